Source: an optimization exercise on an open RTL-to-GDS flow (aim: small area). Production flows keep margins and buffers that such runs may drop.
RTL that was checked went through simulation tests only; none was proved equivalent to the original.
Runs are listed by start time; runs that overlapped did not see each other's results, and the first one shown may already differ from the original design.
Not every run is shown, and edits may drop behaviour that the tests do not exercise.
The RTL of run 1 was laid out without a check of its function.
Power and IR drop assume default switching activity.

`design/flow/constraint.sdc`:
```
create_clock -name core_clock -period 5.0 [get_ports {clk}]
set_input_delay 1.0000 -clock core_clock [delete_from_list [all_inputs] [get_ports {clk}]]
set_output_delay 1.0000 -clock core_clock [all_outputs]
set_load 0.01 [all_outputs]
```
`design/flow/run.sh`:
```
#!/bin/bash
# synth_recipe.tcl (not shown) runs the flow's synth.tcl, then flattens the netlist and writes it again
# the make line also repeats each setting of config.mk as NAME=value (left out here)
make -C /OpenROAD-flow-scripts/flow DESIGN_CONFIG=/design/flow/config.mk WORK_HOME=/design/flow/orfs CLKGATE_MAP_FILE= SYNTH_SCRIPT=/design/flow/synth_recipe.tcl finish
```
`design/flow/design.v`:
```
`timescale 1ns / 1ps
module utile_To_Pulse(
	input		clk,
	input		signal_in,
	output	reg	pulse_out
    );
    reg		temp_state;
    always	@(posedge clk)	begin
    	pulse_out	<=	1'b0;
    	if(temp_state == 0)	begin
    		if(signal_in == 1)	begin
    			pulse_out	<=	1'b1;
    			temp_state	<=	1'b1;
    		end
    	end
    	else begin
    		if(signal_in == 0)	begin
    			pulse_out	<=	1'b0;
    			temp_state	<=	1'b0;
    		end
    	end
    end
endmodule
`timescale 1ns / 1ps
module Grar_Box_6b_2_12b(
	input				clk,
	input				rst, 
	input				ce,    
	output				rise,  
	input		[5:0]	data_in,
	input				order,
	output	reg [11:0]	data_out,
	output	reg			ready
    );
    reg		[11:0]	temp_data;
    reg				state;
    assign rise = ce & state & ~rst;
    always	@(posedge clk)	begin
		if (rst == 1'b1)begin
			temp_data <= 12'b0;
			data_out <= 12'b0;
			ready	<= 1'b0;
			state <= 1'b0;
		end
		else if (ce) begin
			if (state == 1'b0)begin
				data_out[11:0] <= temp_data[11:0];
				if (order) begin
					temp_data[5:0] <= data_in[5:0];
				end
				else begin
					temp_data[11:6] <= data_in[5:0];
				end
				ready <= 1'b0;
				state <= 1'b1;
			end
			else begin
				if (order) begin
					temp_data[11:6] <= data_in[5:0];
				end
				else begin
					temp_data[5:0] <= data_in[5:0];
				end
				ready <= 1'b1;
				state <= 1'b0;
			end
		end
    end
endmodule
`timescale 1ns / 1ps
module add_operation
(
	input				rst,
	input 				clk,
	input				ce,    
	input 		[10:0]	add_times,
	input				en,
	input		[11:0]	data_in,
	output	reg	[27:0]	data_out
	);
	reg		[12:0]	cnt_add;
	reg		[27:0]	temp_sum;
	reg		[10:0]	add_times_copy;
	reg				flag_add_times_changed;
	always	@(posedge clk)	begin
		if (rst == 1'b1) begin
			flag_add_times_changed <= 0;
			add_times_copy <= add_times;
		end
		else if (ce == 1'b0) begin
		end
		else if (en == 1'b0) begin
			flag_add_times_changed <= 0;
			add_times_copy <= add_times;
		end
		else begin
			if(add_times != add_times_copy) begin
				flag_add_times_changed <= 1'b1;
			end
			else begin
				flag_add_times_changed <= 1'b0;
			end
			add_times_copy <= add_times;
		end
	end
	always	@(posedge clk)	begin
		if (rst == 1'b1) begin
			cnt_add <= 0;
			temp_sum <= 0;
			data_out <= 0;
		end
		else if (ce == 1'b0) begin
		end
		else if ((en == 1'b0) || (flag_add_times_changed == 1'b1))begin
			cnt_add <= 0;
			temp_sum <= 0;
			data_out <= 0;
		end
		else begin
			if (cnt_add < add_times)begin
				temp_sum <= temp_sum + data_in;
				cnt_add <= cnt_add + 1'b1;
			end
			else begin
				cnt_add <= 0;
				temp_sum <= data_in;
				data_out 	<= temp_sum;
			end
		end
	end
endmodule
`timescale 1ns / 1ps
module Data_processing 
	(
	input 		wire			clk,
	input		wire			rst,
	input		wire	[95:0]	data_in_adc0,
	input		wire	[95:0]	data_in_adc1,
	input		wire	[7:0]	ce_adc0,    
	input		wire	[7:0]	ce_adc1,
	input 		wire	[15:0]	en_channel,
	input		wire			en_trans,
	input		wire	[10:0]	add_times, 
	input		wire			S_AXIS_tready,
	output		wire	[3:0]	S_AXIS_tkeep,
	output		reg				S_AXIS_tlast,
	output		reg				S_AXIS_tvalid,
	output		reg		[31:0]	S_AXIS_tdata
	);
	wire	en_pulse;
	wire	[223:0]		result_add_adc0;
	wire	[223:0]		result_add_adc1;
	reg		[27:0]		test_reg;
	wire	[27:0]		test_wire;
	reg	[1:0]	state;
	reg [3:0]	cnt_ch;
	assign S_AXIS_tkeep = 4'b1111;
	assign	test_wire = test_reg;
	utile_To_Pulse u_to_pulse_en(
		.clk			(clk), 
		.signal_in		(en_trans),
		.pulse_out		(en_pulse)
	);
	genvar adc0_add_opt_var;
	generate	
		for(adc0_add_opt_var = 0; adc0_add_opt_var < 8; adc0_add_opt_var = adc0_add_opt_var + 1) begin:	gen_add_option_adc0
			add_operation u_add_opt_adc0(
				.rst(rst),
				.clk(clk),
				.ce(ce_adc0[adc0_add_opt_var]),
				.add_times(add_times),
				.en(en_channel[adc0_add_opt_var]),
				.data_in(data_in_adc0[(adc0_add_opt_var*12+11) : (adc0_add_opt_var*12)]),
				.data_out(result_add_adc0[(adc0_add_opt_var*28+27) : (adc0_add_opt_var*28)])
			);
		end
	endgenerate
	genvar adc1_add_opt_var;
	generate	
		for(adc1_add_opt_var = 0; adc1_add_opt_var < 8; adc1_add_opt_var = adc1_add_opt_var + 1) begin:	gen_add_option_adc1
			add_operation u_add_opt_adc1(
				.rst(rst),
				.clk(clk),
				.ce(ce_adc1[adc1_add_opt_var]),
				.add_times(add_times),
				.en(en_channel[adc1_add_opt_var + 8]),
				.data_in(data_in_adc1[(adc1_add_opt_var*12+11) : (adc1_add_opt_var*12)]),
				.data_out(result_add_adc1[(adc1_add_opt_var*28+27) : (adc1_add_opt_var*28)])
			);
		end
	endgenerate
always@(posedge clk)
begin
	if(rst) begin
		S_AXIS_tvalid <= 1'b0;
		S_AXIS_tdata <= 32'd0;
		S_AXIS_tlast <= 1'b0;
		state 		<=0;
		cnt_ch 		<= 4'd0;
	end
	else begin
		case(state)
			0: 	begin
				if(en_pulse && S_AXIS_tready) begin
					S_AXIS_tvalid <= 1'b0; 
					S_AXIS_tdata <= 32'd0;
					S_AXIS_tlast <= 1'b0;
					cnt_ch <= 4'd0;
					state <= 1;
				end
				else begin
					S_AXIS_tvalid <= 1'b0;
					S_AXIS_tlast <= 1'b0;
					S_AXIS_tdata <= 32'd0;
					cnt_ch <= 4'd0;
					state <= 0;
				end
			end
			1:	begin
				if(S_AXIS_tready) begin
					case(cnt_ch)
						4'd0:begin
								S_AXIS_tdata <= {cnt_ch[3:0], result_add_adc0[27:0]};
							end
						4'd1:begin
								S_AXIS_tdata <= {cnt_ch[3:0], result_add_adc0[55:28]};
							end
						4'd2:begin
								S_AXIS_tdata <= {cnt_ch[3:0], result_add_adc0[83:56]};
							end
						4'd3:begin
								S_AXIS_tdata <= {cnt_ch[3:0], result_add_adc0[111:84]};
							end
						4'd4:begin
								S_AXIS_tdata <= {cnt_ch[3:0], result_add_adc0[139:112]};
							end
						4'd5:begin
								S_AXIS_tdata <= {cnt_ch[3:0], result_add_adc0[167:140]};
							end
						4'd6:begin
								S_AXIS_tdata <= {cnt_ch[3:0], result_add_adc0[195:168]};
							end
						4'd7:begin
								S_AXIS_tdata <= {cnt_ch[3:0], result_add_adc0[223:196]};
							end
						4'd8:begin
								S_AXIS_tdata <= {cnt_ch[3:0], result_add_adc1[27:0]};
							end
						4'd9:begin
								S_AXIS_tdata <= {cnt_ch[3:0], result_add_adc1[55:28]};
							end
						4'd10:begin
								S_AXIS_tdata <= {cnt_ch[3:0], result_add_adc1[83:56]};
							end
						4'd11:begin
								S_AXIS_tdata <= {cnt_ch[3:0], result_add_adc1[111:84]};
							end
						4'd12:begin
								S_AXIS_tdata <= {cnt_ch[3:0], result_add_adc1[139:112]};
							end
						4'd13:begin
								S_AXIS_tdata <= {cnt_ch[3:0], result_add_adc1[167:140]};
							end
						4'd14:begin
								S_AXIS_tdata <= {cnt_ch[3:0], result_add_adc1[195:168]};
							end
						4'd15:begin
								S_AXIS_tdata <= {cnt_ch[3:0], result_add_adc1[223:196]};
							end
						default:S_AXIS_tdata <= 0;
					endcase
					S_AXIS_tlast <= 1'b1;
					S_AXIS_tvalid <= 1'b1;
					if(cnt_ch == 4'b1111)begin
						state <= 0;
						cnt_ch <= 4'd0;
					end
					else begin
						state <= 2;
					end
				end
				else begin
					S_AXIS_tdata <= S_AXIS_tdata;
					S_AXIS_tvalid <= S_AXIS_tvalid;
					S_AXIS_tlast <= S_AXIS_tlast;
					state <= 1;
				end
			end       
			2:	begin
				if(S_AXIS_tready) begin
					cnt_ch <= cnt_ch + 1'b1;
					S_AXIS_tvalid <= 1'b0;
					S_AXIS_tlast <= 1'b0;
					S_AXIS_tdata <= 32'd0;
					state <= 1;
				end
				else begin
					S_AXIS_tdata <= S_AXIS_tdata;
					S_AXIS_tvalid <= S_AXIS_tvalid;
					S_AXIS_tlast <= S_AXIS_tlast;
					state <= 2;
				end
			end
			default: state <=0;
		endcase
	end              
end	
endmodule
`timescale 1ns / 1ps
module ad9637_datapath (
	input	wire			clk,
	input	wire			rst,			 
	input	wire			adc0_word_valid,	 
	input	wire	[47:0]	adc0_word,			 
	input	wire			adc1_word_valid,
	input	wire	[47:0]	adc1_word,
	input	wire	[15:0]	bit_order,
	input	wire	[15:0]	en_data_process,
	input	wire			en_trans,
	input	wire	[10:0]	add_times_cfg,
	input	wire			debug_choise,
	output	wire	[5:0]	led_data_show,
	input	wire			M_AXIS_tready,
	output	wire	[3:0]	M_AXIS_tkeep,
	output	wire			M_AXIS_tlast,
	output	wire			M_AXIS_tvalid,
	output	wire	[31:0]	M_AXIS_tdata,
	output	wire			M_AXIS_aresetn
);
	wire	[95:0]	data_paral_adc0;
	wire	[95:0]	data_paral_adc1;
	wire	[7:0]	adc0_data_ready;
	wire	[7:0]	adc1_data_ready;
	wire	[7:0]	adc0_sample;
	wire	[7:0]	adc1_sample;
	assign	led_data_show[5:0] = (debug_choise == 1'b1) ? adc1_word[5:0] : adc0_word[5:0];
	assign	M_AXIS_aresetn = ~rst;
	genvar	g;
	generate
		for (g = 0; g < 8; g = g + 1) begin: gen_adc0_gear_box
			Grar_Box_6b_2_12b GB_adc0(
				.rst		(rst),
				.clk		(clk),
				.ce			(adc0_word_valid),
				.rise		(adc0_sample[g]),
				.data_in	(adc0_word[(g*6+5) : (g*6)]),
				.order		(bit_order[g]),
				.data_out	(data_paral_adc0[(g*12+11) : (g*12)]),
				.ready		(adc0_data_ready[g])
			);
		end
		for (g = 0; g < 8; g = g + 1) begin: gen_adc1_gear_box
			Grar_Box_6b_2_12b GB_adc1(
				.rst		(rst),
				.clk		(clk),
				.ce			(adc1_word_valid),
				.rise		(adc1_sample[g]),
				.data_in	(adc1_word[(g*6+5) : (g*6)]),
				.order		(bit_order[g+8]),
				.data_out	(data_paral_adc1[(g*12+11) : (g*12)]),
				.ready		(adc1_data_ready[g])
			);
		end
	endgenerate
	Data_processing	u_data_processing_ch0(
		.rst				(rst),
		.clk				(clk),
		.ce_adc0			(adc0_sample),
		.ce_adc1			(adc1_sample),
		.data_in_adc0		(data_paral_adc0),
		.data_in_adc1		(data_paral_adc1),
		.en_channel			(en_data_process),
		.en_trans			(en_trans),
		.add_times			(add_times_cfg),
		.S_AXIS_tready		(M_AXIS_tready),
		.S_AXIS_tkeep		(M_AXIS_tkeep),
		.S_AXIS_tlast		(M_AXIS_tlast),
		.S_AXIS_tvalid		(M_AXIS_tvalid),
		.S_AXIS_tdata		(M_AXIS_tdata)
	);
endmodule
```
`design/flow/config.mk`:
```
export PLATFORM = sky130hd
export DESIGN_NAME = ad9637_datapath
export DESIGN_NICKNAME = ad9637_datapath
export VERILOG_FILES = /design/flow/design.v
export SDC_FILE = /design/flow/constraint.sdc
export NUM_CORES = 4
export LEC_CHECK = 0
export CAP_MARGIN = 20
export CORE_MARGIN = 2
export CORE_UTILIZATION = 40
export SLEW_MARGIN = 20
```
==> results.yml, run 1 <==
outcome:
  status: "finished clean"
global_routing:
  grt_pass1_vias: 62630
  grt_usage: 0.2617
  grt_overflow: 0
  antenna_found_initial: 17
  grt_max_degree: 131
  grt_pass1_wl_mm: 408.0
hold_path:
  holdPathEnd: "u_data_processing_ch0.u_to_pulse_en.pulse_out"
  hold_depth: 1
  min_path_type: "flip-flop to flip-flop"
  worstHoldStart: "u_data_processing_ch0.u_to_pulse_en.temp_state"
place:
  place_ws_ns: 0.8813
  dp_cells: 11330
  gp_congestion: 1.085
  dpl-instance-area_mm2: 0.08534
  port_buffers: 186
  dp_hpwl_mm: 205.0
drt:
  initialDrtViolationCount: 6283
  vias_per_cell: 5.803
  drt-wirelength-per-cell_um: 23.65
  final_antenna_net_count: 0
  vias: 67760
  dr.pass1.iters: 6
  drt-total-wl_mm: 276.1
  drc: 0
worst_setup_path:
  cp-end-kind: "flip-flop"
  rr_endpoint: "u_data_processing_ch0.S_AXIS_tdata[12]"
  worstReg2RegStart: "u_data_processing_ch0.cnt_ch[0]"
  crit_path_start_kind: "flip-flop"
  setup.worst_path.start: "u_data_processing_ch0.cnt_ch[0]"
  cp.arrival_ns: 4.97
  critPathRequiredTime_ns: 5.69
  worst-r2r-setup-slack_ns: 0.72
  critical_path_class: "flip-flop to flip-flop"
  worst-path-max-fanout: 11
  reg2regPathDepth: 8
power:
  p_clk_frac: 0.470
  comb_power_share: 0.056
  p_sw_mw: 7.250
  power_mw: 30.65
  p_per_area_mw_per_mm2: 333.9
  leakage_nw: 36.79
  peakVddDrop_v: 0.0003573
  seqPwrFrac: 0.474
  swShare: 0.2365
  power.internal_mw: 23.40
clock_tree:
  postCtsHoldBufs: 0
  cts_sinks: 1737
  cts_buffers: 184
  htree_levels: 4
  cts_tree: "yes"
  cts.clk_slew.worst_paths_ns: 0.06
  cts_buffer_depth: 3
  postCtsSetupRepairBufs: 0
  ctsResizeCount: 0
  cts_root_buffer: "clkbuf_16"
  clock_latency_ns: 0.85
logic_synthesis:
  ys_warn_count: 4
  synth_cell_type_count: 91
  seq_area_frac_synth: 0.4547
  synth_edf_count: 176
  ys_top_cells_by_area: "dfxtp_1 (39%), edfxtp_1 (6.6%), ha_1 (5.8%), a22o_1 (5.4%), nand2_1 (5.1%)"
  yosysTopAreaCellShare: 0.3889
  ys_seq_elements: 1737
  netlist_instances: 8765
  async_flop_share: 0
  synth.avg_cell_area_um2: 9.167
  yosysTopAreaCell: "dfxtp_1"
  syn_area_mm2: 0.08035
  dominantRegCellSynth: "dfxtp_1"
floorplanning:
  core_mm2: 0.1997
  dieArea_mm2: 0.2045
  dieHeight_um: 452.2
  start_util: 0.4025
  fp.dieW_um: 452.2
  rows: 164
  pin_count: 191
timing:
  finalSetupViolCount: 0
  rsz0062_at_grt: "no"
  min_period_ns: 4.276
  whs_ns: 0.3943
  slew_headroom: 0.1914
  timing.fmax_mhz: 233.8
  finalWorstSetupSlack_ns: 0.7236
  finalMaxSlewViolations: 0
  tightest_slew_ns: 1.213
  finalCritPeriodShare: 0.8553
  clock_skew_ns: 0.03307
  hold_viol_final: 0
  finalSetupTns_ns: 0
finish:
  syn_to_final_growth_pct: 14.24
  final_util: 0.4597
  drive_above_1_share: 0.06999
  post-route-cell-area_mm2: 0.09179
  final_net_count: 9397
  fin_cells: 11680
  layout_commonest_cell: "dfxtp_1"
  layout_common_cells: "dfxtp_1 (1559), nand2_1 (1098), o21ai_0 (743)"
job:
  cap_violations: 0
-- power by group through the flow --
stage	clock, mW	combinational (mW)	sequential, mW
floorplan	0	1.10	14.8
global placement	0	1.67	14.8
detailed placement	0	1.71	14.8
CTS	14.6	1.72	14.5
global route	15.2	1.88	14.6
finish	14.4	1.72	14.5
-- worst max-delay path by stage --
stage,end,depth (start not counted),slack [ns]
after CTS,u_data_processing_ch0.S_AXIS_tdata[1],10,1.13
after detailed placement,flip-flop,13,0.88
final,u_data_processing_ch0.S_AXIS_tdata[12],8,0.72
after global routing,u_data_processing_ch0.S_AXIS_tdata[12],8,0.85
after floorplan,flip-flop,15,0.55
after global placement,flip-flop,13,0.96
-- metal layers --
metal  vias to the layer above  part of all wire  global-route usage
met5                         -           0.00022                   0
met2                      2204              0.43              0.3954
met3                       477             0.064             0.03839
met1                     32950              0.45              0.3647
li1                      32120                 -                   -
met4                        10             0.053              0.1268
-- cell families after synthesis --
family / Yosys count / share of synthesized area
compound gates: 2568 / 0.2114
xor+xnor: 441 / 0.04807
fa+ha+maj: 389 / 0.06204
buf+inv: 638 / 0.03110
flops: 1737 / 0.4547
mux: 298 / 0.03742
other cells: 1 / 0.00004667
simple gates: 2693 / 0.1553
-- cells in the mapped netlist (all sizes together) (16+ instances only) --
library cell and n:
dfxtp 1561, nand2 1098, o21ai 755, nor2 538, a21oi 528, a22o 499, clkbuf 387, ha 372
mux2i 279, nand3 271, xor2 269, edfxtp 176, xnor2 172, and3 158, inv 158, a21o 141
a22oi 123, nand4 121, nor3 97, buf 88, a31oi 83, and2 73, nor2b 66, nand2b 57
o211ai 47, nor4 41, nor3b 37, or2 37, a211oi 34, o21a 34, or3 32, o31ai 31
a32oi 26, a211o 22, a222oi 22, a221oi 21, o21bai 21, o22ai 21, mux2 19, and4 18
o221ai 18, fa 16
-- critical path, cell delays in order (launching register included) --
cell      delay, ns
dfxtp_1        0.47
ha_1           0.54
buf_4          0.31
and2_0         0.43
a22o_1         0.36
a221oi_1       0.94
nand4_1        0.24
o221ai_1       0.70
a21oi_1        0.14
-- area by class of cell --
class,count,area (um2)
Sequential cell,1737,36540
Tap cell,2656,3323
Timing Repair Buffer,384,3416
Antenna cell,6,15.01
Inverter,163,611.8
Clock inverter,89,1135
Fill cell,18870,107900
Clock buffer,249,5265
Multi-Input combinational cell,6393,41490
==> run 2: changes to the inputs <==
==> design/flow/design.v (replaced) <==
module utile_To_Pulse(
	input		clk,
	input		signal_in,
	output	reg	pulse_out
	);
	reg		temp_state;
	always	@(posedge clk)	begin
		temp_state	<= signal_in;
		pulse_out	<= signal_in & ~temp_state;
	end
endmodule
module Grar_Box_6b_2_12b(
	input				clk,
	input				rst,
	input				ce,			 
	input				rise,		 
	input		[5:0]	data_in,
	input				order,
	output	reg [11:0]	data_out
	);
	reg		[5:0]	w;
	reg				o1;
	always	@(posedge clk)	begin
		if (ce) begin
			w	<= data_in;
			o1	<= order;
		end
	end
	wire	[5:0]	hi = order ? data_in : (o1 ? data_out[11:6] : w);
	wire	[5:0]	lo = order ? (o1 ? w : data_out[5:0]) : data_in;
	always	@(posedge clk)	begin
		if (rst)
			data_out <= 12'd0;
		else if (rise)
			data_out <= {hi, lo};
	end
endmodule
module add_operation
(
	input				rst,
	input 				clk,
	input				ce,			 
	input				chg,		 
	input 		[10:0]	add_times,
	input				en,
	input		[11:0]	data_in,
	output	reg	[22:0]	res,
	output	reg			res_ok
	);
	reg		[10:0]	cnt_add;
	reg		[22:0]	temp_sum;
	reg				flag_add_times_changed;
	wire	clr  = ~en | flag_add_times_changed;
	wire	lt   = cnt_add < add_times;
	wire	keep = ~ce | (~clr & lt);
	wire	add  = ce & ~clr;
	wire	ld   = ce & ~clr & ~lt;
	always	@(posedge clk)	begin
		if (rst) begin
			cnt_add		<= 11'd0;
			temp_sum	<= 23'd0;
			flag_add_times_changed <= 1'b0;
			res_ok		<= 1'b0;
		end
		else begin
			temp_sum	<= (keep ? temp_sum : 23'd0) + (add ? {11'd0, data_in} : 23'd0);
			cnt_add		<= keep ? cnt_add + {10'd0, add} : 11'd0;
			if (ce)
				flag_add_times_changed <= en & chg;
			if (ce & clr)
				res_ok	<= 1'b0;
			else if (ld)
				res_ok	<= 1'b1;
		end
	end
	always	@(posedge clk)	begin
		if (ld)
			res <= temp_sum;
	end
endmodule
module Data_processing
	(
	input		wire			clk,
	input		wire			rst,
	input		wire	[367:0]	res_all,	 
	input		wire	[15:0]	res_ok,
	input		wire			en_trans,
	input		wire			S_AXIS_tready,
	output		wire	[3:0]	S_AXIS_tkeep,
	output		wire			S_AXIS_tlast,
	output		wire			S_AXIS_tvalid,
	output		wire	[31:0]	S_AXIS_tdata
	);
	localparam	IDLE = 2'b00, LAST = 2'b01, WAIT = 2'b10, BEAT = 2'b11;
	wire			en_pulse;
	reg		[1:0]	state;
	reg		[3:0]	cnt_ch;
	reg		[22:0]	beat_data;
	assign S_AXIS_tkeep  = 4'b1111;
	assign S_AXIS_tvalid = state[0];
	assign S_AXIS_tlast  = state[0];
	assign S_AXIS_tdata  = {cnt_ch & {4{state[0]}}, 5'd0, beat_data & {23{state[0]}}};
	utile_To_Pulse u_to_pulse_en(
		.clk		(clk),
		.signal_in	(en_trans),
		.pulse_out	(en_pulse)
	);
	wire	[22:0]	sel_res = res_all[cnt_ch*23 +: 23] & {23{res_ok[cnt_ch]}};
	always @(posedge clk) begin
		if (rst) begin
			state	<= IDLE;
			cnt_ch	<= 4'd0;
		end
		else if (!state[1]) begin
			cnt_ch	<= 4'd0;
			state	<= (en_pulse && S_AXIS_tready) ? WAIT : IDLE;
		end
		else if (S_AXIS_tready) begin
			if (state == WAIT)
				state	<= (cnt_ch == 4'd15) ? LAST : BEAT;
			else begin
				state	<= WAIT;
				cnt_ch	<= cnt_ch + 4'd1;
			end
		end
	end
	always @(posedge clk) begin
		if (state == WAIT && S_AXIS_tready)
			beat_data	<= sel_res;
	end
endmodule
module ad9637_datapath (
	input	wire			clk,
	input	wire			rst,			 
	input	wire			adc0_word_valid,	 
	input	wire	[47:0]	adc0_word,			 
	input	wire			adc1_word_valid,
	input	wire	[47:0]	adc1_word,
	input	wire	[15:0]	bit_order,
	input	wire	[15:0]	en_data_process,
	input	wire			en_trans,
	input	wire	[10:0]	add_times_cfg,
	input	wire			debug_choise,
	output	wire	[5:0]	led_data_show,
	input	wire			M_AXIS_tready,
	output	wire	[3:0]	M_AXIS_tkeep,
	output	wire			M_AXIS_tlast,
	output	wire			M_AXIS_tvalid,
	output	wire	[31:0]	M_AXIS_tdata,
	output	wire			M_AXIS_aresetn
);
	assign	led_data_show[5:0] = (debug_choise == 1'b1) ? adc1_word[5:0] : adc0_word[5:0];
	assign	M_AXIS_aresetn = ~rst;
	reg		[1:0]	phase;
	reg		[10:0]	add_times_copy0, add_times_copy1;
	wire	[1:0]	valid = {adc1_word_valid, adc0_word_valid};
	wire	[1:0]	first = valid & ~phase;
	wire	[1:0]	rise  = valid & phase & {2{~rst}};
	wire	[1:0]	chg;
	assign	chg[0] = add_times_cfg != add_times_copy0;
	assign	chg[1] = add_times_cfg != add_times_copy1;
	always @(posedge clk) begin
		if (rst)
			phase <= 2'b00;
		else
			phase <= phase ^ valid;
		if (rst | rise[0])
			add_times_copy0 <= add_times_cfg;
		if (rst | rise[1])
			add_times_copy1 <= add_times_cfg;
	end
	wire	[95:0]	word = {adc1_word, adc0_word};
	wire	[191:0]	sample;
	wire	[367:0]	res_all;
	wire	[15:0]	res_ok;
	genvar	g;
	generate
		for (g = 0; g < 16; g = g + 1) begin: gen_ch
			Grar_Box_6b_2_12b GB(
				.clk		(clk),
				.rst		(rst),
				.ce			(first[g/8]),
				.rise		(rise[g/8]),
				.data_in	(word[g*6 +: 6]),
				.order		(bit_order[g]),
				.data_out	(sample[g*12 +: 12])
			);
			add_operation ACC(
				.rst		(rst),
				.clk		(clk),
				.ce			(rise[g/8]),
				.chg		(chg[g/8]),
				.add_times	(add_times_cfg),
				.en			(en_data_process[g]),
				.data_in	(sample[g*12 +: 12]),
				.res		(res_all[g*23 +: 23]),
				.res_ok		(res_ok[g])
			);
		end
	endgenerate
	Data_processing	u_data_processing(
		.clk			(clk),
		.rst			(rst),
		.res_all		(res_all),
		.res_ok			(res_ok),
		.en_trans		(en_trans),
		.S_AXIS_tready	(M_AXIS_tready),
		.S_AXIS_tkeep	(M_AXIS_tkeep),
		.S_AXIS_tlast	(M_AXIS_tlast),
		.S_AXIS_tvalid	(M_AXIS_tvalid),
		.S_AXIS_tdata	(M_AXIS_tdata)
	);
endmodule
==> run 2 against run 1 <==
Effect of this change: still clean on timing, DRC and antenna; via count down 33%; clock power down 24%; combinational power down 37%; hold slack worse by 0.0037 ns; sequential share of layout area up 1.5 points; core utilization up 2.8 points; final cell count down 26%; synthesized cell count down 34%; sequential power down 23%; clock skew down 0.0014 ns; first-iteration DRC count down 45%; largest power group unchanged; critical path type is now input port to flip-flop.
==> results.yml, run 2 <==
drt:
  drt-total-wl_mm: 170.8
  initialDrtViolationCount: 3461
  drc: 0
  drt-wirelength-per-cell_um: 19.73
  vias: 45280
  dr.pass1.iters: 5
  final_antenna_net_count: 0
  vias_per_cell: 5.229
clock_tree:
  cts.clk_slew.worst_paths_ns: 0.06
  cts_buffers: 146
  htree_levels: 4
  cts_root_buffer: "clkbuf_16"
  cts_buffer_depth: 3
  cts_sinks: 1303
  clock_latency_ns: 0.78
  cts_tree: "yes"
  postCtsHoldBufs: 0
power:
  leakage_nw: 29.87
  p_sw_mw: 5.210
  comb_power_share: 0.047
  p_clk_frac: 0.470
  peakVddDrop_v: 0.0003308
  power.internal_mw: 18.05
  swShare: 0.2240
  seqPwrFrac: 0.483
  p_per_area_mw_per_mm2: 306.3
floorplanning:
  start_util: 0.4017
  fp.dieW_um: 399.4
  pin_count: 191
  dieHeight_um: 399.4
  core_mm2: 0.1557
  dieArea_mm2: 0.1595
  rows: 145
logic_synthesis:
  synth_edf_count: 525
  netlist_instances: 5778
  syn_area_mm2: 0.06253
  dominantRegCellSynth: "dfxtp_1"
  async_flop_share: 0
  yosysTopAreaCell: "edfxtp_1"
  ys_warn_count: 5
  post-synth-top-count-cell: "nor2_1"
  synth.avg_cell_area_um2: 10.82
  yosysTopAreaCellShare: 0.2521
  ys_seq_elements: 1303
  ys_top_cells_by_count: "nor2_1 (822), dfxtp_1 (778), edfxtp_1 (525)"
  synth_cell_type_count: 86
  seq_area_frac_synth: 0.5012
  ys_top_cells_by_area: "edfxtp_1 (25%), dfxtp_1 (25%), ha_1 (7.8%), nor2_1 (4.9%), mux4_2 (4.3%)"
hold_path:
  holdPathEnd: "u_data_processing.u_to_pulse_en.pulse_out"
  hold_depth: 1
  min_path_type: "flip-flop to flip-flop"
  worstHoldStart: "u_data_processing.u_to_pulse_en.temp_state"
finish:
  drive_above_1_share: 0.1588
  syn_to_final_growth_pct: 21.46
  layout_commonest_cell: "nor2_1"
  layout_common_cells: "nor2_1 (816), dfxtp_1 (774), buf_4 (562)"
  final_net_count: 7018
worst_setup_path:
  slowest_delay_ns: 0.55
  worst-r2r-setup-slack_ns: 0.68
  crit_path_start_kind: "input port"
  reg2regPathDepth: 21
  worst-path-max-fanout: 7
  crit_chain: "clkdlybuf4s50_1 > inv_2 > buf_4 > ha_1 > a2111oi_2 > o21ai_1 > a2111oi_4 > a311oi_2 > buf_12 > nor2b_1 > ha_1 > inv_1 > fa_1 > nor2b_2 > o31a_1 > o21ba_2 > o31ai_2 > nor2_1 > buf_4 > nand4_1 > xor2_1 > nor3_1"
  critPathRequiredTime_ns: 5.69
  critical_path_class: "input port to flip-flop"
  cp.arrival_ns: 5.51
  cp-end-kind: "flip-flop"
  slowest_stage: "clkdlybuf4s50_1"
  rr_endpoint: "gen_ch[7].ACC.temp_sum[14]"
  worstReg2RegStart: "gen_ch[7].ACC.cnt_add[4]"
place:
  port_buffers: 181
  place_ws_ns: -0.8229
  dp_hpwl_mm: 129.6
  gp_congestion: 0.9008
job:
  cap_violations: 0
global_routing:
  grt_overflow: 0
  grt_pass1_wl_mm: 259.2
  antenna_found_initial: 13
  grt_pass1_vias: 43540
  grt_max_degree: 161
  grt_usage: 0.2117
timing:
  whs_ns: 0.3906
  finalCritPeriodShare: 0.9640
  finalWorstSetupSlack_ns: 0.1800
  slew_headroom: 0.2989
  finalMaxSlewViolations: 0
  finalSetupViolCount: 0
  clock_skew_ns: 0.03165
  hold_viol_final: 0
  min_period_ns: 4.820
  tightest_slew_ns: 1.052
  finalSetupTns_ns: 0
  timing.fmax_mhz: 207.5
outcome:
  status: "finished clean"
==> run 2: power groups by stage <==
stage	Sequential [mW]	Combinational (mW)	Clock, mW
after global routing	11.3	1.18	11.6
final	11.2	1.08	10.9
after CTS	11.2	1.08	11.2
after global placement	11.5	1.06	0
after detailed placement	11.5	1.07	0
after floorplan	11.4	0.570	0
==> run 2: worst max path at each step <==
stage,end,from,cells past startpoint,slack [ns]
final,gen_ch[6].ACC.temp_sum[22],add_times_cfg[3],22,0.18
after global routing,gen_ch[6].ACC.temp_sum[11],add_times_cfg[3],21,-0.06
after CTS,gen_ch[10].ACC.temp_sum[22],add_times_cfg[8],23,0.01
after detailed placement,gen_ch[8].ACC.temp_sum[22],add_times_cfg[8],22,-0.82
after global placement,gen_ch[7].ACC.temp_sum[22],add_times_cfg[4],24,-0.81
after floorplan,gen_ch[0].ACC.temp_sum[22],add_times_cfg[6],20,0.15
==> run 2: critical path: cells and delay by family <==
kind | cells | cell delay, ns
AOI/OAI and AO/OA | 7 | 1.71
adders and majority gates | 3 | 0.76
and+or+nand+nor | 5 | 0.61
buffers and inverters | 6 | 1.22
xor gates and xnor gates | 1 | 0.16
==> run 2: cells by family (layout without fill, tap and decap cells) <==
logic type,Yosys count,after routing,share of synthesized area
XOR/XNOR,406,406,0.05687
buffers and inverters,354,1162,0.02265
multiplexers,319,319,0.07502
flip-flops,1303,1303,0.5012
other,2,16,0.0001201
AO/OA/AOI/OAI,865,865,0.09293
adder cells (fa/ha/maj),405,405,0.08296
AND/OR/NAND/NOR,2124,2124,0.1682
==> run 2: cell type report <==
type | count | area [um2]
antenna | 7 | 17.52
inverter | 122 | 465.4
sequential | 1303 | 31350
tap | 2058 | 2575
fill | 14130 | 79710
clock inverter | 68 | 739.5
clock buffer | 206 | 4155
timing repair buffer | 766 | 6507
multi-input combinational | 4128 | 30140
==> run 2: per-stage QoR <==
step	area, um2	power (mW)	util	instances
floorplan	62560	12.02	-	5785
global placement	70730	12.53	0.4544	8373
detailed placement	70730	12.55	0.4544	8373
CTS	75630	23.48	0.4858	8647
global route	75940	24.02	0.4878	8653
finish	75950	23.26	0.4879	8658
==> run 2: routing by layer <==
layer  GRT usage  vias to the layer above  wire, um
met5           0                        -        15
li1            -                    22130         -
met4     0.05505                        2      3730
met3     0.02969                      217      9523
met2      0.3254                     1093     75030
met1      0.3117                    21830     82510
==> run 2: what timing repair did <==
item / in CTS / in global routing
setup buffers: 0 / 4
setup endpoints to repair: 1 / 153
resized for setup: 1 / 72
pin swaps: 0 / 14
==> run 3: changes to the inputs <==
--- a/design/flow/design.v
+++ b/design/flow/design.v
@@ -41,29 +41,38 @@
 	input 				clk,
 	input				ce,			 
+	input				pc,			 
 	input				chg,		 
 	input 		[10:0]	add_times,
+	input				at_nz,		 
 	input				en,
 	input		[11:0]	data_in,
-	output	reg	[22:0]	res,
+	output	wire [22:0]	res,
 	output	reg			res_ok
 	);
 	reg		[10:0]	cnt_add;
-	reg		[22:0]	temp_sum;
+	reg		[11:0]	sum_lo;
+	reg		[10:0]	sum_hi;
+	reg				carry;
+	reg		[22:0]	res_q;
 	reg				flag_add_times_changed;
+	assign	res = res_q;
 	wire	clr  = ~en | flag_add_times_changed;
 	wire	lt   = cnt_add < add_times;
-	wire	keep = ~ce | (~clr & lt);
-	wire	add  = ce & ~clr;
-	wire	ld   = ce & ~clr & ~lt;
+	wire	run  = ~clr & ~pc;
+	wire	keep = ~ce | (run & lt);
+	wire	add  = ce & run;
+	wire	ld   = ce & run & ~lt;
+	wire	inc  = ce & ~clr & (pc ? at_nz : lt);
+	always	@(posedge clk)	begin
+		{carry, sum_lo}	<= {1'b0, keep ? sum_lo : 12'd0} + {1'b0, add ? data_in : 12'd0};
+		sum_hi		<= keep ? sum_hi + {10'd0, carry} : 11'd0;
+		cnt_add		<= (keep ? cnt_add : 11'd0) + {10'd0, inc};
+	end
 	always	@(posedge clk)	begin
 		if (rst) begin
-			cnt_add		<= 11'd0;
-			temp_sum	<= 23'd0;
 			flag_add_times_changed <= 1'b0;
 			res_ok		<= 1'b0;
 		end
 		else begin
-			temp_sum	<= (keep ? temp_sum : 23'd0) + (add ? {11'd0, data_in} : 23'd0);
-			cnt_add		<= keep ? cnt_add + {10'd0, add} : 11'd0;
 			if (ce)
 				flag_add_times_changed <= en & chg;
@@ -76,5 +85,5 @@
 	always	@(posedge clk)	begin
 		if (ld)
-			res <= temp_sum;
+			res_q <= {sum_hi, sum_lo};
 	end
 endmodule
@@ -153,4 +162,5 @@
 	assign	M_AXIS_aresetn = ~rst;
 	reg		[1:0]	phase;
+	reg		[1:0]	pc;
 	reg		[10:0]	add_times_copy0, add_times_copy1;
 	wire	[1:0]	valid = {adc1_word_valid, adc0_word_valid};
@@ -161,8 +171,12 @@
 	assign	chg[1] = add_times_cfg != add_times_copy1;
 	always @(posedge clk) begin
-		if (rst)
+		if (rst) begin
 			phase <= 2'b00;
-		else
+			pc <= 2'b11;
+		end
+		else begin
 			phase <= phase ^ valid;
+			pc <= pc & ~rise;
+		end
 		if (rst | rise[0])
 			add_times_copy0 <= add_times_cfg;
@@ -190,5 +204,7 @@
 				.clk		(clk),
 				.ce			(rise[g/8]),
+				.pc			(pc[g/8]),
 				.chg		(chg[g/8]),
+				.at_nz		(|add_times_cfg),
 				.add_times	(add_times_cfg),
 				.en			(en_data_process[g]),
==> design/flow/flow/run.sh (new file) <==
#!/bin/bash
# Standard ORFS layout (standard.sh, standard synthesis unchanged) with the
# port buffers made from buf_2 instead of the default buffer cell.
set -euo pipefail
bash standard.sh "BUFFER_PORTS_ARGS=-buffer_cell sky130_fd_sc_hd__buf_2" finish > make_finish.log 2>&1
==> design/flow/standard.sh (new file) <==
#!/bin/bash
# synth_recipe.tcl (not shown) runs the flow's synth.tcl, then flattens the netlist and writes it again
# the make line also repeats each setting of config.mk as NAME=value (left out here)
make -C /OpenROAD-flow-scripts/flow DESIGN_CONFIG=/design/flow/config.mk WORK_HOME=/design/flow/orfs CLKGATE_MAP_FILE= SYNTH_SCRIPT=/design/flow/synth_recipe.tcl "${@:-finish}"
--- a/design/flow/config.mk
+++ b/design/flow/config.mk
@@ -9,3 +9,7 @@
 export CORE_MARGIN = 2
 export CORE_UTILIZATION = 40
+export CTS_CLUSTER_DIAMETER = 60
+export CTS_CLUSTER_SIZE = 30
+export GPL_TIMING_DRIVEN = 0
+export SETUP_SLACK_MARGIN = 0.2
 export SLEW_MARGIN = 20
removed: design/flow/run.sh
==> run 3 against run 2 <==
Effect of this change: register-to-register slack worse by 0.17 ns; core utilization shrank 2.8 points; area after synthesis decreased by 0.80%; via count shrank 6.5%; clock power down 11%; critical path depth down 3; sequential cell count rose by 18; maximum frequency up 3.2%; hold slack worse by 0.027 ns; non-clock buffer count decreased by 299; die area decreased by 0.79%.
==> results.yml, run 3 <==
worst_setup_path:
  critical_path_class: "input port to flip-flop"
  critPathRequiredTime_ns: 5.68
  worst-path-max-fanout: 10
  worst-r2r-setup-slack_ns: 0.51
  rr_endpoint: "gen_ch[13].ACC.carry"
  cp.arrival_ns: 5.35
  worstReg2RegStart: "phase[1]"
  crit_path_start_kind: "input port"
  cp-end-kind: "flip-flop"
  reg2regPathDepth: 17
global_routing:
  grt_max_degree: 52
  grt_pass1_wl_mm: 248.8
  grt_pass1_vias: 40670
  antenna_found_initial: 17
  grt_overflow: 0
  grt_usage: 0.2068
finish:
  final_util: 0.4602
  largest_register: "gen_ch.ACC.res_q"
  layout_common_cells: "dfxtp_1 (796), nor2_1 (647), edfxtp_1 (525)"
  largest_reg_flops: 368
  layout_commonest_cell: "dfxtp_1"
  seqCellArea_mm2: 0.03170
  fillers: 14210
  drive_above_1_share: 0.1277
  syn_to_final_growth_pct: 14.29
  multiInputGateArea_mm2: 0.02933
  final_net_count: 6481
logic_synthesis:
  synth_cell_type_count: 57
  post-synth-top-count-cell: "dfxtp_1"
  netlist_instances: 5518
  yosysTopAreaCellShare: 0.2569
  ys_warn_count: 5
  syn_area_mm2: 0.06203
  synth_edf_count: 525
  async_flop_share: 0
  seq_area_frac_synth: 0.5110
  synth.avg_cell_area_um2: 11.24
  ys_top_cells_by_count: "dfxtp_1 (796), nor2_1 (654), edfxtp_1 (525)"
  dominantRegCellSynth: "dfxtp_1"
  ys_seq_elements: 1321
  yosysTopAreaCell: "dfxtp_1"
  ys_top_cells_by_area: "dfxtp_1 (26%), edfxtp_1 (25%), ha_1 (8.5%), mux4_2 (4.3%), nor2_1 (4.0%)"
timing:
  finalMaxSlewViolations: 0
  clock_skew_ns: 0.03251
  tightest_slew_ns: 1.203
  finalSetupViolCount: 0
  timing.fmax_mhz: 214.1
  finalCritPeriodShare: 0.9341
  min_period_ns: 4.671
  rsz0062_at_grt: "yes"
  hold_viol_final: 0
  whs_ns: 0.3639
  slew_headroom: 0.1983
  finalWorstSetupSlack_ns: 0.3295
floorplanning:
  rows: 144
  pin_count: 191
  core_mm2: 0.1540
  start_util: 0.4027
  dieHeight_um: 397.8
  fp.dieW_um: 397.8
  dieArea_mm2: 0.1582
clock_tree:
  htree_levels: 3
  cts.clk_slew.worst_paths_ns: 0.09
  clock_latency_ns: 0.75
  cts_tree: "yes"
  cts_sinks: 1321
  cts_buffers: 114
  cts_buffer_depth: 3
  postCtsHoldBufs: 0
  cts_root_buffer: "clkbuf_16"
hold_path:
  holdPathEnd: "u_data_processing.u_to_pulse_en.temp_state"
  hold_depth: 1
  min_path_type: "input port to flip-flop"
  worstHoldStart: "en_trans"
drt:
  wl_met1_mm: 79.07
  drt-wirelength-per-cell_um: 20.44
  route.met2.wl_mm: 69.61
  initialDrtViolationCount: 3313
  final_antenna_net_count: 0
  vias_per_cell: 5.259
  wl_met3_mm: 10.73
  drt-total-wl_mm: 164.5
  drc: 0
  dr.pass1.iters: 5
  vias: 42340
  highest_layer: "met5"
power:
  leakage_nw: 28.64
  power_mw: 22.89
  p_per_area_mw_per_mm2: 322.9
  peakVddDrop_v: 0.0003323
outcome:
  status: "finished clean"
job:
  cap_violations: 0
place:
  place_ws_ns: -1.658
  dp_hpwl_mm: 126.3
  gp_congestion: 0.8813
  port_buffers: 179
run 3: cell types whose count changed after synthesis, sizes merged, moves of 54 or more:
cell / delta
and2: -89
nand2: -66
nor2: -167
nor2b: +118
or3: -54
xnor2: +87
run 3: how the worst max path moves through the flow:
| stage | from | cells past startpoint | end | slack, ns |
|---|---|---|---|---|
| 5_1_grt | add_times_cfg[4] | 19 | gen_ch[7].ACC.sum_lo[11] | 0.11 |
| 2_1_floorplan | add_times_cfg[4] | 16 | gen_ch[7].ACC.sum_lo[11] | 0.35 |
| 4_1_cts | add_times_cfg[4] | 19 | gen_ch[7].ACC.sum_lo[11] | 0.11 |
| 3_3_place_gp | rst | 14 | gen_ch[7].ACC.sum_lo[11] | -2.00 |
| 3_5_place_dp | add_times_cfg[2] | 17 | gen_ch[7].ACC.sum_lo[11] | -1.66 |
| 6_report | add_times_cfg[4] | 19 | gen_ch[7].ACC.sum_lo[11] | 0.33 |
run 3: critical path, cell delays in order:
cell        delay [ns]
buf_2             0.19
clkinvlp_4        0.15
buf_12            0.16
ha_1              0.31
a21o_1            0.21
a221oi_2          0.30
o21ai_2           0.14
a2111oi_4         0.38
buf_4             0.21
nor2_1            0.12
buf_2             0.29
nor2b_1           0.18
ha_1              0.29
and3_1            0.23
a2111oi_4         0.46
o21ai_1           0.18
a21o_1            0.21
a21oi_1           0.18
xnor2_1           0.13
run 3: timing repair:
action                                  in CTS  in global routing
hold endpoints to repair                     0                  0
setup buffers                               36                  6
endpoints found under the setup margin     102                 58
pin swaps                                    6                  7
resized for setup                           38                 80
run 3: cells by family (layout without fill, tap and decap cells):
family                     count (synthesis)  after routing  share of synthesized area
AOI/OAI and AO/OA                        846            846                    0.09184
xor gates and xnor gates                 449            449                    0.06340
adders and majority gates                437            437                    0.09008
buffers and inverters                    347            822                    0.02332
DFF                                     1321           1321                     0.5110
muxes                                    319            319                    0.07562
other                                      2             16                  0.0001211
and+or+nand+nor                         1797           1797                     0.1446
run 3: cell type report:
type	count	area share
inverters	137	0.007713
clock buffers	124	0.04121
multi-input cells	3857	0.4137
repair buffers	257	0.02310
well taps	2044	0.03607
clock inverters	94	0.01687
flip-flops and latches	1321	0.4472
plain buffers	210	0.01394
diodes	7	0.0002471
run 3: where the power goes:
group | internal [mW] | switching (mW) | total (mW)
sequential | 11.6 | 0.296 | 11.9
clock | 4.81 | 4.85 | 9.65
combinational | 0.563 | 0.796 | 1.36
run 3: routing by layer:
metal  GRT usage  vias to the layer above
li1            -                    20600
met1      0.3033                    20560
met2      0.3052                      967
met3     0.03813                      203
met4     0.06879                        8
met5           0                        -
run 3: per-stage QoR:
step	TNS, ns	cells	instance area, um2
after floorplan	0	5525	62060
after global placement	-546.28	7748	65510
after detailed placement	-147.47	7784	65980
after CTS	0	8038	70640
after global routing	0	8047	70880
final	0	8051	70890
==> run 4: changes to the inputs <==
--- a/design/flow/config.mk
+++ b/design/flow/config.mk
@@ -9,6 +9,6 @@
 export CORE_MARGIN = 2
 export CORE_UTILIZATION = 40
-export CTS_CLUSTER_DIAMETER = 60
-export CTS_CLUSTER_SIZE = 30
+export CTS_CLUSTER_DIAMETER = 80
+export CTS_CLUSTER_SIZE = 20
 export GPL_TIMING_DRIVEN = 0
 export SETUP_SLACK_MARGIN = 0.2
==> run 4 against run 3 <==
Effect of this change: wire length fell by 0.33%; hold slack gained 0.027 ns; highest routed layer unchanged; still clean; final cell count fell by 0.65%.
==> results.yml, run 4 <==
worst_setup_path:
  worst-path-max-fanout: 10
  cp-end-kind: "flip-flop"
  critical_path_class: "input port to flip-flop"
  crit_path_start_kind: "input port"
  cp.arrival_ns: 5.34
  critPathRequiredTime_ns: 5.67
  worst-r2r-setup-slack_ns: 0.56
finish:
  largest_register: "gen_ch.ACC.res_q"
  seqCellArea_mm2: 0.03170
  multiInputGateArea_mm2: 0.02937
  largest_reg_flops: 368
  layout_commonest_cell: "dfxtp_1"
  layout_common_cells: "dfxtp_1 (796), nor2_1 (646), edfxtp_1 (525)"
  drive_above_1_share: 0.1168
  syn_to_final_growth_pct: 12.44
  fillers: 14310
  final_net_count: 6456
place:
  place_ws_ns: -1.658
  port_buffers: 179
  dp_hpwl_mm: 126.3
  gp_congestion: 0.8813
drt:
  dr.pass1.iters: 5
  drc: 0
  drt-total-wl_mm: 164.0
  drt-wirelength-per-cell_um: 20.50
  vias_per_cell: 5.271
  vias: 42160
  final_antenna_net_count: 0
  initialDrtViolationCount: 3196
global_routing:
  antenna_found_initial: 19
  grt_pass1_vias: 40250
  grt_pass1_wl_mm: 247.5
  grt_max_degree: 52
  grt_usage: 0.2060
  grt_overflow: 0
timing:
  min_period_ns: 4.662
  finalCritPeriodShare: 0.9323
  finalSetupTns_ns: 0
  rsz0062_at_grt: "yes"
  finalMaxSlewViolations: 0
  whs_ns: 0.3904
  tightest_slew_ns: 1.169
  finalSetupViolCount: 0
  timing.fmax_mhz: 214.5
  finalWorstSetupSlack_ns: 0.3383
  hold_viol_final: 0
  slew_headroom: 0.2206
  clock_skew_ns: 0.04559
clock_tree:
  clock_latency_ns: 0.74
  cts_buffer_depth: 3
  cts_buffers: 88
  postCtsHoldBufs: 0
  cts_root_buffer: "clkbuf_16"
  cts.clk_slew.worst_paths_ns: 0.08
  cts_sinks: 1321
  htree_levels: 3
  cts_tree: "yes"
power:
  p_per_area_mw_per_mm2: 301.3
  leakage_nw: 28.09
  peakVddDrop_v: 0.0003081
hold_path:
  min_path_type: "input port to flip-flop"
floorplanning:
  core_mm2: 0.1540
  pin_count: 191
  fp.dieW_um: 397.8
  dieArea_mm2: 0.1582
  dieHeight_um: 397.8
  start_util: 0.4027
  rows: 144
logic_synthesis:
  post-synth-top-count-cell: "dfxtp_1"
  netlist_instances: 5518
  yosysTopAreaCell: "dfxtp_1"
  synth.avg_cell_area_um2: 11.24
  ys_top_cells_by_area: "dfxtp_1 (26%), edfxtp_1 (25%), ha_1 (8.5%), mux4_2 (4.3%), nor2_1 (4.0%)"
  dominantRegCellSynth: "dfxtp_1"
  synth_cell_type_count: 57
  seq_area_frac_synth: 0.5110
  syn_area_mm2: 0.06203
  ys_warn_count: 5
  ys_seq_elements: 1321
  yosysTopAreaCellShare: 0.2569
  async_flop_share: 0
  synth_edf_count: 525
  ys_top_cells_by_count: "dfxtp_1 (796), nor2_1 (654), edfxtp_1 (525)"
job:
  cap_violations: 0
outcome:
  status: "finished clean"
-- run 4: cell counts after synthesis --
Identical to the previous run, type by type.
-- run 4: stage by stage --
stage | cells | util | cell area, um2 | power, mW
floorplan | 5525 | - | 62060 | 12.90
global placement | 7748 | 0.4253 | 65510 | 13.37
detailed placement | 7784 | 0.4283 | 65980 | 13.44
CTS | 7986 | 0.4508 | 69450 | 21.21
global route | 7996 | 0.4527 | 69740 | 21.83
finish | 7999 | 0.4528 | 69750 | 21.01
-- run 4: final timing paths --
| path | start | to | cells after the start |
|---|---|---|---|
| min reg2reg | u_data_processing.u_to_pulse_en.temp_state | u_data_processing.u_to_pulse_en.pulse_out | 1 |
| max reg2reg | phase[0] | gen_ch[4].ACC.carry | 16 |
| max | rst | gen_ch[7].ACC.sum_lo[11] | 13 |
| min | en_trans | u_data_processing.u_to_pulse_en.temp_state | 1 |
-- run 4: final cells by class --
| cell class | count | share of cell area |
|---|---|---|
| sequential | 1321 | 0.4545 |
| multi-input combinational | 3857 | 0.4211 |
| tap | 2044 | 0.03667 |
| clock buffer | 132 | 0.03600 |
| timing repair buffer | 258 | 0.02341 |
| buffer | 210 | 0.01433 |
| inverter | 137 | 0.007804 |
| clock inverter | 34 | 0.005956 |
| antenna | 6 | 0.0002153 |
-- run 4: logic make-up (layout without fill, tap and decap cells) --
family	after synthesis	in the layout	share of synthesized area
compound gates	846	846	0.09184
xor+xnor	449	449	0.06340
fa+ha+maj	437	437	0.09008
buf+inv	347	771	0.02332
flops	1321	1321	0.5110
mux	319	319	0.07562
other cells	2	15	0.0001211
simple gates	1797	1797	0.1446
-- run 4: critical path: stages --
cell and delay [ns]:
buf_2 0.38, clkinv_1 0.50, nand2_2 0.47, clkdlybuf4s15_1 0.77
o21ai_0 0.48, inv_1 0.14, ha_1 0.23, a21o_1 0.21
a2111oi_4 0.39, o21ai_1 0.17, a21o_1 0.21, a21oi_1 0.19
xnor2_1 0.13
-- run 4: report_power, final --
group	internal, mW	switching, mW	total (mW)
sequential	11.6	0.295	11.9
clock	3.77	4.00	7.78
combinational	0.563	0.798	1.36
total	15.9	5.10	21.0
-- run 4: timing repair --
item	4_1_cts	5_1_grt
setup endpoints to repair	109	58
pin swaps	6	8
gates resized for setup	40	95
buffers inserted	36	7
-- run 4: layer usage --
layer / vias up / global-route usage / share of wire / wire length (um)
met5: - / 0 / 0.00034 / 55
met4: 8 / 0.06453 / 0.030 / 4899
met3: 200 / 0.03338 / 0.067 / 10920
met2: 1018 / 0.3062 / 0.43 / 69750
met1: 20430 / 0.3048 / 0.48 / 78370
li1: 20510 / - / - / -
==> run 5: changes to the inputs <==
--- a/design/flow/design.v
+++ b/design/flow/design.v
@@ -165,5 +165,5 @@
 	reg		[10:0]	add_times_copy0, add_times_copy1;
 	wire	[1:0]	valid = {adc1_word_valid, adc0_word_valid};
-	wire	[1:0]	first = valid & ~phase;
+	wire	[1:0]	first = ~phase;
 	wire	[1:0]	rise  = valid & phase & {2{~rst}};
 	wire	[1:0]	chg;
==> design/flow/flow/run.sh (replaced) <==
#!/bin/bash
# Standard ORFS layout (standard.sh, standard synthesis unchanged) with the
# port buffers made from buf_2 instead of the default buffer cell, and power
# recovery (downsizing of gates off the critical paths) after global routing.
set -euo pipefail
bash standard.sh "BUFFER_PORTS_ARGS=-buffer_cell sky130_fd_sc_hd__buf_2" RECOVER_POWER=100 finish > make_finish.log 2>&1
==> run 5 against run 4 <==
Effect of this change: the layout now fails its checks (capacitance limit, slew limit); final area decreased by 1.2%; via count is essentially flat; hold slack lost 0.0032 ns; highest routed layer unchanged.
==> results.yml, run 5 <==
drt:
  wl_met1_mm: 78.02
  drt-total-wl_mm: 165.6
  route.met2.wl_mm: 71.90
  wl_met3_mm: 11.45
  highest_layer: "met5"
  final_antenna_net_count: 0
  dr.pass1.iters: 5
  initialDrtViolationCount: 3279
  vias: 42130
  drt-wirelength-per-cell_um: 20.72
  drc: 0
  vias_per_cell: 5.270
logic_synthesis:
  synth_cell_type_count: 57
  dominantRegCellSynth: "dfxtp_1"
  netlist_instances: 5518
  async_flop_share: 0
  post-synth-top-count-cell: "dfxtp_1"
  ys_top_cells_by_count: "dfxtp_1 (796), nor2_1 (653), edfxtp_1 (525)"
  ys_top_cells_by_area: "dfxtp_1 (26%), edfxtp_1 (25%), ha_1 (8.5%), mux4_2 (4.3%), nor2_1 (4.0%)"
  yosysTopAreaCell: "dfxtp_1"
  ys_warn_count: 5
  ys_seq_elements: 1321
  yosysTopAreaCellShare: 0.2571
  synth.avg_cell_area_um2: 11.23
  synth_edf_count: 525
  seq_area_frac_synth: 0.5114
  syn_area_mm2: 0.06199
worst_setup_path:
  slowest_delay_ns: 0.88
  cp.arrival_ns: 3.84
  critPathRequiredTime_ns: 4.00
  worst-path-max-fanout: 10
  crit_path_start_kind: "flip-flop"
  critical_path_class: "flip-flop to output port"
  crit_chain: "clkbuf_1 > clkbuf_1 > clkbuf_1 > and2_0 > buf_2"
  cp-end-kind: "output port"
  slowest_stage: "clkbuf_1"
  crit_top_cell: "clkbuf_1"
finish:
  largest_register: "gen_ch.ACC.res_q"
  syn_to_final_growth_pct: 11.12
  final_net_count: 6444
  layout_commonest_cell: "dfxtp_1"
  fillers: 14410
  final_util: 0.4471
  largest_reg_flops: 368
  layout_common_cells: "dfxtp_1 (796), nor2_1 (642), edfxtp_1 (525)"
  drive_above_1_share: 0.07931
timing:
  finalWorstSetupSlack_ns: 0.1615
  clock_skew_ns: 0.04128
  finalSetupTns_ns: 0
  tightest_slew_ns: 3.075
  rsz0062_at_grt: "yes"
  finalSetupViolCount: 0
  finalCritPeriodShare: 0.9677
  hold_viol_final: 0
  timing.fmax_mhz: 206.7
  finalMaxSlewViolations: 114
  slew_headroom: -1.050
  min_period_ns: 4.839
outcome:
  so_faults: "capacitance limit, slew limit"
  status: "failed layout checks"
floorplanning:
  fp.dieW_um: 397.7
  core_mm2: 0.1540
  start_util: 0.4024
  rows: 144
  dieHeight_um: 397.7
  dieArea_mm2: 0.1581
  pin_count: 191
global_routing:
  grt_pass1_wl_mm: 248.6
  grt_max_degree: 50
  grt_pass1_vias: 40560
  antenna_found_initial: 25
  grt_usage: 0.2075
  grt_overflow: 0
power:
  p_per_area_mw_per_mm2: 303.4
  leakage_nw: 27.38
  peakVddDrop_v: 0.0002723
hold_path:
  min_path_type: "input port to flip-flop"
clock_tree:
  cts.clk_slew.worst_paths_ns: 0.08
  cts_buffers: 88
  cts_tree: "yes"
  clock_latency_ns: 0.74
  cts_sinks: 1321
  cts_buffer_depth: 3
  htree_levels: 3
  cts_root_buffer: "clkbuf_16"
job:
  cap_violations: 4
place:
  place_ws_ns: -2.100
  port_buffers: 179
  gp_congestion: 0.8863
  dp_hpwl_mm: 126.8
[run 5: changes by cell type after synthesis, moves of 14 or more]
| cell | previous run | this run |
|---|---|---|
| and2_1 | 221 | 238 |
| buf_2 | 34 | 52 |
| clkbuf_1 | 149 | 128 |
| nand3_1 | 205 | 184 |
| nor2b_1 | 300 | 286 |
[run 5: cell families after synthesis]
kind of cell / Yosys count / synth area share
and+or+nand+nor: 1793 / 0.1442
DFF: 1321 / 0.5114
AOI/OAI and AO/OA: 857 / 0.09279
xor gates and xnor gates: 441 / 0.06231
adders and majority gates: 435 / 0.08974
buffers and inverters: 350 / 0.02376
muxes: 319 / 0.07567
other: 2 / 0.0001212
[run 5: final timing paths]
path | start | end | slack [ns] | depth (start not counted)
worst min-delay path | en_trans | u_data_processing.u_to_pulse_en.temp_state | 0.39 | 1
worst min register to register | u_data_processing.u_to_pulse_en.temp_state | u_data_processing.u_to_pulse_en.pulse_out | 0.40 | 1
worst max-delay path | u_data_processing.cnt_ch[1] | M_AXIS_tdata[29] | 0.16 | 5
worst max register to register | u_data_processing.cnt_ch[1] | u_data_processing.beat_data[4] | 0.54 | 6
[run 5: per-stage QoR]
stage	hold WS (ns)	std cells	cell area, um2	power, mW
2_1_floorplan	0.3674	5525	62010	12.95
3_3_place_gp	0.3884	7748	65470	13.42
3_5_place_dp	0.3924	7780	65840	13.50
4_1_cts	0.3128	7976	69180	21.15
5_1_grt	0.3792	7987	68860	21.72
6_report	0.3872	7994	68880	20.90
[run 5: metal layers]
metal,vias to the layer above,global-route usage
met5,-,0
met4,8,0.06446
met3,163,0.03265
met2,1057,0.3133
met1,20400,0.3041
li1,20500,-
[run 5: power by group]
part / internal [mW] / switching [mW]
Combinational: 0.531 / 0.799
Sequential: 11.6 / 0.312
Clock: 3.59 / 4.05
Total: 15.7 / 5.16
[run 5: cell type report]
cell class | count | area, um2 | share of cell area
Sequential cell | 1321 | 31700 | 0.4602
Multi-Input combinational cell | 3854 | 29130 | 0.4229
Tap cell | 2044 | 2557 | 0.03713
Clock buffer | 126 | 2401 | 0.03486
Timing Repair Buffer | 248 | 1109 | 0.01609
Buffer | 208 | 939.7 | 0.01364
Inverter | 142 | 565.5 | 0.008210
Clock inverter | 40 | 450.4 | 0.006539
Antenna cell | 11 | 27.53 | 0.0003996
[run 5: worst max-delay path: cells and delay by family (launching register included)]
kind,cells,cell delay [ns]
DFF,1,0.36
and+or+nand+nor,1,0.30
buffers and inverters,4,2.44
[run 5: timing repair]
item,in CTS,in global routing
hold buffers,0,0
cloned,0,0
setup endpoints to repair,152,53
gates resized for setup,46,79
setup buffers,30,7
pin swaps,7,8
==> run 6: changes to the inputs <==
==> design/flow/flow/run.sh (replaced) <==
#!/bin/bash
# Layout flow: the standard synthesis, then the combinational logic re-mapped
# for area by Yosys/ABC (flip-flops untouched), then the standard ORFS layout
# with the port buffers made from buf_2. Each tool's output goes to a log here.
set -euo pipefail
W=$PWD
R=$W/orfs/results/sky130hd/ad9637_datapath/base
BP="BUFFER_PORTS_ARGS=-buffer_cell sky130_fd_sc_hd__buf_2"
LIB=$FLOW_HOME/platforms/sky130hd/lib/sky130_fd_sc_hd__tt_025C_1v80.lib
bash standard.sh "$BP" synth > make_synth.log 2>&1
cp "$R/1_2_yosys.v" "$W/std_1_2_yosys.v"
sed -e "s#@LIB@#$LIB#g" -e "s#@IN@#$W/std_1_2_yosys.v#" -e "s#@OUT@#$W/remap_1_2_yosys.v#" \
    -e "s#@ABC@#$W/flow/area.abc#" flow/remap.ys > remap_run.ys
yosys -s remap_run.ys > yosys_remap.log 2>&1
cp "$W/remap_1_2_yosys.v" "$R/1_2_yosys.v"
rm -f "$R/1_synth.odb" "$R/1_synth.sdc"
bash standard.sh "$BP" finish > make_finish.log 2>&1
==> design/flow/flow/area.abc (new file) <==
strash
&get -n
&fraig -x
&put
dch -f
map -a
strash
dch -f
map -a
topo
==> design/flow/flow/remap.ys (new file) <==
# Re-map the combinational logic of the standard synthesis for area. The
# flip-flops (and tie cells) stay as the standard synthesis made them, with
# the same instance names and cell types.
read_liberty -ignore_miss_func @LIB@
read_verilog @IN@
hierarchy -top ad9637_datapath
setattr -mod -set keep_hierarchy 1 sky130_fd_sc_hd__df* sky130_fd_sc_hd__edf* sky130_fd_sc_hd__conb_1
flatten
blackbox sky130_fd_sc_hd__*
opt_clean -purge
abc -liberty @LIB@ -script @ABC@ -dont_use *lpflow* -dont_use *probe*
opt_clean -purge
read_liberty -lib -ignore_redef @LIB@
hilomap -singleton -hicell sky130_fd_sc_hd__conb_1 HI -locell sky130_fd_sc_hd__conb_1 LO
splitnets
opt_clean -purge
check -assert
stat -liberty @LIB@
write_verilog -noattr -nohex -nodec @OUT@
==> run 6 against run 5 <==
Effect of this change: wire length decreased by 0.96%; power fell by 4.1%; the run now finishes clean; sequential cell count is the same; clock skew decreased by 0.0054 ns; non-clock buffer count is 175 lower; clock power fell by 8.9%; via count rose by 8.8%; register-to-register slack worse by 0.20 ns; critical path depth increased by 6; count of clock-buffer cells in the layout rose by 4.
==> results.yml, run 6 <==
outcome:
  status: "finished clean"
floorplanning:
  dieHeight_um: 377.9
  fp.dieW_um: 377.9
  rows: 137
  core_mm2: 0.1392
  pin_count: 191
  dieArea_mm2: 0.1428
  start_util: 0.4018
worst_setup_path:
  worstReg2RegStart: "u_data_processing.cnt_ch[0]"
  worst-r2r-setup-slack_ns: 0.34
  rr_endpoint: "u_data_processing.beat_data[18]"
  crit_path_start_kind: "flip-flop"
  worst-path-max-fanout: 25
  critPathCapture: "u_data_processing.beat_data[18]"
  critPathRequiredTime_ns: 5.40
  cp.arrival_ns: 5.06
  setup.worst_path.start: "u_data_processing.cnt_ch[0]"
  cp-end-kind: "flip-flop"
  reg2regPathDepth: 11
  critical_path_class: "flip-flop to flip-flop"
power:
  peakVddDrop_v: 0.0002509
  p_per_area_mw_per_mm2: 311.2
  leakage_nw: 22.37
logic_synthesis:
  synth.avg_cell_area_um2: 8.813
  ys_warn_count: 5
  syn_area_mm2: 0.05593
  netlist_instances: 6346
global_routing:
  antenna_found_initial: 7
  grt_pass1_wl_mm: 242.4
  grt_max_degree: 46
  grt_pass1_vias: 41690
  grt_usage: 0.2209
  grt_overflow: 0
clock_tree:
  clock_latency_ns: 0.72
  cts_root_buffer: "clkbuf_16"
  cts_sinks: 1321
  cts_buffer_depth: 3
  cts.clk_slew.worst_paths_ns: 0.08
  cts_buffers: 80
  cts_tree: "yes"
  htree_levels: 3
finish:
  final_net_count: 6883
  syn_to_final_growth_pct: 15.17
  multiInputGateArea_mm2: 0.02127
  drive_above_1_share: 0.09191
  largest_reg_flops: 368
  layout_common_cells: "clkinv_1 (979), nor2_1 (854), nand2_1 (824)"
  largest_register: "gen_ch.ACC.res_q"
  seqCellArea_mm2: 0.03171
  layout_commonest_cell: "clkinv_1"
  fillers: 13440
drt:
  final_antenna_net_count: 0
  drc: 0
  initialDrtViolationCount: 4171
  vias_per_cell: 5.279
  drt-total-wl_mm: 164.1
  dr.pass1.iters: 5
  drt-wirelength-per-cell_um: 18.90
  vias: 45830
timing:
  slew_headroom: 0.3230
  rsz0062_at_grt: "yes"
  finalCritPeriodShare: 0.9314
  finalSetupViolCount: 0
  finalWorstSetupSlack_ns: 0.3432
  whs_ns: 0.3891
  timing.fmax_mhz: 214.7
  min_period_ns: 4.657
  hold_viol_final: 0
  clock_skew_ns: 0.03587
  finalSetupTns_ns: 0
  finalMaxSlewViolations: 0
  tightest_slew_ns: 1.013
place:
  place_ws_ns: -2.668
  gp_congestion: 0.8485
  dp_hpwl_mm: 111.6
  port_buffers: 181
hold_path:
  min_path_type: "flip-flop to flip-flop"
job:
  cap_violations: 0
==> run 6: cell types whose count changed in the layout (fill, tap and decap cells not counted), sizes merged, moves of 193 or more <==
cell    change
clkbuf    -328
nor2      +236
a21oi     +203
ha        -419
clkinv   +1001
and2      -228
mux2i     -193
o21ai     +425
nand2     +698
a211oi    -215
nor2b     -286
==> run 6: metal layers <==
layer	up-vias	wire length, um	track usage
li1	22640	-	-
met1	21560	74690	0.3143
met2	1394	71640	0.3421
met3	231	11780	0.03007
met4	2	5923	0.08156
met5	-	13	0
==> run 6: where the power goes <==
group          internal, mW  switching [mW]
registers              11.5           0.231
clock network          3.19            3.77
logic                 0.434           0.893
total                  15.1            4.90
==> run 6: area by class of cell <==
cell class | count | share of cell area
clock inverter | 15 | 0.002253
timing repair buffer | 281 | 0.03685
tap | 1876 | 0.03644
timing repair inverter | 11 | 0.001573
multi-input combinational | 4015 | 0.3302
clock buffer | 130 | 0.03530
sequential | 1321 | 0.4924
antenna | 5 | 0.0001943
inverter | 1027 | 0.06488
==> run 6: worst max-delay path: stages (launching register included) <==
cell and delay [ns]:
dfxtp_1 0.57, clkinv_1 0.46, nor2_4 0.55, buf_12 0.27, buf_16 0.18, buf_16 0.18
a22oi_1 0.09, a21oi_1 0.20, nor3_1 0.08, nor2_1 0.11, clkinv_1 0.67, a21oi_1 0.96
==> run 6: worst min-delay path by stage <==
stage,depth (start not counted),endpoint,slack [ns],startpoint
6_report,1,u_data_processing.u_to_pulse_en.pulse_out,0.39,u_data_processing.u_to_pulse_en.temp_state
2_1_floorplan,1,u_data_processing.u_to_pulse_en.pulse_out,0.37,u_data_processing.u_to_pulse_en.temp_state
4_1_cts,1,u_data_processing.u_to_pulse_en.temp_state,0.36,en_trans
3_5_place_dp,1,u_data_processing.u_to_pulse_en.pulse_out,0.37,u_data_processing.u_to_pulse_en.temp_state
3_3_place_gp,1,u_data_processing.u_to_pulse_en.pulse_out,0.37,u_data_processing.u_to_pulse_en.temp_state
5_1_grt,1,u_data_processing.u_to_pulse_en.temp_state,0.39,en_trans
==> run 6: what timing repair did <==
item / CTS / global route
setup endpoints to repair: 584 / 80
gates cloned: 10 / 11
hold buffers: 0 / 0
resized for setup: 112 / 100
pin swaps: 12 / 31
setup buffers: 18 / 44
==> run 6: per-stage QoR <==
stage	util	std cells	instance area, um2	total power [mW]
after detailed placement	0.4343	8447	60440	13.18
after global placement	0.4269	8410	59420	13.13
after floorplan	-	6353	56160	12.69
after global routing	0.4627	8676	64400	20.76
final	0.4628	8681	64410	20.04
after CTS	0.4564	8620	63520	20.15
==> run 7: changes to the inputs <==
==> design/flow/flow/area.abc (replaced) <==
strash
dch -f
amap
topo
--- a/design/flow/config.mk
+++ b/design/flow/config.mk
@@ -12,4 +12,4 @@
 export CTS_CLUSTER_SIZE = 20
 export GPL_TIMING_DRIVEN = 0
-export SETUP_SLACK_MARGIN = 0.2
+export SETUP_SLACK_MARGIN = 0.0
 export SLEW_MARGIN = 20
==> run 7 against run 6 <==
Effect of this change: core utilization barely moved; critical endpoint is now gen_ch[5].ACC.carry; global-route usage fell by 0.27 points; combinational power barely moved; sequential power barely moved; via count fell by 1.2%; largest cell class unchanged; wire length fell by 3.2%; still clean; worst setup slack got worse by 0.18 ns; power rose by 0.77%; count of clock-buffer cells in the layout rose by 2; sequential cell count did not move; critical path depth rose by 8.
==> results.yml, run 7 <==
floorplanning:
  pin_count: 191
  core_mm2: 0.1372
  dieArea_mm2: 0.1407
  rows: 136
  fp.dieW_um: 375.1
  start_util: 0.4017
  dieHeight_um: 375.1
drt:
  drt-wirelength-per-cell_um: 19.61
  vias_per_cell: 5.587
  drc: 0
  dr.pass1.iters: 7
  initialDrtViolationCount: 3801
  vias: 45260
  final_antenna_net_count: 0
  drt-total-wl_mm: 158.9
clock_tree:
  clock_latency_ns: 0.71
  cts.clk_slew.worst_paths_ns: 0.09
  cts_tree: "yes"
  cts_sinks: 1321
  cts_buffer_depth: 3
  htree_levels: 3
  cts_buffers: 81
  cts_root_buffer: "clkbuf_16"
worst_setup_path:
  crit_path_start_kind: "flip-flop"
  crit_chain: "clkinv_2 > buf_12 > a31oi_4 > buf_6 > nor2b_1 > a31oi_2 > o21a_1 > a21oi_1 > a21oi_1 > nor2_2 > o32ai_2 > nor2_1 > a31o_1 > a21oi_1 > nor3_2 > nor2_1 > a21oi_2 > and2_0 > a221o_1"
  setup.worst_path.start: "pc[0]"
  critical_path_class: "flip-flop to flip-flop"
  slowest_delay_ns: 0.76
  crit_top_cell: "a21oi_1"
  path_delay_family: "compound AO/OA/AOI/OAI gates"
  critPathRequiredTime_ns: 5.61
  cp_num_buf_inv: 3
  cp-end-kind: "flip-flop"
  slowest_stage: "dfxtp_1"
  worst-path-max-fanout: 19
  cp.arrival_ns: 5.44
  worstReg2RegStart: "pc[0]"
hold_path:
  min_path_type: "flip-flop to flip-flop"
  worstHoldStart: "gen_ch[14].ACC.sum_lo[8]"
finish:
  syn_to_final_growth_pct: 15.16
  largest_register: "gen_ch.ACC.res_q"
  layout_common_cells: "nor2_1 (1021), dfxtp_1 (791), edfxtp_1 (525)"
  fillers: 12940
  largest_reg_flops: 368
  fin_cells: 8100
  layout_commonest_cell: "nor2_1"
  drive_above_1_share: 0.08772
  final_net_count: 6383
place:
  port_buffers: 181
  gp_congestion: 0.8627
  dp_cells: 7880
  place_ws_ns: -2.540
  dp_hpwl_mm: 108.9
global_routing:
  grt_pass1_vias: 40910
  grt_pass1_wl_mm: 239.9
  antenna_found_initial: 9
  grt_overflow: 0
  grt_usage: 0.2181
  grt_max_degree: 120
timing:
  timing.fmax_mhz: 206.9
  finalSetupTns_ns: 0
  finalCritPeriodShare: 0.9665
  finalWorstSetupSlack_ns: 0.1677
  slew_headroom: 0.1446
  hold_viol_final: 0
  whs_ns: 0.4160
  min_period_ns: 4.832
  tightest_slew_ns: 1.270
  finalMaxSlewViolations: 0
  clock_skew_ns: 0.03021
  finalSetupViolCount: 0
logic_synthesis:
  ys_warn_count: 5
  netlist_instances: 5856
  synth.avg_cell_area_um2: 9.409
  syn_area_mm2: 0.05510
outcome:
  status: "finished clean"
power:
  p_per_area_mw_per_mm2: 318.3
  leakage_nw: 21.70
  peakVddDrop_v: 0.0003272
job:
  cap_violations: 0
[run 7: final timing paths]
kind / to / slack (ns) / depth (start not counted)
worst min register to register: gen_ch[14].ACC.res_q[8] / 0.42 / 0
worst max-delay path: gen_ch[5].ACC.carry / 0.17 / 19
worst min-delay path: gen_ch[14].ACC.res_q[8] / 0.42 / 0
worst max register to register: gen_ch[5].ACC.carry / 0.17 / 19
[run 7: cell type report]
class | instances | area, um2 | share of cell area
antenna | 2 | 5.005 | 0.00007888
clock buffer | 132 | 2302 | 0.03629
clock inverter | 18 | 205.2 | 0.003234
inverter | 537 | 2320 | 0.03656
multi-input combinational | 4011 | 22300 | 0.3515
sequential | 1321 | 31710 | 0.4998
tap | 1794 | 2245 | 0.03538
timing repair buffer | 280 | 2321 | 0.03658
timing repair inverter | 5 | 37.54 | 0.0005916
[run 7: what timing repair did]
item | CTS | global route
pin swaps | 20 | 23
setup buffers | 39 | 18
hold buffers | 0 | 0
endpoints found under the setup margin | 247 | 76
cloned | 7 | 4
gates resized for setup | 57 | 105
[run 7: power by group]
group | internal [mW] | total [mW] | leakage, nW | switching (mW)
logic | 0.472 | 1.33 | 8.72 | 0.861
clock network | 3.25 | 7.08 | 1.20 | 3.83
registers | 11.6 | 11.8 | 11.8 | 0.233
[run 7: per-stage QoR]
stage	instance area (um2)	total power [mW]	util
after global placement	58680	13.22	0.4278
after floorplan	55530	12.75	-
final	63450	20.20	0.4626
after detailed placement	59770	13.29	0.4358
after global routing	63440	20.94	0.4626
after CTS	62910	20.30	0.4587
[run 7: worst register-to-register path: stages (launching register included)]
cell	delay (ns)
dfxtp_1	0.76
clkinv_2	0.62
buf_12	0.37
a31oi_4	0.33
buf_6	0.26
nor2b_1	0.12
a31oi_2	0.22
o21a_1	0.15
a21oi_1	0.06
a21oi_1	0.23
nor2_2	0.09
o32ai_2	0.24
nor2_1	0.10
a31o_1	0.21
a21oi_1	0.18
nor3_2	0.07
nor2_1	0.13
a21oi_2	0.07
and2_0	0.19
a221o_1	0.34
[run 7: metal layers]
metal  share of wire  vias up  track usage
li1                -    22450            -
met1            0.47    21380       0.3168
met2            0.43     1200       0.3326
met3           0.064      223      0.03517
met4           0.031       10      0.06683
met5         0.00043        -            0
==> run 8: changes to the inputs <==
--- a/design/flow/design.v
+++ b/design/flow/design.v
@@ -104,6 +104,11 @@
 	wire			en_pulse;
 	reg		[1:0]	state;
-	reg		[3:0]	cnt_ch;
+	reg		[15:0]	sel;
 	reg		[22:0]	beat_data;
+	wire	[3:0]	cnt_ch;
+	assign	cnt_ch[0] = sel[1] | sel[3] | sel[5] | sel[7] | sel[9] | sel[11] | sel[13] | sel[15];
+	assign	cnt_ch[1] = sel[2] | sel[3] | sel[6] | sel[7] | sel[10] | sel[11] | sel[14] | sel[15];
+	assign	cnt_ch[2] = |sel[7:4] | (|sel[15:12]);
+	assign	cnt_ch[3] = |sel[15:8];
 	assign S_AXIS_tkeep  = 4'b1111;
 	assign S_AXIS_tvalid = state[0];
@@ -115,20 +120,26 @@
 		.pulse_out	(en_pulse)
 	);
-	wire	[22:0]	sel_res = res_all[cnt_ch*23 +: 23] & {23{res_ok[cnt_ch]}};
+	reg		[22:0]	sel_res;
+	integer	i;
+	always @(*) begin
+		sel_res = 23'd0;
+		for (i = 0; i < 16; i = i + 1)
+			sel_res = sel_res | (res_all[i*23 +: 23] & {23{sel[i] & res_ok[i]}});
+	end
 	always @(posedge clk) begin
 		if (rst) begin
 			state	<= IDLE;
-			cnt_ch	<= 4'd0;
+			sel		<= 16'd1;
 		end
 		else if (!state[1]) begin
-			cnt_ch	<= 4'd0;
+			sel		<= 16'd1;
 			state	<= (en_pulse && S_AXIS_tready) ? WAIT : IDLE;
 		end
 		else if (S_AXIS_tready) begin
 			if (state == WAIT)
-				state	<= (cnt_ch == 4'd15) ? LAST : BEAT;
+				state	<= sel[15] ? LAST : BEAT;
 			else begin
 				state	<= WAIT;
-				cnt_ch	<= cnt_ch + 4'd1;
+				sel		<= {sel[14:0], sel[15]};
 			end
 		end
==> design/flow/flow/area.abc (replaced) <==
strash
dch -f
amap
strash
dch -f
amap
strash
dch -f
amap
strash
dch -f
amap
strash
dch -f
amap
strash
dch -f
amap
strash
dch -f
amap
strash
dch -f
amap
strash
dch -f
amap
strash
dch -f
amap
strash
dch -f
amap
strash
dch -f
amap
strash
dch -f
amap
strash
dch -f
amap
strash
dch -f
amap
strash
dch -f
amap
topo
--- a/design/flow/config.mk
+++ b/design/flow/config.mk
@@ -12,4 +12,4 @@
 export CTS_CLUSTER_SIZE = 20
 export GPL_TIMING_DRIVEN = 0
-export SETUP_SLACK_MARGIN = 0.0
+export SETUP_SLACK_MARGIN = 0.1
 export SLEW_MARGIN = 20
==> run 8 against run 7 <==
Effect of this change: global-route usage up 2.9 points; count of clock-buffer cells in the layout unchanged; synthesized cell count is 7.9% lower; power rose by 1.3%; area after synthesis shrank 4.1%; wire length rose by 11%; final cell count is 4.8% lower; worst setup slack gained 0.060 ns; first-iteration DRC count grew 13%; combinational power increased by 13%.
==> results.yml, run 8 <==
floorplanning:
  dieArea_mm2: 0.1350
  start_util: 0.4025
  rows: 133
  fp.dieW_um: 367.5
  pin_count: 191
  core_mm2: 0.1313
  dieHeight_um: 367.5
logic_synthesis:
  netlist_instances: 5395
  synth.avg_cell_area_um2: 9.795
  ys_warn_count: 5
  syn_area_mm2: 0.05285
finish:
  largest_register: "gen_ch.ACC.res_q"
  final_net_count: 6037
  syn_to_final_growth_pct: 19.24
  layout_commonest_cell: "dfxtp_1"
  layout_common_cells: "dfxtp_1 (805), nor2_1 (794), edfxtp_1 (525)"
  final_util: 0.4799
  largest_reg_flops: 368
  drive_above_1_share: 0.1429
hold_path:
  worstHoldStart: "u_data_processing.u_to_pulse_en.temp_state"
  min_path_type: "flip-flop to flip-flop"
timing:
  hold_viol_final: 0
  rsz0062_at_grt: "yes"
  timing.fmax_mhz: 209.5
  finalMaxSlewViolations: 0
  slew_headroom: 0.1595
  finalSetupViolCount: 0
  finalWorstSetupSlack_ns: 0.2276
  finalCritPeriodShare: 0.9545
  tightest_slew_ns: 1.257
  min_period_ns: 4.772
  clock_skew_ns: 0.03620
  finalSetupTns_ns: 0
drt:
  dr.pass1.iters: 9
  drt-total-wl_mm: 175.8
  drt-wirelength-per-cell_um: 22.79
  vias_per_cell: 5.645
  drc: 0
  initialDrtViolationCount: 4301
  final_antenna_net_count: 0
  vias: 43540
clock_tree:
  cts_buffers: 80
  cts_tree: "yes"
  cts_sinks: 1333
  cts_buffer_depth: 3
  htree_levels: 3
  clock_latency_ns: 0.70
  postCtsHoldBufs: 0
  cts_root_buffer: "clkbuf_16"
  cts.clk_slew.worst_paths_ns: 0.09
outcome:
  status: "finished clean"
place:
  port_buffers: 181
  place_ws_ns: -2.665
  dp_hpwl_mm: 121.5
  gp_congestion: 0.9118
worst_setup_path:
  setup.worst_path.start: "add_times_cfg[1]"
  slowest_stage: "o32ai_2"
  critPathRequiredTime_ns: 5.58
  cp.arrival_ns: 5.35
  rr_endpoint: "gen_ch[6].ACC.sum_lo[11]"
  worst-r2r-setup-slack_ns: 0.38
  worst-path-max-fanout: 8
  slowest_delay_ns: 0.27
  critical_path_class: "input port to flip-flop"
  critPathCapture: "gen_ch[14].ACC.sum_lo[11]"
  crit_top_cell: "nand2_2"
  reg2regPathDepth: 33
  crit_path_start_kind: "input port"
  cp-end-kind: "flip-flop"
  worstReg2RegStart: "gen_ch[6].ACC.cnt_add[1]"
global_routing:
  grt_usage: 0.2474
  grt_pass1_wl_mm: 249.0
  antenna_found_initial: 6
  grt_pass1_vias: 38530
  grt_max_degree: 57
  grt_overflow: 0
job:
  cap_violations: 0
power:
  p_per_area_mw_per_mm2: 324.8
  peakVddDrop_v: 0.0002711
  leakage_nw: 22.36
  power_mw: 20.47
-- run 8: power breakdown --
group          internal (mW)  switching [mW]
logic                  0.560           0.941
registers               11.7           0.249
clock network           3.24            3.81
-- run 8: routing by layer --
metal,wire [um],track usage,vias up
met5,34,0,-
met4,9235,0.1189,6
met3,14340,0.03378,347
met2,77520,0.3857,1607
met1,74650,0.3390,20720
li1,-,-,20860
-- run 8: critical path: cells and delay by family --
kind / cells / cell delay [ns]
AO/OA/AOI/OAI: 21 / 2.68
AND/OR/NAND/NOR: 13 / 1.06
buffers and inverters: 4 / 0.59
-- run 8: final cells by class --
class,count,area [um2]
Sequential cell,1333,31940
Multi-Input combinational cell,3659,21150
Clock buffer,132,2312
Clock inverter,15,160.2
Timing Repair Buffer,394,3422
Fill cell,12100,68280
Inverter,420,1780
Antenna cell,2,5.005
Timing Repair inverter,3,41.29
Tap cell,1755,2196
-- run 8: worst min path at each step --
| stage | to | depth (start not counted) |
|---|---|---|
| 2_1_floorplan | u_data_processing.u_to_pulse_en.pulse_out | 1 |
| 3_3_place_gp | u_data_processing.u_to_pulse_en.pulse_out | 1 |
| 3_5_place_dp | u_data_processing.u_to_pulse_en.pulse_out | 1 |
| 6_report | u_data_processing.u_to_pulse_en.pulse_out | 1 |
| 4_1_cts | u_data_processing.u_to_pulse_en.temp_state | 1 |
| 5_1_grt | u_data_processing.u_to_pulse_en.temp_state | 1 |
-- run 8: metrics by stage --
stage | hold WS, ns | area [um2] | instances
floorplan | 0.3674 | 53370 | 5402
finish | 0.3919 | 63020 | 7713
global placement | 0.3722 | 56470 | 7338
CTS | 0.3875 | 61160 | 7607
global route | 0.4053 | 63010 | 7711
detailed placement | 0.3886 | 57590 | 7388
-- run 8: repair_timing --
action | in CTS | in global routing
cloned | 14 | 6
endpoints found under the setup margin | 250 | 89
pin swaps | 35 | 125
buffers inserted | 58 | 95
gates resized for setup | 100 | 283
==> run 9: changes to the inputs <==
==> design/flow/flow/area.abc (replaced) <==
strash
dch -f
amap
strash
dch -f
amap
strash
dch -f
amap
strash
dch -f
amap
strash
dch -f
amap
strash
dch -f
amap
strash
dch -f
amap
strash
dch -f
amap
strash
dch -f
map -D 3000
topo
==> run 9 against run 8 <==
Effect of this change: still clean; via count increased by 3.5%; final area about the same; clock power increased by 4.8%; critical path depth decreased by 10; power increased by 1.0%; non-clock buffer count decreased by 116; clock skew decreased by 0.0010 ns; die area increased by 3.8%; largest cell class unchanged; highest routed layer unchanged.
==> results.yml, run 9 <==
clock_tree:
  cts_sinks: 1333
  clock_latency_ns: 0.72
  cts_root_buffer: "clkbuf_16"
  postCtsHoldBufs: 0
  htree_levels: 3
  cts_tree: "yes"
  cts_buffer_depth: 3
  cts.clk_slew.worst_paths_ns: 0.09
  cts_buffers: 83
drt:
  final_antenna_net_count: 0
  drt-wirelength-per-cell_um: 21.58
  dr.pass1.iters: 6
  drc: 0
  vias: 45050
  drt-total-wl_mm: 178.4
  initialDrtViolationCount: 4893
  vias_per_cell: 5.447
timing:
  clock_skew_ns: 0.03520
  tightest_slew_ns: 1.162
  slew_headroom: 0.2202
  finalCritPeriodShare: 0.9545
  rsz0062_at_grt: "yes"
  hold_viol_final: 0
  finalSetupViolCount: 0
  timing.fmax_mhz: 209.5
  min_period_ns: 4.772
  finalMaxSlewViolations: 0
place:
  dp_hpwl_mm: 123.5
  port_buffers: 181
  gp_congestion: 0.9073
  dpl-instance-area_mm2: 0.05886
logic_synthesis:
  netlist_instances: 6026
  synth.avg_cell_area_um2: 9.107
  ys_warn_count: 5
  syn_area_mm2: 0.05488
global_routing:
  grt_pass1_vias: 40490
  grt_usage: 0.2434
  antenna_found_initial: 14
  grt_overflow: 0
  grt_pass1_wl_mm: 255.2
  grt_max_degree: 41
power:
  p_sw_mw: 5.122
  p_clk_frac: 0.358
  comb_power_share: 0.066
  p_per_area_mw_per_mm2: 327.8
  power.internal_mw: 15.55
  seqPwrFrac: 0.576
  leakage_nw: 21.94
  peakVddDrop_v: 0.0002757
  swShare: 0.2477
finish:
  layout_common_cells: "clkinv_1 (900), nand2_1 (815), dfxtp_1 (806)"
  final_net_count: 6562
  largest_reg_flops: 368
  seqCellArea_mm2: 0.03195
  drive_above_1_share: 0.09437
  layout_commonest_cell: "clkinv_1"
  post-route-cell-area_mm2: 0.06306
  fillers: 12880
  multiInputGateArea_mm2: 0.02037
  syn_to_final_growth_pct: 14.92
  final_util: 0.4644
  largest_register: "gen_ch.ACC.res_q"
floorplanning:
  start_util: 0.4041
  core_mm2: 0.1358
  rows: 135
  pin_count: 191
  dieHeight_um: 374.4
  fp.dieW_um: 374.4
  dieArea_mm2: 0.1402
worst_setup_path:
  critical_path_class: "input port to flip-flop"
  critPathRequiredTime_ns: 5.56
  crit_path_start_kind: "input port"
  worst-path-max-fanout: 26
  cp.arrival_ns: 5.34
  cp-end-kind: "flip-flop"
hold_path:
  min_path_type: "input port to flip-flop"
job:
  cap_violations: 0
outcome:
  status: "finished clean"
==> run 9: final timing paths <==
path                                   from                                    endpoint  slack (ns)  cells past startpoint
setup / recovery           add_times_cfg[5]                         gen_ch[2].ACC.carry        0.23                     28
hold / removal                     en_trans  u_data_processing.u_to_pulse_en.temp_state        0.40                      1
setup reg to reg  u_data_processing.sel[10]              u_data_processing.beat_data[1]        0.27                      6
hold reg to reg     gen_ch[2].ACC.sum_lo[5]                      gen_ch[2].ACC.res_q[5]        0.44                      0
==> run 9: worst max-delay path, cell delays in order <==
cell and delay [ns]:
buf_4 0.33, inv_8 0.15, nand2_1 0.08, o21ai_0 0.07, o22ai_1 0.14, a21oi_1 0.08
o22ai_1 0.12, o21ai_0 0.12, o221ai_1 0.13, o21ai_4 0.17, o21ai_4 0.21, buf_12 0.17
buf_16 0.18, nand3_1 0.13, clkinv_1 0.08, a21boi_0 0.12, nand2_1 0.11, a31oi_1 0.12
o21bai_1 0.29, nand3_1 0.11, nand2_1 0.10, clkinv_1 0.07, nand2_1 0.05, nand2_1 0.10
o21ai_2 0.19, and2_2 0.18, nor2_1 0.10, o41ai_4 0.54
==> run 9: final cells by class <==
cell class                      instances  share of cell area
Tap cell                             1781             0.03534
Sequential cell                      1333              0.5066
Timing Repair inverter                  9            0.001250
Clock buffer                          133             0.03807
Clock inverter                         21            0.003849
Multi-Input combinational cell       3773              0.3230
Inverter                              938             0.06037
Antenna cell                            4           0.0001587
Timing Repair Buffer                  278             0.03133
==> run 9: metal layers <==
metal | vias to the layer above | part of all wire | wire, um | GRT usage
li1 | 21660 | - | - | -
met1 | 21400 | 0.42 | 74880 | 0.3293
met2 | 1713 | 0.45 | 79640 | 0.3890
met3 | 274 | 0.095 | 16900 | 0.04468
met4 | 8 | 0.039 | 6976 | 0.08818
met5 | - | 0.00031 | 55 | 0
==> run 9: stage by stage <==
step                setup TNS, ns  hold slack (ns)  worst slack [ns]  total power, mW  std cells
floorplan                       0           0.3656            0.1036            12.88       6033
global placement         -1406.25           0.4155            -4.803            13.34       7995
detailed placement        -750.47           0.4190            -3.103            13.39       8020
CTS                             0           0.3519           0.09054            20.70       8215
global route                    0           0.3861           0.06745            21.32       8267
finish                          0           0.3969            0.2277            20.68       8270
==> run 9: power groups by stage <==
stage,logic (mW),registers (mW),clock network [mW]
after detailed placement,1.24,12.2,0
after floorplan,0.801,12.1,0
after global routing,1.51,12.0,7.84
after global placement,1.19,12.1,0
final,1.37,11.9,7.39
after CTS,1.31,11.9,7.48
==> run 9: what timing repair did <==
action / CTS / global route
pin swaps: 14 / 19
setup buffers: 31 / 41
gates resized for setup: 107 / 76
endpoints found under the setup margin: 648 / 63
cloned: 10 / 10
==> run 10: changes to the inputs <==
--- a/design/flow/design.v
+++ b/design/flow/design.v
@@ -63,9 +63,13 @@
 	wire	add  = ce & run;
 	wire	ld   = ce & run & ~lt;
-	wire	inc  = ce & ~clr & (pc ? at_nz : lt);
-	always	@(posedge clk)	begin
-		{carry, sum_lo}	<= {1'b0, keep ? sum_lo : 12'd0} + {1'b0, add ? data_in : 12'd0};
+	wire	[12:0]	sum_plus = {1'b0, sum_lo} + {1'b0, data_in};
+	wire	[10:0]	cnt_inc = cnt_add + 11'd1;
+	always	@(posedge clk)	begin
+		sum_lo	<= (sum_lo & {12{~ce}}) | (sum_plus[11:0] & {12{ce & run & lt}})
+				 | (data_in & {12{ce & run & ~lt}});
+		carry	<= ce & run & lt & sum_plus[12];
 		sum_hi		<= keep ? sum_hi + {10'd0, carry} : 11'd0;
-		cnt_add		<= (keep ? cnt_add : 11'd0) + {10'd0, inc};
+		cnt_add		<= (cnt_add & {11{~ce}}) | (cnt_inc & {11{ce & run & lt}})
+					 | {10'd0, ce & ~clr & pc & at_nz};
 	end
 	always	@(posedge clk)	begin
--- a/design/flow/flow/area.abc
+++ b/design/flow/flow/area.abc
@@ -25,4 +25,25 @@
 strash
 dch -f
-map -D 3000
+amap
+strash
+dch -f
+amap
+strash
+dch -f
+amap
+strash
+dch -f
+amap
+strash
+dch -f
+amap
+strash
+dch -f
+amap
+strash
+dch -f
+amap
+strash
+dch -f
+amap
 topo
==> run 10 against run 9 <==
Effect of this change: power up 1.9%; final cell count down 7.8%; worst setup slack better by 0.090 ns; core utilization down 0.78 points; largest power group unchanged; largest cell class unchanged; maximum frequency up 1.9%; sequential cell count unchanged.
==> results.yml, run 10 <==
hold_path:
  min_path_type: "flip-flop to flip-flop"
floorplanning:
  core_mm2: 0.1333
  rows: 134
  fp.dieW_um: 370.4
  pin_count: 191
  dieArea_mm2: 0.1372
  dieHeight_um: 370.4
  start_util: 0.4030
worst_setup_path:
  cp.arrival_ns: 5.26
  slowest_delay_ns: 0.59
  crit_chain: "buf_2 > inv_4 > buf_16 > o22ai_1 > a31oi_1 > a21oi_1 > o21ai_0 > o221ai_1 > o221ai_1 > o221ai_1 > o221ai_1 > o221ai_1 > o221ai_1 > o21ai_0 > nand2_1 > o21ai_1 > nand2_1 > clkinvlp_4 > nor2_4 > buf_16 > a211oi_1"
  worst-path-max-fanout: 19
  slowest_stage: "o21ai_1"
  cp-end-kind: "flip-flop"
  critPathRequiredTime_ns: 5.58
  critical_path_class: "input port to flip-flop"
  crit_top_cell: "o221ai_1"
  crit_path_start_kind: "input port"
  path_delay_family: "compound AO/OA/AOI/OAI gates"
  cp_num_buf_inv: 5
outcome:
  status: "finished clean"
clock_tree:
  cts_tree: "yes"
  htree_levels: 3
  cts_buffer_depth: 3
  cts_sinks: 1333
  postCtsHoldBufs: 0
  cts_buffers: 81
  cts_root_buffer: "clkbuf_16"
  cts.clk_slew.worst_paths_ns: 0.08
  clock_latency_ns: 0.69
global_routing:
  grt_overflow: 0
  grt_pass1_wl_mm: 253.3
  grt_max_degree: 69
  antenna_found_initial: 15
  grt_pass1_vias: 40150
  grt_usage: 0.2439
drt:
  final_antenna_net_count: 0
  initialDrtViolationCount: 4601
  drt-wirelength-per-cell_um: 22.44
  vias: 44260
  drt-total-wl_mm: 171.0
  drc: 0
  dr.pass1.iters: 6
  vias_per_cell: 5.807
finish:
  largest_reg_flops: 368
  drive_above_1_share: 0.07415
  final_net_count: 5934
  layout_commonest_cell: "dfxtp_1"
  layout_common_cells: "dfxtp_1 (808), nor2_1 (676), clkinv_1 (566)"
  fillers: 12560
  final_util: 0.4566
  largest_register: "gen_ch.ACC.res_q"
  fin_cells: 7622
  syn_to_final_growth_pct: 13.30
timing:
  timing.fmax_mhz: 213.6
  tightest_slew_ns: 1.147
  rsz0062_at_grt: "yes"
  clock_skew_ns: 0.04032
  finalCritPeriodShare: 0.9365
  finalMaxSlewViolations: 0
  slew_headroom: 0.2309
  finalSetupViolCount: 0
  finalSetupTns_ns: 0
  min_period_ns: 4.682
  hold_viol_final: 0
place:
  gp_congestion: 0.8858
  dp_cells: 7461
  dp_hpwl_mm: 124.2
  port_buffers: 181
logic_synthesis:
  synth.avg_cell_area_um2: 9.839
  netlist_instances: 5459
  ys_warn_count: 5
  syn_area_mm2: 0.05371
job:
  cap_violations: 0
power:
  p_per_area_mw_per_mm2: 346.3
  peakVddDrop_v: 0.0002552
  leakage_nw: 20.60
run 10: layout make-up:
class                           count  area [um2]  share of cell area
Clock buffer                      133        2370             0.03894
Timing Repair Buffer              239        1883             0.03094
Clock inverter                     15       157.7            0.002591
Sequential cell                  1333       31940              0.5249
Antenna cell                        1       2.502          0.00004112
Tap cell                         1768        2212             0.03635
Multi-Input combinational cell   3534       19950              0.3278
Inverter                          599        2340             0.03845
run 10: path summary, 6_finish.rpt:
kind / start / endpoint / slack, ns / cells after the start
worst max-delay path: add_times_cfg[1] / gen_ch[2].ACC.sum_lo[5] / 0.32 / 21
worst min-delay path: u_data_processing.u_to_pulse_en.temp_state / u_data_processing.u_to_pulse_en.pulse_out / 0.39 / 1
worst max register to register: phase[1] / gen_ch[9].ACC.cnt_add[10] / 0.78 / 15
worst min register to register: u_data_processing.u_to_pulse_en.temp_state / u_data_processing.u_to_pulse_en.pulse_out / 0.39 / 1
run 10: stage by stage:
stage | total power, mW | cell area, um2 | setup WS [ns] | hold slack [ns]
floorplan | 13.46 | 53840 | 0.1211 | 0.3674
global placement | 14.00 | 56950 | -3.884 | 0.3784
detailed placement | 14.09 | 58020 | -2.062 | 0.3819
CTS | 21.16 | 60640 | 0.1372 | 0.3904
global route | 21.86 | 60850 | 0.09377 | 0.4136
finish | 21.07 | 60850 | 0.3177 | 0.3940
run 10: report_power, final:
group / internal (mW) / total [mW] / switching [mW] / leakage (nW)
combinational: 0.614 / 1.65 / 1.04 / 7.76
clock: 3.36 / 7.20 / 3.84 / 1.22
sequential: 11.8 / 12.2 / 0.405 / 11.6
run 10: what timing repair did:
item                       in CTS  in global routing
gates resized for setup        27                 28
setup endpoints to repair     435                241
buffers inserted                2                  8
pin swaps                       1                  2
run 10: per-layer routing:
| metal | vias to the layer above | wire, um | share of wire | track usage |
|---|---|---|---|---|
| li1 | 21350 | - | - | - |
| met1 | 21150 | 75460 | 0.44 | 0.3369 |
| met2 | 1481 | 77030 | 0.45 | 0.3865 |
| met3 | 273 | 11670 | 0.068 | 0.03548 |
| met4 | 2 | 6852 | 0.040 | 0.09350 |
| met5 | - | 13 | 0.000076 | 0 |
==> run 11: changes to the inputs <==
--- a/design/flow/design.v
+++ b/design/flow/design.v
@@ -64,5 +64,5 @@
 	wire	ld   = ce & run & ~lt;
 	wire	[12:0]	sum_plus = {1'b0, sum_lo} + {1'b0, data_in};
-	wire	[10:0]	cnt_inc = cnt_add + 11'd1;
+	wire	inc  = ce & ~clr & (pc ? at_nz : lt);
 	always	@(posedge clk)	begin
 		sum_lo	<= (sum_lo & {12{~ce}}) | (sum_plus[11:0] & {12{ce & run & lt}})
@@ -70,6 +70,5 @@
 		carry	<= ce & run & lt & sum_plus[12];
 		sum_hi		<= keep ? sum_hi + {10'd0, carry} : 11'd0;
-		cnt_add		<= (cnt_add & {11{~ce}}) | (cnt_inc & {11{ce & run & lt}})
-					 | {10'd0, ce & ~clr & pc & at_nz};
+		cnt_add		<= (keep ? cnt_add : 11'd0) + {10'd0, inc};
 	end
 	always	@(posedge clk)	begin
==> run 11 against run 10 <==
Effect of this change: critical endpoint is now gen_ch[8].ACC.cnt_add[10]; critical path type unchanged; register-to-register slack lost 0.44 ns; die area fell by 0.26%; still clean on timing, DRC and antenna; power fell by 0.83%; count of clock-buffer cells in the layout fell by 7; sequential share of layout area fell by 0.36 points.
==> results.yml, run 11 <==
global_routing:
  grt_max_degree: 61
  grt_pass1_wl_mm: 256.5
  grt_pass1_vias: 40540
  grt_overflow: 0
  antenna_found_initial: 13
  grt_usage: 0.2483
finish:
  largest_reg_flops: 368
  seqCellArea_mm2: 0.03194
  multiInputGateArea_mm2: 0.02010
  syn_to_final_growth_pct: 14.39
  drive_above_1_share: 0.08504
  largest_register: "gen_ch.ACC.res_q"
  fillers: 12510
  layout_commonest_cell: "dfxtp_1"
  layout_common_cells: "dfxtp_1 (808), nor2_1 (665), o22ai_1 (553)"
  final_net_count: 5938
drt:
  drt-wirelength-per-cell_um: 23.07
  dr.pass1.iters: 7
  vias_per_cell: 5.894
  vias: 44990
  final_antenna_net_count: 0
  drc: 0
  initialDrtViolationCount: 4795
  drt-total-wl_mm: 176.1
power:
  p_per_area_mw_per_mm2: 341.0
  power.internal_mw: 15.68
  p_sw_mw: 5.215
  seqPwrFrac: 0.578
  leakage_nw: 21.07
  peakVddDrop_v: 0.0002294
  power_mw: 20.90
  swShare: 0.2496
  p_clk_frac: 0.345
  comb_power_share: 0.077
logic_synthesis:
  netlist_instances: 5430
  ys_warn_count: 5
  synth.avg_cell_area_um2: 9.866
  syn_area_mm2: 0.05357
timing:
  timing.fmax_mhz: 211.6
  finalMaxSlewViolations: 0
  finalWorstSetupSlack_ns: 0.2735
  finalSetupViolCount: 0
  finalSetupTns_ns: 0
  tightest_slew_ns: 1.284
  hold_viol_final: 0
  slew_headroom: 0.1438
  min_period_ns: 4.726
  finalCritPeriodShare: 0.9453
  clock_skew_ns: 0.03323
  rsz0062_at_grt: "yes"
clock_tree:
  cts.clk_slew.worst_paths_ns: 0.08
  cts_buffers: 81
  cts_buffer_depth: 3
  postCtsHoldBufs: 0
  cts_sinks: 1333
  clock_latency_ns: 0.71
  htree_levels: 3
  cts_root_buffer: "clkbuf_16"
  cts_tree: "yes"
place:
  port_buffers: 181
  dp_hpwl_mm: 126.3
  place_ws_ns: -2.386
  gp_congestion: 0.8898
worst_setup_path:
  worstReg2RegStart: "phase[1]"
  crit_path_start_kind: "input port"
  reg2regPathDepth: 16
  worst-path-max-fanout: 62
  cp-end-kind: "flip-flop"
  critPathRequiredTime_ns: 5.57
  critical_path_class: "input port to flip-flop"
  cp.arrival_ns: 5.30
  worst-r2r-setup-slack_ns: 0.34
  setup.worst_path.start: "rst"
floorplanning:
  start_util: 0.4024
  core_mm2: 0.1331
  pin_count: 191
  rows: 134
  dieHeight_um: 370.0
  fp.dieW_um: 370.0
  dieArea_mm2: 0.1369
hold_path:
  hold_depth: 1
  min_path_type: "flip-flop to flip-flop"
  worstHoldStart: "u_data_processing.u_to_pulse_en.temp_state"
outcome:
  status: "finished clean"
job:
  cap_violations: 0
run 11: cell types whose count changed in the layout (fill, tap and decap cells not counted), sizes merged, moves of 15 or more:
cell    change
a211oi     -57
a21oi      -53
a221oi     -15
and2       +16
buf        +24
nand3      +32
o21a       -33
o221ai     +41
o22ai      +34
run 11: metrics by stage:
| stage | instances | cell area [um2] | hold WS [ns] | util |
|---|---|---|---|---|
| after floorplan | 5437 | 53740 | 0.3674 | - |
| after global placement | 7386 | 56860 | 0.3774 | 0.4271 |
| after detailed placement | 7441 | 57860 | 0.3834 | 0.4347 |
| after CTS | 7606 | 60810 | 0.3948 | 0.4568 |
| after global routing | 7626 | 61260 | 0.4155 | 0.4602 |
| final | 7634 | 61280 | 0.3899 | 0.4603 |
run 11: final timing paths:
path                                          endpoint
min          u_data_processing.u_to_pulse_en.pulse_out
max reg2reg                  gen_ch[8].ACC.cnt_add[10]
max                          gen_ch[8].ACC.cnt_add[10]
min reg2reg  u_data_processing.u_to_pulse_en.pulse_out
run 11: cell type report:
class,count,area share
Inverter,584,0.03863
Clock buffer,126,0.03741
Timing Repair inverter,3,0.0003063
Tap cell,1768,0.03610
Sequential cell,1333,0.5212
Multi-Input combinational cell,3524,0.3280
Antenna cell,10,0.0004084
Clock inverter,21,0.004063
Timing Repair Buffer,265,0.03383
run 11: power by group through the flow:
stage / Clock, mW / Combinational, mW / Sequential, mW
2_1_floorplan: 0 / 1.01 / 12.2
3_3_place_gp: 0 / 1.44 / 12.3
3_5_place_dp: 0 / 1.51 / 12.3
4_1_cts: 7.29 / 1.57 / 12.1
5_1_grt: 7.68 / 1.78 / 12.1
6_report: 7.20 / 1.61 / 12.1
run 11: repair_timing:
item,CTS,global route
endpoints found under the setup margin,326,71
hold endpoints to repair,0,0
resized for setup,59,69
buffers inserted,17,9
pin swaps,6,10
gates cloned,1,6
run 11: worst max-delay path: stages:
cell      delay, ns
buf_2          0.39
nor2_4         0.74
buf_16         0.25
buf_12         0.20
clkinv_4       0.52
a31oi_4        0.72
nor2_1         0.11
nand2_1        0.13
nor2_1         0.09
and3_1         0.21
and3_1         0.22
and3_1         0.22
nand2_1        0.10
nor2_1         0.05
nor2_1         0.09
nor2_1         0.05
run 11: metal layers:
metal  vias to the layer above  wire, um  global-route usage
met4                         8      7572             0.09967
met2                      1719     79000              0.3906
met3                       313     14240             0.03732
li1                      21330         -                   -
met1                     21620     75250              0.3432
met5                         -        55                   0
==> run 12: changes to the inputs <==
--- a/design/flow/design.v
+++ b/design/flow/design.v
@@ -64,5 +64,5 @@
 	wire	ld   = ce & run & ~lt;
 	wire	[12:0]	sum_plus = {1'b0, sum_lo} + {1'b0, data_in};
-	wire	inc  = ce & ~clr & (pc ? at_nz : lt);
+	wire	[10:0]	cnt_inc = cnt_add + 11'd1;
 	always	@(posedge clk)	begin
 		sum_lo	<= (sum_lo & {12{~ce}}) | (sum_plus[11:0] & {12{ce & run & lt}})
@@ -70,5 +70,6 @@
 		carry	<= ce & run & lt & sum_plus[12];
 		sum_hi		<= keep ? sum_hi + {10'd0, carry} : 11'd0;
-		cnt_add		<= (keep ? cnt_add : 11'd0) + {10'd0, inc};
+		cnt_add		<= (cnt_add & {11{~ce}}) | (cnt_inc & {11{ce & run & lt}})
+					 | {10'd0, ce & ~clr & pc & at_nz};
 	end
 	always	@(posedge clk)	begin
--- a/design/flow/config.mk
+++ b/design/flow/config.mk
@@ -9,6 +9,7 @@
 export CORE_MARGIN = 2
 export CORE_UTILIZATION = 40
-export CTS_CLUSTER_DIAMETER = 80
-export CTS_CLUSTER_SIZE = 20
+export CTS_BUF_LIST = sky130_fd_sc_hd__clkbuf_8
+export CTS_CLUSTER_DIAMETER = 50
+export CTS_CLUSTER_SIZE = 14
 export GPL_TIMING_DRIVEN = 0
 export SETUP_SLACK_MARGIN = 0.1
==> run 12 against run 11 <==
Effect of this change: still clean on timing, DRC and antenna; worst setup slack better by 0.032 ns; critical path depth is 5 higher; die area is 0.26% higher; count of clock-buffer cells in the layout grew 29; sequential power about the same; wire length fell by 2.2%; via count down 0.70%; non-clock buffer count decreased by 30; first-iteration DRC count is 6.1% lower; sequential cell count unchanged; area after synthesis rose by 0.27%; largest cell class unchanged; highest routed layer unchanged.
==> results.yml, run 12 <==
place:
  dpl-instance-area_mm2: 0.05802
  dp_cells: 7461
  place_ws_ns: -2.062
  dp_hpwl_mm: 124.2
  gp_congestion: 0.8858
  port_buffers: 181
global_routing:
  grt_overflow: 0
  grt_max_degree: 69
  antenna_found_initial: 15
  grt_pass1_vias: 40600
  grt_usage: 0.2469
  grt_pass1_wl_mm: 255.3
floorplanning:
  core_mm2: 0.1333
  dieHeight_um: 370.4
  pin_count: 191
  rows: 134
  start_util: 0.4030
  fp.dieW_um: 370.4
  dieArea_mm2: 0.1372
clock_tree:
  postCtsHoldBufs: 0
  cts_buffers: 144
  cts_tree: "yes"
  cts.clk_slew.worst_paths_ns: 0.09
  cts_root_buffer: "clkbuf_8"
  htree_levels: 4
  clock_latency_ns: 0.93
  cts_buffer_depth: 3
  cts_sinks: 1333
hold_path:
  min_path_type: "input port to flip-flop"
  holdPathEnd: "u_data_processing.u_to_pulse_en.temp_state"
  worstHoldStart: "en_trans"
  hold_depth: 1
drt:
  drt-wirelength-per-cell_um: 22.24
  final_antenna_net_count: 0
  dr.pass1.iters: 6
  vias: 44680
  drc: 0
  vias_per_cell: 5.770
  drt-total-wl_mm: 172.2
  initialDrtViolationCount: 4502
logic_synthesis:
  syn_area_mm2: 0.05371
  ys_warn_count: 5
  netlist_instances: 5459
  synth.avg_cell_area_um2: 9.839
worst_setup_path:
  critPathRequiredTime_ns: 5.84
  crit_path_start_kind: "input port"
  rr_endpoint: "gen_ch[10].ACC.cnt_add[5]"
  setup.worst_path.start: "add_times_cfg[2]"
  worst-r2r-setup-slack_ns: 0.68
  crit_chain: "buf_2 > clkinv_2 > a221oi_1 > o32ai_1 > o21a_1 > a221oi_1 > nor2_1 > a221oi_1 > a21oi_1 > o21a_1 > a21oi_1 > o21a_1 > a21oi_1 > o21a_1 > a21oi_1 > nand2_1 > nor2_2 > nand2_2 > clkinv_1 > o211ai_1 > o221ai_1"
  critical_path_class: "input port to flip-flop"
  worstReg2RegStart: "gen_ch[10].ACC.cnt_add[1]"
  cp-end-kind: "flip-flop"
  worst-path-max-fanout: 13
  slowest_stage: "nor2_2"
  cp.arrival_ns: 5.53
  reg2regPathDepth: 15
  slowest_delay_ns: 0.44
timing:
  timing.fmax_mhz: 213.0
  hold_viol_final: 0
  finalCritPeriodShare: 0.9390
  rsz0062_at_grt: "yes"
  clock_skew_ns: 0.05407
  finalMaxSlewViolations: 0
  min_period_ns: 4.695
  tightest_slew_ns: 1.145
  finalWorstSetupSlack_ns: 0.3051
  finalSetupViolCount: 0
  slew_headroom: 0.2322
power:
  seqPwrFrac: 0.557
  p_sw_mw: 5.819
  leakage_nw: 21.04
  swShare: 0.2651
  p_clk_frac: 0.368
  p_per_area_mw_per_mm2: 357.2
  power.internal_mw: 16.14
  peakVddDrop_v: 0.0002855
  comb_power_share: 0.075
finish:
  post-route-cell-area_mm2: 0.06147
  largest_register: "gen_ch.ACC.res_q"
  seqCellArea_mm2: 0.03194
  drive_above_1_share: 0.09348
  final_util: 0.4611
  layout_common_cells: "dfxtp_1 (808), nor2_1 (676), clkinv_1 (573)"
  largest_reg_flops: 368
  final_net_count: 5994
  layout_commonest_cell: "dfxtp_1"
  syn_to_final_growth_pct: 14.43
  multiInputGateArea_mm2: 0.01992
  fillers: 12620
  fin_cells: 7743
outcome:
  status: "finished clean"
job:
  cap_violations: 0
==> run 12: power by group through the flow <==
stage	clock [mW]	combinational [mW]	sequential [mW]
2_1_floorplan	0	1.12	12.3
3_3_place_gp	0	1.55	12.4
3_5_place_dp	0	1.63	12.5
4_1_cts	8.19	1.64	12.2
5_1_grt	8.62	1.86	12.3
6_report	8.08	1.65	12.2
==> run 12: what timing repair did <==
item | in CTS | in global routing
buffers inserted | 0 | 6
setup endpoints to repair | 249 | 158
pin swaps | 0 | 2
gates resized for setup | 17 | 26
gates cloned | 0 | 1
==> run 12: metal layers <==
metal / wire length (um) / track usage
met5: 24 / 0
met2: 78150 / 0.3885
met1: 75600 / 0.3388
met4: 6591 / 0.1007
met3: 11850 / 0.03922
==> run 12: per-stage QoR <==
step	power (mW)	setup TNS, ns	hold slack, ns
final	21.96	0	0.1897
after global routing	22.78	0	0.1582
after CTS	22.04	0	0.1159
after detailed placement	14.09	-530.63	0.3819
after global placement	14.00	-2080.77	0.3784
after floorplan	13.46	0	0.3674
==> run 12: worst max-delay path, delay by kind of cell <==
kind	cells	cell delay [ns]
AOI/OAI and AO/OA	14	2.37
and+or+nand+nor	4	0.95
buffers and inverters	3	1.16
==> run 12: worst max-delay path by stage <==
stage | endpoint | slack, ns | cells after the start
6_report | gen_ch[3].ACC.sum_lo[3] | 0.31 | 21
3_3_place_gp | gen_ch[15].ACC.carry | -3.88 | 6
5_1_grt | gen_ch[11].ACC.sum_lo[6] | 0.009 | 22
2_1_floorplan | gen_ch[9].ACC.sum_lo[3] | 0.12 | 18
3_5_place_dp | gen_ch[15].ACC.carry | -2.06 | 19
4_1_cts | gen_ch[0].ACC.sum_lo[10] | 0.08 | 23
==> run 12: final cells by class <==
class / count / share of cell area
diodes: 6 / 0.0002443
repair inverters: 1 / 0.0001221
repair buffers: 235 / 0.03007
clock inverters: 112 / 0.01722
well taps: 1768 / 0.03599
clock buffers: 155 / 0.03471
multi-input cells: 3534 / 0.3241
inverters: 599 / 0.03790
flip-flops and latches: 1333 / 0.5197
==> run 13: changes to the inputs <==
--- a/design/flow/config.mk
+++ b/design/flow/config.mk
@@ -9,8 +9,7 @@
 export CORE_MARGIN = 2
 export CORE_UTILIZATION = 40
-export CTS_BUF_LIST = sky130_fd_sc_hd__clkbuf_8
-export CTS_CLUSTER_DIAMETER = 50
-export CTS_CLUSTER_SIZE = 14
+export CTS_CLUSTER_DIAMETER = 80
+export CTS_CLUSTER_SIZE = 20
 export GPL_TIMING_DRIVEN = 0
-export SETUP_SLACK_MARGIN = 0.1
+export SETUP_SLACK_MARGIN = 0.03
 export SLEW_MARGIN = 20
==> run 13 against run 12 <==
Effect of this change: still clean; power down 4.3%; first-iteration DRC count rose by 0.58%; register-to-register slack gained 0.11 ns; worst setup slack got worse by 0.035 ns; critical path type unchanged; critical endpoint is now gen_ch[2].ACC.sum_lo[4]; highest routed layer unchanged.
==> results.yml, run 13 <==
floorplanning:
  start_util: 0.4030
  rows: 134
  dieArea_mm2: 0.1372
  fp.dieW_um: 370.4
  pin_count: 191
  core_mm2: 0.1333
  dieHeight_um: 370.4
power:
  leakage_nw: 20.57
  p_per_area_mw_per_mm2: 345.4
  peakVddDrop_v: 0.0002849
logic_synthesis:
  netlist_instances: 5459
  synth.avg_cell_area_um2: 9.839
  ys_warn_count: 5
  syn_area_mm2: 0.05371
finish:
  drive_above_1_share: 0.07164
  largest_register: "gen_ch.ACC.res_q"
  syn_to_final_growth_pct: 13.25
  layout_commonest_cell: "dfxtp_1"
  final_util: 0.4564
  layout_common_cells: "dfxtp_1 (808), nor2_1 (676), clkinv_1 (573)"
  fin_cells: 7621
  largest_reg_flops: 368
  final_net_count: 5930
worst_setup_path:
  crit_chain: "buf_2 > inv_4 > o22ai_1 > a31oi_1 > a21oi_1 > o21ai_0 > o221ai_1 > o221ai_1 > o221ai_1 > o221ai_1 > o221ai_1 > o221ai_1 > o21ai_0 > nand2_1 > o21ai_1 > nand2_1 > clkinv_1 > nor2_4 > buf_16 > a211oi_1"
  slowest_stage: "clkinv_1"
  crit_path_start_kind: "input port"
  cp-end-kind: "flip-flop"
  slowest_delay_ns: 0.67
  cp.arrival_ns: 5.26
  cp_num_buf_inv: 4
  path_delay_family: "compound AO/OA/AOI/OAI gates"
  worst-path-max-fanout: 18
  critPathRequiredTime_ns: 5.53
  critical_path_class: "input port to flip-flop"
  crit_top_cell: "o221ai_1"
drt:
  drt-wirelength-per-cell_um: 22.50
  final_antenna_net_count: 0
  initialDrtViolationCount: 4528
  dr.pass1.iters: 9
  drt-total-wl_mm: 171.4
  drc: 0
  vias: 44530
  vias_per_cell: 5.844
timing:
  hold_viol_final: 0
  clock_skew_ns: 0.03362
  tightest_slew_ns: 1.131
  finalWorstSetupSlack_ns: 0.2702
  finalSetupViolCount: 0
  finalMaxSlewViolations: 0
  finalCritPeriodShare: 0.9460
  rsz0062_at_grt: "no"
  timing.fmax_mhz: 211.4
  min_period_ns: 4.730
  finalSetupTns_ns: 0
  slew_headroom: 0.2412
global_routing:
  grt_usage: 0.2430
  grt_max_degree: 69
  grt_util_met1: 0.3325
  grtUsageMet3: 0.03567
  grt_use_met2: 0.3868
  grt-busiest-layer: "met2"
  grt_pass1_wl_mm: 252.6
  grt_overflow: 0
  antenna_found_initial: 11
  grt_pass1_vias: 40450
clock_tree:
  htree_levels: 3
  postCtsHoldBufs: 0
  cts.clk_slew.worst_paths_ns: 0.08
  clock_latency_ns: 0.71
  cts_tree: "yes"
  cts_buffers: 81
  cts_sinks: 1333
  cts_root_buffer: "clkbuf_16"
  cts_buffer_depth: 3
place:
  dp_cells: 7463
  gp_congestion: 0.8728
  port_buffers: 181
  place_ws_ns: -2.070
  dp_hpwl_mm: 125.3
hold_path:
  min_path_type: "flip-flop to flip-flop"
outcome:
  status: "finished clean"
job:
  cap_violations: 0
run 13: path summary, 6_finish.rpt:
path                                                            startpoint                                   endpoint  slack [ns]  cells after the start
worst max register to register                    gen_ch[2].ACC.cnt_add[2]                    gen_ch[2].ACC.sum_lo[4]        0.79                     18
worst max-delay path                                      add_times_cfg[2]                    gen_ch[2].ACC.sum_lo[4]        0.27                     20
worst min register to register  u_data_processing.u_to_pulse_en.temp_state  u_data_processing.u_to_pulse_en.pulse_out        0.39                      1
worst min-delay path            u_data_processing.u_to_pulse_en.temp_state  u_data_processing.u_to_pulse_en.pulse_out        0.39                      1
run 13: metal layers:
layer	routed length, um	share of wire
met2	77340	0.45
met5	30	0.00017
met4	7290	0.043
met1	74880	0.44
met3	11900	0.069
run 13: where the power goes:
part           switching (mW)  internal (mW)  leakage, nW
Clock                    3.88           3.25         1.19
Combinational            1.04          0.616         7.76
Sequential              0.409           11.8         11.6
run 13: layout make-up:
cell class | count | area (um2)
Timing Repair Buffer | 235 | 1919
Fill cell | 12530 | 72460
Clock inverter | 21 | 234.0
Tap cell | 1768 | 2212
Sequential cell | 1333 | 31940
Clock buffer | 127 | 2262
Inverter | 599 | 2332
Antenna cell | 4 | 10.01
Multi-Input combinational cell | 3534 | 19920
run 13: repair_timing:
action | in CTS | in global routing
resized for setup | 26 | 16
setup endpoints to repair | 386 | 148
buffers inserted | 0 | 4
pin swaps | 0 | 2
run 13: per-stage QoR:
step	power, mW	cell area (um2)	hold slack, ns
after floorplan	13.46	53830	0.3674
after global placement	14.00	56940	0.3760
after detailed placement	14.10	58100	0.3839
after CTS	21.08	60670	0.3923
after global routing	21.76	60830	0.4061
final	21.01	60830	0.3891
run 13: worst register-to-register path: cells and delay by family, from the launching register on:
family	cells	cell delay, ns
AND/OR/NAND/NOR	3	1.11
AO/OA/AOI/OAI	13	1.68
buffers and inverters	2	0.89
flip-flops	1	0.37
==> run 14: changes to the inputs <==
--- a/design/flow/config.mk
+++ b/design/flow/config.mk
@@ -10,5 +10,5 @@
 export CORE_UTILIZATION = 40
 export CTS_CLUSTER_DIAMETER = 80
-export CTS_CLUSTER_SIZE = 20
+export CTS_CLUSTER_SIZE = 25
 export GPL_TIMING_DRIVEN = 0
 export SETUP_SLACK_MARGIN = 0.03
==> run 14 against run 13 <==
Effect of this change: critical endpoint is now gen_ch[8].ACC.carry; non-clock buffer count is 1 lower; synthesized cell count is the same; count of clock-buffer cells in the layout fell by 28; critical path depth fell by 1; via count is 0.12% lower; hold slack better by 0.0013 ns; die area unchanged; still clean; wire length shrank 0.51%; final area decreased by 0.27%; critical path type unchanged; first-iteration DRC count increased by 3.2%; area after synthesis is the same; highest routed layer unchanged; combinational power about the same.
==> results.yml, run 14 <==
outcome:
  status: "finished clean"
floorplanning:
  dieArea_mm2: 0.1372
  fp.dieW_um: 370.4
  pin_count: 191
  dieHeight_um: 370.4
  start_util: 0.4030
  core_mm2: 0.1333
  rows: 134
global_routing:
  antenna_found_initial: 10
  grt_usage: 0.2427
  grt_pass1_vias: 40260
  grt_max_degree: 69
  grt_pass1_wl_mm: 251.8
  grt_overflow: 0
power:
  leakage_nw: 20.49
  p_per_area_mw_per_mm2: 342.2
  peakVddDrop_v: 0.0003150
  power_mw: 20.76
timing:
  finalSetupTns_ns: 0
  min_period_ns: 4.797
  clock_skew_ns: 0.03158
  finalMaxSlewViolations: 0
  hold_viol_final: 0
  finalCritPeriodShare: 0.9594
  tightest_slew_ns: 1.133
  slew_headroom: 0.2402
  timing.fmax_mhz: 208.5
  rsz0062_at_grt: "no"
  finalSetupViolCount: 0
clock_tree:
  cts_buffers: 72
  cts.clk_slew.worst_paths_ns: 0.10
  cts_root_buffer: "clkbuf_16"
  clock_latency_ns: 0.70
  cts_sinks: 1333
  cts_tree: "yes"
  cts_buffer_depth: 3
  htree_levels: 3
worst_setup_path:
  worst-r2r-setup-slack_ns: 0.81
  critPathRequiredTime_ns: 5.59
  cp-end-kind: "flip-flop"
  cp.arrival_ns: 5.39
  reg2regPathDepth: 18
  critical_path_class: "input port to flip-flop"
  rr_endpoint: "gen_ch[2].ACC.sum_lo[6]"
  worstReg2RegStart: "gen_ch[2].ACC.cnt_add[2]"
  crit_path_start_kind: "input port"
  worst-path-max-fanout: 18
drt:
  dr.pass1.iters: 7
  initialDrtViolationCount: 4674
  drt-total-wl_mm: 170.6
  drc: 0
  vias: 44480
  final_antenna_net_count: 0
  vias_per_cell: 5.850
  drt-wirelength-per-cell_um: 22.43
finish:
  syn_to_final_growth_pct: 12.95
  final_util: 0.4552
  largest_reg_flops: 368
  largest_register: "gen_ch.ACC.res_q"
  post-route-cell-area_mm2: 0.06067
  drive_above_1_share: 0.07151
  fillers: 12510
  final_net_count: 5920
  layout_commonest_cell: "dfxtp_1"
  layout_common_cells: "dfxtp_1 (808), nor2_1 (676), clkinv_1 (576)"
logic_synthesis:
  ys_warn_count: 5
  netlist_instances: 5459
  synth.avg_cell_area_um2: 9.839
  syn_area_mm2: 0.05371
place:
  gp_congestion: 0.8728
  dpl-instance-area_mm2: 0.05810
  port_buffers: 181
  dp_hpwl_mm: 125.3
hold_path:
  min_path_type: "flip-flop to flip-flop"
  holdPathEnd: "u_data_processing.u_to_pulse_en.pulse_out"
  hold_depth: 1
  worstHoldStart: "u_data_processing.u_to_pulse_en.temp_state"
job:
  cap_violations: 0
## run 14: what timing repair did
action,4_1_cts,5_1_grt
pin swaps,0,2
hold buffers,0,0
endpoints found under the setup margin,382,127
buffers inserted,0,3
gates resized for setup,25,16
## run 14: worst max-delay path by stage
stage / cells after the start / end / from / slack, ns
2_1_floorplan: 14 / gen_ch[6].ACC.sum_lo[10] / add_times_cfg[1] / 0.04
3_3_place_gp: 8 / gen_ch[13].ACC.sum_lo[11] / rst / -4.06
3_5_place_dp: 19 / gen_ch[15].ACC.carry / add_times_cfg[3] / -2.07
4_1_cts: 17 / gen_ch[12].ACC.carry / add_times_cfg[2] / 0.02
5_1_grt: 23 / gen_ch[0].ACC.cnt_add[0] / add_times_cfg[2] / 0.02
6_report: 19 / gen_ch[8].ACC.carry / add_times_cfg[2] / 0.20
## run 14: report_power, final
group	internal, mW	total [mW]	leakage [nW]	switching, mW
Sequential	11.8	12.2	11.6	0.408
Combinational	0.616	1.66	7.75	1.04
Clock	2.99	6.87	1.12	3.89
Total	15.4	20.8	20.5	5.34
## run 14: cell type report
| class | count | area [um2] | area share |
|---|---|---|---|
| diodes | 4 | 10.01 | 0.0001650 |
| clock buffers | 99 | 1987 | 0.03275 |
| clock inverters | 32 | 354.1 | 0.005836 |
| inverters | 599 | 2328 | 0.03838 |
| multi-input cells | 3534 | 19930 | 0.3284 |
| flip-flops and latches | 1333 | 31940 | 0.5265 |
| well taps | 1768 | 2212 | 0.03646 |
| repair buffers | 234 | 1912 | 0.03151 |
## run 14: per-layer routing
metal	vias up	track usage	wire length, um
met4	4	0.09686	7314
met5	-	0	30
li1	21320	-	-
met3	311	0.03709	11630
met1	21290	0.3333	74860
met2	1560	0.3840	76730
## run 14: stage by stage
| stage | std cells | setup slack, ns | hold slack, ns |
|---|---|---|---|
| 6_report | 7603 | 0.2031 | 0.3904 |
| 5_1_grt | 7602 | 0.01649 | 0.3844 |
| 4_1_cts | 7594 | 0.01711 | 0.3730 |
| 3_5_place_dp | 7463 | -2.070 | 0.3839 |
| 3_3_place_gp | 7415 | -4.062 | 0.3760 |
| 2_1_floorplan | 5466 | 0.04411 | 0.3674 |
## run 14: critical path, stage by stage
cell	delay (ns)
buf_2	0.41
inv_4	0.20
buf_16	0.21
a221oi_1	0.27
a21oi_1	0.08
o21ai_0	0.12
a222oi_1	0.10
o32ai_1	0.27
o21ai_0	0.13
o221a_1	0.15
a21oi_1	0.12
a21boi_0	0.20
nor2_1	0.07
o21a_1	0.10
a21oi_1	0.43
nand2_1	0.22
nor2_4	0.38
clkinv_1	0.43
a211oi_4	0.44
==> run 15: changes to the inputs <==
--- a/design/flow/flow/run.sh
+++ b/design/flow/flow/run.sh
@@ -6,5 +6,5 @@
 W=$PWD
 R=$W/orfs/results/sky130hd/ad9637_datapath/base
-BP="BUFFER_PORTS_ARGS=-buffer_cell sky130_fd_sc_hd__buf_2"
+BP="BUFFER_PORTS_ARGS=-buffer_cell sky130_fd_sc_hd__buf_1"
 LIB=$FLOW_HOME/platforms/sky130hd/lib/sky130_fd_sc_hd__tt_025C_1v80.lib
 bash standard.sh "$BP" synth > make_synth.log 2>&1
--- a/design/flow/config.mk
+++ b/design/flow/config.mk
@@ -10,5 +10,5 @@
 export CORE_UTILIZATION = 40
 export CTS_CLUSTER_DIAMETER = 80
-export CTS_CLUSTER_SIZE = 25
+export CTS_CLUSTER_SIZE = 20
 export GPL_TIMING_DRIVEN = 0
 export SETUP_SLACK_MARGIN = 0.03
==> run 15 against run 14 <==
Effect of this change: worst setup slack gained 0.047 ns; global-route usage is 0.070 points higher; power up 1.7%; maximum frequency is 1.0% higher; sequential cell count is the same; register-to-register slack better by 0.10 ns; final area about the same; critical endpoint is now gen_ch[0].ACC.sum_lo[10]; clock skew shrank 0.0050 ns; highest routed layer unchanged; hold slack worse by 0.00068 ns.
==> results.yml, run 15 <==
worst_setup_path:
  crit_path_start_kind: "input port"
  cp.arrival_ns: 5.36
  worst-path-max-fanout: 24
  critical_path_class: "input port to flip-flop"
  critPathRequiredTime_ns: 5.61
  cp-end-kind: "flip-flop"
power:
  p_clk_frac: 0.343
  peakVddDrop_v: 0.0002642
  swShare: 0.2515
  p_per_area_mw_per_mm2: 347.7
  leakage_nw: 20.13
  p_sw_mw: 5.308
  seqPwrFrac: 0.579
  power_mw: 21.11
  power.internal_mw: 15.80
  comb_power_share: 0.077
clock_tree:
  cts_buffer_depth: 3
  cts.clk_slew.worst_paths_ns: 0.08
  htree_levels: 3
  cts_root_buffer: "clkbuf_16"
  cts_sinks: 1333
  cts_buffers: 82
  clock_latency_ns: 0.70
  cts_tree: "yes"
place:
  place_ws_ns: -2.824
  port_buffers: 181
  gp_congestion: 0.8752
  dp_hpwl_mm: 124.9
logic_synthesis:
  ys_warn_count: 5
  syn_area_mm2: 0.05371
  netlist_instances: 5459
  synth.avg_cell_area_um2: 9.839
timing:
  rsz0062_at_grt: "yes"
  finalCritPeriodShare: 0.9499
  clock_skew_ns: 0.02660
  slew_headroom: 0.2227
  finalSetupViolCount: 0
  tightest_slew_ns: 1.159
  min_period_ns: 4.749
  finalMaxSlewViolations: 0
  finalSetupTns_ns: 0
  timing.fmax_mhz: 210.6
  finalWorstSetupSlack_ns: 0.2505
  hold_viol_final: 0
hold_path:
  min_path_type: "flip-flop to flip-flop"
drt:
  dr.pass1.iters: 7
  vias: 44390
  vias_per_cell: 5.817
  initialDrtViolationCount: 4435
  drt-wirelength-per-cell_um: 22.38
  drc: 0
  drt-total-wl_mm: 170.8
  final_antenna_net_count: 0
global_routing:
  grtUsageMet3: 0.03581
  grt-busiest-layer: "met2"
  antenna_found_initial: 13
  grt_pass1_wl_mm: 251.8
  grt_usage: 0.2434
  grt_util_met1: 0.3352
  grt_overflow: 0
  grt_max_degree: 69
  grt_use_met2: 0.3881
  grt_pass1_vias: 40250
finish:
  largest_reg_flops: 368
  final_net_count: 5937
  syn_to_final_growth_pct: 13.03
  drive_above_1_share: 0.04489
  layout_commonest_cell: "dfxtp_1"
  layout_common_cells: "dfxtp_1 (808), nor2_1 (677), clkinv_1 (567)"
  largest_register: "gen_ch.ACC.res_q"
floorplanning:
  start_util: 0.4030
  rows: 134
  core_mm2: 0.1333
  pin_count: 191
  dieArea_mm2: 0.1372
  dieHeight_um: 370.4
  fp.dieW_um: 370.4
outcome:
  status: "finished clean"
job:
  cap_violations: 0
## run 15: final timing paths
check	start	end	slack, ns	depth (start not counted)
worst min-delay path	u_data_processing.u_to_pulse_en.temp_state	u_data_processing.u_to_pulse_en.pulse_out	0.39	1
worst min register to register	u_data_processing.u_to_pulse_en.temp_state	u_data_processing.u_to_pulse_en.pulse_out	0.39	1
worst max register to register	gen_ch[12].GB.data_out[0]	gen_ch[12].ACC.carry	0.91	21
worst max-delay path	add_times_cfg[3]	gen_ch[0].ACC.sum_lo[10]	0.25	19
## run 15: layout make-up
type / instances / area (um2)
inverters: 599 / 2356
well taps: 1768 / 2212
fillers: 12570 / 72580
clock inverters: 17 / 158.9
diodes: 4 / 10.01
repair buffers: 241 / 1697
multi-input cells: 3534 / 19920
clock buffers: 135 / 2419
flip-flops and latches: 1333 / 31940
## run 15: power groups by stage
stage	clock network (mW)	registers, mW	logic [mW]
final	7.25	12.2	1.63
after global placement	0	12.4	1.53
after global routing	7.77	12.3	1.84
after detailed placement	0	12.5	1.61
after CTS	7.37	12.2	1.63
after floorplan	0	12.3	1.12
## run 15: timing repair
item / CTS / global route
pin swaps: 0 / 4
hold buffers: 0 / 0
setup buffers: 0 / 9
gates resized for setup: 40 / 18
endpoints found under the setup margin: 860 / 208
gates cloned: 0 / 0
## run 15: stage by stage
stage          hold WS [ns]  std cells    util  cell area [um2]
3_5_place_dp         0.3782       7465  0.4340            57850
3_3_place_gp         0.3767       7415  0.4255            56720
4_1_cts              0.3883       7617  0.4543            60560
5_1_grt              0.4101       7630  0.4555            60710
2_1_floorplan        0.3674       5466       -            53830
6_report             0.3897       7631  0.4555            60710
## run 15: worst max-delay path: stages
cell        delay (ns)
buf_2             0.46
clkinv_4          0.38
o221ai_1          0.28
o21ai_0           0.13
a222oi_1          0.28
nor2_1            0.09
a221oi_1          0.23
a21oi_1           0.07
o21a_1            0.13
a21oi_1           0.11
o21a_1            0.14
a21oi_1           0.05
o21a_1            0.15
a21oi_2           0.45
nor3b_1           0.38
nand2_1           0.35
clkinvlp_4        0.40
o211ai_1          0.14
o221ai_1          0.09
## run 15: layer usage
layer | vias up | part of all wire
met5 | - | 0.000076
met1 | 21220 | 0.44
met4 | 2 | 0.036
met2 | 1555 | 0.45
met3 | 262 | 0.072
li1 | 21360 | -
==> run 16: changes to the inputs <==
--- a/design/flow/config.mk
+++ b/design/flow/config.mk
@@ -10,5 +10,5 @@
 export CORE_UTILIZATION = 40
 export CTS_CLUSTER_DIAMETER = 80
-export CTS_CLUSTER_SIZE = 20
+export CTS_CLUSTER_SIZE = 25
 export GPL_TIMING_DRIVEN = 0
 export SETUP_SLACK_MARGIN = 0.03
==> run 16 against run 15 <==
Effect of this change: register-to-register slack lost 0.04 ns; via count shrank 0.35%; non-clock buffer count is the same; synthesized cell count is the same; maximum frequency shrank 0.36%; sequential power is essentially flat; critical endpoint is now gen_ch[15].ACC.carry; hold slack is essentially flat; die area is the same; highest routed layer unchanged; area after synthesis is the same; wire length shrank 0.11%; final cell count shrank 0.25%; power shrank 0.75%.
==> results.yml, run 16 <==
outcome:
  status: "finished clean"
finish:
  post-route-cell-area_mm2: 0.06063
  largest_register: "gen_ch.ACC.res_q"
  layout_commonest_cell: "dfxtp_1"
  drive_above_1_share: 0.04622
  largest_reg_flops: 368
  final_util: 0.4548
  layout_common_cells: "dfxtp_1 (808), nor2_1 (677), clkinv_1 (567)"
  fillers: 12570
  syn_to_final_growth_pct: 12.87
  multiInputGateArea_mm2: 0.01993
  seqCellArea_mm2: 0.03194
  fin_cells: 7612
  final_net_count: 5930
timing:
  slew_headroom: 0.2422
  tightest_slew_ns: 1.130
  finalCritPeriodShare: 0.9533
  min_period_ns: 4.766
  finalSetupTns_ns: 0
  rsz0062_at_grt: "yes"
  finalWorstSetupSlack_ns: 0.2336
  whs_ns: 0.3900
  timing.fmax_mhz: 209.8
  hold_viol_final: 0
  clock_skew_ns: 0.03829
  finalMaxSlewViolations: 0
  finalSetupViolCount: 0
clock_tree:
  cts_buffers: 75
  cts_tree: "yes"
  clock_latency_ns: 0.70
  postCtsHoldBufs: 0
  cts_buffer_depth: 3
  cts_root_buffer: "clkbuf_16"
  htree_levels: 3
  cts_sinks: 1333
  cts.clk_slew.worst_paths_ns: 0.10
worst_setup_path:
  cp-end-kind: "flip-flop"
  cp.arrival_ns: 5.35
  critPathRequiredTime_ns: 5.58
  critical_path_class: "input port to flip-flop"
  crit_path_start_kind: "input port"
  worst-path-max-fanout: 24
  worstReg2RegStart: "gen_ch[12].GB.data_out[0]"
  reg2regPathDepth: 21
  worst-r2r-setup-slack_ns: 0.87
  rr_endpoint: "gen_ch[12].ACC.carry"
  setup.worst_path.start: "add_times_cfg[3]"
place:
  port_buffers: 181
  dp_hpwl_mm: 124.9
  place_ws_ns: -2.824
  gp_congestion: 0.8752
  dpl-instance-area_mm2: 0.05785
  dp_cells: 7465
global_routing:
  grtUsageMet3: 0.03870
  grt_pass1_wl_mm: 251.2
  grt_pass1_vias: 40220
  grt_usage: 0.2427
  grt_util_met1: 0.3324
  antenna_found_initial: 16
  grt_max_degree: 69
  grt-busiest-layer: "met2"
  grt_use_met2: 0.3864
  grt_overflow: 0
floorplanning:
  pin_count: 191
  core_mm2: 0.1333
  dieArea_mm2: 0.1372
  fp.dieW_um: 370.4
  dieHeight_um: 370.4
  rows: 134
  start_util: 0.4030
logic_synthesis:
  netlist_instances: 5459
  ys_warn_count: 5
  syn_area_mm2: 0.05371
  synth.avg_cell_area_um2: 9.839
drt:
  drt-total-wl_mm: 170.6
  drt-wirelength-per-cell_um: 22.42
  final_antenna_net_count: 0
  vias: 44240
  drc: 0
  dr.pass1.iters: 8
  initialDrtViolationCount: 4603
  vias_per_cell: 5.812
power:
  leakage_nw: 20.10
  p_per_area_mw_per_mm2: 345.5
  peakVddDrop_v: 0.0002356
  power_mw: 20.95
hold_path:
  worstHoldStart: "u_data_processing.u_to_pulse_en.temp_state"
  holdPathEnd: "u_data_processing.u_to_pulse_en.pulse_out"
  hold_depth: 1
  min_path_type: "flip-flop to flip-flop"
job:
  cap_violations: 0
## run 16: area by class of cell
type | instances | area share
Timing Repair Buffer | 241 | 0.02799
Antenna cell | 2 | 0.00008255
Clock inverter | 36 | 0.007244
Clock buffer | 99 | 0.03383
Tap cell | 1768 | 0.03649
Inverter | 599 | 0.03886
Sequential cell | 1333 | 0.5269
Multi-Input combinational cell | 3534 | 0.3287
## run 16: what timing repair did
action / 4_1_cts / 5_1_grt
gates cloned: 0 / 0
gates resized for setup: 39 / 21
endpoints found under the setup margin: 866 / 237
pin swaps: 0 / 4
setup buffers: 0 / 9
## run 16: per-layer routing
metal | vias to the layer above | share of wire
met2 | 1523 | 0.45
met1 | 21140 | 0.44
met3 | 257 | 0.071
li1 | 21310 | -
met4 | 8 | 0.039
met5 | - | 0.00032
## run 16: worst max path at each step
stage | to | slack [ns] | cells past startpoint
floorplan | gen_ch[6].ACC.sum_lo[10] | 0.04 | 14
global placement | gen_ch[13].ACC.sum_lo[11] | -4.71 | 8
detailed placement | gen_ch[8].ACC.carry | -2.82 | 18
CTS | gen_ch[3].ACC.sum_lo[3] | 0.06 | 21
global route | gen_ch[11].ACC.carry | 0.02 | 19
finish | gen_ch[15].ACC.carry | 0.23 | 19
## run 16: power breakdown
group          internal (mW)  total, mW  switching [mW]
Clock                   3.09       7.09            4.00
Combinational          0.599       1.64            1.04
Sequential              11.8       12.2           0.407
## run 16: critical path, stage by stage
cell and delay (ns):
buf_2 0.46, clkinv_4 0.38, o221ai_1 0.30, o221ai_1 0.14
o21ai_0 0.12, o21a_1 0.14, a221oi_1 0.04, a221oi_1 0.23
nor2_1 0.09, o21a_1 0.11, a21oi_1 0.11, o21a_1 0.13
a21oi_1 0.04, o21a_1 0.13, a21oi_1 0.33, nand4_1 0.23
nor2_4 0.47, clkinv_2 0.40, a211oi_2 0.42
==> run 17: changes to the inputs <==
--- a/design/flow/config.mk
+++ b/design/flow/config.mk
@@ -8,8 +8,9 @@
 export CAP_MARGIN = 20
 export CORE_MARGIN = 2
-export CORE_UTILIZATION = 40
+export CORE_UTILIZATION = 60
 export CTS_CLUSTER_DIAMETER = 80
 export CTS_CLUSTER_SIZE = 25
 export GPL_TIMING_DRIVEN = 0
+export PLACE_DENSITY = 0.7
 export SETUP_SLACK_MARGIN = 0.03
 export SLEW_MARGIN = 20
==> run 17 against run 16 <==
Effect of this change: sequential share of layout area is 1.3 points higher; core utilization rose by 21 points; still clean; first-iteration DRC count up 15%; synthesized cell count stayed put; power is 5.7% lower.
==> results.yml, run 17 <==
worst_setup_path:
  critical_path_class: "input port to flip-flop"
  critPathRequiredTime_ns: 5.62
  reg2regPathDepth: 15
  cp-end-kind: "flip-flop"
  worst-r2r-setup-slack_ns: 0.91
  rr_endpoint: "gen_ch[10].ACC.sum_hi[5]"
  cp.arrival_ns: 5.36
  crit_path_start_kind: "input port"
  worst-path-max-fanout: 28
  worstReg2RegStart: "gen_ch[10].ACC.cnt_add[1]"
global_routing:
  grt_pass1_wl_mm: 234.2
  grt_max_degree: 69
  antenna_found_initial: 6
  grt_usage: 0.3376
  grt_overflow: 0
  grt_pass1_vias: 38940
clock_tree:
  cts_buffers: 61
  clock_latency_ns: 0.69
  cts_root_buffer: "clkbuf_16"
  htree_levels: 2
  cts_sinks: 1333
  cts_tree: "yes"
  cts.clk_slew.worst_paths_ns: 0.11
  cts_buffer_depth: 3
logic_synthesis:
  synth.avg_cell_area_um2: 9.839
  ys_warn_count: 5
  syn_area_mm2: 0.05371
  netlist_instances: 5459
power:
  peakVddDrop_v: 0.0003676
  p_per_area_mw_per_mm2: 333.8
  leakage_nw: 19.71
hold_path:
  holdPathEnd: "u_data_processing.u_to_pulse_en.pulse_out"
  min_path_type: "flip-flop to flip-flop"
  hold_depth: 1
  worstHoldStart: "u_data_processing.u_to_pulse_en.temp_state"
drt:
  initialDrtViolationCount: 5311
  drt-total-wl_mm: 159.4
  vias: 44360
  wl_met3_mm: 12.93
  final_antenna_net_count: 0
  vias_per_cell: 6.350
  highest_layer: "met5"
  drt-wirelength-per-cell_um: 22.83
  dr.pass1.iters: 6
  route.met2.wl_mm: 71.89
  drc: 0
  wl_met1_mm: 67.23
timing:
  finalCritPeriodShare: 0.9479
  finalMaxSlewViolations: 0
  finalWorstSetupSlack_ns: 0.2607
  timing.fmax_mhz: 211.0
  min_period_ns: 4.739
  tightest_slew_ns: 1.173
  slew_headroom: 0.2129
  hold_viol_final: 0
  whs_ns: 0.4034
  clock_skew_ns: 0.01648
  finalSetupViolCount: 0
  rsz0062_at_grt: "no"
floorplanning:
  dieArea_mm2: 0.09193
  start_util: 0.6068
  dieHeight_um: 303.2
  core_mm2: 0.08851
  pin_count: 191
  fp.dieW_um: 303.2
  rows: 109
outcome:
  status: "finished clean"
finish:
  layout_common_cells: "dfxtp_1 (808), nor2_1 (677), clkinv_1 (573)"
  layout_commonest_cell: "dfxtp_1"
  largest_register: "gen_ch.ACC.res_q"
  post-route-cell-area_mm2: 0.05917
  final_net_count: 5916
  fillers: 7110
  final_util: 0.6685
  syn_to_final_growth_pct: 10.17
  largest_reg_flops: 368
  drive_above_1_share: 0.03832
place:
  dpl-instance-area_mm2: 0.05704
  port_buffers: 181
  gp_congestion: 0.9074
  place_ws_ns: -2.852
  dp_hpwl_mm: 116.5
job:
  cap_violations: 0
## run 17: per-stage QoR
| stage | setup TNS (ns) | instances | total power, mW |
|---|---|---|---|
| 2_1_floorplan | 0 | 5466 | 13.46 |
| 3_3_place_gp | -2507.63 | 6812 | 13.94 |
| 3_5_place_dp | -1218.51 | 6860 | 14.04 |
| 4_1_cts | 0 | 6972 | 19.76 |
| 5_1_grt | 0 | 6985 | 20.44 |
| 6_report | 0 | 6985 | 19.75 |
## run 17: worst max-delay path, cell delays in order
cell,delay (ns)
clkdlybuf4s15_2,0.51
inv_8,0.18
o22ai_1,0.17
a31oi_1,0.07
o32ai_1,0.26
o21a_1,0.16
a21oi_1,0.04
o21ai_0,0.09
o221ai_1,0.13
o221ai_1,0.11
o21ai_0,0.12
o21a_1,0.13
a21oi_1,0.12
o21a_1,0.15
nor2_1,0.06
o21a_1,0.11
a21oi_2,0.32
clkinv_1,0.19
nor3_2,0.45
nand2_1,0.36
clkinv_1,0.36
o211ai_1,0.15
o221ai_1,0.09
## run 17: area by class of cell
class	instances	area [um2]	area share
Timing Repair inverter	1	7.507	0.0001269
Multi-Input combinational cell	3534	19930	0.3368
Antenna cell	1	2.502	0.00004229
Clock buffer	104	1760	0.02975
Tap cell	1165	1458	0.02463
Sequential cell	1333	31940	0.5398
Inverter	599	2347	0.03967
Clock inverter	8	73.82	0.001248
Timing Repair Buffer	240	1655	0.02797
## run 17: worst max-delay path by stage
stage	from	end	slack [ns]	cells past startpoint
after floorplan	add_times_cfg[1]	gen_ch[6].ACC.sum_lo[10]	0.04	14
after global placement	rst	gen_ch[13].ACC.sum_lo[11]	-4.38	8
after detailed placement	add_times_cfg[2]	gen_ch[11].ACC.carry	-2.85	19
after CTS	add_times_cfg[1]	gen_ch[15].ACC.carry	0.03	21
after global routing	add_times_cfg[3]	gen_ch[4].ACC.sum_lo[1]	0.05	19
final	add_times_cfg[1]	gen_ch[1].ACC.sum_lo[9]	0.26	23
## run 17: metal layers
metal	up-vias	global-route usage
met1	20960	0.4730
met5	-	0
li1	21280	-
met4	4	0.1407
met3	296	0.04191
met2	1825	0.5343
## run 17: timing repair
action | CTS | global route
gates cloned | 0 | 1
pin swaps | 0 | 2
resized for setup | 39 | 29
setup buffers | 0 | 10
setup endpoints to repair | 866 | 182
hold buffers | 0 | 0
endpoints found under the hold margin | 0 | 0
## run 17: report_power, final
group          switching [mW]  leakage (nW)  internal [mW]
Clock                    3.47         0.871           2.44
Combinational            1.03          7.22          0.595
Sequential              0.403          11.6           11.8
Total                    4.90          19.7           14.9
==> run 18: changes to the inputs <==
--- a/design/flow/config.mk
+++ b/design/flow/config.mk
@@ -8,9 +8,9 @@
 export CAP_MARGIN = 20
 export CORE_MARGIN = 2
-export CORE_UTILIZATION = 60
+export CORE_UTILIZATION = 70
 export CTS_CLUSTER_DIAMETER = 80
 export CTS_CLUSTER_SIZE = 25
 export GPL_TIMING_DRIVEN = 0
-export PLACE_DENSITY = 0.7
+export PLACE_DENSITY = 0.78
 export SETUP_SLACK_MARGIN = 0.03
 export SLEW_MARGIN = 20
==> run 18 against run 17 <==
Effect of this change: power is 0.31% lower; critical endpoint is now gen_ch[1].ACC.sum_lo[10]; clock power is 2% lower; count of clock-buffer cells in the layout up 4; die area is 14% lower; sequential power hardly changed; register-to-register slack got worse by 0.29 ns; via count grew 3.1%; critical path depth did not move; global-route usage up 5.8 points; synthesized cell count unchanged; maximum frequency fell by 0.75%.
==> results.yml, run 18 <==
worst_setup_path:
  worst-path-max-fanout: 27
  slowest_delay_ns: 0.44
  crit_top_cell: "o21a_1"
  cp-end-kind: "flip-flop"
  critPathRequiredTime_ns: 5.60
  critical_path_class: "input port to flip-flop"
  crit_path_start_kind: "input port"
  slowest_stage: "buf_2"
  cp.arrival_ns: 5.38
  crit_chain: "buf_2 > inv_8 > o22ai_1 > a31oi_1 > o32ai_1 > o21a_1 > a21oi_1 > o21ai_0 > o221ai_1 > o221ai_1 > o21ai_0 > o21a_1 > a21oi_1 > o21a_1 > nor2_1 > o21a_1 > a21oi_2 > clkinv_1 > nor3_4 > nand2_1 > clkinvlp_4 > o211ai_1 > o221ai_1"
job:
  cap_violations: 0
clock_tree:
  cts_sinks: 1333
  clock_latency_ns: 0.69
  postCtsHoldBufs: 0
  cts_buffers: 59
  cts_buffer_depth: 3
  cts_tree: "yes"
  htree_levels: 2
  cts_root_buffer: "clkbuf_16"
  cts.clk_slew.worst_paths_ns: 0.10
outcome:
  status: "finished clean"
timing:
  finalMaxSlewViolations: 0
  slew_headroom: 0.1909
  hold_viol_final: 0
  timing.fmax_mhz: 209.4
  min_period_ns: 4.775
  whs_ns: 0.3818
  finalSetupViolCount: 0
  rsz0062_at_grt: "no"
  clock_skew_ns: 0.02177
  finalCritPeriodShare: 0.9550
  finalSetupTns_ns: 0
  tightest_slew_ns: 1.206
drt:
  vias_per_cell: 6.685
  dr.pass1.iters: 9
  initialDrtViolationCount: 6035
  drc: 0
  drt-wirelength-per-cell_um: 23.21
  vias: 45720
  final_antenna_net_count: 0
  drt-total-wl_mm: 158.8
global_routing:
  grt_pass1_vias: 41190
  antenna_found_initial: 6
  grt_overflow: 0
  grt_usage: 0.3956
  grt_pass1_wl_mm: 237.4
  grt_max_degree: 84
hold_path:
  min_path_type: "flip-flop to flip-flop"
floorplanning:
  dieHeight_um: 281.0
  start_util: 0.7072
  fp.dieW_um: 281.0
  core_mm2: 0.07595
  dieArea_mm2: 0.07896
  rows: 101
  pin_count: 191
power:
  peakVddDrop_v: 0.0003614
  leakage_nw: 19.66
  power_mw: 19.69
  p_per_area_mw_per_mm2: 334.3
finish:
  largest_register: "gen_ch.ACC.res_q"
  drive_above_1_share: 0.03393
  layout_common_cells: "dfxtp_1 (808), nor2_1 (677), clkinv_1 (577)"
  largest_reg_flops: 368
  layout_commonest_cell: "dfxtp_1"
  final_util: 0.7756
  syn_to_final_growth_pct: 9.662
  final_net_count: 5903
  fillers: 5167
  fin_cells: 6840
logic_synthesis:
  netlist_instances: 5459
  ys_warn_count: 5
  syn_area_mm2: 0.05371
  synth.avg_cell_area_um2: 9.839
place:
  dp_cells: 6721
  dp_hpwl_mm: 115.0
  gp_congestion: 0.9513
  port_buffers: 181
[run 18: where the power goes]
group,switching [mW],internal [mW],total (mW)
registers,0.415,11.8,12.2
clock network,3.39,2.43,5.81
logic,1.05,0.599,1.64
[run 18: path summary, 6_finish.rpt]
| kind | slack (ns) | from | endpoint | cells after the start |
|---|---|---|---|---|
| worst min register to register | 0.38 | u_data_processing.u_to_pulse_en.temp_state | u_data_processing.u_to_pulse_en.pulse_out | 1 |
| worst min-delay path | 0.38 | u_data_processing.u_to_pulse_en.temp_state | u_data_processing.u_to_pulse_en.pulse_out | 1 |
| worst max-delay path | 0.23 | add_times_cfg[2] | gen_ch[1].ACC.sum_lo[10] | 23 |
| worst max register to register | 0.62 | gen_ch[10].ACC.cnt_add[1] | gen_ch[10].ACC.sum_hi[9] | 15 |
[run 18: layout make-up]
type                       instances  area [um2]  area share
antenna                            4       10.01   0.0001699
clock inverter                     2       33.78   0.0005735
sequential                      1333       31940      0.5423
multi-input combinational       3534       19910      0.3380
clock buffer                     108        1744     0.02961
timing repair buffer             230        1638     0.02781
inverter                         599        2337     0.03968
tap                             1030        1289     0.02188
[run 18: metal layers]
metal / track usage / wire length, um
met5: 0 / 32
met4: 0.2161 / 9960
met3: 0.07307 / 17550
met2: 0.6199 / 71480
met1: 0.5239 / 59760
[run 18: critical path: cells and delay by family]
family	cells	cell delay, ns
buf+inv	4	1.19
simple gates	3	0.71
compound gates	16	2.44
[run 18: through the flow]
stage               setup WS, ns  area [um2]
finish                    0.2251       58900
global route             0.04305       58900
CTS                      0.03007       58750
detailed placement        -2.645       56830
global placement          -4.157       55790
floorplan                0.04411       53830
[run 18: timing repair]
action	4_1_cts	5_1_grt
setup endpoints to repair	838	176
endpoints found under the hold margin	0	0
setup buffers	0	1
pin swaps	0	1
gates resized for setup	44	21
==> run 19: changes to the inputs <==
--- a/design/flow/flow/run.sh
+++ b/design/flow/flow/run.sh
@@ -2,5 +2,5 @@
 # Layout flow: the standard synthesis, then the combinational logic re-mapped
 # for area by Yosys/ABC (flip-flops untouched), then the standard ORFS layout
-# with the port buffers made from buf_2. Each tool's output goes to a log here.
+# with the port buffers made from buf_1. Each tool's output goes to a log here.
 set -euo pipefail
 W=$PWD
==> run 19 against run 18 <==
Effect of this change: still clean; final cell count did not move; highest routed layer unchanged; core utilization did not move; critical path type unchanged; worst setup slack did not move; global-route usage did not move.
==> results.yml, run 19 <==
global_routing:
  antenna_found_initial: 6
  grt_usage: 0.3956
  grt_overflow: 0
  grt_pass1_wl_mm: 237.4
  grt_pass1_vias: 41190
  grt_max_degree: 84
power:
  seqPwrFrac: 0.621
  power.internal_mw: 14.85
  leakage_nw: 19.66
  power_mw: 19.69
  p_per_area_mw_per_mm2: 334.3
  comb_power_share: 0.083
  p_clk_frac: 0.295
  swShare: 0.2461
  peakVddDrop_v: 0.0003614
  p_sw_mw: 4.845
drt:
  drc: 0
  initialDrtViolationCount: 6035
  drt-total-wl_mm: 158.8
  dr.pass1.iters: 9
  final_antenna_net_count: 0
  drt-wirelength-per-cell_um: 23.21
  vias: 45720
  vias_per_cell: 6.685
logic_synthesis:
  ys_warn_count: 5
  netlist_instances: 5459
  syn_area_mm2: 0.05371
  synth.avg_cell_area_um2: 9.839
finish:
  multiInputGateArea_mm2: 0.01991
  layout_commonest_cell: "dfxtp_1"
  syn_to_final_growth_pct: 9.662
  final_net_count: 5903
  seqCellArea_mm2: 0.03194
  largest_reg_flops: 368
  post-route-cell-area_mm2: 0.05890
  drive_above_1_share: 0.03393
  largest_register: "gen_ch.ACC.res_q"
  layout_common_cells: "dfxtp_1 (808), nor2_1 (677), clkinv_1 (577)"
  fillers: 5167
floorplanning:
  dieArea_mm2: 0.07896
  core_mm2: 0.07595
  rows: 101
  start_util: 0.7072
  dieHeight_um: 281.0
  pin_count: 191
  fp.dieW_um: 281.0
worst_setup_path:
  slowest_stage: "buf_2"
  worstReg2RegStart: "gen_ch[10].ACC.cnt_add[1]"
  reg2regPathDepth: 15
  cp_num_buf_inv: 4
  cp.arrival_ns: 5.38
  slowest_delay_ns: 0.44
  setup.worst_path.start: "add_times_cfg[2]"
  rr_endpoint: "gen_ch[10].ACC.sum_hi[9]"
  critPathRequiredTime_ns: 5.60
  worst-path-max-fanout: 27
  critical_path_class: "input port to flip-flop"
  crit_chain: "buf_2 > inv_8 > o22ai_1 > a31oi_1 > o32ai_1 > o21a_1 > a21oi_1 > o21ai_0 > o221ai_1 > o221ai_1 > o21ai_0 > o21a_1 > a21oi_1 > o21a_1 > nor2_1 > o21a_1 > a21oi_2 > clkinv_1 > nor3_4 > nand2_1 > clkinvlp_4 > o211ai_1 > o221ai_1"
  cp-end-kind: "flip-flop"
  path_delay_family: "compound AO/OA/AOI/OAI gates"
  crit_top_cell: "o21a_1"
  worst-r2r-setup-slack_ns: 0.62
  crit_path_start_kind: "input port"
hold_path:
  min_path_type: "flip-flop to flip-flop"
  worstHoldStart: "u_data_processing.u_to_pulse_en.temp_state"
  holdPathEnd: "u_data_processing.u_to_pulse_en.pulse_out"
  hold_depth: 1
timing:
  timing.fmax_mhz: 209.4
  finalSetupViolCount: 0
  min_period_ns: 4.775
  slew_headroom: 0.1909
  finalMaxSlewViolations: 0
  finalCritPeriodShare: 0.9550
  tightest_slew_ns: 1.206
  rsz0062_at_grt: "no"
  hold_viol_final: 0
  clock_skew_ns: 0.02177
place:
  port_buffers: 181
  gp_congestion: 0.9513
  dpl-instance-area_mm2: 0.05683
  dp_hpwl_mm: 115.0
clock_tree:
  postCtsHoldBufs: 0
  clock_latency_ns: 0.69
  cts_root_buffer: "clkbuf_16"
  cts_sinks: 1333
  cts_buffers: 59
  cts.clk_slew.worst_paths_ns: 0.10
  cts_tree: "yes"
  htree_levels: 2
  cts_buffer_depth: 3
job:
  cap_violations: 0
outcome:
  status: "finished clean"
run 19: worst max path at each step:
stage                               endpoint  slack, ns  cells after the start
floorplan           gen_ch[6].ACC.sum_lo[10]       0.04                     14
global placement    gen_ch[13].ACC.sum_lo[9]      -4.16                      8
detailed placement  gen_ch[11].ACC.sum_lo[7]      -2.64                     21
CTS                 gen_ch[1].ACC.sum_lo[10]       0.03                     23
global route         gen_ch[5].ACC.sum_lo[0]       0.04                     23
finish              gen_ch[1].ACC.sum_lo[10]       0.23                     23
run 19: routing by layer:
metal | global-route usage | wire (um)
met5 | 0 | 32
met4 | 0.2161 | 9960
met3 | 0.07307 | 17550
met2 | 0.6199 | 71480
met1 | 0.5239 | 59760
run 19: final cells by class:
type	instances	area share
tap	1030	0.02188
sequential	1333	0.5423
inverter	599	0.03968
timing repair buffer	230	0.02781
multi-input combinational	3534	0.3380
clock inverter	2	0.0005735
clock buffer	108	0.02961
antenna	4	0.0001699
run 19: power groups by stage:
stage	Sequential, mW	Combinational (mW)	Clock [mW]
floorplan	12.3	1.12	0
global placement	12.4	1.48	0
detailed placement	12.5	1.59	0
CTS	12.2	1.61	5.77
global route	12.3	1.83	6.12
finish	12.2	1.64	5.81
run 19: what timing repair did:
action / in CTS / in global routing
buffers inserted: 0 / 1
pin swaps: 0 / 1
endpoints found under the setup margin: 838 / 176
gates resized for setup: 44 / 21
run 19: per-stage QoR:
stage / instances / setup TNS [ns] / setup slack, ns / hold WS [ns] / util
CTS: 6831 / 0 / 0.03007 / 0.3789 / 0.7735
finish: 6840 / 0 / 0.2251 / 0.3818 / 0.7756
floorplan: 5466 / 0 / 0.04411 / 0.3674 / -
global placement: 6677 / -2324.94 / -4.157 / 0.3709 / 0.7346
global route: 6839 / 0 / 0.04305 / 0.3932 / 0.7755
detailed placement: 6721 / -1177.04 / -2.645 / 0.3878 / 0.7483
==> run 20: changes to the inputs <==
--- a/design/flow/flow/run.sh
+++ b/design/flow/flow/run.sh
@@ -2,5 +2,5 @@
 # Layout flow: the standard synthesis, then the combinational logic re-mapped
 # for area by Yosys/ABC (flip-flops untouched), then the standard ORFS layout
-# with the port buffers made from buf_1. Each tool's output goes to a log here.
+# with the port buffers made from buf_2. Each tool's output goes to a log here.
 set -euo pipefail
 W=$PWD
--- a/design/flow/config.mk
+++ b/design/flow/config.mk
@@ -6,5 +6,5 @@
 export NUM_CORES = 4
 export LEC_CHECK = 0
-export CAP_MARGIN = 20
+export CAP_MARGIN = 5
 export CORE_MARGIN = 2
 export CORE_UTILIZATION = 70
@@ -14,3 +14,3 @@
 export PLACE_DENSITY = 0.78
 export SETUP_SLACK_MARGIN = 0.03
-export SLEW_MARGIN = 20
+export SLEW_MARGIN = 5
==> run 20 against run 19 <==
Effect of this change: hold slack improved by 0.012 ns; non-clock buffer count is 13 lower; critical path depth shrank 7; clock skew is 0.0071 ns higher; via count about the same; die area unchanged; critical endpoint is now gen_ch[8].ACC.sum_hi[5]; register-to-register slack improved by 0.20 ns; worst setup slack better by 0.024 ns; wire length about the same.
==> results.yml, run 20 <==
outcome:
  status: "finished clean"
timing:
  timing.fmax_mhz: 210.5
  whs_ns: 0.3938
  slew_headroom: 0.1252
  rsz0062_at_grt: "yes"
  finalCritPeriodShare: 0.9502
  finalMaxSlewViolations: 0
  hold_viol_final: 0
  min_period_ns: 4.751
  tightest_slew_ns: 1.304
  clock_skew_ns: 0.02887
  finalSetupViolCount: 0
logic_synthesis:
  synth.avg_cell_area_um2: 9.839
  netlist_instances: 5459
  syn_area_mm2: 0.05371
  ys_warn_count: 5
global_routing:
  grt_pass1_vias: 41110
  grt_pass1_wl_mm: 235.8
  grt_max_degree: 85
  grt_overflow: 0
  grt_usage: 0.3933
  antenna_found_initial: 10
power:
  seqPwrFrac: 0.623
  p_per_area_mw_per_mm2: 335.1
  leakage_nw: 19.56
  p_clk_frac: 0.294
  comb_power_share: 0.084
  power.internal_mw: 14.81
  peakVddDrop_v: 0.0003507
  p_sw_mw: 4.842
  swShare: 0.2465
clock_tree:
  cts.clk_slew.worst_paths_ns: 0.10
  cts_sinks: 1333
  cts_buffers: 59
  clock_latency_ns: 0.70
  cts_buffer_depth: 3
  htree_levels: 2
  cts_root_buffer: "clkbuf_16"
  postCtsHoldBufs: 0
  cts_tree: "yes"
finish:
  largest_reg_flops: 368
  syn_to_final_growth_pct: 9.155
  largest_register: "gen_ch.ACC.res_q"
  layout_commonest_cell: "dfxtp_1"
  layout_common_cells: "dfxtp_1 (808), nor2_1 (677), clkinv_1 (580)"
  final_net_count: 5892
  fin_cells: 6831
  drive_above_1_share: 0.03158
place:
  dp_hpwl_mm: 114.3
  port_buffers: 181
  dp_cells: 6705
  gp_congestion: 0.9513
hold_path:
  hold_depth: 1
  worstHoldStart: "u_data_processing.u_to_pulse_en.temp_state"
  min_path_type: "flip-flop to flip-flop"
drt:
  dr.pass1.iters: 10
  final_antenna_net_count: 0
  drt-total-wl_mm: 158.7
  initialDrtViolationCount: 5711
  drt-wirelength-per-cell_um: 23.23
  drc: 0
  vias: 45700
  vias_per_cell: 6.690
worst_setup_path:
  crit_path_start_kind: "input port"
  critPathRequiredTime_ns: 5.57
  cp-end-kind: "flip-flop"
  setup.worst_path.start: "add_times_cfg[4]"
  worst-path-max-fanout: 26
  reg2regPathDepth: 15
  critPathCapture: "gen_ch[8].ACC.sum_hi[5]"
  worstReg2RegStart: "gen_ch[10].ACC.cnt_add[1]"
  worst-r2r-setup-slack_ns: 0.82
  critical_path_class: "input port to flip-flop"
  cp.arrival_ns: 5.32
  rr_endpoint: "gen_ch[10].ACC.sum_hi[7]"
floorplanning:
  fp.dieW_um: 281.0
  core_mm2: 0.07595
  dieArea_mm2: 0.07896
  start_util: 0.7072
  pin_count: 191
  dieHeight_um: 281.0
  rows: 101
job:
  cap_violations: 0
[run 20: through the flow]
step / setup WS [ns] / power, mW / instance area [um2] / utilization / TNS [ns]
2_1_floorplan: 0.04411 / 13.46 / 53830 / - / 0
3_3_place_gp: -4.157 / 13.92 / 55790 / 0.7346 / -2324.94
3_5_place_dp: -3.183 / 14.04 / 56520 / 0.7442 / -1313.22
4_1_cts: 0.07148 / 19.56 / 58480 / 0.7700 / 0
5_1_grt: 0.009596 / 20.20 / 58630 / 0.7719 / 0
6_report: 0.2490 / 19.65 / 58630 / 0.7720 / 0
[run 20: final cells by class]
class	instances	area [um2]
diodes	6	15.01
clock buffers	108	1754
clock inverters	2	8.758
fillers	5230	17320
inverters	599	2320
multi-input cells	3536	19940
flip-flops and latches	1333	31940
well taps	1030	1289
repair buffers	217	1365
[run 20: metal layers]
metal,GRT usage,part of all wire,vias up,routed length (um)
met1,0.5197,0.38,21430,59810
met2,0.6087,0.45,2521,70740
li1,-,-,21240,-
met4,0.2316,0.067,4,10580
met3,0.07424,0.11,500,17550
met5,0,0.00020,-,31
[run 20: power groups by stage]
stage               clock [mW]  sequential, mW  combinational, mW
floorplan                    0            12.3               1.12
global placement             0            12.4               1.48
detailed placement           0            12.5               1.58
CTS                       5.74            12.2               1.60
global route              6.08            12.3               1.83
finish                    5.77            12.2               1.64
[run 20: worst max-delay path, stage by stage]
cell and delay [ns]:
clkdlybuf4s15_2 0.56, clkinv_4 0.40, a22oi_1 0.26, a222oi_1 0.09
o32ai_1 0.26, o21ai_0 0.14, o221a_1 0.16, a21oi_1 0.11
a21boi_0 0.19, nor2_1 0.07, o21a_1 0.10, a21oi_1 0.32
nand2_1 0.18, nand2_1 0.34, clkinv_1 0.70, nor3_1 0.43
[run 20: worst min-delay path by stage]
stage	endpoint	slack, ns
floorplan	u_data_processing.u_to_pulse_en.pulse_out	0.37
global placement	u_data_processing.u_to_pulse_en.pulse_out	0.37
detailed placement	u_data_processing.u_to_pulse_en.pulse_out	0.38
CTS	u_data_processing.u_to_pulse_en.pulse_out	0.40
global route	u_data_processing.u_to_pulse_en.pulse_out	0.40
finish	u_data_processing.u_to_pulse_en.pulse_out	0.39
[run 20: timing repair]
action	4_1_cts	5_1_grt
pin swaps	1	5
cloned	1	1
setup buffers	0	7
setup endpoints to repair	891	217
resized for setup	57	23
==> run 21: changes to the inputs <==
--- a/design/flow/config.mk
+++ b/design/flow/config.mk
@@ -6,5 +6,5 @@
 export NUM_CORES = 4
 export LEC_CHECK = 0
-export CAP_MARGIN = 5
+export CAP_MARGIN = 0
 export CORE_MARGIN = 2
 export CORE_UTILIZATION = 70
@@ -14,3 +14,3 @@
 export PLACE_DENSITY = 0.78
 export SETUP_SLACK_MARGIN = 0.03
-export SLEW_MARGIN = 5
+export SLEW_MARGIN = 0
==> run 21 against run 20 <==
Effect of this change: still clean; final cell count about the same; via count increased by 0.33%; sequential cell count unchanged; core utilization increased by 0.11 points; synthesized cell count unchanged; first-iteration DRC count increased by 3.8%; power about the same; largest cell class unchanged.
==> results.yml, run 21 <==
outcome:
  status: "finished clean"
clock_tree:
  cts_root_buffer: "clkbuf_16"
  cts_buffer_depth: 3
  cts_buffers: 60
  clock_latency_ns: 0.70
  postCtsHoldBufs: 0
  cts_sinks: 1333
  htree_levels: 2
  cts_tree: "yes"
  cts.clk_slew.worst_paths_ns: 0.10
finish:
  final_net_count: 5897
  syn_to_final_growth_pct: 9.308
  largest_reg_flops: 368
  largest_register: "gen_ch.ACC.res_q"
  layout_commonest_cell: "dfxtp_1"
  layout_common_cells: "dfxtp_1 (808), nor2_1 (677), clkinv_1 (575)"
  final_util: 0.7731
  drive_above_1_share: 0.03379
place:
  dp_hpwl_mm: 114.7
  gp_congestion: 0.9513
  port_buffers: 181
power:
  power_mw: 19.66
  leakage_nw: 19.58
  p_per_area_mw_per_mm2: 334.8
  peakVddDrop_v: 0.0003775
worst_setup_path:
  path_delay_family: "compound AO/OA/AOI/OAI gates"
  cp.arrival_ns: 5.36
  crit_top_cell: "a21oi_1"
  critPathRequiredTime_ns: 5.60
  crit_chain: "clkbuf_4 > clkinv_4 > nor2_1 > a21oi_1 > a21oi_1 > o21ai_0 > o221ai_1 > o21ai_0 > a222oi_1 > nor2_1 > a221oi_1 > a21oi_1 > o21a_1 > a21oi_1 > o21a_1 > a21oi_1 > o21a_1 > a21oi_2 > nor3b_2 > nand2_1 > clkinvlp_4 > o211ai_1 > o221ai_1"
  worst-r2r-setup-slack_ns: 0.60
  critical_path_class: "input port to flip-flop"
  path_depth: 23
  rr_endpoint: "gen_ch[1].ACC.sum_lo[1]"
  worstReg2RegStart: "phase[0]"
  critPathCapture: "gen_ch[0].ACC.sum_lo[9]"
  slowest_delay_ns: 0.48
  cp-end-kind: "flip-flop"
  setup.worst_path.start: "add_times_cfg[0]"
  crit_path_start_kind: "input port"
  worst-path-max-fanout: 13
  cp_num_buf_inv: 3
  slowest_stage: "nor3b_2"
  reg2regPathDepth: 7
drt:
  highest_layer: "met5"
  initialDrtViolationCount: 5926
  wl_met3_mm: 17.44
  vias: 45850
  drt-wirelength-per-cell_um: 23.11
  vias_per_cell: 6.706
  final_antenna_net_count: 0
  wl_met1_mm: 59.73
  route.met2.wl_mm: 71.23
  drt-total-wl_mm: 158.0
  dr.pass1.iters: 8
  drc: 0
global_routing:
  grt_max_degree: 84
  grt_overflow: 0
  antenna_found_initial: 7
  grt_pass1_vias: 41200
  grt_pass1_wl_mm: 235.6
  grt_usage: 0.3924
logic_synthesis:
  syn_area_mm2: 0.05371
  netlist_instances: 5459
  ys_warn_count: 5
  synth.avg_cell_area_um2: 9.839
timing:
  clock_skew_ns: 0.03434
  min_period_ns: 4.756
  timing.fmax_mhz: 210.3
  finalSetupViolCount: 0
  hold_viol_final: 0
  slew_headroom: 0.1126
  finalCritPeriodShare: 0.9512
  finalMaxSlewViolations: 0
  finalSetupTns_ns: 0
  tightest_slew_ns: 1.323
  rsz0062_at_grt: "no"
floorplanning:
  dieArea_mm2: 0.07896
  fp.dieW_um: 281.0
  dieHeight_um: 281.0
  start_util: 0.7072
  rows: 101
  core_mm2: 0.07595
  pin_count: 191
job:
  cap_violations: 0
hold_path:
  min_path_type: "flip-flop to flip-flop"
[run 21: worst min-delay path by stage]
stage	start	endpoint	slack, ns	depth (start not counted)
finish	u_data_processing.u_to_pulse_en.temp_state	u_data_processing.u_to_pulse_en.pulse_out	0.39	1
global route	u_data_processing.u_to_pulse_en.temp_state	u_data_processing.u_to_pulse_en.pulse_out	0.40	1
CTS	u_data_processing.u_to_pulse_en.temp_state	u_data_processing.u_to_pulse_en.pulse_out	0.39	1
detailed placement	u_data_processing.u_to_pulse_en.temp_state	u_data_processing.u_to_pulse_en.pulse_out	0.38	1
global placement	u_data_processing.u_to_pulse_en.temp_state	u_data_processing.u_to_pulse_en.pulse_out	0.37	1
floorplan	u_data_processing.u_to_pulse_en.temp_state	u_data_processing.u_to_pulse_en.pulse_out	0.37	1
[run 21: stage by stage]
stage / setup WS (ns) / cell area, um2 / hold WS (ns) / std cells
6_report: 0.2441 / 58710 / 0.3909 / 6837
5_1_grt: 0.04416 / 58710 / 0.3957 / 6835
4_1_cts: 0.07812 / 58570 / 0.3935 / 6820
3_5_place_dp: -3.165 / 56600 / 0.3803 / 6708
3_3_place_gp: -4.157 / 55790 / 0.3709 / 6677
2_1_floorplan: 0.04411 / 53830 / 0.3674 / 5466
[run 21: report_power, final]
part	switching (mW)	total, mW	internal, mW
Clock	3.42	5.79	2.37
Sequential	0.413	12.2	11.8
Combinational	1.04	1.64	0.597
[run 21: cell type report]
cell class	count	area, um2
clock inverter	7	48.80
timing repair buffer	222	1450
inverter	599	2350
tap	1030	1289
clock buffer	105	1722
multi-input combinational	3535	19900
antenna	6	15.01
fill	5288	17240
sequential	1333	31940
[run 21: timing repair]
item                                    4_1_cts  5_1_grt
gates cloned                                  0        1
gates resized for setup                      60       29
endpoints found under the setup margin      878      288
pin swaps                                     0        4
setup buffers                                 0        9
[run 21: routing by layer]
metal  up-vias  track usage
met5         -            0
li1      21250            -
met2      2526       0.6185
met3       467      0.07781
met4         4       0.2047
met1     21600       0.5170
==> run 22: changes to the inputs <==
--- a/design/flow/flow/run.sh
+++ b/design/flow/flow/run.sh
@@ -2,5 +2,5 @@
 # Layout flow: the standard synthesis, then the combinational logic re-mapped
 # for area by Yosys/ABC (flip-flops untouched), then the standard ORFS layout
-# with the port buffers made from buf_2. Each tool's output goes to a log here.
+# with the port buffers made from buf_1. Each tool's output goes to a log here.
 set -euo pipefail
 W=$PWD
--- a/design/flow/config.mk
+++ b/design/flow/config.mk
@@ -6,5 +6,5 @@
 export NUM_CORES = 4
 export LEC_CHECK = 0
-export CAP_MARGIN = 0
+export CAP_MARGIN = 5
 export CORE_MARGIN = 2
 export CORE_UTILIZATION = 70
@@ -14,3 +14,3 @@
 export PLACE_DENSITY = 0.78
 export SETUP_SLACK_MARGIN = 0.03
-export SLEW_MARGIN = 0
+export SLEW_MARGIN = 5
==> run 22 against run 21 <==
Effect of this change: power is essentially flat; largest cell class unchanged; count of clock-buffer cells in the layout grew 3; first-iteration DRC count decreased by 3.6%; die area unchanged; final cell count barely moved.
==> results.yml, run 22 <==
drt:
  drt-total-wl_mm: 158.7
  drt-wirelength-per-cell_um: 23.23
  vias_per_cell: 6.690
  initialDrtViolationCount: 5711
  vias: 45700
  drc: 0
  final_antenna_net_count: 0
  dr.pass1.iters: 10
clock_tree:
  htree_levels: 2
  clock_latency_ns: 0.70
  postCtsHoldBufs: 0
  cts_root_buffer: "clkbuf_16"
  cts.clk_slew.worst_paths_ns: 0.10
  cts_sinks: 1333
  cts_buffers: 59
  cts_buffer_depth: 3
  cts_tree: "yes"
floorplanning:
  core_mm2: 0.07595
  rows: 101
  fp.dieW_um: 281.0
  dieArea_mm2: 0.07896
  start_util: 0.7072
  pin_count: 191
  dieHeight_um: 281.0
outcome:
  status: "finished clean"
finish:
  layout_common_cells: "dfxtp_1 (808), nor2_1 (677), clkinv_1 (580)"
  largest_reg_flops: 368
  syn_to_final_growth_pct: 9.155
  largest_register: "gen_ch.ACC.res_q"
  layout_commonest_cell: "dfxtp_1"
  drive_above_1_share: 0.03158
  final_net_count: 5892
timing:
  rsz0062_at_grt: "yes"
  min_period_ns: 4.751
  finalSetupViolCount: 0
  hold_viol_final: 0
  tightest_slew_ns: 1.304
  finalCritPeriodShare: 0.9502
  clock_skew_ns: 0.02887
  finalMaxSlewViolations: 0
  timing.fmax_mhz: 210.5
  finalSetupTns_ns: 0
  slew_headroom: 0.1252
worst_setup_path:
  worst-path-max-fanout: 26
  critical_path_class: "input port to flip-flop"
  cp-end-kind: "flip-flop"
  cp.arrival_ns: 5.32
  crit_path_start_kind: "input port"
  critPathRequiredTime_ns: 5.57
  reg2regPathDepth: 15
logic_synthesis:
  netlist_instances: 5459
  synth.avg_cell_area_um2: 9.839
  syn_area_mm2: 0.05371
  ys_warn_count: 5
power:
  p_per_area_mw_per_mm2: 335.1
  peakVddDrop_v: 0.0003507
  power_mw: 19.65
  leakage_nw: 19.56
place:
  dp_hpwl_mm: 114.3
  port_buffers: 181
  gp_congestion: 0.9513
global_routing:
  grt_max_degree: 85
  antenna_found_initial: 10
  grt_pass1_vias: 41110
  grt_overflow: 0
  grt_pass1_wl_mm: 235.8
  grt_usage: 0.3933
hold_path:
  min_path_type: "flip-flop to flip-flop"
  hold_depth: 1
job:
  cap_violations: 0
==> run 22: layout make-up <==
| class | instances | area [um2] |
|---|---|---|
| inverters | 599 | 2320 |
| clock inverters | 2 | 8.758 |
| fillers | 5230 | 17320 |
| multi-input cells | 3536 | 19940 |
| flip-flops and latches | 1333 | 31940 |
| well taps | 1030 | 1289 |
| clock buffers | 108 | 1754 |
| diodes | 6 | 15.01 |
| repair buffers | 217 | 1365 |
==> run 22: layer usage <==
metal | track usage | routed length, um | vias to the layer above
li1 | - | - | 21240
met1 | 0.5197 | 59810 | 21430
met2 | 0.6087 | 70740 | 2521
met3 | 0.07424 | 17550 | 500
met4 | 0.2316 | 10580 | 4
met5 | 0 | 31 | -
==> run 22: power by group <==
part | switching [mW] | internal, mW
Clock | 3.39 | 2.39
Combinational | 1.04 | 0.598
Sequential | 0.414 | 11.8
==> run 22: repair_timing <==
item | CTS | global route
setup endpoints to repair | 891 | 217
hold endpoints to repair | 0 | 0
setup buffers | 0 | 7
gates resized for setup | 57 | 23
pin swaps | 1 | 5
gates cloned | 1 | 1
==> run 22: critical path, cell delays in order <==
cell and delay, ns:
clkdlybuf4s15_2 0.56, clkinv_4 0.40, a22oi_1 0.26, a222oi_1 0.09, o32ai_1 0.26, o21ai_0 0.14
o221a_1 0.16, a21oi_1 0.11, a21boi_0 0.19, nor2_1 0.07, o21a_1 0.10, a21oi_1 0.32
nand2_1 0.18, nand2_1 0.34, clkinv_1 0.70, nor3_1 0.43
==> run 22: through the flow <==
step | cell area, um2 | cells | util | worst slack [ns] | hold WS [ns]
after floorplan | 53830 | 5466 | - | 0.04411 | 0.3674
after global placement | 55790 | 6677 | 0.7346 | -4.157 | 0.3709
after detailed placement | 56520 | 6705 | 0.7442 | -3.183 | 0.3797
after CTS | 58480 | 6816 | 0.7700 | 0.07148 | 0.3952
after global routing | 58630 | 6829 | 0.7719 | 0.009596 | 0.4006
final | 58630 | 6831 | 0.7720 | 0.2490 | 0.3938
==> run 22: path summary, 6_finish.rpt <==
kind                                              startpoint                                   endpoint  slack [ns]
setup / recovery                            add_times_cfg[4]                    gen_ch[8].ACC.sum_hi[5]        0.25
hold / removal    u_data_processing.u_to_pulse_en.temp_state  u_data_processing.u_to_pulse_en.pulse_out        0.39
setup reg to reg                   gen_ch[10].ACC.cnt_add[1]                   gen_ch[10].ACC.sum_hi[7]        0.82
hold reg to reg   u_data_processing.u_to_pulse_en.temp_state  u_data_processing.u_to_pulse_en.pulse_out        0.39
==> run 23: changes to the inputs <==
--- a/design/flow/flow/run.sh
+++ b/design/flow/flow/run.sh
@@ -2,5 +2,5 @@
 # Layout flow: the standard synthesis, then the combinational logic re-mapped
 # for area by Yosys/ABC (flip-flops untouched), then the standard ORFS layout
-# with the port buffers made from buf_1. Each tool's output goes to a log here.
+# with the port buffers made from buf_2. Each tool's output goes to a log here.
 set -euo pipefail
 W=$PWD
--- a/design/flow/config.mk
+++ b/design/flow/config.mk
@@ -8,9 +8,9 @@
 export CAP_MARGIN = 5
 export CORE_MARGIN = 2
-export CORE_UTILIZATION = 70
+export CORE_UTILIZATION = 75
 export CTS_CLUSTER_DIAMETER = 80
 export CTS_CLUSTER_SIZE = 25
 export GPL_TIMING_DRIVEN = 0
-export PLACE_DENSITY = 0.78
+export PLACE_DENSITY = 0.82
 export SETUP_SLACK_MARGIN = 0.03
 export SLEW_MARGIN = 5
==> run 23 against run 22 <==
Effect of this change: worst setup slack worse by 0.090 ns; global-route usage is 2.8 points higher; synthesized cell count stayed put; critical path depth up 4; maximum frequency is 1.9% lower; power grew 0.15%; via count up 1.9%; register-to-register slack lost 0.10 ns; die area is 6.6% lower; largest power group unchanged; highest routed layer unchanged.
==> results.yml, run 23 <==
drt:
  drt-wirelength-per-cell_um: 23.77
  dr.pass1.iters: 9
  drt-total-wl_mm: 160.5
  initialDrtViolationCount: 6470
  vias: 46580
  vias_per_cell: 6.900
  final_antenna_net_count: 0
  drc: 0
timing:
  whs_ns: 0.3977
  finalMaxSlewViolations: 0
  rsz0062_at_grt: "no"
  timing.fmax_mhz: 206.6
  tightest_slew_ns: 1.335
  finalSetupViolCount: 0
  finalWorstSetupSlack_ns: 0.1589
  slew_headroom: 0.1048
  hold_viol_final: 0
  finalCritPeriodShare: 0.9682
  clock_skew_ns: 0.02707
  min_period_ns: 4.841
  finalSetupTns_ns: 0
place:
  place_ws_ns: -3.291
  gp_congestion: 0.9672
  dp_hpwl_mm: 114.4
  port_buffers: 181
global_routing:
  grtUsageMet3: 0.08377
  antenna_found_initial: 10
  grt_use_met2: 0.6482
  grt_pass1_vias: 42430
  grt-busiest-layer: "met2"
  grt_overflow: 0
  grt_usage: 0.4218
  grt_pass1_wl_mm: 239.5
  grt_util_met1: 0.5520
  grt_max_degree: 84
hold_path:
  min_path_type: "flip-flop to flip-flop"
  worstHoldStart: "u_data_processing.u_to_pulse_en.temp_state"
clock_tree:
  cts_buffers: 59
  cts_sinks: 1333
  htree_levels: 2
  cts.clk_slew.worst_paths_ns: 0.10
  postCtsHoldBufs: 0
  cts_root_buffer: "clkbuf_16"
  clock_latency_ns: 0.69
  cts_tree: "yes"
  cts_buffer_depth: 3
logic_synthesis:
  synth.avg_cell_area_um2: 9.839
  netlist_instances: 5459
  ys_warn_count: 5
  syn_area_mm2: 0.05371
finish:
  layout_common_cells: "dfxtp_1 (808), nor2_1 (677), clkinv_1 (577)"
  largest_reg_flops: 368
  drive_above_1_share: 0.03243
  largest_register: "gen_ch.ACC.res_q"
  final_net_count: 5893
  layout_commonest_cell: "dfxtp_1"
  fillers: 4364
  final_util: 0.8210
  syn_to_final_growth_pct: 8.889
worst_setup_path:
  cp-end-kind: "flip-flop"
  setup.worst_path.start: "add_times_cfg[0]"
  worstReg2RegStart: "phase[0]"
  critPathRequiredTime_ns: 5.59
  critical_path_class: "input port to flip-flop"
  crit_path_start_kind: "input port"
  cp.arrival_ns: 5.43
  worst-path-max-fanout: 21
power:
  comb_power_share: 0.084
  swShare: 0.2479
  p_clk_frac: 0.294
  p_per_area_mw_per_mm2: 336.4
  leakage_nw: 19.53
  p_sw_mw: 4.878
  power.internal_mw: 14.80
  seqPwrFrac: 0.622
  peakVddDrop_v: 0.0003670
outcome:
  status: "finished clean"
floorplanning:
  core_mm2: 0.07124
  dieArea_mm2: 0.07377
  rows: 98
  start_util: 0.7540
  dieHeight_um: 271.6
  fp.dieW_um: 271.6
  pin_count: 191
job:
  cap_violations: 0
[run 23: changes by cell type in the layout (fill, tap and decap cells not counted), sizes merged]
cell,change
buf,+3
clkinvlp,+3
clkdlybuf4s18,+1
clkinv,-4
nor2,-1
diode,-3
[run 23: worst paths after layout]
path         slack, ns  cells after the start                                         to
max reg2reg       0.72                      7                    gen_ch[1].ACC.sum_lo[8]
min reg2reg       0.40                      1  u_data_processing.u_to_pulse_en.pulse_out
min               0.40                      1  u_data_processing.u_to_pulse_en.pulse_out
max               0.16                     20                   gen_ch[8].ACC.cnt_add[6]
[run 23: layout make-up]
type,count,area (um2),area share
clock buffers,110,1752,0.02995
diodes,3,7.507,0.0001284
repair buffers,219,1326,0.02268
clock inverters,1,8.758,0.0001497
multi-input cells,3535,19930,0.3408
well taps,950,1189,0.02032
flip-flops and latches,1333,31940,0.5461
inverters,599,2331,0.03985
[run 23: metrics by stage]
step	instances	instance area, um2	power (mW)
after global placement	6597	55690	13.91
final	6750	58490	19.68
after detailed placement	6626	56360	14.05
after global routing	6748	58480	20.19
after CTS	6737	58290	19.53
after floorplan	5466	53830	13.46
[run 23: layer usage]
layer  part of all wire  vias to the layer above
met3               0.12                      552
met4              0.074                        6
li1                   -                    21190
met1               0.36                    21970
met5            0.00021                        -
met2               0.44                     2859
[run 23: what timing repair did]
item,4_1_cts,5_1_grt
endpoints found under the setup margin,885,176
hold endpoints to repair,0,0
setup buffers,0,8
gates resized for setup,54,27
pin swaps,0,4
cloned,0,1
[run 23: power groups by stage]
stage / Clock [mW] / Combinational, mW / Sequential, mW
global placement: 0 / 1.48 / 12.4
finish: 5.78 / 1.66 / 12.2
global route: 6.07 / 1.82 / 12.3
CTS: 5.71 / 1.61 / 12.2
floorplan: 0 / 1.12 / 12.3
detailed placement: 0 / 1.59 / 12.5
[run 23: critical path: stages]
cell and delay (ns):
clkdlybuf4s18_2 0.51, clkinv_4 0.29, nor2_1 0.16, a21oi_1 0.05, a221oi_1 0.23, a21oi_1 0.07, o21ai_0 0.10, a222oi_1 0.08
o32ai_1 0.27, o21ai_0 0.12, o221a_1 0.14, a21oi_1 0.10, a21boi_0 0.19, nor2_1 0.07, o21a_1 0.10, a21oi_1 0.43
nand2_1 0.20, nand2_1 0.39, clkinvlp_4 0.53, a211oi_1 0.35
==> run 24: changes to the inputs <==
==> design/flow/run.sh (new file) <==
#!/bin/bash
# synth_recipe.tcl (not shown) runs the flow's synth.tcl, then flattens the netlist and writes it again
# the make line also repeats each setting of config.mk as NAME=value (left out here)
make -C /OpenROAD-flow-scripts/flow DESIGN_CONFIG=/design/flow/config.mk WORK_HOME=/design/flow/orfs CLKGATE_MAP_FILE= SYNTH_SCRIPT=/design/flow/synth_recipe.tcl finish
==> design/flow/config.mk (replaced) <==
export PLATFORM = sky130hd
export DESIGN_NAME = ad9637_datapath
export DESIGN_NICKNAME = ad9637_datapath
export VERILOG_FILES = /design/flow/design.v
export SDC_FILE = /design/flow/constraint.sdc
export NUM_CORES = 4
export LEC_CHECK = 0
export CAP_MARGIN = 20
export CORE_MARGIN = 2
export CORE_UTILIZATION = 70
export CTS_CLUSTER_DIAMETER = 80
export CTS_CLUSTER_SIZE = 25
export PLACE_DENSITY = 0.78
export SETUP_SLACK_MARGIN = 0.1
export SLEW_MARGIN = 20
removed: design/flow/flow/run.sh
removed: design/flow/flow/area.abc
removed: design/flow/flow/remap.ys
removed: design/flow/standard.sh
==> run 24 against run 23 <==
Effect of this change: clock power about the same; largest power group unchanged; worst setup slack better by 0.96 ns; critical endpoint is now gen_ch[1].ACC.sum_hi[1]; maximum frequency up 25%.
==> results.yml, run 24 <==
global_routing:
  grt_pass1_wl_mm: 251.7
  grt_pass1_vias: 43260
  grt_overflow: 0
  antenna_found_initial: 8
  grt_usage: 0.3620
  grt_max_degree: 139
power:
  leakage_nw: 26.94
  power_mw: 19.18
  peakVddDrop_v: 0.0003054
  p_per_area_mw_per_mm2: 287.5
drt:
  dr.pass1.iters: 7
  drt-total-wl_mm: 165.7
  initialDrtViolationCount: 5103
  drc: 0
  drt-wirelength-per-cell_um: 23.77
  vias_per_cell: 6.540
  final_antenna_net_count: 0
  vias: 45600
clock_tree:
  cts_root_buffer: "clkbuf_16"
  clock_latency_ns: 0.70
  cts_tree: "yes"
  postCtsSetupRepairBufs: 0
  postCtsHoldBufs: 0
  ctsResizeCount: 0
  htree_levels: 2
  cts.clk_slew.worst_paths_ns: 0.10
  cts_buffer_depth: 3
  cts_buffers: 60
  cts_sinks: 1333
floorplanning:
  core_mm2: 0.08702
  dieHeight_um: 300.6
  start_util: 0.7075
  rows: 108
  dieArea_mm2: 0.09035
  pin_count: 191
  fp.dieW_um: 300.6
timing:
  whs_ns: 0.4514
  tightest_slew_ns: 1.160
  finalCritPeriodShare: 0.7755
  finalWorstSetupSlack_ns: 1.122
  finalMaxSlewViolations: 0
  min_period_ns: 3.878
  hold_viol_final: 0
  clock_skew_ns: 0.02191
  timing.fmax_mhz: 257.9
  slew_headroom: 0.2245
  finalSetupViolCount: 0
  rsz0062_at_grt: "no"
  finalSetupTns_ns: 0
logic_synthesis:
  synth_edf_count: 525
  synth_top_family_by_area: "compound AO/OA/AOI/OAI gates"
  netlist_instances: 5662
  async_flop_share: 0
  yosysTopAreaCellShare: 0.2627
  synth_xor_area_frac: 0.06046
  synth_cell_type_count: 79
  dominantRegCellSynth: "dfxtp_1"
  synth_simple_gate_area_frac: 0.1139
  seq_area_frac_synth: 0.5188
  synth_fa_ha_area_frac: 0.08689
  ys_top_cells_by_area: "dfxtp_1 (26%), edfxtp_1 (26%), ha_1 (8.2%), nor2_1 (4.1%), xor2_1 (3.7%)"
  yosysTopAreaCell: "dfxtp_1"
  syn_area_mm2: 0.06157
  ys_top_cells_by_count: "dfxtp_1 (808), nor2_1 (673), edfxtp_1 (525)"
  post-synth-top-count-cell: "dfxtp_1"
  synth_compound_area_frac: 0.1615
  synth.avg_cell_area_um2: 10.87
  ys_warn_count: 5
  synth_mux_area_frac: 0.03231
  ys_seq_elements: 1333
worst_setup_path:
  worst-r2r-setup-slack_ns: 1.92
  cp_num_buf_inv: 3
  critPathCapture: "gen_ch[1].ACC.sum_hi[1]"
  path_depth: 10
  path_delay_family: "buffers and inverters"
  setup.worst_path.start: "add_times_cfg[7]"
  critical_path_class: "input port to flip-flop"
  cp.arrival_ns: 4.41
  reg2regPathDepth: 5
  crit_path_start_kind: "input port"
  cp-end-kind: "flip-flop"
  rr_endpoint: "gen_ch[14].ACC.res_ok"
  worstReg2RegStart: "pc[1]"
  worst-path-max-fanout: 18
  crit_chain: "clkdlybuf4s50_1 > inv_1 > buf_4 > ha_1 > and4_1 > nand3_1 > or3_1 > a31o_2 > a31oi_2 > nor2b_1"
  critPathRequiredTime_ns: 5.53
  slowest_stage: "a31oi_2"
  slowest_delay_ns: 0.88
job:
  cap_violations: 0
place:
  gp_congestion: 0.9669
  port_buffers: 181
  dpl-instance-area_mm2: 0.06491
  dp_cells: 6857
  place_ws_ns: 0.4384
  dp_hpwl_mm: 121.4
hold_path:
  min_path_type: "flip-flop to flip-flop"
finish:
  post-route-cell-area_mm2: 0.06670
  largest_reg_flops: 368
  syn_to_final_growth_pct: 8.338
  largest_register: "gen_ch.ACC.res_q"
  fin_cells: 6972
  layout_common_cells: "dfxtp_1 (808), nor2_1 (672), edfxtp_1 (525)"
  final_net_count: 6329
  final_util: 0.7665
  layout_commonest_cell: "dfxtp_1"
  fillers: 5940
  drive_above_1_share: 0.04180
outcome:
  status: "finished clean"
## run 24: logic make-up (layout without fill, tap and decap cells)
logic type / Yosys count / count (layout)
xor gates and xnor gates: 425 / 425
AOI/OAI and AO/OA: 1372 / 1372
buffers and inverters: 400 / 545
and+or+nand+nor: 1514 / 1514
muxes: 198 / 198
other: 2 / 12
DFF: 1333 / 1333
adders and majority gates: 418 / 418
## run 24: worst min-delay path by stage
stage                                                from                                         to  slack [ns]  depth (start not counted)
2_1_floorplan  u_data_processing.u_to_pulse_en.temp_state  u_data_processing.u_to_pulse_en.pulse_out        0.37                          1
3_3_place_gp                      gen_ch[4].ACC.sum_hi[0]                    gen_ch[4].ACC.res_q[12]        0.42                          0
3_5_place_dp                     gen_ch[13].ACC.sum_hi[0]                   gen_ch[13].ACC.res_q[12]        0.43                          0
4_1_cts        u_data_processing.u_to_pulse_en.temp_state  u_data_processing.u_to_pulse_en.pulse_out        0.45                          1
5_1_grt                           gen_ch[2].ACC.sum_hi[0]                    gen_ch[2].ACC.res_q[12]        0.47                          0
6_report                          gen_ch[8].ACC.sum_hi[0]                    gen_ch[8].ACC.res_q[12]        0.45                          0
## run 24: metal layers
metal | vias to the layer above | global-route usage | wire length [um]
met4 | 4 | 0.1853 | 9654
met1 | 22010 | 0.4903 | 67180
met3 | 392 | 0.05390 | 14460
met2 | 1884 | 0.5701 | 74400
met5 | - | 0 | 27
li1 | 21300 | - | -
## run 24: power breakdown
part | leakage (nW) | switching [mW] | internal [mW]
logic | 14.2 | 0.769 | 0.594
registers | 11.9 | 0.377 | 11.7
clock network | 0.849 | 3.42 | 2.36
total | 26.9 | 4.57 | 14.6
## run 24: area by class of cell
class                   instances  area (um2)  share of cell area
flip-flops and latches       1333       31940              0.4788
multi-input cells            3936       28200              0.4228
repair buffers                289        2799             0.04196
clock buffers                 103        1714             0.02570
well taps                    1155        1445             0.02166
inverters                     145       544.3            0.008160
clock inverters                 8       50.05           0.0007503
diodes                          3       7.507           0.0001125
==> run 25: changes to the inputs <==
==> design/flow/flow/run.sh (new file) <==
#!/bin/bash
# Layout flow: the standard synthesis, then the combinational logic re-mapped
# for area by Yosys/ABC (flip-flops untouched), then the standard ORFS layout
# with the port buffers made from buf_2. Each tool's output goes to a log here.
set -euo pipefail
W=$PWD
R=$W/orfs/results/sky130hd/ad9637_datapath/base
BP="BUFFER_PORTS_ARGS=-buffer_cell sky130_fd_sc_hd__buf_1"
LIB=$FLOW_HOME/platforms/sky130hd/lib/sky130_fd_sc_hd__tt_025C_1v80.lib
bash standard.sh "$BP" synth > make_synth.log 2>&1
cp "$R/1_2_yosys.v" "$W/std_1_2_yosys.v"
sed -e "s#@LIB@#$LIB#g" -e "s#@IN@#$W/std_1_2_yosys.v#" -e "s#@OUT@#$W/remap_1_2_yosys.v#" \
    -e "s#@ABC@#$W/flow/area.abc#" flow/remap.ys > remap_run.ys
yosys -s remap_run.ys > yosys_remap.log 2>&1
cp "$W/remap_1_2_yosys.v" "$R/1_2_yosys.v"
rm -f "$R/1_synth.odb" "$R/1_synth.sdc"
bash standard.sh "$BP" finish > make_finish.log 2>&1
==> design/flow/flow/area.abc (new file) <==
strash
dch -f
amap
strash
dch -f
amap
strash
dch -f
amap
strash
dch -f
amap
strash
dch -f
amap
strash
dch -f
amap
strash
dch -f
amap
strash
dch -f
amap
strash
dch -f
amap
strash
dch -f
amap
strash
dch -f
amap
strash
dch -f
amap
strash
dch -f
amap
strash
dch -f
amap
strash
dch -f
amap
strash
dch -f
amap
topo
==> design/flow/flow/remap.ys (new file) <==
# Re-map the combinational logic of the standard synthesis for area. The
# flip-flops (and tie cells) stay as the standard synthesis made them, with
# the same instance names and cell types.
read_liberty -ignore_miss_func @LIB@
read_verilog @IN@
hierarchy -top ad9637_datapath
setattr -mod -set keep_hierarchy 1 sky130_fd_sc_hd__df* sky130_fd_sc_hd__edf* sky130_fd_sc_hd__conb_1
flatten
blackbox sky130_fd_sc_hd__*
opt_clean -purge
abc -liberty @LIB@ -script @ABC@ -dont_use *lpflow* -dont_use *probe*
opt_clean -purge
read_liberty -lib -ignore_redef @LIB@
hilomap -singleton -hicell sky130_fd_sc_hd__conb_1 HI -locell sky130_fd_sc_hd__conb_1 LO
splitnets
opt_clean -purge
check -assert
stat -liberty @LIB@
write_verilog -noattr -nohex -nodec @OUT@
==> design/flow/standard.sh (new file) <==
#!/bin/bash
# synth_recipe.tcl (not shown) runs the flow's synth.tcl, then flattens the netlist and writes it again
# the make line also repeats each setting of config.mk as NAME=value (left out here)
make -C /OpenROAD-flow-scripts/flow DESIGN_CONFIG=/design/flow/config.mk WORK_HOME=/design/flow/orfs CLKGATE_MAP_FILE= SYNTH_SCRIPT=/design/flow/synth_recipe.tcl "${@:-finish}"
--- a/design/flow/config.mk
+++ b/design/flow/config.mk
@@ -6,10 +6,13 @@
 export NUM_CORES = 4
 export LEC_CHECK = 0
-export CAP_MARGIN = 20
+export CAP_MARGIN = 5
+export CELL_PAD_IN_SITES_DETAIL_PLACEMENT = 0
+export CELL_PAD_IN_SITES_GLOBAL_PLACEMENT = 0
 export CORE_MARGIN = 2
 export CORE_UTILIZATION = 70
 export CTS_CLUSTER_DIAMETER = 80
 export CTS_CLUSTER_SIZE = 25
+export GPL_TIMING_DRIVEN = 0
 export PLACE_DENSITY = 0.78
-export SETUP_SLACK_MARGIN = 0.1
-export SLEW_MARGIN = 20
+export SETUP_SLACK_MARGIN = 0.03
+export SLEW_MARGIN = 5
removed: design/flow/run.sh
==> run 25 against run 24 <==
Effect of this change: still clean on timing, DRC and antenna; power rose by 2.4%; hold slack worse by 0.058 ns; non-clock buffer count is 72 lower; count of clock-buffer cells in the layout increased by 5; clock power about the same; sequential share of layout area grew 6.6 points; synthesized cell count fell by 3.6%; final cell count down 2.0%; critical path depth increased by 6.
==> results.yml, run 25 <==
global_routing:
  grt_pass1_vias: 41110
  grt_pass1_wl_mm: 235.8
  grt_overflow: 0
  antenna_found_initial: 10
  grt_max_degree: 85
  grt_usage: 0.3933
hold_path:
  holdPathEnd: "u_data_processing.u_to_pulse_en.pulse_out"
  worstHoldStart: "u_data_processing.u_to_pulse_en.temp_state"
  hold_depth: 1
  min_path_type: "flip-flop to flip-flop"
worst_setup_path:
  cp-end-kind: "flip-flop"
  cp.arrival_ns: 5.32
  worst-r2r-setup-slack_ns: 0.82
  crit_path_start_kind: "input port"
  worstReg2RegStart: "gen_ch[10].ACC.cnt_add[1]"
  worst-path-max-fanout: 26
  rr_endpoint: "gen_ch[10].ACC.sum_hi[7]"
  critPathRequiredTime_ns: 5.57
  critical_path_class: "input port to flip-flop"
  reg2regPathDepth: 15
finish:
  fin_cells: 6831
  layout_common_cells: "dfxtp_1 (808), nor2_1 (677), clkinv_1 (580)"
  largest_reg_flops: 368
  multiInputGateArea_mm2: 0.01994
  seqCellArea_mm2: 0.03194
  layout_commonest_cell: "dfxtp_1"
  drive_above_1_share: 0.03158
  final_net_count: 5892
  fillers: 5230
  largest_register: "gen_ch.ACC.res_q"
  syn_to_final_growth_pct: 9.155
clock_tree:
  htree_levels: 2
  cts_tree: "yes"
  cts_sinks: 1333
  cts_buffers: 59
  cts_buffer_depth: 3
  clock_latency_ns: 0.70
  cts_root_buffer: "clkbuf_16"
  postCtsHoldBufs: 0
  cts.clk_slew.worst_paths_ns: 0.10
timing:
  finalCritPeriodShare: 0.9502
  hold_viol_final: 0
  rsz0062_at_grt: "yes"
  slew_headroom: 0.1252
  timing.fmax_mhz: 210.5
  tightest_slew_ns: 1.304
  min_period_ns: 4.751
  finalSetupViolCount: 0
  finalMaxSlewViolations: 0
  clock_skew_ns: 0.02887
drt:
  drt-total-wl_mm: 158.7
  final_antenna_net_count: 0
  initialDrtViolationCount: 5711
  vias_per_cell: 6.690
  drt-wirelength-per-cell_um: 23.23
  vias: 45700
  drc: 0
  dr.pass1.iters: 10
place:
  port_buffers: 181
  dp_hpwl_mm: 114.3
  dp_cells: 6705
  gp_congestion: 0.9513
logic_synthesis:
  netlist_instances: 5459
  ys_warn_count: 5
  synth.avg_cell_area_um2: 9.839
  syn_area_mm2: 0.05371
job:
  cap_violations: 0
power:
  peakVddDrop_v: 0.0003507
  leakage_nw: 19.56
  p_per_area_mw_per_mm2: 335.1
  power_mw: 19.65
floorplanning:
  fp.dieW_um: 281.0
  core_mm2: 0.07595
  dieHeight_um: 281.0
  pin_count: 191
  rows: 101
  start_util: 0.7072
  dieArea_mm2: 0.07896
outcome:
  status: "finished clean"
==> run 25: cell type report <==
type,instances,area share
Inverter,599,0.03957
Clock inverter,2,0.0001494
Multi-Input combinational cell,3536,0.3401
Tap cell,1030,0.02198
Timing Repair Buffer,217,0.02328
Antenna cell,6,0.0002561
Sequential cell,1333,0.5448
Clock buffer,108,0.02992
==> run 25: repair_timing <==
item | 4_1_cts | 5_1_grt
cloned | 1 | 1
resized for setup | 57 | 23
endpoints found under the setup margin | 891 | 217
pin swaps | 1 | 5
setup buffers | 0 | 7
==> run 25: worst max path at each step <==
| stage | start | to | slack (ns) | cells past startpoint |
|---|---|---|---|---|
| final | add_times_cfg[4] | gen_ch[8].ACC.sum_hi[5] | 0.25 | 16 |
| after global routing | add_times_cfg[3] | gen_ch[7].ACC.sum_lo[7] | 0.01 | 20 |
| after CTS | add_times_cfg[2] | gen_ch[1].ACC.sum_lo[10] | 0.07 | 23 |
| after detailed placement | add_times_cfg[3] | gen_ch[15].ACC.carry | -3.18 | 19 |
| after global placement | rst | gen_ch[13].ACC.sum_lo[9] | -4.16 | 8 |
| after floorplan | add_times_cfg[1] | gen_ch[6].ACC.sum_lo[10] | 0.04 | 14 |
==> run 25: layer usage <==
layer | up-vias | wire length [um] | track usage
met5 | - | 31 | 0
met4 | 4 | 10580 | 0.2316
met3 | 500 | 17550 | 0.07424
met2 | 2521 | 70740 | 0.6087
met1 | 21430 | 59810 | 0.5197
li1 | 21240 | - | -
==> run 25: power breakdown <==
| part | internal [mW] | switching (mW) |
|---|---|---|
| logic | 0.598 | 1.04 |
| clock network | 2.39 | 3.39 |
| registers | 11.8 | 0.414 |
==> run 25: stage by stage <==
| step | utilization | setup TNS (ns) | instance area (um2) | hold WS (ns) | worst slack [ns] |
|---|---|---|---|---|---|
| floorplan | - | 0 | 53830 | 0.3674 | 0.04411 |
| detailed placement | 0.7442 | -1313.22 | 56520 | 0.3797 | -3.183 |
| global placement | 0.7346 | -2324.94 | 55790 | 0.3709 | -4.157 |
| CTS | 0.7700 | 0 | 58480 | 0.3952 | 0.07148 |
| finish | 0.7720 | 0 | 58630 | 0.3938 | 0.2490 |
| global route | 0.7719 | 0 | 58630 | 0.4006 | 0.009596 |
==> run 25: worst max-delay path, stage by stage <==
cell and delay [ns]:
clkdlybuf4s15_2 0.56, clkinv_4 0.40, a22oi_1 0.26, a222oi_1 0.09
o32ai_1 0.26, o21ai_0 0.14, o221a_1 0.16, a21oi_1 0.11
a21boi_0 0.19, nor2_1 0.07, o21a_1 0.10, a21oi_1 0.32
nand2_1 0.18, nand2_1 0.34, clkinv_1 0.70, nor3_1 0.43
==> run 26: changes to the inputs <==
--- a/design/flow/config.mk
+++ b/design/flow/config.mk
@@ -7,10 +7,8 @@
 export LEC_CHECK = 0
 export CAP_MARGIN = 5
-export CELL_PAD_IN_SITES_DETAIL_PLACEMENT = 0
-export CELL_PAD_IN_SITES_GLOBAL_PLACEMENT = 0
 export CORE_MARGIN = 2
 export CORE_UTILIZATION = 70
-export CTS_CLUSTER_DIAMETER = 80
-export CTS_CLUSTER_SIZE = 25
+export CTS_CLUSTER_DIAMETER = 60
+export CTS_CLUSTER_SIZE = 30
 export GPL_TIMING_DRIVEN = 0
 export PLACE_DENSITY = 0.78
==> run 26 against run 25 <==
Effect of this change: still clean; combinational power barely moved; synthesized cell count did not move; critical path depth increased by 2; clock power is 34% higher; worst setup slack better by 0.0038 ns; maximum frequency about the same; final area grew 2.1%; largest cell class unchanged.
==> results.yml, run 26 <==
outcome:
  status: "finished clean"
job:
  cap_violations: 0
worst_setup_path:
  crit_path_start_kind: "input port"
  crit_chain: "clkdlybuf4s15_2 > clkinv_4 > or2_0 > a222oi_1 > nor2_1 > a221oi_1 > a21oi_1 > o21a_1 > a21oi_1 > o21a_1 > a21oi_1 > o21a_1 > a21oi_2 > nor3b_4 > nand2_1 > clkinvlp_4 > o211ai_1 > o221ai_1"
  critPathRequiredTime_ns: 5.60
  worst-r2r-setup-slack_ns: 0.73
  critical_path_class: "input port to flip-flop"
  worst-path-max-fanout: 26
  slowest_stage: "clkdlybuf4s15_2"
  cp-end-kind: "flip-flop"
  slowest_delay_ns: 0.56
  cp.arrival_ns: 5.34
floorplanning:
  fp.dieW_um: 281.0
  core_mm2: 0.07595
  dieArea_mm2: 0.07896
  rows: 101
  start_util: 0.7072
  dieHeight_um: 281.0
  pin_count: 191
drt:
  dr.pass1.iters: 9
  vias: 46190
  vias_per_cell: 6.725
  final_antenna_net_count: 0
  drc: 0
  drt-wirelength-per-cell_um: 23.39
  initialDrtViolationCount: 5839
  drt-total-wl_mm: 160.7
logic_synthesis:
  syn_area_mm2: 0.05371
  ys_warn_count: 5
  synth.avg_cell_area_um2: 9.839
  netlist_instances: 5459
clock_tree:
  cts.clk_slew.worst_paths_ns: 0.10
  cts_tree: "yes"
  cts_buffers: 80
  clock_latency_ns: 0.68
  htree_levels: 3
  cts_buffer_depth: 3
  cts_root_buffer: "clkbuf_16"
  cts_sinks: 1333
place:
  gp_congestion: 0.9513
  dp_hpwl_mm: 114.3
  port_buffers: 181
global_routing:
  grt_usage: 0.4005
  grt_max_degree: 85
  grt_pass1_wl_mm: 239.9
  grt_pass1_vias: 41880
  grt_overflow: 0
  antenna_found_initial: 8
power:
  power_mw: 21.64
  p_per_area_mw_per_mm2: 361.7
  leakage_nw: 20.14
  peakVddDrop_v: 0.0003994
timing:
  clock_skew_ns: 0.02517
  finalCritPeriodShare: 0.9494
  slew_headroom: 0.1301
  timing.fmax_mhz: 210.7
  finalMaxSlewViolations: 0
  finalSetupViolCount: 0
  finalSetupTns_ns: 0
  tightest_slew_ns: 1.297
  min_period_ns: 4.747
  hold_viol_final: 0
  rsz0062_at_grt: "no"
finish:
  syn_to_final_growth_pct: 11.40
  largest_register: "gen_ch.ACC.res_q"
  layout_common_cells: "dfxtp_1 (808), nor2_1 (677), clkinv_1 (580)"
  largest_reg_flops: 368
  final_net_count: 5913
  drive_above_1_share: 0.04508
  layout_commonest_cell: "dfxtp_1"
  final_util: 0.7879
  fillers: 4998
hold_path:
  min_path_type: "flip-flop to flip-flop"
run 26: cell type report:
cell class	instances	area (um2)	area share
clock buffers	94	2212	0.03697
clock inverters	55	747.0	0.01248
multi-input cells	3536	19940	0.3333
well taps	1030	1289	0.02154
flip-flops and latches	1333	31940	0.5338
repair buffers	217	1355	0.02265
diodes	5	12.51	0.0002091
inverters	599	2338	0.03908
run 26: worst paths after layout:
| path | startpoint | to | depth (start not counted) |
|---|---|---|---|
| worst max-delay path | add_times_cfg[4] | gen_ch[0].ACC.sum_lo[10] | 18 |
| worst min-delay path | u_data_processing.u_to_pulse_en.temp_state | u_data_processing.u_to_pulse_en.pulse_out | 1 |
| worst max register to register | gen_ch[10].ACC.cnt_add[1] | gen_ch[10].ACC.sum_hi[5] | 15 |
| worst min register to register | u_data_processing.u_to_pulse_en.temp_state | u_data_processing.u_to_pulse_en.pulse_out | 1 |
run 26: per-stage QoR:
step / instance area, um2 / setup WS, ns / hold WS [ns] / instances
6_report: 59840 / 0.2528 / 0.3922 / 6869
5_1_grt: 59830 / 0.06223 / 0.4077 / 6867
4_1_cts: 59680 / 0.05108 / 0.3911 / 6855
3_5_place_dp: 56520 / -3.183 / 0.3797 / 6705
3_3_place_gp: 55790 / -4.157 / 0.3709 / 6677
2_1_floorplan: 53830 / 0.04411 / 0.3674 / 5466
run 26: per-layer routing:
layer | vias to the layer above | global-route usage | wire length, um
met5 | - | 0 | 21
met4 | 4 | 0.2478 | 11350
met3 | 542 | 0.08047 | 17540
met2 | 2633 | 0.6180 | 71520
met1 | 21710 | 0.5228 | 60230
li1 | 21310 | - | -
run 26: power by group:
| part | leakage (nW) | switching [mW] | internal [mW] |
|---|---|---|---|
| sequential | 11.6 | 0.416 | 11.8 |
| combinational | 7.08 | 1.05 | 0.597 |
| clock | 1.43 | 4.19 | 3.56 |
| total | 20.1 | 5.66 | 16.0 |
run 26: what timing repair did:
action / CTS / global route
cloned: 1 / 1
pin swaps: 1 / 4
resized for setup: 56 / 30
hold buffers: 0 / 0
buffers inserted: 0 / 7
setup endpoints to repair: 899 / 253
run 26: critical path: cells and delay by family:
family	cells	cell delay, ns
buffers and inverters	3	1.31
AND/OR/NAND/NOR	4	1.13
AO/OA/AOI/OAI	11	1.88

==> what the ideal ports hide <==
The results above use ideal ports. As a check the final layouts listed here were re-extracted and re-timed, cells and wires unchanged. Step 1 (the two cells are an assumption about what drives the block):
set clk [get_ports {clk}]
set_driving_cell -lib_cell sky130_fd_sc_hd__clkbuf_16 $clk
set_driving_cell -lib_cell sky130_fd_sc_hd__buf_2 [delete_from_list [all_inputs] $clk]
Step 2 moves the port delays by t, midway between the first and last clock arrival at a register: inputs arrive t later, outputs are due t later. That takes back most of the time a late clock gives input paths. Three values: no drivers, after step 1, after step 2; two values: the first two.
run	t, ns	setup WS [ns]	hold WS [ns]	pins driven straight from the clock port
run 1	0.920	0.724 / 0.724 / 0.723	0.394 / 0.394 / 0.394	1
run 2	0.851	0.180 / 0.241 / -0.610	0.391 / 0.391 / 0.391	1
run 3	0.817	0.329 / 0.380 / -0.436	0.364 / 0.317 / 0.416	1
run 4	0.796	0.338 / 0.392 / -0.404	0.390 / 0.341 / 0.406	1
run 5	0.799	0.161 / 0.085 / -0.534	0.387 / 0.336 / 0.399	1
run 6	0.778	0.343 / 0.343 / -0.326	0.389 / 0.344 / 0.389	1
run 7	0.776	0.168 / 0.168 / -0.558	0.416 / 0.382 / 0.416	1
run 8	0.758	0.228 / 0.122 / -0.637	0.392 / 0.356 / 0.392	1
run 9	0.773	0.228 / 0.268 / -0.505	0.397 / 0.344 / 0.439	1
run 10	0.750	0.318 / 0.352 / -0.397	0.394 / 0.380 / 0.394	1
run 11	0.772	0.274 / 0.325 / -0.447	0.390 / 0.372 / 0.390	1
run 12	0.980	0.305 / 0.346 / -0.634	0.190 / 0.142 / 0.394	1
run 13	0.764	0.270 / 0.320 / -0.445	0.389 / 0.389 / 0.389	1
run 14	0.768	0.203 / 0.241 / -0.528	0.390 / 0.373 / 0.390	1
run 15	0.774	0.251 / 0.299 / -0.475	0.390 / 0.373 / 0.390	1
run 16	0.760	0.234 / 0.282 / -0.479	0.390 / 0.390 / 0.390	1
run 17	0.752	0.261 / 0.289 / -0.463	0.403 / 0.379 / 0.403	1
run 18	0.757	0.225 / 0.278 / -0.479	0.382 / 0.382 / 0.382	1
run 19	0.757	0.225 / 0.278 / -0.479	0.382 / 0.382 / 0.382	1
run 20	0.758	0.249 / 0.304 / -0.453	0.394 / 0.389 / 0.394	1
run 21	0.752	0.244 / 0.288 / -0.464	0.391 / 0.391 / 0.391	1
run 22	0.758	0.249 / 0.304 / -0.453	0.394 / 0.389 / 0.394	1
run 23	0.758	0.159 / 0.211 / -0.546	0.398 / 0.389 / 0.398	1
run 24	0.763	1.122 / 1.169 / 0.406	0.451 / 0.451 / 0.451	1
run 25	0.758	0.249 / 0.304 / -0.453	0.394 / 0.389 / 0.394	1
run 26	0.744	0.253 / 0.304 / -0.441	0.392 / 0.388 / 0.392	1
For run 12, which loses most, drivers alone change the setup slack by +0.041 ns; drivers and shift together by -0.939 ns.
